This is an optimization exercise on Yosys and OpenROAD, whose aim is small area, a short achievable clock period and few clock cycles per item, not a production implementation.
RTL that was checked went through simulation tests only; none was proved equivalent to the original.
The runs stand in the order in which they began. Some may have run side by side, so a run need not build on the results above it, and the first need not be the original design.
Some runs may be left out. An edit can pass the tests and still lose a function that they never use.
The RTL of runs 1 to 4, 7, 8, 11 to 14 and 17 to 19 was laid out without a check of its function.
Power and IR drop assume default switching activity.

==> design.v <==
`timescale 1ns / 1ps
module NN
    # (parameter DATAWIDTH = 32)
    (
    input wire signed[31:0] input_1,
    input wire signed[31:0] input_2,
    input wire clk,
    input wire resetn,
    input wire enable,
    output reg signed[31:0] final_output,
    output reg total_ovf,
    output reg total_zero,
    output reg[2:0] ovf_fsm_state,
    output reg[2:0] zero_fsm_state,
    output wire ready,
    output reg done
);
function gt_const31(input [30:0] x, input [30:0] c);
    integer k;
    reg g;
    begin
        g = 1'b0;
        for (k = 0; k < 31; k = k + 1)
            g = c[k] ? (x[k] & g) : (x[k] | g);
        gt_const31 = g;
    end
endfunction
wire [30:0] i1o = {~input_1[31], input_1[30:2]};
wire [30:0] i2o = {~input_2[31], input_2[30:1]};
wire r3 = !gt_const31(i1o, ((357913941) + 31'sd536870912)) &&  gt_const31(i1o, ((-357913941) + 31'sd536870912)) &&
          !gt_const31(i2o, ((429496729) + 32'sd1073741824)) &&  gt_const31(i2o, ((-429496730) + 32'sd1073741824));
wire r4 = !gt_const31(i1o, ((44739243) + 31'sd536870912)) &&  gt_const31(i1o, ((-44739242) + 31'sd536870912)) &&
          !gt_const31(i2o, ((42949673) + 32'sd1073741824)) &&  gt_const31(i2o, ((-42949673) + 32'sd1073741824));
wire z3 = (input_1[31:2] == 30'd0) || (input_2[31:1] == 31'd0);
wire z4 = (input_1[31:2] == 30'd89478486) || (input_1[31:2] == (30'h3FFFFFFF & -30'sd178956970)) ||
          (input_2[31:1] == (31'h7FFFFFFF & -31'sd429496729));
wire [31:0] i1x = {{2{input_1[31]}}, input_1[31:2]};
wire [31:0] i2x = {input_2[31], input_2[31:1]};
wire [31:0] u = (i1x << 4) + (i1x << 3) + (i2x << 4) + (i2x << 3) + i2x - 32'd34;
reg [31:0] u_q;
reg r3_q, r4_q, z3_q, z4_q;
always @(posedge clk) begin
    u_q  <= u;
    r3_q <= r3;
    r4_q <= r4;
    z3_q <= z3;
    z4_q <= z4 && r3;
end
always @(posedge clk, negedge resetn) begin
    if (!resetn)
        done <= 1'b0;
    else
        done <= enable;
end
assign ready = 1'b1;
wire u31 = (u_q[31] == u_q[30]);
wire u29 = (u_q[31:28] == 4'b0000) || (u_q[31:28] == 4'b1111);
wire ovf = !(r4_q && u29);
always @(*) begin
    final_output = ovf ? 32'hFFFFFFFF : {u_q[28:0], 3'b100};
    total_ovf = ovf;
    total_zero = 1'b0;
    ovf_fsm_state = !r3_q ? 3'd3 : (!r4_q || !u31) ? 3'd4 : !u29 ? 3'd5 : 3'd0;
    zero_fsm_state = z4_q ? 3'd4 : z3_q ? 3'd3 : 3'd0;
end
endmodule
==> run.sh <==
#!/bin/bash
# synth_recipe.tcl (not shown) runs the flow's synth.tcl, then flattens the netlist and writes it again
# the make line also repeats each setting of config.mk as NAME=value (left out here)
make -C /OpenROAD-flow-scripts/flow DESIGN_CONFIG=/design/flow/config.mk WORK_HOME=/design/flow/orfs CLKGATE_MAP_FILE= SYNTH_SCRIPT=/design/flow/synth_recipe.tcl finish
==> config.mk <==
export PLATFORM = sky130hd
export DESIGN_NAME = NN
export DESIGN_NICKNAME = NN
export VERILOG_FILES = /design/flow/design.v
export SDC_FILE = /design/flow/constraint.sdc
export NUM_CORES = 4
export LEC_CHECK = 0
export CAP_MARGIN = 20
export CORE_MARGIN = 2
export CORE_UTILIZATION = 40
export SLEW_MARGIN = 20
==> constraint.sdc <==
create_clock -name core_clock -period 16.0 [get_ports {clk}]
set_input_delay 3.2000 -clock core_clock [delete_from_list [all_inputs] [get_ports {clk}]]
set_output_delay 3.2000 -clock core_clock [all_outputs]
set_load 0.01 [all_outputs]
==> impl_metrics.toml, run 1 <==
[outcome]
status = "finished clean"

[floorplanning]
start_util_pct = 40.73
io_pins = 109
die_h_um = 133.5
coreArea_um2 = 16470
dieWidth_um = 133.5
rows = 47
die_area_um2 = 17820

[timing]
hold_viol = 0
setup_tns_ps = 0
finalSetupViolCount = 0
fin_crit_sh_pct = 46.37
rsz0062_at_grt = "false"
maxSlewViolCount = 0
clock.fmax_ghz = 0.1348
period_needed_ps = 7419
slew_headroom_pct = 45.91
tightestPinTransition_ps = 790.9

[clocking]
cts_buffers = 5
root_buffer = "clkbuf_16"
cts_max_path_buffers = 2
cts_tree = "yes"
clkSinkCount = 37
cts_resized = 0
clk_pin_slew_ps = 60
cts_hold_buf = 0
cts_htree_levels = 2
cts_setup_buffers = 0

[grt]
grt_pass1_wl_um = 27400
grt_pass1_vias = 5319
grtUsageTotal_pct = 19.67
grt_max_degree = 32
globalRouteOverflowTotal = 0
antenna_found_initial = 0

[worst_setup_path]
cp.arrival_ps = 7600
worst_setup_path_end_kind = "flip-flop"
cp_max_fo = 7
required_ps = 16180
crit_path_start_kind = "primary input"
crit_type = "primary input to flip-flop"

[place]
portBuffers = 102
dp_hpwl_um = 14390
place.gp.congestion = 0.9000
placedCellCount = 1062

[synthesis]
synth_cell_type_count = 63
synth_area_leader_cell = "fa_1"
syn-cell-area_um2 = 6706
yosys_register_bits = 37
yosysWarnings = 1
synth.top_cell.area_share_pct = 24.48
avgSynthCellArea_um2 = 8.871
async_reset_ff_share_pct = 2.703
synth-edff-count = 0
ys.flop_type = "dfxtp_1"
synthCells = 756
synth.area.top_cells = "fa_1, ha_1, dfxtp_1"
synthTopCellsByCount = "inv_1, ha_1, fa_1"
post-synth-top-count-cell = "inv_1"
yosysSeqAreaShare_pct = 11.12

[worst_hold_path]
hp-class = "primary input to async pin"

[route]
drcViolationCount = 0
first_pass_iters = 4
wl_per_cell_um = 15.79
wirelength_um = 16880
via_per_inst = 5.025
drt_iter0_drc = 251
via_count = 5372
ant_nets = 0

[power]
power.density_nw_per_um2 = 112.5
p_leak_nw = 3.828
peakVddDrop_uv = 72.84

[layout]
final_core_util_pct = 48.88
final_layout_size_suffix_gt1_share_pct = 5.418
area_growth_pct = 20.00
final_cells = 1069
n_antenna_cell = 0
nets = 1118

[run]
cap_violations = 0
-- cell families after synthesis --
group | synth area share, %
fa+ha+maj | 46.87
other cells | 0.1120
xor+xnor | 3.787
buf+inv | 11.12
flops | 11.12
simple gates | 12.16
compound gates | 14.83
-- layer usage --
metal	track usage (%)	share of wire (%)	vias to the layer above
li1	-	-	2663
met1	27.13	47	2540
met2	32.50	46	152
met3	2.740	5.1	17
met4	5.260	1.8	0
met5	0	0	-
-- power by group --
group | switching, mW | internal, mW
logic | 0.373 | 0.289
clock network | 0.0387 | 0.0566
registers | 0.00841 | 0.140
-- sequential cells by signal, summed over array words and instances, names as in the netlist --
name  flops
u_q      32
done      1
r3_q      1
r4_q      1
z3_q      1
z4_q      1
-- per-stage QoR --
stage | hold slack (ps) | total power, mW | cell area (um^2) | setup WS, ps
detailed placement | 3351 | 0.8123 | 7914 | 8276
global placement | 3351 | 0.8086 | 7914 | 8305
floorplan | 2904 | 0.6625 | 6710 | 9281
global route | 3042 | 1.009 | 8048 | 8418
CTS | 3034 | 0.9156 | 8048 | 8578
finish | 3043 | 0.9058 | 8048 | 8581
-- final cells by class --
class	instances	area, um^2
fill	1635	8418
multi-input combinational	529	5219
timing repair buffer	102	1021
sequential	37	745.7
inverter	174	653.1
tap	220	275.3
clock buffer	6	128.9
clock inverter	1	5.005
-- placed cells by master, fill, tap and decap left out, types with 2 or more instances in the layout --
cell type / instances
a2111oi_0: 6
a211oi_1: 5
a21o_1: 6
a21oi_1: 40
a311oi_1: 3
a31o_2: 3
a31oi_1: 3
a32oi_1: 5
and3_1: 5
and4_1: 3
clkbuf_16: 5
clkdlybuf4s50_1: 102
conb_1: 3
dfxtp_1: 36
fa_1: 82
ha_1: 120
inv_1: 174
nand2_1: 22
nand2b_1: 3
nand3_1: 11
nand4_1: 19
nand4b_1: 2
nor2_1: 24
nor2b_1: 2
nor3_1: 7
nor4_1: 13
o211ai_1: 7
o21a_1: 9
o21ai_0: 31
o21bai_1: 6
o22ai_1: 2
o22ai_2: 2
o311ai_0: 2
or2_2: 29
xnor2_1: 21
xor2_1: 8
-- critical path: stages --
cell	delay (ps)
clkdlybuf4s50_1	700
fa_1	650
inv_1	50
fa_1	490
fa_1	490
inv_1	40
ha_1	400
and4_1	360
nand3_1	140
o32ai_1	620
o22ai_2	180
a31o_2	280
-- worst max path at each step --
| stage | endpoint | start |
|---|---|---|
| 5_1_grt | u_q[20]$_DFF_P_ | input_2[5] |
| 6_report | u_q[30]$_DFF_P_ | input_2[20] |
| 2_1_floorplan | u_q[20]$_DFF_P_ | input_2[5] |
| 4_1_cts | u_q[20]$_DFF_P_ | input_2[5] |
| 3_5_place_dp | u_q[20]$_DFF_P_ | input_2[5] |
| 3_3_place_gp | u_q[20]$_DFF_P_ | input_2[5] |
==> inputs of run 2 (changes only) <==
==> flow/run.sh (new file) <==
#!/bin/bash
# Own layout flow: the standard ORFS flow (standard.sh, standard synthesis unchanged),
# with the port buffers chosen explicitly instead of the resizer's default pick.
set -euo pipefail
bash standard.sh "BUFFER_PORTS_ARGS=-buffer_cell sky130_fd_sc_hd__buf_2" finish > flow_standard.log 2>&1
==> standard.sh (new file) <==
#!/bin/bash
# synth_recipe.tcl (not shown) runs the flow's synth.tcl, then flattens the netlist and writes it again
# the make line also repeats each setting of config.mk as NAME=value (left out here)
make -C /OpenROAD-flow-scripts/flow DESIGN_CONFIG=/design/flow/config.mk WORK_HOME=/design/flow/orfs CLKGATE_MAP_FILE= SYNTH_SCRIPT=/design/flow/synth_recipe.tcl "${@:-finish}"
removed: run.sh
==> run 2 against run 1 <==
  * Still clean
  * Count of clock-buffer cells in the layout unchanged
  * Clock power increased by 0.4%
  * Power decreased by 0.91%
  * Non-clock buffer count unchanged
  * Final cell count unchanged
  * Die area unchanged
  * Maximum frequency up 7.7%
  * Largest cell class unchanged
==> impl_metrics.toml, run 2 <==
[worst_setup_path]
crit_slowest_cell = "fa_1"
path_common_cell = "fa_1"
cp.arrival_ps = 7110
crit_type = "primary input to flip-flop"
startpoint = "input_2[5]"
required_ps = 16220
path_cells = "buf_2 > inv_1 > fa_1 > fa_1 > inv_1 > ha_1 > ha_1 > fa_1 > a211oi_2 > o21ai_2 > a21oi_4 > o22ai_2 > nor2_4 > or4b_1 > o211ai_1"
crit_path_start_kind = "primary input"
crit_family = "adder cells"
slowest_delay_ps = 540
worst_setup_path_end_kind = "flip-flop"
path_depth = 15
cp_max_fo = 6
critPathBufInv = 3
setup.worst_path.end = "u_q[20]$_DFF_P_"

[floorplanning]
die_h_um = 133.5
dieWidth_um = 133.5
io_pins = 109
start_util_pct = 40.73
rows = 47
coreArea_um2 = 16470
die_area_um2 = 17820

[power]
switching_share_pct = 46.85
seqPwrFrac_pct = 16.5
p_sw_mw = 0.4205
power.total_mw = 0.8976
peakVddDrop_uv = 62.46
p_int_mw = 0.4770
power.density_nw_per_um2 = 119.1
p_leak_nw = 3.765
power_frac_clock_pct = 10.7
p_comb_share_pct = 72.8

[synthesis]
ys.flop_type = "dfxtp_1"
synth_area_leader_cell = "fa_1"
synthCells = 756
post-synth-top-count-cell = "inv_1"
synth_cell_type_count = 63
yosysWarnings = 1
synthTopCellsByCount = "inv_1, ha_1, fa_1"
avgSynthCellArea_um2 = 8.871
synth.area.top_cells = "fa_1, ha_1, dfxtp_1"
async_reset_ff_share_pct = 2.703
yosysSeqAreaShare_pct = 11.12
yosys_register_bits = 37
synth-edff-count = 0
syn-cell-area_um2 = 6706
synth.top_cell.area_share_pct = 24.48

[clocking]
cts_buffers = 5
cts_resized = 0
cts_htree_levels = 2
clk_pin_slew_ps = 60
root_buffer = "clkbuf_16"
cts_hold_buf = 0
cts_tree = "yes"
clkSinkCount = 37
cts_setup_buffers = 0
cts_max_path_buffers = 2

[timing]
slew_headroom_pct = 47.47
rsz0062_at_grt = "false"
maxSlewViolCount = 0
hold_viol = 0
period_needed_ps = 6888
fin_crit_sh_pct = 43.05
tightestPinTransition_ps = 786.0
clock.fmax_ghz = 0.1452
finalSetupViolCount = 0
setup_tns_ps = 0

[layout]
area_growth_pct = 12.39
largest_register = "u_q"
nets = 1118
final_layout_size_suffix_gt1_share_pct = 17.43
num-fill-cells = 1662
n_antenna_cell = 0
largest_reg_flops = 32
most-common-layout-cells = "inv_1, ha_1, buf_2"
mostFrequentLayoutCell = "inv_1"

[place]
place.gp.congestion = 0.9571
portBuffers = 102
dp_hpwl_um = 14390

[outcome]
status = "finished clean"

[route]
wirelength_um = 16690
ant_nets = 0
via_per_inst = 5.058
via_count = 5407
drt_iter0_drc = 284
drcViolationCount = 0
first_pass_iters = 4
wl_per_cell_um = 15.61

[grt]
grt_pass1_wl_um = 26910
globalRouteOverflowTotal = 0
grtUsageTotal_pct = 19.26
grt_max_degree = 32
grt_pass1_vias = 5322
antenna_found_initial = 0

[worst_hold_path]
hp-class = "primary input to async pin"

[run]
cap_violations = 0
## run 2: cell counts after synthesis
Identical to the previous run, type by type.
## run 2: cell families after synthesis
kind of cell,share of synthesized area (%)
xor+xnor,3.787
other cells,0.1120
compound gates,14.83
buf+inv,11.12
simple gates,12.16
flops,11.12
fa+ha+maj,46.87
## run 2: power groups by stage
stage,combinational (mW),clock [mW],sequential (mW)
2_1_floorplan,0.514,0,0.148
4_1_cts,0.657,0.100,0.149
6_report,0.654,0.0957,0.148
3_3_place_gp,0.649,0,0.150
5_1_grt,0.745,0.103,0.152
3_5_place_dp,0.653,0,0.151
## run 2: worst min path at each step
stage           start              to  slack (ps)
2_1_floorplan  resetn  done$_DFF_PN0_        2900
3_3_place_gp   resetn  done$_DFF_PN0_        2980
3_5_place_dp   resetn  done$_DFF_PN0_        2980
4_1_cts        resetn  done$_DFF_PN0_        2660
5_1_grt        resetn  done$_DFF_PN0_        2660
6_report       resetn  done$_DFF_PN0_        2670
## run 2: metal layers
layer	track usage [%]	vias to the layer above	share of wire, %
met1	27.18	2581	47
met2	31.90	145	46
li1	-	2665	-
met5	0	-	0
met4	4.314	0	1.5
met3	2.131	16	4.7
## run 2: layout make-up
class	count	area [um^2]	share of cell area, %
clock inverters	1	5.005	0.06640
multi-input cells	529	5219	69.24
clock buffers	6	128.9	1.710
flip-flops and latches	37	745.7	9.894
well taps	220	275.3	3.652
inverters	174	653.1	8.665
repair buffers	102	510.5	6.773
## run 2: per-stage QoR
step	worst slack, ps	instance area, um^2	hold WS, ps	std cells	util (%)
after global placement	8808	7403	2976	1062	44.96
after CTS	9081	7537	2661	1069	45.78
after global routing	8888	7537	2664	1069	45.78
after floorplan	9281	6710	2904	757	-
final	9112	7537	2668	1069	45.78
after detailed placement	8779	7403	2976	1062	44.96
==> inputs of run 3 (changes only) <==
==> flow/run.sh (replaced) <==
#!/bin/bash
# Own layout flow: the standard ORFS flow (standard.sh, standard synthesis unchanged),
# with the port buffers chosen explicitly instead of the resizer's default pick.
set -euo pipefail
bash standard.sh "BUFFER_PORTS_ARGS=-buffer_cell sky130_fd_sc_hd__buf_2" SETUP_SLACK_MARGIN=10 finish > flow_standard.log 2>&1
==> run 3 against run 2 <==
  * Non-clock buffer count increased by 30
  * Die area unchanged
  * Count of clock-buffer cells in the layout increased by 1
  * Utilization increased by 5.9 points
  * Still clean
  * Routed wire length increased by 7.1%
  * Power increased by 37%
  * Largest cell class unchanged
==> impl_metrics.toml, run 3 <==
[layout]
seq_area_um2 = 745.7
final_layout_size_suffix_gt1_share_pct = 29.43
most-common-layout-cells = "inv_1, ha_1, buf_2"
num-fill-cells = 1584
largest_register = "u_q"
final_cells = 1100
largest_reg_flops = 32
nets = 1148
area_growth_pct = 26.94
mostFrequentLayoutCell = "inv_1"
multi_input_area_um2 = 5798
n_antenna_cell = 0
final_core_util_pct = 51.70

[power]
power.density_nw_per_um2 = 144.7
peakVddDrop_uv = 77.46
p_leak_nw = 3.988

[synthesis]
post-synth-top-count-cell = "inv_1"
synth_cell_type_count = 63
synth-edff-count = 0
yosysSeqAreaShare_pct = 11.12
synth.area.top_cells = "fa_1, ha_1, dfxtp_1"
ys.flop_type = "dfxtp_1"
synthTopCellsByCount = "inv_1, ha_1, fa_1"
synthCells = 756
synth_area_leader_cell = "fa_1"
async_reset_ff_share_pct = 2.703
synth.top_cell.area_share_pct = 24.48
yosys_register_bits = 37
yosysWarnings = 1
avgSynthCellArea_um2 = 8.871
syn-cell-area_um2 = 6706

[route]
via_count = 5571
first_pass_iters = 4
ant_nets = 0
wirelength_um = 17870
via_per_inst = 5.065
wl_per_cell_um = 16.24
drt_iter0_drc = 255
drcViolationCount = 0

[floorplanning]
io_pins = 109
coreArea_um2 = 16470
rows = 47
start_util_pct = 40.73
die_area_um2 = 17820
die_h_um = 133.5
dieWidth_um = 133.5

[timing]
finalSetupViolCount = 0
rsz0062_at_grt = "true"
clock.fmax_ghz = 0.1562
period_needed_ps = 6403
fin_hold_ws_ps = 2670
hold_viol = 0
fin_crit_sh_pct = 40.02
setup_tns_ps = 0
maxSlewViolCount = 0
slew_headroom_pct = 46.38
tightestPinTransition_ps = 802.4

[worst_setup_path]
crit_slowest_cell = "fa_1"
required_ps = 16210
worst_setup_path_end_kind = "flip-flop"
path_common_cell = "fa_1"
slowest_delay_ps = 540
setup.worst_path.end = "u_q[20]$_DFF_P_"
startpoint = "input_1[3]"
cp_max_fo = 3
crit_path_start_kind = "primary input"
cp.arrival_ps = 6610
path_cells = "buf_8 > fa_1 > inv_2 > fa_1 > inv_1 > fa_1 > fa_2 > a211oi_4 > o21ai_2 > a21oi_4 > o22ai_4 > nor2_4 > or4b_1 > o211ai_1"
crit_type = "primary input to flip-flop"

[run]
cap_violations = 0

[clocking]
cts_htree_levels = 2
cts_hold_buf = 0
root_buffer = "clkbuf_16"
cts_tree = "yes"
cts_buffers = 5
clk_pin_slew_ps = 60
cts_max_path_buffers = 2
clkSinkCount = 37

[grt]
globalRouteOverflowTotal = 0
grtUsageMet1_pct = 28.57
grt_pass1_vias = 5549
grt_pass1_wl_um = 28680
grt_use_met3_pct = 3.311
antenna_found_initial = 0
grtUsageTotal_pct = 20.68
grt_busiest_layer = "met2"
grt_max_degree = 32
use_met2_pct = 33.88

[place]
place.gp.congestion = 0.9321
dp_hpwl_um = 14350
portBuffers = 102
placedCellCount = 1062

[outcome]
status = "finished clean"

[worst_hold_path]
hp-class = "primary input to async pin"
[run 3: routing by layer]
layer  vias up  part of all wire (%)
met2       148                    47
met4         0                   1.6
met5         -                     0
met1      2679                    46
met3        16                   5.7
li1       2728                     -
[run 3: cells by family after synthesis]
| logic type | Yosys count | synth area share (%) |
|---|---|---|
| adder cells (fa/ha/maj) | 202 | 46.87 |
| buffers and inverters | 191 | 11.12 |
| AND/OR/NAND/NOR | 148 | 12.16 |
| AO/OA/AOI/OAI | 147 | 14.83 |
| flip-flops | 37 | 11.12 |
| XOR/XNOR | 29 | 3.787 |
| other | 2 | 0.1120 |
[run 3: stage by stage]
step	setup WS (ps)	cell area, um^2	total power, mW
after global routing	9487	8513	1.350
after floorplan	9491	6820	0.7011
final	9597	8513	1.232
after CTS	9524	8185	1.108
after detailed placement	8964	7502	0.8385
after global placement	8981	7502	0.8343
[run 3: worst max-delay path, delay by kind of cell]
family          cells  cell delay [ps]
simple gates        2              530
fa+ha+maj           4             1880
compound gates      5              790
buf+inv             3              190
[run 3: worst min path at each step]
stage | cells past startpoint | slack, ps | endpoint
floorplan | 0 | 2900 | done$_DFF_PN0_
detailed placement | 1 | 2980 | done$_DFF_PN0_
CTS | 1 | 2660 | done$_DFF_PN0_
global route | 1 | 2650 | done$_DFF_PN0_
global placement | 1 | 2980 | done$_DFF_PN0_
finish | 1 | 2670 | done$_DFF_PN0_
[run 3: repair_timing]
| action | 4_1_cts | 5_1_grt |
|---|---|---|
| pin swaps | 24 | 46 |
| resized for setup | 79 | 60 |
| endpoints found under the setup margin | 21 | 21 |
| buffers inserted | 16 | 14 |
[run 3: area by class of cell]
| cell class | count | area share, % |
|---|---|---|
| inverters | 174 | 7.745 |
| well taps | 220 | 3.233 |
| multi-input cells | 529 | 68.11 |
| repair buffers | 132 | 10.13 |
| flip-flops and latches | 37 | 8.760 |
| clock buffers | 7 | 1.675 |
| clock inverters | 1 | 0.3527 |
[run 3: power breakdown]
part	switching [mW]	internal [mW]	leakage, nW
Sequential	0.00832	0.140	0.314
Clock	0.0403	0.0779	0.0841
Combinational	0.491	0.475	3.59
==> inputs of run 4 (changes only) <==
==> flow/run.sh (replaced) <==
#!/bin/bash
# Own layout flow: the standard ORFS flow (standard.sh, standard synthesis unchanged),
# with the port buffers chosen explicitly instead of the resizer's default pick.
set -euo pipefail
bash standard.sh "BUFFER_PORTS_ARGS=-buffer_cell sky130_fd_sc_hd__buf_2" SETUP_SLACK_MARGIN=11 finish > flow_standard.log 2>&1
==> run 4 against run 3 <==
  * Worst setup slack worse by 45 ps
  * Maximum frequency is 0.69% lower
  * Count of clock-buffer cells in the layout is 1 lower
  * Non-clock buffer count stayed put
  * Sequential power is 4% higher
  * First-iteration DRC count is 12% lower
  * Die area stayed put
  * Sequential share of layout area is 0.20 points lower
  * Final area is 2.3% higher
  * Critical path type unchanged
  * Critical endpoint is now u_q[28]$_DFF_P_
  * Largest cell class unchanged
==> impl_metrics.toml, run 4 <==
[worst_hold_path]
hp-class = "primary input to async pin"

[synthesis]
yosys_register_bits = 37
avgSynthCellArea_um2 = 8.871
synthTopCellsByCount = "inv_1, ha_1, fa_1"
synth.top_cell.area_share_pct = 24.48
async_reset_ff_share_pct = 2.703
yosysWarnings = 1
yosysSeqAreaShare_pct = 11.12
synth_area_leader_cell = "fa_1"
synth_cell_type_count = 63
synth.area.top_cells = "fa_1, ha_1, dfxtp_1"
post-synth-top-count-cell = "inv_1"
ys.flop_type = "dfxtp_1"
synth-edff-count = 0
synthCells = 756
syn-cell-area_um2 = 6706

[worst_setup_path]
cp_max_fo = 5
crit_type = "primary input to flip-flop"
crit_family = "adder cells"
crit_slowest_cell = "fa_1"
critPathBufInv = 6
required_ps = 16180
worst_setup_path_end_kind = "flip-flop"
cp.arrival_ps = 6630
crit_path_start_kind = "primary input"
path_cells = "buf_12 > clkinvlp_4 > buf_6 > fa_1 > fa_1 > fa_1 > inv_2 > ha_4 > o21ai_4 > o21ai_2 > a21oi_4 > buf_4 > o32ai_4 > o22ai_2 > buf_4 > xnor2_2"
slowest_delay_ps = 520
path_common_cell = "fa_1"

[layout]
area_growth_pct = 29.85
most-common-layout-cells = "inv_1, ha_1, buf_2"
num-fill-cells = 1535
mostFrequentLayoutCell = "inv_1"
nets = 1151
largest_register = "u_q"
seq_area_um2 = 745.7
multi_input_area_um2 = 6033
final_cells = 1102
final_layout_size_suffix_gt1_share_pct = 30.95
n_antenna_cell = 0
largest_reg_flops = 32

[clocking]
root_buffer = "clkbuf_16"
cts_max_path_buffers = 2
cts_hold_buf = 0
cts_tree = "yes"
cts_buffers = 5
clk_pin_slew_ps = 60
cts_htree_levels = 2
clkSinkCount = 37

[grt]
grtUsageTotal_pct = 20.17
grt_max_degree = 17
globalRouteOverflowTotal = 0
grt_pass1_vias = 5450
grt_pass1_wl_um = 28100
antenna_found_initial = 0

[place]
dp_slack_ps = 8989
dp_hpwl_um = 14300
place.gp.congestion = 0.9600
placedCellCount = 1062
portBuffers = 102

[floorplanning]
rows = 47
die_h_um = 133.5
dieWidth_um = 133.5
coreArea_um2 = 16470
start_util_pct = 40.73
io_pins = 109
die_area_um2 = 17820

[route]
via_per_inst = 5.107
drt_iter0_drc = 225
wirelength_um = 18350
drcViolationCount = 0
wl_per_cell_um = 16.65
first_pass_iters = 5
via_count = 5628
ant_nets = 0

[timing]
hold_viol = 0
setup_tns_ps = 0
fin_hold_ws_ps = 2664
rsz0062_at_grt = "true"
tightestPinTransition_ps = 883.1
maxSlewViolCount = 0
clock.fmax_ghz = 0.1551
finalSetupViolCount = 0
slew_headroom_pct = 41.05
fin_ws_ps = 9553
period_needed_ps = 6447
fin_crit_sh_pct = 40.30

[power]
p_leak_nw = 4.047
peakVddDrop_uv = 77.52
power.density_nw_per_um2 = 140.4

[run]
cap_violations = 0

[outcome]
status = "finished clean"
## run 4: stage by stage
step / utilization [%] / total power, mW / cell area (um^2)
after global routing: 52.89 / 1.336 / 8708
after detailed placement: 45.61 / 0.8421 / 7510
after floorplan: - / 0.7040 / 6828
final: 52.89 / 1.223 / 8708
after CTS: 48.34 / 1.006 / 7960
after global placement: 45.61 / 0.8388 / 7510
## run 4: power breakdown
| group | internal, mW | total [mW] | switching (mW) |
|---|---|---|---|
| logic | 0.473 | 0.973 | 0.500 |
| registers | 0.141 | 0.154 | 0.0131 |
| clock network | 0.0566 | 0.0959 | 0.0393 |
| total | 0.671 | 1.22 | 0.552 |
## run 4: layout make-up
class                      count  share of cell area [%]
inverter                     174                   7.572
clock buffer                   6                   1.480
multi-input combinational    532                   69.28
clock inverter                 1                 0.05747
tap                          220                   3.161
timing repair buffer         132                   9.885
sequential                    37                   8.563
## run 4: logic make-up after synthesis
group,share of synthesized area [%]
DFF,11.12
xor gates and xnor gates,3.787
AOI/OAI and AO/OA,14.83
and+or+nand+nor,12.16
other,0.1120
adders and majority gates,46.87
buffers and inverters,11.12
## run 4: final timing paths
path | slack [ps] | cells after the start | endpoint | startpoint
setup / recovery | 9550 | 16 | u_q[28]$_DFF_P_ | input_2[5]
min in group core_clock | 3010 | 1 | done$_DFF_PN0_ | enable
hold / removal | 2660 | 1 | done$_DFF_PN0_ | resetn
max in group asynchronous | 13250 | 1 | done$_DFF_PN0_ | resetn
## run 4: repair_timing
action | 4_1_cts | 5_1_grt
resized for setup | 48 | 149
setup buffers | 13 | 17
pin swaps | 29 | 71
endpoints found under the setup margin | 61 | 59
cloned | 1 | 2
## run 4: layer usage
metal / up-vias / share of wire, % / GRT usage [%]
met2: 140 / 46 / 31.59
met3: 21 / 4.1 / 2.131
met1: 2728 / 48 / 29.46
li1: 2739 / - / -
met5: - / 0 / 0
met4: 0 / 2.1 / 5.969
==> inputs of run 5 (changes only) <==
--- a/design.v
+++ b/design.v
@@ -37,5 +37,19 @@
 wire [31:0] i1x = {{2{input_1[31]}}, input_1[31:2]};
 wire [31:0] i2x = {input_2[31], input_2[31:1]};
-wire [31:0] u = (i1x << 4) + (i1x << 3) + (i2x << 4) + (i2x << 3) + i2x - 32'd34;
+wire [31:0] p1 = i1x << 3;
+wire [31:0] p2 = i1x << 4;
+wire [31:0] p3 = i2x << 3;
+wire [31:0] p4 = i2x << 4;
+wire [31:0] p5 = i2x;
+wire [31:0] pk = 32'hFFFFFFDE;
+wire [31:0] s1 = p1 ^ p2 ^ p3;
+wire [31:0] c1 = ((p1 & p2) | (p1 & p3) | (p2 & p3)) << 1;
+wire [31:0] s2 = p4 ^ p5 ^ pk;
+wire [31:0] c2 = ((p4 & p5) | (p4 & pk) | (p5 & pk)) << 1;
+wire [31:0] s3 = s1 ^ c1 ^ s2;
+wire [31:0] c3 = ((s1 & c1) | (s1 & s2) | (c1 & s2)) << 1;
+wire [31:0] s4 = s3 ^ c3 ^ c2;
+wire [31:0] c4 = ((s3 & c3) | (s3 & c2) | (c3 & c2)) << 1;
+wire [31:0] u = s4 + c4;
 reg [31:0] u_q;
 reg r3_q, r4_q, z3_q, z4_q;
==> flow/run.sh (replaced) <==
#!/bin/bash
# Own layout flow: the standard ORFS flow (standard.sh, standard synthesis unchanged),
# with the port buffers chosen explicitly instead of the resizer's default pick.
set -euo pipefail
bash standard.sh "BUFFER_PORTS_ARGS=-buffer_cell sky130_fd_sc_hd__buf_2" finish > flow_standard.log 2>&1
==> run 5 against run 4 <==
  * Still clean
  * Global-route usage is 0.19 points lower
  * Via count down 8.8%
  * Maximum frequency decreased by 7.0%
  * Critical path depth decreased by 1
  * Utilization fell by 6.4 points
  * Area after synthesis down 7.6%
  * Sequential share of layout area is 2.0 points higher
  * Synthesized cell count shrank 9.3%
  * Sequential cell count stayed put
  * Combinational power is 33% lower
  * Routed wire length decreased by 13%
  * Largest power group unchanged
  * Highest routed layer is now met5
==> impl_metrics.toml, run 5 <==
[outcome]
status = "finished clean"

[power]
seqPwrFrac_pct = 16.4
p_leak_nw = 3.326
power.total_mw = 0.9161
switching_share_pct = 45.16
power_frac_clock_pct = 12.8
peakVddDrop_uv = 94.95
p_comb_share_pct = 70.9
p_sw_mw = 0.4137
power.density_nw_per_um2 = 130.0
p_int_mw = 0.5024

[synthesis]
syn-cell-area_um2 = 6197
synth.top_cell.area_share_pct = 26.49
yosysSeqAreaShare_pct = 12.03
async_reset_ff_share_pct = 2.703
synth-edff-count = 0
yosysWarnings = 1
yosys_register_bits = 37
synth_area_leader_cell = "fa_1"
synthCells = 686
ys.flop_type = "dfxtp_1"
synth_cell_type_count = 60
post-synth-top-count-cell = "inv_1"
synth.area.top_cells = "fa_1, ha_1, dfxtp_1"
avgSynthCellArea_um2 = 9.034
synthTopCellsByCount = "inv_1, ha_1, fa_1"

[grt]
grt_max_degree = 32
use_met2_pct = 33.17
globalRouteOverflowTotal = 0
antenna_found_initial = 2
grtUsageMet1_pct = 26.02
grt_busiest_layer = "met2"
grt_pass1_wl_um = 25590
grtUsageTotal_pct = 19.98
grt_use_met3_pct = 4.532
grt_pass1_vias = 5246

[run]
cap_violations = 0

[route]
drt_iter0_drc = 244
wl_per_cell_um = 16.33
via_count = 5134
first_pass_iters = 5
via_per_inst = 5.276
wirelength_um = 15890
ant_nets = 0
drcViolationCount = 0

[clocking]
cts_hold_buf = 0
cts_buffers = 5
clk_pin_slew_ps = 60
cts_max_path_buffers = 2
cts_setup_buffers = 0
clkSinkCount = 37
root_buffer = "clkbuf_16"
cts_resized = 0
cts_tree = "yes"
cts_htree_levels = 2

[timing]
rsz0062_at_grt = "false"
tightestPinTransition_ps = 526.4
fin_crit_sh_pct = 43.33
maxSlewViolCount = 0
clock.fmax_ghz = 0.1442
setup_tns_ps = 0
finalSetupViolCount = 0
period_needed_ps = 6933
slew_headroom_pct = 64.58
hold_viol = 0

[worst_setup_path]
required_ps = 16200
startpoint = "input_2[4]"
cp.arrival_ps = 7140
cp_max_fo = 6
worst_setup_path_end_kind = "flip-flop"
crit_path_start_kind = "primary input"
crit_type = "primary input to flip-flop"
setup.worst_path.end = "u_q[30]$_DFF_P_"

[place]
dp_hpwl_um = 13850
place.gp.congestion = 0.8825
portBuffers = 102

[layout]
num-fill-cells = 1504
mostFrequentLayoutCell = "inv_1"
most-common-layout-cells = "inv_1, buf_2, ha_1"
largest_register = "u_q"
multi_input_area_um2 = 4866
area_growth_pct = 13.69
nets = 1025
largest_reg_flops = 32
seq_area_um2 = 745.7
final_core_util_pct = 46.52
final_layout_size_suffix_gt1_share_pct = 18.37

[floorplanning]
io_pins = 109
start_util_pct = 40.92
rows = 45
dieWidth_um = 128.5
die_area_um2 = 16500
die_h_um = 128.5
coreArea_um2 = 15150

[worst_hold_path]
hp-class = "primary input to async pin"
run 5: worst min-delay path by stage:
stage                           endpoint  depth (start not counted)
after floorplan           done$_DFF_PN0_                          0
after global placement    done$_DFF_PN0_                          1
after detailed placement  done$_DFF_PN0_                          1
after CTS                 done$_DFF_PN0_                          1
final                     done$_DFF_PN0_                          1
after global routing      done$_DFF_PN0_                          1
run 5: power groups by stage:
stage          Clock [mW]  Combinational [mW]  Sequential [mW]
3_5_place_dp            0               0.648            0.153
4_1_cts             0.123               0.654            0.151
3_3_place_gp            0               0.636            0.151
2_1_floorplan           0               0.514            0.149
6_report            0.117               0.649            0.150
5_1_grt             0.125               0.737            0.155
run 5: layout make-up:
type	instances	share of cell area [%]
clock inverter	2	0.5505
multi-input combinational	502	69.06
inverter	134	7.139
sequential	37	10.58
antenna	1	0.03552
timing repair buffer	103	7.459
tap	188	3.339
clock buffer	6	1.829
run 5: critical path, cell delays in order:
cell      delay [ps]
buf_2            130
inv_1            250
fa_1             490
fa_1             460
fa_1             490
inv_1             40
ha_1             320
o21ai_0          130
o21a_1           230
nor4_2           320
o21ai_1          140
nor2_1           210
o21ai_1          200
a2111o_1         410
o211ai_1         110
run 5: stage by stage:
step | hold WS [ps] | setup slack [ps] | cell area [um^2] | instances
5_1_grt | 2651 | 8913 | 7043 | 972
4_1_cts | 2652 | 9097 | 7028 | 971
3_3_place_gp | 2975 | 8822 | 6860 | 963
6_report | 2666 | 9067 | 7046 | 973
2_1_floorplan | 2904 | 9492 | 6201 | 687
3_5_place_dp | 2975 | 8791 | 6860 | 963
run 5: cells by family after synthesis:
group	Yosys count	synth area share, %
adders and majority gates	175	45.27
DFF	37	12.03
other	2	0.1212
AOI/OAI and AO/OA	152	16.15
buffers and inverters	148	9.509
xor gates and xnor gates	30	4.240
and+or+nand+nor	142	12.68
run 5: layer usage:
metal	vias up	wire length (um)	share of wire, %
li1	2489	-	-
met1	2477	6967	44
met2	144	7593	48
met3	22	982	6.2
met4	2	333	2.1
met5	-	13	0.082
Testbench counts for the RTL of run 5, summed over its fixed seeds: cycles 2,400, items 2,400.
==> inputs of run 6 (changes only) <==
--- a/config.mk
+++ b/config.mk
@@ -8,4 +8,4 @@
 export CAP_MARGIN = 20
 export CORE_MARGIN = 2
-export CORE_UTILIZATION = 40
+export CORE_UTILIZATION = 65
 export SLEW_MARGIN = 20
==> run 6 against run 5 <==
  * Still clean on timing, DRC and antenna
  * Maximum frequency up 0.26%
  * Utilization up 28 points
  * Worst setup slack better by 18 ps
  * Clock power shrank 35%
  * Global-route usage grew 11 points
  * Routed wire length decreased by 5.8%
  * Non-clock buffer count fell by 1
  * Critical endpoint unchanged
==> impl_metrics.toml, run 6 <==
[layout]
n_antenna_cell = 0
area_growth_pct = 11.14
final_cell_area_um2 = 6888
largest_register = "u_q"
final_core_util_pct = 74.54
final_layout_size_suffix_gt1_share_pct = 18.39
largest_reg_flops = 32
most-common-layout-cells = "inv_1, buf_2, ha_1"
nets = 1024
mostFrequentLayoutCell = "inv_1"

[floorplanning]
die_area_um2 = 10330
io_pins = 109
start_util_pct = 67.07
coreArea_um2 = 9240
die_h_um = 101.6
rows = 35
dieWidth_um = 101.6

[timing]
clock.fmax_ghz = 0.1446
hold_viol = 0
setup_tns_ps = 0
period_needed_ps = 6915
finalSetupViolCount = 0
maxSlewViolCount = 0
slew_headroom_pct = 38.67
fin_crit_sh_pct = 43.22
rsz0062_at_grt = "false"
tightestPinTransition_ps = 917.7

[place]
dp_hpwl_um = 12960
postPlaceCellArea_um2 = 6787
portBuffers = 102
place.gp.congestion = 0.9338

[clocking]
cts_tree = "yes"
cts_buffers = 5
clkSinkCount = 37
cts_htree_levels = 2
clk_pin_slew_ps = 80
cts_hold_buf = 0
root_buffer = "clkbuf_8"
cts_setup_buffers = 0
cts_resized = 0
cts_max_path_buffers = 2

[grt]
grt_max_degree = 32
globalRouteOverflowTotal = 0
grtUsageTotal_pct = 30.84
grt_pass1_vias = 5362
antenna_found_initial = 0
grt_pass1_wl_um = 24870

[worst_setup_path]
crit_type = "primary input to flip-flop"
cp.arrival_ps = 7130
cp_max_fo = 6
required_ps = 16220
worst_setup_path_end_kind = "flip-flop"
crit_path_start_kind = "primary input"

[synthesis]
muxShareOfSynthArea_pct = 0
ys.flop_type = "dfxtp_1"
synth_area_leader_cell = "fa_1"
synth-edff-count = 0
synth_cell_type_count = 60
avgSynthCellArea_um2 = 9.034
yosysSeqAreaShare_pct = 12.03
syn-cell-area_um2 = 6197
synthCells = 686
synthTopCellsByCount = "inv_1, ha_1, fa_1"
synth_top_family_by_area = "adder cells"
post-synth-top-count-cell = "inv_1"
synthXorXnorAreaFrac_pct = 4.240
yosysWarnings = 1
synthAdderAreaFrac_pct = 45.27
synth.top_cell.area_share_pct = 26.49
yosys_register_bits = 37
async_reset_ff_share_pct = 2.703
synth-simple-area-share_pct = 12.68
synth_compound_area_share_pct = 16.15
synth.area.top_cells = "fa_1, ha_1, dfxtp_1"

[route]
ant_nets = 0
via_per_inst = 5.724
drt_iter0_drc = 218
drcViolationCount = 0
wirelength_um = 14970
first_pass_iters = 5
wl_per_cell_um = 16.42
via_count = 5220

[power]
power.density_nw_per_um2 = 127.6
peakVddDrop_uv = 115.0
p_leak_nw = 3.292

[outcome]
status = "finished clean"

[run]
cap_violations = 0

[worst_hold_path]
hp-class = "primary input to async pin"
## run 6: critical path: stages
cell      delay, ps
buf_2           130
inv_1           240
fa_1            490
fa_1            460
fa_1            490
inv_1            40
ha_1            330
o21ai_0         140
o21a_1          250
nor4_2          290
o21ai_1         180
nor2_1          210
o21ai_1         190
a2111o_1        410
o211ai_1         90
## run 6: kinds of logic after synthesis
logic type,after synthesis
AO/OA/AOI/OAI,152
XOR/XNOR,30
adder cells (fa/ha/maj),175
buffers and inverters,148
flip-flops,37
other,2
AND/OR/NAND/NOR,142
## run 6: worst max-delay path by stage
stage                from         endpoint  slack (ps)  cells past startpoint
2_1_floorplan  input_2[4]  u_q[31]$_DFF_P_        9490                     14
3_3_place_gp   input_2[4]  u_q[30]$_DFF_P_        8840                     15
3_5_place_dp   input_2[4]  u_q[31]$_DFF_P_        8820                     15
4_1_cts        input_2[4]  u_q[30]$_DFF_P_        9130                     15
5_1_grt        input_2[4]  u_q[30]$_DFF_P_        8870                     15
6_report       input_2[4]  u_q[30]$_DFF_P_        9090                     15
## run 6: layer usage
metal  GRT usage, %  routed length [um]
met1          37.49                6003
met3          3.934                 787
met4          11.02                 483
met2          55.87                7697
met5              0                   0
## run 6: cell type report
type / count / area (um^2)
inverters: 134 / 503.0
repair buffers: 102 / 510.5
clock buffers: 7 / 96.34
flip-flops and latches: 37 / 745.7
well taps: 129 / 161.4
multi-input cells: 502 / 4866
clock inverters: 1 / 5.005
fillers: 712 / 2352
## run 6: power by group
part | internal [mW] | switching [mW] | leakage, nW
sequential | 0.141 | 0.00932 | 0.314
combinational | 0.287 | 0.366 | 2.92
clock | 0.0390 | 0.0366 | 0.0542
total | 0.467 | 0.412 | 3.29
## run 6: per-stage QoR
stage / setup WS [ps] / instances / total power, mW / hold WS [ps]
2_1_floorplan: 9492 / 687 / 0.6623 / 2904
3_3_place_gp: 8837 / 904 / 0.7729 / 2974
3_5_place_dp: 8818 / 904 / 0.7988 / 2976
4_1_cts: 9134 / 912 / 0.8813 / 2657
5_1_grt: 8870 / 912 / 0.9735 / 2650
6_report: 9085 / 912 / 0.8788 / 2664
==> inputs of run 7 (changes only) <==
--- a/design.v
+++ b/design.v
@@ -26,5 +26,5 @@
     end
 endfunction
-wire [30:0] i1o = {~input_1[31], input_1[30:2]};
+wire [30:0] i1o = {1'b0, ~input_1[31], input_1[30:2]};
 wire [30:0] i2o = {~input_2[31], input_2[30:1]};
 wire r3 = !gt_const31(i1o, ((357913941) + 31'sd536870912)) &&  gt_const31(i1o, ((-357913941) + 31'sd536870912)) &&
@@ -35,25 +35,45 @@
 wire z4 = (input_1[31:2] == 30'd89478486) || (input_1[31:2] == (30'h3FFFFFFF & -30'sd178956970)) ||
           (input_2[31:1] == (31'h7FFFFFFF & -31'sd429496729));
-wire [31:0] i1x = {{2{input_1[31]}}, input_1[31:2]};
-wire [31:0] i2x = {input_2[31], input_2[31:1]};
-wire [31:0] p1 = i1x << 3;
-wire [31:0] p2 = i1x << 4;
-wire [31:0] p3 = i2x << 3;
-wire [31:0] p4 = i2x << 4;
-wire [31:0] p5 = i2x;
-wire [31:0] pk = 32'hFFFFFFDE;
-wire [31:0] s1 = p1 ^ p2 ^ p3;
-wire [31:0] c1 = ((p1 & p2) | (p1 & p3) | (p2 & p3)) << 1;
-wire [31:0] s2 = p4 ^ p5 ^ pk;
-wire [31:0] c2 = ((p4 & p5) | (p4 & pk) | (p5 & pk)) << 1;
-wire [31:0] s3 = s1 ^ c1 ^ s2;
-wire [31:0] c3 = ((s1 & c1) | (s1 & s2) | (c1 & s2)) << 1;
-wire [31:0] s4 = s3 ^ c3 ^ c2;
-wire [31:0] c4 = ((s3 & c3) | (s3 & c2) | (c3 & c2)) << 1;
-wire [31:0] u = s4 + c4;
-reg [31:0] u_q;
+wire [31:0] na = ~input_1;
+wire [31:0] nb = ~input_2;
+wire [31:0] q1 = {na[30:2], 3'b000};
+wire [31:0] q2 = {na[29:2], 4'b0000};
+wire [31:0] q3 = {nb[29:1], 3'b000};
+wire [31:0] q4 = {nb[28:1], 4'b0000};
+wire [31:0] q5 = {nb[31], nb[31:1]};
+wire [31:0] qk = 32'd82;
+wire [31:0] s1 = q1 ^ q3 ^ q5;
+wire [31:0] c1 = ((q1 & q3) | (q1 & q5) | (q3 & q5)) << 1;
+wire [31:0] s2 = s1 ^ c1 ^ q2;
+wire [31:0] c2 = ((s1 & c1) | (s1 & q2) | (c1 & q2)) << 1;
+wire [31:0] s3 = s2 ^ c2 ^ q4;
+wire [31:0] c3 = ((s2 & c2) | (s2 & q4) | (c2 & q4)) << 1;
+wire [31:0] s4 = s3 ^ c3 ^ qk;
+wire [31:0] c4 = ((s3 & c3) | (s3 & qk) | (c3 & qk)) << 1;
+wire [31:0] pg_p = s4 ^ c4;
+wire [31:0] pg_g = s4 & c4;
+wire [31:0] gl [0:5];
+wire [31:0] pl [0:5];
+assign gl[0] = pg_g;
+assign pl[0] = pg_p;
+genvar lv, bi;
+generate
+    for (lv = 0; lv < 5; lv = lv + 1) begin : PREFIX
+        for (bi = 0; bi < 32; bi = bi + 1) begin : BIT
+            if (bi & (1 << lv)) begin : COMB
+                assign gl[lv+1][bi] = gl[lv][bi] | (pl[lv][bi] & gl[lv][((bi >> lv) << lv) - 1]);
+                assign pl[lv+1][bi] = pl[lv][bi] & pl[lv][((bi >> lv) << lv) - 1];
+            end else begin : PASS
+                assign gl[lv+1][bi] = gl[lv][bi];
+                assign pl[lv+1][bi] = pl[lv][bi];
+            end
+        end
+    end
+endgenerate
+wire [31:0] w = pg_p ^ {gl[5][30:0], 1'b0};
+reg [31:0] w_q;
 reg r3_q, r4_q, z3_q, z4_q;
 always @(posedge clk) begin
-    u_q  <= u;
+    w_q  <= w;
     r3_q <= r3;
     r4_q <= r4;
@@ -68,9 +88,9 @@
 end
 assign ready = 1'b1;
-wire u31 = (u_q[31] == u_q[30]);
-wire u29 = (u_q[31:28] == 4'b0000) || (u_q[31:28] == 4'b1111);
+wire u31 = (w_q[31] == w_q[30]);
+wire u29 = (w_q[31:28] == 4'b0000) || (w_q[31:28] == 4'b1111);
 wire ovf = !(r4_q && u29);
 always @(*) begin
-    final_output = ovf ? 32'hFFFFFFFF : {u_q[28:0], 3'b100};
+    final_output = {~w_q[28:0] | {29{ovf}}, 1'b1, ovf, ovf};
     total_ovf = ovf;
     total_zero = 1'b0;
==> run 7 against run 6 <==
  * Final area shrank 14%
  * Still clean
  * Routed wire length shrank 21%
  * Largest cell class unchanged
  * Non-clock buffer count is the same
  * Maximum frequency shrank 7.3%
  * Sequential share of layout area grew 1.8 points
  * Clock power grew 34%
==> impl_metrics.toml, run 7 <==
[outcome]
status = "finished clean"

[synthesis]
synthCells = 543
synth_cell_type_count = 55
async_reset_ff_share_pct = 2.703
synthTopCellsByCount = "fa_1, inv_1, ha_1"
synth-edff-count = 0
syn-cell-area_um2 = 5187
synth.top_cell.area_share_pct = 32.03
avgSynthCellArea_um2 = 9.553
synth.area.top_cells = "fa_1, ha_1, dfxtp_1"
yosysSeqAreaShare_pct = 14.38
yosys_register_bits = 37
ys.flop_type = "dfxtp_1"
synth_area_leader_cell = "fa_1"
post-synth-top-count-cell = "fa_1"
yosysWarnings = 1

[clocking]
clk_pin_slew_ps = 90
cts_hold_buf = 0
cts_buffers = 5
clkSinkCount = 37
cts_tree = "yes"
cts_setup_buffers = 0
cts_htree_levels = 2
cts_max_path_buffers = 2
root_buffer = "clkbuf_8"
cts_resized = 0

[worst_setup_path]
worst_setup_path_end_kind = "flip-flop"
cp_max_fo = 6
path_cells = "buf_2 > fa_1 > fa_1 > fa_1 > inv_1 > ha_1 > ha_1 > a21o_1 > a21oi_1 > a21oi_1 > nor3_1 > o211ai_1 > a21o_1 > fa_1 > xor2_1"
crit_family = "adder cells"
slowest_delay_ps = 560
crit_type = "primary input to flip-flop"
crit_slowest_cell = "fa_1"
path_common_cell = "fa_1"
critPathBufInv = 2
required_ps = 16180
cp.arrival_ps = 7650
crit_path_start_kind = "primary input"

[route]
first_pass_iters = 4
ant_nets = 0
wirelength_um = 11900
drt_iter0_drc = 312
via_per_inst = 5.775
wl_per_cell_um = 15.95
drcViolationCount = 0
via_count = 4308

[floorplanning]
coreArea_um2 = 7727
dieWidth_um = 93.34
die_h_um = 93.34
start_util_pct = 67.13
die_area_um2 = 8711
rows = 32
io_pins = 109

[grt]
grt_pass1_wl_um = 19830
grt_max_degree = 31
grtUsageTotal_pct = 29.09
antenna_found_initial = 0
globalRouteOverflowTotal = 0
grt_pass1_vias = 4259

[power]
p_sw_mw = 0.3830
power.density_nw_per_um2 = 144.7
peakVddDrop_uv = 152.8
power_frac_clock_pct = 11.8
seqPwrFrac_pct = 17.9
p_leak_nw = 2.730
p_comb_share_pct = 70.3
switching_share_pct = 44.85
p_int_mw = 0.4710

[timing]
tightestPinTransition_ps = 640.8
setup_tns_ps = 0
maxSlewViolCount = 0
hold_viol = 0
clock.fmax_ghz = 0.1340
fin_crit_sh_pct = 46.64
period_needed_ps = 7462
finalSetupViolCount = 0
slew_headroom_pct = 57.28
rsz0062_at_grt = "false"
fin_hold_ws_ps = 2656

[worst_hold_path]
hp-class = "primary input to async pin"

[layout]
final_layout_size_suffix_gt1_share_pct = 18.48
num-fill-cells = 594
largest_register = "w_q"
area_growth_pct = 13.75
largest_reg_flops = 32
mostFrequentLayoutCell = "buf_2"
final_cells = 746
multi_input_area_um2 = 4120
nets = 852
n_antenna_cell = 0
seq_area_um2 = 745.7
most-common-layout-cells = "buf_2, fa_1, inv_1"

[place]
dp_hpwl_um = 10150
portBuffers = 102
place.gp.congestion = 0.8918
placedCellCount = 738

[run]
cap_violations = 0
-- run 7: area by class of cell --
cell class / count / area share [%]
Clock inverter: 3 / 1.103
Inverter: 70 / 4.453
Clock buffer: 5 / 1.166
Timing Repair Buffer: 102 / 8.651
Tap cell: 102 / 2.163
Sequential cell: 37 / 12.64
Multi-Input combinational cell: 427 / 69.83
-- run 7: final timing paths --
check,startpoint,endpoint,slack [ps],cells past startpoint
max in group asynchronous,resetn,done$_DFF_PN0_,13260,1
worst min-delay path,resetn,done$_DFF_PN0_,2660,1
worst max-delay path,input_1[6],w_q[17]$_DFF_P_,8540,15
min in group core_clock,enable,done$_DFF_PN0_,3000,1
-- run 7: metrics by stage --
stage / utilization, % / power [mW] / setup WS, ps / cell area (um^2)
2_1_floorplan: - / 0.6120 / 8911 / 5191
3_3_place_gp: 74.61 / 0.7204 / 8352 / 5766
3_5_place_dp: 74.61 / 0.7513 / 8214 / 5766
4_1_cts: 76.34 / 0.8572 / 8531 / 5899
5_1_grt: 76.36 / 0.9458 / 8424 / 5901
6_report: 76.36 / 0.8541 / 8538 / 5901
-- run 7: logic make-up (layout without fill, tap and decap cells) --
kind of cell               count (synthesis)  in the layout  share of synthesized area [%]
and+or+nand+nor                          156            156                          14.93
adders and majority gates                142            142                          46.26
AOI/OAI and AO/OA                         99             99                          13.44
buffers and inverters                     80            180                          6.295
DFF                                       37             37                          14.38
xor gates and xnor gates                  27             27                          4.559
other                                      2              3                         0.1448
-- run 7: layer usage --
layer | GRT usage (%) | vias to the layer above | part of all wire [%]
met5 | 0 | - | 0
met4 | 5.637 | 0 | 1.2
met3 | 3.384 | 14 | 4.8
met2 | 52.22 | 129 | 52
met1 | 38.19 | 2101 | 42
li1 | - | 2064 | -
-- run 7: power by group through the flow --
stage	clock (mW)	combinational (mW)	sequential, mW
6_report	0.101	0.600	0.153
5_1_grt	0.105	0.685	0.156
4_1_cts	0.102	0.602	0.153
3_5_place_dp	0	0.596	0.155
3_3_place_gp	0	0.567	0.153
2_1_floorplan	0	0.460	0.152
==> inputs of run 8 (changes only) <==
--- a/design.v
+++ b/design.v
@@ -35,22 +35,20 @@
 wire z4 = (input_1[31:2] == 30'd89478486) || (input_1[31:2] == (30'h3FFFFFFF & -30'sd178956970)) ||
           (input_2[31:1] == (31'h7FFFFFFF & -31'sd429496729));
-wire [31:0] na = ~input_1;
-wire [31:0] nb = ~input_2;
-wire [31:0] q1 = {na[30:2], 3'b000};
-wire [31:0] q2 = {na[29:2], 4'b0000};
-wire [31:0] q3 = {nb[29:1], 3'b000};
-wire [31:0] q4 = {nb[28:1], 4'b0000};
-wire [31:0] q5 = {nb[31], nb[31:1]};
-wire [31:0] qk = 32'd82;
-wire [31:0] s1 = q1 ^ q3 ^ q5;
-wire [31:0] c1 = ((q1 & q3) | (q1 & q5) | (q3 & q5)) << 1;
-wire [31:0] s2 = s1 ^ c1 ^ q2;
-wire [31:0] c2 = ((s1 & c1) | (s1 & q2) | (c1 & q2)) << 1;
-wire [31:0] s3 = s2 ^ c2 ^ q4;
-wire [31:0] c3 = ((s2 & c2) | (s2 & q4) | (c2 & q4)) << 1;
-wire [31:0] s4 = s3 ^ c3 ^ qk;
-wire [31:0] c4 = ((s3 & c3) | (s3 & qk) | (c3 & qk)) << 1;
-wire [31:0] pg_p = s4 ^ c4;
-wire [31:0] pg_g = s4 & c4;
+wire [31:0] t1 = {input_1[30:2], 3'b111};
+wire [31:0] t2 = {input_1[29:2], 4'b1111};
+wire [31:0] t3 = {input_2[29:1], 3'b111};
+wire [31:0] t4 = {input_2[28:1], 4'b1111};
+wire [31:0] t5 = {input_2[31], input_2[31:1]};
+wire [31:0] tk = ~32'd82;
+wire [31:0] sa = t1 ^ t3 ^ t5;
+wire [31:0] ca = {((t1 & t3) | (t1 & t5) | (t3 & t5)), 1'b1};
+wire [31:0] sb = t2 ^ t4 ^ tk;
+wire [31:0] cb = {((t2 & t4) | (t2 & tk) | (t4 & tk)), 1'b1};
+wire [31:0] s2 = sa ^ ca ^ sb;
+wire [31:0] c2 = {((sa & ca) | (sa & sb) | (ca & sb)), 1'b1};
+wire [31:0] s3 = s2 ^ c2 ^ cb;
+wire [31:0] c3 = {((s2 & c2) | (s2 & cb) | (c2 & cb)), 1'b1};
+wire [31:0] pg_p = s3 ^ c3;
+wire [31:0] pg_g = ~(s3 | c3);
 wire [31:0] gl [0:5];
 wire [31:0] pl [0:5];
==> run 8 against run 7 <==
  * Clock power fell by 14%
  * Sequential power barely moved
  * Worst setup slack improved by 550 ps
  * Sequential share of layout area fell by 0.77 points
  * Critical path type unchanged
  * Critical endpoint unchanged
  * Largest power group unchanged
==> impl_metrics.toml, run 8 <==
[power]
p_leak_nw = 3.221
power.density_nw_per_um2 = 120.0
peakVddDrop_uv = 127.7

[grt]
globalRouteOverflowTotal = 0
grtUsageTotal_pct = 30.24
grt_pass1_vias = 5171
grt_pass1_wl_um = 23210
antenna_found_initial = 0
grt_max_degree = 18

[timing]
period_needed_ps = 6917
finalSetupViolCount = 0
rsz0062_at_grt = "false"
tightestPinTransition_ps = 630.1
fin_crit_sh_pct = 43.23
setup_tns_ps = 0
hold_viol = 0
clock.fmax_ghz = 0.1446
slew_headroom_pct = 57.99
maxSlewViolCount = 0

[synthesis]
synthCells = 646
synth_cell_type_count = 55
async_reset_ff_share_pct = 2.703
syn-cell-area_um2 = 5580
post-synth-top-count-cell = "inv_1"
synth.area.top_cells = "fa_1, ha_1, dfxtp_1"
ys.flop_type = "dfxtp_1"
avgSynthCellArea_um2 = 8.638
yosysWarnings = 1
synth_area_leader_cell = "fa_1"
synth.top_cell.area_share_pct = 27.62
synth-edff-count = 0
synthTopCellsByCount = "inv_1, fa_1, ha_1"
yosys_register_bits = 37
yosysSeqAreaShare_pct = 13.36

[layout]
most-common-layout-cells = "inv_1, buf_2, fa_1"
num-fill-cells = 632
n_antenna_cell = 0
area_growth_pct = 12.62
mostFrequentLayoutCell = "inv_1"
seq_area_um2 = 745.7
final_layout_size_suffix_gt1_share_pct = 15.51
nets = 961
largest_register = "w_q"
multi_input_area_um2 = 4140
largest_reg_flops = 32
final_cell_area_um2 = 6285

[worst_setup_path]
cp.arrival_ps = 7110
slowest_delay_ps = 500
crit_path_start_kind = "primary input"
path_cells = "buf_2 > fa_1 > fa_1 > fa_1 > inv_1 > ha_1 > and4b_1 > o31a_1 > a311o_2 > a21boi_0 > inv_1 > fa_1 > xor2_1"
critPathBufInv = 3
worst_setup_path_end_kind = "flip-flop"
required_ps = 16200
crit_slowest_cell = "a311o_2"
crit_family = "adder cells"
cp_max_fo = 7
crit_type = "primary input to flip-flop"
path_common_cell = "fa_1"

[outcome]
status = "finished clean"

[clocking]
cts_resized = 0
cts_htree_levels = 2
cts_buffers = 5
cts_max_path_buffers = 2
cts_hold_buf = 0
clkSinkCount = 37
clk_pin_slew_ps = 80
cts_tree = "yes"
cts_setup_buffers = 0
root_buffer = "clkbuf_8"

[place]
dp_hpwl_um = 11520
portBuffers = 102
postPlaceCellArea_um2 = 6170
place.gp.congestion = 0.9395

[route]
via_per_inst = 5.698
wl_per_cell_um = 15.77
first_pass_iters = 5
wirelength_um = 13450
drcViolationCount = 0
drt_iter0_drc = 282
via_count = 4860
ant_nets = 0

[floorplanning]
dieWidth_um = 96.66
die_area_um2 = 9342
die_h_um = 96.66
rows = 33
start_util_pct = 67.58
io_pins = 109
coreArea_um2 = 8258

[run]
cap_violations = 0

[worst_hold_path]
hp-class = "primary input to async pin"
## run 8: cell types whose count changed after synthesis, sizes merged, moves of 3 or more
cell,change
inv,+99
nor3,-13
ha,+11
a21o,-9
xor2,+9
nor4,+8
nand3,-7
nor2b,-7
fa,-6
nor2,+6
a211oi,+5
a21oi,+4
o31ai,+4
or2,-3
## run 8: cell type report
cell class,instances,share of cell area (%)
clock buffer,5,1.095
clock inverter,3,0.7366
inverter,169,10.09
multi-input combinational,431,65.88
sequential,37,11.87
tap,105,2.090
timing repair buffer,103,8.242
## run 8: kinds of logic (layout without fill, tap and decap cells)
| kind of cell | Yosys count | in the layout | share of synthesized area (%) |
|---|---|---|---|
| xor gates and xnor gates | 36 | 36 | 5.650 |
| DFF | 37 | 37 | 13.36 |
| adders and majority gates | 147 | 147 | 43.32 |
| AOI/OAI and AO/OA | 101 | 101 | 12.49 |
| and+or+nand+nor | 144 | 144 | 12.53 |
| buffers and inverters | 179 | 280 | 12.51 |
| other | 2 | 3 | 0.1346 |
## run 8: metal layers
metal,vias to the layer above,track usage (%),routed length [um]
met5,-,0,0
met4,0,9.317,293
met3,33,4.624,765
met2,183,54.59,6883
met1,2358,37.20,5506
li1,2286,-,-
## run 8: through the flow
step | hold WS [ps] | setup slack [ps] | util [%] | power (mW) | instances
4_1_cts | 2649 | 9072 | 76.11 | 0.7581 | 853
2_1_floorplan | 2904 | 9177 | - | 0.5429 | 647
3_5_place_dp | 2977 | 8733 | 74.71 | 0.6673 | 845
5_1_grt | 2644 | 8889 | 76.11 | 0.8377 | 853
6_report | 2651 | 9083 | 76.11 | 0.7541 | 853
3_3_place_gp | 2974 | 8781 | 74.71 | 0.6416 | 845
## run 8: worst paths after layout
path                            start              end  slack, ps  depth (start not counted)
worst min-delay path           resetn   done$_DFF_PN0_       2650                          1
min in group core_clock        enable   done$_DFF_PN0_       3000                          1
worst max-delay path       input_2[7]  w_q[17]$_DFF_P_       9080                         13
max in group asynchronous      resetn   done$_DFF_PN0_      13270                          1
## run 8: power by group
part           total (mW)  internal, mW  switching (mW)
clock network      0.0870        0.0467          0.0403
logic               0.517         0.226           0.291
registers           0.150         0.139          0.0108
total               0.754         0.412           0.342
==> inputs of run 9 (changes only) <==
--- a/design.v
+++ b/design.v
@@ -35,20 +35,22 @@
 wire z4 = (input_1[31:2] == 30'd89478486) || (input_1[31:2] == (30'h3FFFFFFF & -30'sd178956970)) ||
           (input_2[31:1] == (31'h7FFFFFFF & -31'sd429496729));
-wire [31:0] t1 = {input_1[30:2], 3'b111};
-wire [31:0] t2 = {input_1[29:2], 4'b1111};
-wire [31:0] t3 = {input_2[29:1], 3'b111};
-wire [31:0] t4 = {input_2[28:1], 4'b1111};
-wire [31:0] t5 = {input_2[31], input_2[31:1]};
-wire [31:0] tk = ~32'd82;
-wire [31:0] sa = t1 ^ t3 ^ t5;
-wire [31:0] ca = {((t1 & t3) | (t1 & t5) | (t3 & t5)), 1'b1};
-wire [31:0] sb = t2 ^ t4 ^ tk;
-wire [31:0] cb = {((t2 & t4) | (t2 & tk) | (t4 & tk)), 1'b1};
+wire [31:0] na = ~input_1;
+wire [31:0] nb = ~input_2;
+wire [31:0] q1 = {na[30:2], 3'b000};
+wire [31:0] q2 = {na[29:2], 4'b0000};
+wire [31:0] q3 = {nb[29:1], 3'b000};
+wire [31:0] q4 = {nb[28:1], 4'b0000};
+wire [31:0] q5 = {nb[31], nb[31:1]};
+wire [31:0] qk = 32'd82;
+wire [31:0] sa = q1 ^ q3 ^ q5;
+wire [31:0] ca = ((q1 & q3) | (q1 & q5) | (q3 & q5)) << 1;
+wire [31:0] sb = q2 ^ q4 ^ qk;
+wire [31:0] cb = ((q2 & q4) | (q2 & qk) | (q4 & qk)) << 1;
 wire [31:0] s2 = sa ^ ca ^ sb;
-wire [31:0] c2 = {((sa & ca) | (sa & sb) | (ca & sb)), 1'b1};
+wire [31:0] c2 = ((sa & ca) | (sa & sb) | (ca & sb)) << 1;
 wire [31:0] s3 = s2 ^ c2 ^ cb;
-wire [31:0] c3 = {((s2 & c2) | (s2 & cb) | (c2 & cb)), 1'b1};
+wire [31:0] c3 = ((s2 & c2) | (s2 & cb) | (c2 & cb)) << 1;
 wire [31:0] pg_p = s3 ^ c3;
-wire [31:0] pg_g = ~(s3 | c3);
+wire [31:0] pg_g = s3 & c3;
 wire [31:0] gl [0:5];
 wire [31:0] pl [0:5];
==> flow/run.sh (replaced) <==
#!/bin/bash
# Own layout flow: the standard ORFS flow (standard.sh, standard synthesis unchanged),
# with the port buffers chosen explicitly instead of the resizer's default pick.
set -euo pipefail
bash standard.sh "BUFFER_PORTS_ARGS=-buffer_cell sky130_fd_sc_hd__buf_2" SETUP_SLACK_MARGIN=10 finish > flow_standard.log 2>&1
==> run 9 against run 8 <==
  * Still clean on timing, DRC and antenna
  * Sequential power about the same
  * Sequential share of layout area down 1.1 points
  * Maximum frequency up 7.1%
  * Power up 37%
  * Combinational power up 57%
  * Clock power down 23%
  * Worst setup slack better by 460 ps
  * Area after synthesis up 1.4%
  * Final cell count up 3.5%
  * Routed wire length up 14%
  * Synthesized cell count up 0.46%
  * Critical path type unchanged
  * Highest routed layer unchanged
==> impl_metrics.toml, run 9 <==
[place]
portBuffers = 102
place.gp.congestion = 0.9457
dp_hpwl_um = 11990
dp_slack_ps = 9022
placedCellCount = 851

[timing]
clock.fmax_ghz = 0.1548
rsz0062_at_grt = "true"
maxSlewViolCount = 0
fin_ws_ps = 9542
setup_tns_ps = 0
fin_crit_sh_pct = 40.37
tightestPinTransition_ps = 556.4
hold_viol = 0
slew_headroom_pct = 62.51
period_needed_ps = 6458
finalSetupViolCount = 0

[synthesis]
avgSynthCellArea_um2 = 8.720
synthTopCellsByCount = "inv_1, fa_1, ha_1"
ys.flop_type = "dfxtp_1"
synth-edff-count = 0
async_reset_ff_share_pct = 2.703
syn-cell-area_um2 = 5659
yosysSeqAreaShare_pct = 13.18
synth.top_cell.area_share_pct = 29.36
post-synth-top-count-cell = "inv_1"
yosysWarnings = 1
yosys_register_bits = 37
synth_area_leader_cell = "fa_1"
synth.area.top_cells = "fa_1, ha_1, dfxtp_1"
synthCells = 649
synth_cell_type_count = 60

[clocking]
clkSinkCount = 37
root_buffer = "clkbuf_8"
cts_htree_levels = 2
clk_pin_slew_ps = 80
cts_max_path_buffers = 2
cts_buffers = 5
cts_tree = "yes"
cts_hold_buf = 0

[worst_setup_path]
path_common_cell = "fa_1"
crit_type = "primary input to flip-flop"
slowest_delay_ps = 550
startpoint = "input_1[5]"
cp.arrival_ps = 6700
crit_path_start_kind = "primary input"
path_cells = "buf_8 > fa_1 > inv_1 > fa_1 > fa_1 > ha_4 > and4b_1 > o31a_1 > a22o_4 > a211oi_4 > fa_1 > inv_1"
critPathBufInv = 3
crit_family = "adder cells"
required_ps = 16250
worst_setup_path_end_kind = "flip-flop"
cp_max_fo = 3
crit_slowest_cell = "fa_1"

[layout]
area_growth_pct = 22.77
largest_register = "w_q"
final_cells = 883
n_antenna_cell = 0
mostFrequentLayoutCell = "inv_1"
nets = 984
final_layout_size_suffix_gt1_share_pct = 24.39
largest_reg_flops = 32
most-common-layout-cells = "inv_1, buf_2, fa_1"

[grt]
grt_pass1_vias = 5278
antenna_found_initial = 0
grt_max_degree = 22
globalRouteOverflowTotal = 0
grt_pass1_wl_um = 24560
grtUsageTotal_pct = 32.08

[run]
cap_violations = 0

[power]
peakVddDrop_uv = 98.91
power.density_nw_per_um2 = 148.4
power.total_mw = 1.031
p_leak_nw = 3.341

[route]
wl_per_cell_um = 17.35
via_per_inst = 5.863
via_count = 5177
first_pass_iters = 5
wirelength_um = 15320
ant_nets = 0
drcViolationCount = 0
drt_iter0_drc = 296

[floorplanning]
die_area_um2 = 9469
dieWidth_um = 97.31
start_util_pct = 65.86
rows = 34
coreArea_um2 = 8593
io_pins = 109
die_h_um = 97.31

[worst_hold_path]
hp-class = "primary input to async pin"

[outcome]
status = "finished clean"
-- run 9: area by class of cell --
type	instances	area, um^2
sequential	37	745.7
inverter	155	581.8
clock inverter	2	10.01
timing repair buffer	127	779.5
multi-input combinational	448	4623
tap	108	135.1
fill	577	1645
clock buffer	6	72.57
-- run 9: cells by family after synthesis --
logic type,Yosys count,synth area share (%)
and+or+nand+nor,167,15.14
other,2,0.1327
xor gates and xnor gates,25,3.869
adders and majority gates,143,42.63
buffers and inverters,165,11.41
DFF,37,13.18
AOI/OAI and AO/OA,110,13.64
-- run 9: report_power, final --
| part | switching [mW] | total (mW) | internal [mW] |
|---|---|---|---|
| combinational | 0.440 | 0.813 | 0.373 |
| clock | 0.0366 | 0.0668 | 0.0303 |
| sequential | 0.0118 | 0.151 | 0.139 |
| total | 0.488 | 1.03 | 0.543 |
-- run 9: per-stage QoR --
step                instance area (um^2)  hold WS, ps  util [%]
finish                              6948         2656     80.85
global placement                    6359         2974     74.00
global route                        6948         2653     80.85
CTS                                 6683         2657     77.77
floorplan                           5769         2904         -
detailed placement                  6359         2976     74.00
-- run 9: worst paths after layout --
path	to	slack, ps	depth (start not counted)
min	done$_DFF_PN0_	2660	1
max in group asynchronous	done$_DFF_PN0_	13260	1
max	w_q[16]$_DFF_P_	9540	12
min in group core_clock	done$_DFF_PN0_	3010	1
-- run 9: metal layers --
layer	share of wire [%]	vias up	GRT usage [%]	wire length [um]
met4	1.7	0	9.402	266
met3	6.2	26	4.245	957
met1	41	2529	42.04	6252
li1	-	2391	-	-
met5	0	-	0	0
met2	51	231	55.98	7847
-- run 9: timing repair --
action                                  in CTS  in global routing
pin swaps                                   18                 24
gates cloned                                 0                  0
resized for setup                           42                 40
hold endpoints to repair                     0                  0
endpoints found under the setup margin      22                 24
setup buffers                                9                 15
Testbench counts for the RTL of run 9, summed over its fixed seeds: cycles 2,400, items 2,400.
==> inputs of run 10 (changes only) <==
==> flow/run.sh (replaced) <==
#!/bin/bash
# Own layout flow: the standard ORFS flow (standard.sh, standard synthesis unchanged),
# with the port buffers chosen explicitly instead of the resizer's default pick.
set -euo pipefail
bash standard.sh "BUFFER_PORTS_ARGS=-buffer_cell sky130_fd_sc_hd__buf_2" finish > flow_standard.log 2>&1
==> run 10 against run 9 <==
  * Still clean
  * Combinational power is 27% lower
  * First-iteration DRC count is 25% lower
  * Clock power hardly changed
  * Final cell count is 2.7% lower
  * Area after synthesis stayed put
  * Final area is 8.8% lower
  * Critical endpoint unchanged
  * Largest cell class unchanged
==> impl_metrics.toml, run 10 <==
[timing]
period_needed_ps = 6656
finalSetupViolCount = 0
tightestPinTransition_ps = 523.6
fin_ws_ps = 9344
fin_hold_ws_ps = 2660
clock.fmax_ghz = 0.1502
setup_tns_ps = 0
hold_viol = 0
maxSlewViolCount = 0
rsz0062_at_grt = "false"
fin_crit_sh_pct = 41.60
slew_headroom_pct = 64.86

[synthesis]
synth-edff-count = 0
ys.flop_type = "dfxtp_1"
synth_cell_type_count = 60
yosys_register_bits = 37
yosysSeqAreaShare_pct = 13.18
synthCells = 649
yosysWarnings = 1
async_reset_ff_share_pct = 2.703
synth.top_cell.area_share_pct = 29.36
synthTopCellsByCount = "inv_1, fa_1, ha_1"
synth_area_leader_cell = "fa_1"
syn-cell-area_um2 = 5659
synth.area.top_cells = "fa_1, ha_1, dfxtp_1"
post-synth-top-count-cell = "inv_1"
avgSynthCellArea_um2 = 8.720

[grt]
grt_pass1_vias = 5169
antenna_found_initial = 0
grt_pass1_wl_um = 23870
grtUsageTotal_pct = 31.14
grt_max_degree = 22
globalRouteOverflowTotal = 0

[worst_setup_path]
crit_slowest_cell = "fa_1"
startpoint = "input_1[5]"
slowest_delay_ps = 530
setup.worst_path.end = "w_q[16]$_DFF_P_"
worst_setup_path_end_kind = "flip-flop"
path_common_cell = "fa_1"
crit_path_start_kind = "primary input"
crit_type = "primary input to flip-flop"
required_ps = 16240
cp.arrival_ps = 6900
cp_max_fo = 5
path_cells = "buf_2 > fa_1 > inv_1 > fa_1 > fa_1 > ha_1 > and4b_1 > o31a_1 > a22o_4 > a211oi_2 > fa_1 > inv_1"

[clocking]
clk_pin_slew_ps = 80
cts_htree_levels = 2
root_buffer = "clkbuf_8"
cts_resized = 0
clkSinkCount = 37
cts_max_path_buffers = 2
cts_hold_buf = 0
cts_setup_buffers = 0
cts_tree = "yes"
cts_buffers = 5

[layout]
n_antenna_cell = 0
largest_reg_flops = 32
final_cells = 859
final_core_util_pct = 73.72
largest_register = "w_q"
num-fill-cells = 685
final_layout_size_suffix_gt1_share_pct = 15.98
final_cell_area_um2 = 6335
mostFrequentLayoutCell = "inv_1"
most-common-layout-cells = "inv_1, buf_2, fa_1"
nets = 960
seq_area_um2 = 745.7
area_growth_pct = 11.94
multi_input_area_um2 = 4272

[route]
wl_per_cell_um = 16.19
drt_iter0_drc = 223
wirelength_um = 13910
via_per_inst = 5.769
ant_nets = 0
first_pass_iters = 4
via_count = 4956
drcViolationCount = 0

[power]
seqPwrFrac_pct = 18.5
p_leak_nw = 3.102
p_sw_mw = 0.3911
power.total_mw = 0.8141
p_int_mw = 0.4230
switching_share_pct = 48.04
p_comb_share_pct = 73.3
power_frac_clock_pct = 8.2
peakVddDrop_uv = 101.2
power.density_nw_per_um2 = 128.5

[floorplanning]
die_h_um = 97.31
die_area_um2 = 9469
rows = 34
start_util_pct = 65.86
coreArea_um2 = 8593
dieWidth_um = 97.31
io_pins = 109

[place]
postPlaceCellArea_um2 = 6252
portBuffers = 102
dp_hpwl_um = 12040
dp_slack_ps = 9096
placedCellCount = 851
place.gp.congestion = 0.9517

[worst_hold_path]
hp-class = "primary input to async pin"

[outcome]
status = "finished clean"

[run]
cap_violations = 0
run 10: cell types whose count changed in the layout (fill, tap and decap cells not counted), moves of 5 or more:
cell and change:
nor2_1 +6, ha_1 +8, buf_2 +11, clkbuf_4 -5, buf_6 -9, o21ai_0 +6
a21oi_1 +8, buf_4 -19, a21oi_2 -7, o21ai_2 -6, ha_4 -8
run 10: how the worst min path moves through the flow:
stage          startpoint              to  cells past startpoint
5_1_grt            resetn  done$_DFF_PN0_                      1
3_5_place_dp       resetn  done$_DFF_PN0_                      1
4_1_cts            resetn  done$_DFF_PN0_                      1
3_3_place_gp       resetn  done$_DFF_PN0_                      1
2_1_floorplan      resetn  done$_DFF_PN0_                      0
6_report           resetn  done$_DFF_PN0_                      1
run 10: cell families after synthesis:
group	share of synthesized area (%)
adders and majority gates	42.63
DFF	13.18
other	0.1327
xor gates and xnor gates	3.869
buffers and inverters	11.41
and+or+nand+nor	15.14
AOI/OAI and AO/OA	13.64
run 10: critical path, delay by kind of cell:
kind	cells	cell delay [ps]
simple gates	1	220
buf+inv	3	250
fa+ha+maj	5	2220
compound gates	3	1010
run 10: cell type report:
class	instances	share of cell area (%)
Tap cell	108	2.133
Timing Repair Buffer	103	8.177
Inverter	155	9.184
Clock inverter	2	0.1580
Multi-Input combinational cell	448	67.43
Sequential cell	37	11.77
Clock buffer	6	1.146
run 10: power by group through the flow:
stage | registers [mW] | logic, mW | clock network [mW]
2_1_floorplan | 0.150 | 0.452 | 0
3_3_place_gp | 0.151 | 0.558 | 0
3_5_place_dp | 0.153 | 0.589 | 0
4_1_cts | 0.151 | 0.594 | 0.0683
5_1_grt | 0.154 | 0.681 | 0.0713
6_report | 0.150 | 0.597 | 0.0669
run 10: metal layers:
layer  global-route usage, %  vias to the layer above  share of wire, %  wire length (um)
met3                   5.180                       28               5.7               795
met2                   54.11                      175                49              6826
li1                        -                     2343                 -                 -
met1                   40.12                     2410                43              5948
met4                   9.615                        0               2.4               340
met5                       0                        -                 0                 0
==> inputs of run 11 (changes only) <==
--- a/design.v
+++ b/design.v
@@ -51,6 +51,17 @@
 wire [31:0] s3 = s2 ^ c2 ^ cb;
 wire [31:0] c3 = ((s2 & c2) | (s2 & cb) | (c2 & cb)) << 1;
-wire [31:0] pg_p = s3 ^ c3;
-wire [31:0] pg_g = s3 & c3;
+reg [31:0] s3_q, c3_q;
+reg r3_q, r4_q, z3_q, z4_q;
+reg en_q;
+always @(posedge clk) begin
+    s3_q <= s3;
+    c3_q <= c3;
+    r3_q <= r3;
+    r4_q <= r4;
+    z3_q <= z3;
+    z4_q <= z4 && r3;
+end
+wire [31:0] pg_p = s3_q ^ c3_q;
+wire [31:0] pg_g = s3_q & c3_q;
 wire [31:0] gl [0:5];
 wire [31:0] pl [0:5];
@@ -72,29 +83,33 @@
 endgenerate
 wire [31:0] w = pg_p ^ {gl[5][30:0], 1'b0};
-reg [31:0] w_q;
-reg r3_q, r4_q, z3_q, z4_q;
+wire u31 = (w[31] == w[30]);
+wire u29 = (w[31:28] == 4'b0000) || (w[31:28] == 4'b1111);
+wire ovf = !(r4_q && u29);
+reg [28:0] res_q;
+reg ovf_q;
+reg [2:0] ovf_st_q;
+reg [2:0] zero_st_q;
 always @(posedge clk) begin
-    w_q  <= w;
-    r3_q <= r3;
-    r4_q <= r4;
-    z3_q <= z3;
-    z4_q <= z4 && r3;
+    res_q <= ~w[28:0] | {29{ovf}};
+    ovf_q <= ovf;
+    ovf_st_q <= !r3_q ? 3'd3 : (!r4_q || !u31) ? 3'd4 : !u29 ? 3'd5 : 3'd0;
+    zero_st_q <= z4_q ? 3'd4 : z3_q ? 3'd3 : 3'd0;
 end
 always @(posedge clk, negedge resetn) begin
-    if (!resetn)
+    if (!resetn) begin
+        en_q <= 1'b0;
         done <= 1'b0;
-    else
-        done <= enable;
+    end else begin
+        en_q <= enable;
+        done <= en_q;
+    end
 end
 assign ready = 1'b1;
-wire u31 = (w_q[31] == w_q[30]);
-wire u29 = (w_q[31:28] == 4'b0000) || (w_q[31:28] == 4'b1111);
-wire ovf = !(r4_q && u29);
 always @(*) begin
-    final_output = {~w_q[28:0] | {29{ovf}}, 1'b1, ovf, ovf};
-    total_ovf = ovf;
+    final_output = {res_q, 1'b1, ovf_q, ovf_q};
+    total_ovf = ovf_q;
     total_zero = 1'b0;
-    ovf_fsm_state = !r3_q ? 3'd3 : (!r4_q || !u31) ? 3'd4 : !u29 ? 3'd5 : 3'd0;
-    zero_fsm_state = z4_q ? 3'd4 : z3_q ? 3'd3 : 3'd0;
+    ovf_fsm_state = ovf_st_q;
+    zero_fsm_state = zero_st_q;
 end
 endmodule
==> run 11 against run 10 <==
  * Via count is 3.6% higher
  * Sequential cell count is 63 higher
  * Largest cell class unchanged
  * Sequential power rose by 120%
  * Non-clock buffer count did not move
  * Critical path type unchanged
==> impl_metrics.toml, run 11 <==
[synthesis]
synth-simple-area-share_pct = 11.57
synthAdderAreaFrac_pct = 35.87
synth_area_leader_cell = "dfxtp_1"
yosysWarnings = 1
synthCells = 673
yosys_register_bits = 100
synthXorXnorAreaFrac_pct = 3.249
synth_cell_type_count = 60
synth.top_cell.area_share_pct = 29.11
synthTopCellsByCount = "inv_1, dfxtp_1, fa_1"
syn-cell-area_um2 = 6739
synth_compound_area_share_pct = 10.21
ys.flop_type = "dfxtp_1"
synth-edff-count = 0
post-synth-top-count-cell = "inv_1"
avgSynthCellArea_um2 = 10.01
synth.area.top_cells = "dfxtp_1, fa_1, ha_1"
muxShareOfSynthArea_pct = 0
yosysSeqAreaShare_pct = 29.86
synth_top_family_by_area = "adder cells"
async_reset_ff_share_pct = 2.000

[route]
first_pass_iters = 5
wirelength_um = 14810
drt_iter0_drc = 351
ant_nets = 0
drcViolationCount = 0
via_per_inst = 5.579
via_count = 5133
wl_per_cell_um = 16.10

[floorplanning]
rows = 37
die_h_um = 105.8
io_pins = 109
die_area_um2 = 11200
dieWidth_um = 105.8
coreArea_um2 = 10180
start_util_pct = 66.17

[grt]
grt_max_degree = 20
grt_pass1_wl_um = 24340
globalRouteOverflowTotal = 0
grt_pass1_vias = 5191
grtUsageTotal_pct = 28.12
antenna_found_initial = 0

[worst_hold_path]
hp-class = "flip-flop to flip-flop"
min_path_cells = 0
worstHoldStart = "en_q$_DFF_PN0_"
worst_hold_path.endpoint = "done$_DFF_PN0_"

[layout]
largest_register = "s3_q"
n_antenna_cell = 0
final_cell_area_um2 = 7575
largest_reg_flops = 32
reg_top3 = "s3_q: 32 flops, res_q: 29 flops, c3_q: 27 flops"
final_cells = 920
num-fill-cells = 786
nets = 990
mostFrequentLayoutCell = "inv_1"
area_growth_pct = 12.40
most-common-layout-cells = "inv_1, buf_2, dfxtp_1"
final_layout_size_suffix_gt1_share_pct = 16.45

[worst_setup_path]
regToRegEndpoint = "res_q[16]$_DFF_P_"
crit_type = "primary input to flip-flop"
r2r_cells = 17
crit_slowest_cell = "a2111oi_0"
slowest_delay_ps = 530
crit_path_start_kind = "primary input"
cp_max_fo = 5
worst_setup_path_end_kind = "flip-flop"
cp.arrival_ps = 5440
reg2reg_slack_ps = 11190
regToRegStartpoint = "s3_q[10]$_DFF_P_"
required_ps = 16250
path_cells = "buf_2 > inv_1 > ha_1 > nor2b_1 > o21ai_0 > a2111oi_0 > o21ai_0 > a2111oi_0 > o211ai_1 > o211ai_1 > a22oi_1"

[clocking]
root_buffer = "clkbuf_8"
cts_setup_buffers = 0
clkSinkCount = 100
cts_htree_levels = 3
cts_hold_buf = 0
cts_max_path_buffers = 2
insertion_delay_ps = 370
cts_buffers = 9
cts_resized = 0
clk_pin_slew_ps = 100
cts_tree = "yes"

[timing]
finalSetupViolCount = 0
fin_crit_sh_pct = 32.46
rsz0062_at_grt = "false"
setup_tns_ps = 0
period_needed_ps = 5194
slew_headroom_pct = 39.77
hold_viol = 0
fin_hold_ws_ps = 369.0
maxSlewViolCount = 0
clock.fmax_ghz = 0.1925
tightestPinTransition_ps = 894.0
fin_skew_ps = 11.37

[run]
cap_violations = 0

[power]
power.density_nw_per_um2 = 132.7
peakVddDrop_uv = 103.0
p_leak_nw = 3.652

[place]
placedCellCount = 904
portBuffers = 102
dp_hpwl_um = 12290
postPlaceCellArea_um2 = 7352
place.gp.congestion = 0.9169

[outcome]
status = "finished clean"
==> run 11: cell count changes after synthesis, moves of 9 or more <==
| cell | before | now |
|---|---|---|
| nand2_1 | 54 | 36 |
| dfxtp_1 | 36 | 98 |
| nor3_1 | 5 | 17 |
| nor2_1 | 24 | 15 |
| nand4_1 | 19 | 10 |
| inv_1 | 155 | 143 |
==> run 11: how the worst max path moves through the flow <==
stage	endpoint	slack, ps	depth (start not counted)	start
floorplan	r4_q$_DFF_P_	11100	10	input_2[2]
CTS	r4_q$_DFF_P_	10900	11	input_2[2]
global route	r4_q$_DFF_P_	10530	11	input_2[2]
finish	r4_q$_DFF_P_	10810	11	input_2[2]
detailed placement	r4_q$_DFF_P_	10540	11	input_2[2]
global placement	r4_q$_DFF_P_	10490	11	input_2[2]
==> run 11: metal layers <==
layer | up-vias | wire length (um) | share of wire, % | GRT usage, %
li1 | 2403 | - | - | -
met1 | 2503 | 6435 | 43 | 36.82
met2 | 199 | 7125 | 48 | 46.77
met3 | 28 | 826 | 5.6 | 4.700
met4 | 0 | 425 | 2.9 | 11.37
met5 | - | 0 | 0 | 0
==> run 11: power by group <==
part,internal [mW],total (mW),switching (mW)
clock,0.0898,0.179,0.0893
sequential,0.308,0.330,0.0222
combinational,0.211,0.496,0.284
total,0.609,1.01,0.396
==> run 11: final cells by class <==
| cell class | instances | area, um^2 | share of cell area [%] |
|---|---|---|---|
| clock buffers | 10 | 127.6 | 1.685 |
| well taps | 136 | 170.2 | 2.246 |
| multi-input cells | 422 | 4115 | 54.33 |
| inverters | 143 | 536.8 | 7.086 |
| repair buffers | 103 | 518.0 | 6.838 |
| clock inverters | 6 | 95.09 | 1.255 |
| flip-flops and latches | 100 | 2012 | 26.56 |
==> run 11: logic make-up (layout without fill, tap and decap cells) <==
| logic type | after synthesis | count (layout) |
|---|---|---|
| AND/OR/NAND/NOR | 146 | 146 |
| other | 2 | 3 |
| XOR/XNOR | 25 | 25 |
| flip-flops | 100 | 100 |
| AO/OA/AOI/OAI | 104 | 104 |
| buffers and inverters | 152 | 262 |
| adder cells (fa/ha/maj) | 144 | 144 |
==> run 11: stage by stage <==
stage | total power [mW] | setup WS [ps] | util [%]
finish | 1.005 | 10810 | 74.37
global route | 1.091 | 10530 | 74.37
CTS | 1.009 | 10900 | 74.37
detailed placement | 0.8244 | 10540 | 72.19
global placement | 0.7962 | 10490 | 72.19
floorplan | 0.6967 | 11100 | -
==> run 11: worst max-delay path: cells and delay by family <==
kind,cells,cell delay [ps]
AND/OR/NAND/NOR,1,140
adder cells (fa/ha/maj),1,240
buffers and inverters,2,230
AO/OA/AOI/OAI,7,1630
==> inputs of run 12 (changes only) <==
--- a/design.v
+++ b/design.v
@@ -17,11 +17,15 @@
 );
 function gt_const31(input [30:0] x, input [30:0] c);
-    integer k;
-    reg g;
+    integer lv, k;
+    reg [31:0] g, e;
     begin
-        g = 1'b0;
-        for (k = 0; k < 31; k = k + 1)
-            g = c[k] ? (x[k] & g) : (x[k] | g);
-        gt_const31 = g;
+        g = {1'b0, x & ~c};
+        e = {1'b1, ~(x ^ c)};
+        for (lv = 1; lv < 32; lv = lv * 2)
+            for (k = 0; k + lv < 32; k = k + 2 * lv) begin
+                g[k] = g[k+lv] | (e[k+lv] & g[k]);
+                e[k] = e[k+lv] & e[k];
+            end
+        gt_const31 = g[0];
     end
 endfunction
==> run 12 against run 11 <==
  * Still clean
  * Maximum frequency is 6.7% higher
  * Clock power hardly changed
  * Worst hold slack better by 3.7 ps
  * Critical path depth is 3 lower
  * Sequential power is 1% higher
  * Clock skew is 8.7 ps higher
  * Register-to-register slack better by 100 ps
  * Via count is 0.72% higher
  * Die area is 1.5% higher
  * Worst setup slack better by 330 ps
  * Synthesized cell count is 0.89% higher
  * Critical path type unchanged
  * Largest power group unchanged
  * Highest routed layer unchanged
==> impl_metrics.toml, run 12 <==
[place]
place.gp.congestion = 0.9371
portBuffers = 102
dp_hpwl_um = 11930

[power]
p_int_mw = 0.6349
p_comb_share_pct = 50.9
power.density_nw_per_um2 = 136.7
seqPwrFrac_pct = 31.8
p_leak_nw = 3.575
peakVddDrop_uv = 147.4
power_frac_clock_pct = 17.3
switching_share_pct = 39.46
p_sw_mw = 0.4139

[layout]
final_layout_size_suffix_gt1_share_pct = 16.22
n_antenna_cell = 0
nets = 994
largest_reg_flops = 32
most-common-layout-cells = "inv_1, buf_2, dfxtp_1"
mostFrequentLayoutCell = "inv_1"
seq_area_um2 = 2012
reg_top3 = "s3_q: 32 flops, res_q: 29 flops, c3_q: 27 flops"
multi_input_area_um2 = 4250
area_growth_pct = 12.18
num-fill-cells = 804
largest_register = "s3_q"

[synthesis]
yosysWarnings = 1
synthCells = 679
post-synth-top-count-cell = "inv_1"
synth_cell_type_count = 63
muxShareOfSynthArea_pct = 0.3658
yosys_register_bits = 100
async_reset_ff_share_pct = 2.000
syn-cell-area_um2 = 6840
yosysSeqAreaShare_pct = 29.41
synth-edff-count = 0
synth.area.top_cells = "dfxtp_1, fa_1, ha_1"
ys.flop_type = "dfxtp_1"
synthXorXnorAreaFrac_pct = 3.073
synth.top_cell.area_share_pct = 28.68
synth_area_leader_cell = "dfxtp_1"
synth_compound_area_share_pct = 11.76
synth-simple-area-share_pct = 11.51
avgSynthCellArea_um2 = 10.07
synthTopCellsByCount = "inv_1, dfxtp_1, fa_1"
synthAdderAreaFrac_pct = 35.27
synth_top_family_by_area = "adder cells"

[worst_setup_path]
worst_setup_path_end_kind = "flip-flop"
crit_type = "primary input to flip-flop"
path_cells = "buf_2 > or4_1 > nor2_1 > a21boi_0 > o21ai_0 > a21oi_1 > a221oi_1 > nor4bb_1"
required_ps = 16240
crit_slowest_cell = "or4_1"
cp.arrival_ps = 5110
slowest_delay_ps = 550
cp_max_fo = 6
crit_path_start_kind = "primary input"

[grt]
grt_pass1_wl_um = 24660
grt_pass1_vias = 5228
grtUsageTotal_pct = 27.99
grt_max_degree = 20
antenna_found_initial = 0
globalRouteOverflowTotal = 0

[floorplanning]
start_util_pct = 66.56
coreArea_um2 = 10280
die_area_um2 = 11360
rows = 37
dieWidth_um = 106.6
die_h_um = 106.6
io_pins = 109

[route]
wl_per_cell_um = 15.92
drt_iter0_drc = 356
first_pass_iters = 5
via_per_inst = 5.589
ant_nets = 0
wirelength_um = 14730
drcViolationCount = 0
via_count = 5170

[clocking]
insertion_delay_ps = 380
cts_resized = 0
cts_tree = "yes"
clkSinkCount = 100
clk_pin_slew_ps = 100
cts_max_path_buffers = 2
cts_htree_levels = 3
root_buffer = "clkbuf_8"
cts_setup_buffers = 0
cts_buffers = 9
cts_hold_buf = 0

[run]
cap_violations = 0

[timing]
fin_hold_ws_ps = 372.7
slew_headroom_pct = 43.29
fin_crit_sh_pct = 30.43
tightestPinTransition_ps = 841.7
fin_skew_ps = 20.06
hold_viol = 0
setup_tns_ps = 0
finalSetupViolCount = 0
rsz0062_at_grt = "false"
maxSlewViolCount = 0
period_needed_ps = 4869
clock.fmax_ghz = 0.2054

[outcome]
status = "finished clean"

[worst_hold_path]
hp-class = "flip-flop to flip-flop"
## run 12: worst paths after layout
path / start / to / slack, ps / cells after the start
max: input_1[15] / r4_q$_DFF_P_ / 11130 / 8
min: s3_q[1]$_DFF_P_ / res_q[1]$_DFF_P_ / 370 / 1
max in group asynchronous: resetn / done$_DFF_PN0_ / 13320 / 1
max reg2reg: s3_q[19]$_DFF_P_ / res_q[27]$_DFF_P_ / 11290 / 16
min reg2reg: s3_q[1]$_DFF_P_ / res_q[1]$_DFF_P_ / 370 / 1
min in group asynchronous: resetn / en_q$_DFF_PN0_ / 2590 / 1
## run 12: cell type report
class,count,area share [%]
Multi-Input combinational cell,437,55.39
Sequential cell,100,26.22
Inverter,133,6.506
Clock buffer,11,1.842
Tap cell,136,2.218
Clock inverter,5,1.076
Timing Repair Buffer,103,6.750
## run 12: cells by family (layout without fill, tap and decap cells)
group | after synthesis | after routing
simple gates | 149 | 149
other cells | 2 | 3
xor+xnor | 24 | 24
mux | 2 | 2
buf+inv | 143 | 252
compound gates | 116 | 116
fa+ha+maj | 143 | 143
flops | 100 | 100
## run 12: metal layers
metal	track usage, %	part of all wire, %
met2	47.77	49
met3	4.498	5.9
met5	0	0
met1	36.12	43
met4	10.30	2.2
## run 12: power by group through the flow
stage / Clock [mW] / Combinational [mW] / Sequential [mW]
3_5_place_dp: 0 / 0.526 / 0.340
3_3_place_gp: 0 / 0.502 / 0.338
5_1_grt: 0.194 / 0.609 / 0.340
4_1_cts: 0.186 / 0.532 / 0.334
6_report: 0.182 / 0.533 / 0.334
2_1_floorplan: 0 / 0.404 / 0.337
## run 12: stage by stage
step                instances  setup slack (ps)  power, mW  util (%)  cell area (um^2)
CTS                       925             11220      1.052     74.67              7674
global placement          909             10830     0.8401     72.49              7450
floorplan                 680             11140     0.7409         -              6844
global route              925             10850      1.142     74.67              7674
finish                    925             11130      1.049     74.67              7674
detailed placement        909             10850     0.8658     72.49              7450
## run 12: critical path: cells and delay by family
kind / cells / cell delay, ps
AO/OA/AOI/OAI: 4 / 590
buffers and inverters: 1 / 150
AND/OR/NAND/NOR: 3 / 1160
==> inputs of run 13 (changes only) <==
==> flow/run.sh (replaced) <==
#!/bin/bash
# Own layout flow: the standard ORFS flow (standard.sh, standard synthesis unchanged),
# with the port buffers chosen explicitly instead of the resizer's default pick.
set -euo pipefail
bash standard.sh "BUFFER_PORTS_ARGS=-buffer_cell sky130_fd_sc_hd__buf_2" SETUP_SLACK_MARGIN=11 finish > flow_standard.log 2>&1
==> run 13 against run 12 <==
  * Critical path depth did not move
  * Utilization rose by 0.13 points
  * Worst hold slack barely moved
  * Area after synthesis did not move
  * Non-clock buffer count did not move
  * Critical endpoint unchanged
==> impl_metrics.toml, run 13 <==
[clocking]
clkSinkCount = 100
cts_tree = "yes"
cts_resized = 0
root_buffer = "clkbuf_8"
cts_setup_buffers = 0
cts_buffers = 9
cts_htree_levels = 3
insertion_delay_ps = 380
cts_max_path_buffers = 2
clk_pin_slew_ps = 100
cts_hold_buf = 0

[floorplanning]
start_util_pct = 66.56
coreArea_um2 = 10280
io_pins = 109
dieWidth_um = 106.6
die_h_um = 106.6
rows = 37
die_area_um2 = 11360

[timing]
fin_crit_sh_pct = 30.46
setup_tns_ps = 0
rsz0062_at_grt = "false"
tightestPinTransition_ps = 830.6
maxSlewViolCount = 0
period_needed_ps = 4873
fin_skew_ps = 20.95
finalSetupViolCount = 0
clock.fmax_ghz = 0.2052
hold_viol = 0
slew_headroom_pct = 44.04

[layout]
mostFrequentLayoutCell = "inv_1"
largest_register = "s3_q"
most-common-layout-cells = "inv_1, buf_2, dfxtp_1"
nets = 994
seq_area_um2 = 2012
largest_reg_flops = 32
num-fill-cells = 806
reg_top3 = "s3_q: 32 flops, res_q: 29 flops, c3_q: 27 flops"
final_cell_area_um2 = 7687
n_antenna_cell = 0
final_core_util_pct = 74.80
multi_input_area_um2 = 4264
final_layout_size_suffix_gt1_share_pct = 16.60
area_growth_pct = 12.38

[worst_setup_path]
reg2reg_slack_ps = 11490
cp_max_fo = 6
regToRegStartpoint = "s3_q[19]$_DFF_P_"
required_ps = 16240
startpoint = "input_1[15]"
r2r_cells = 16
crit_path_start_kind = "primary input"
worst_setup_path_end_kind = "flip-flop"
cp.arrival_ps = 5120
crit_type = "primary input to flip-flop"

[route]
drcViolationCount = 0
wl_per_cell_um = 15.90
via_count = 5158
via_per_inst = 5.576
wirelength_um = 14700
ant_nets = 0
drt_iter0_drc = 366
first_pass_iters = 5

[power]
p_leak_nw = 3.578
peakVddDrop_uv = 148.0
power.density_nw_per_um2 = 136.5

[synthesis]
synth.area.top_cells = "dfxtp_1, fa_1, ha_1"
synthAdderAreaFrac_pct = 35.27
synth_cell_type_count = 63
async_reset_ff_share_pct = 2.000
avgSynthCellArea_um2 = 10.07
syn-cell-area_um2 = 6840
post-synth-top-count-cell = "inv_1"
synth_top_family_by_area = "adder cells"
ys.flop_type = "dfxtp_1"
synth_area_leader_cell = "dfxtp_1"
synthXorXnorAreaFrac_pct = 3.073
synth-simple-area-share_pct = 11.51
synthCells = 679
yosysSeqAreaShare_pct = 29.41
synth.top_cell.area_share_pct = 28.68
yosysWarnings = 1
synth_compound_area_share_pct = 11.76
synth-edff-count = 0
muxShareOfSynthArea_pct = 0.3658
yosys_register_bits = 100
synthTopCellsByCount = "inv_1, dfxtp_1, fa_1"

[grt]
antenna_found_initial = 0
grt_pass1_vias = 5228
grt_max_degree = 20
grt_pass1_wl_um = 24660
globalRouteOverflowTotal = 0
grtUsageTotal_pct = 27.99

[worst_hold_path]
worstHoldStart = "s3_q[1]$_DFF_P_"
hp-class = "flip-flop to flip-flop"
min_path_cells = 1

[place]
portBuffers = 102
place.gp.congestion = 0.9371
dp_hpwl_um = 11930
postPlaceCellArea_um2 = 7450

[run]
cap_violations = 0

[outcome]
status = "finished clean"
-- run 13: final timing paths --
check / endpoint
max: r4_q$_DFF_P_
min: res_q[1]$_DFF_P_
max reg2reg: res_q[27]$_DFF_P_
min reg2reg: res_q[1]$_DFF_P_
max in group asynchronous: done$_DFF_PN0_
min in group asynchronous: en_q$_DFF_PN0_
-- run 13: worst max-delay path, cell delays in order --
cell,delay [ps]
buf_2,150
or4_1,550
nor2_1,180
a21boi_0,180
o21ai_0,90
a21oi_1,200
a221oi_1,110
nor4bb_1,440
-- run 13: metrics by stage --
stage / instances / total power, mW / worst slack (ps) / hold WS (ps)
6_report: 925 / 1.049 / 11130 / 372.7
5_1_grt: 925 / 1.142 / 11060 / 380.8
4_1_cts: 925 / 1.052 / 11220 / 374.8
3_5_place_dp: 909 / 0.8658 / 10850 / 352.1
3_3_place_gp: 909 / 0.8401 / 10830 / 342.8
2_1_floorplan: 680 / 0.7409 / 11140 / 331.2
-- run 13: logic make-up (layout without fill, tap and decap cells) --
family,after synthesis,in the layout
other,2,3
multiplexers,2,2
buffers and inverters,143,252
AO/OA/AOI/OAI,116,116
flip-flops,100,100
AND/OR/NAND/NOR,149,149
XOR/XNOR,24,24
adder cells (fa/ha/maj),143,143
-- run 13: power by group --
| group | leakage [nW] | switching (mW) | internal, mW |
|---|---|---|---|
| logic | 2.63 | 0.303 | 0.230 |
| clock network | 0.114 | 0.0887 | 0.0930 |
| registers | 0.837 | 0.0223 | 0.312 |
-- run 13: area by class of cell --
cell class | instances | area share (%)
multi-input combinational | 437 | 55.47
clock inverter | 5 | 1.074
inverter | 133 | 6.494
timing repair buffer | 103 | 6.738
tap | 136 | 2.214
sequential | 100 | 26.17
clock buffer | 11 | 1.839
-- run 13: routing by layer --
| layer | global-route usage (%) | part of all wire [%] |
|---|---|---|
| met5 | 0 | 0 |
| met4 | 10.30 | 2.0 |
| met1 | 36.12 | 43 |
| met3 | 4.498 | 5.0 |
| met2 | 47.77 | 50 |
==> inputs of run 14 (changes only) <==
==> flow/run.sh (replaced) <==
#!/bin/bash
# Own layout flow: the standard ORFS flow (standard.sh, standard synthesis unchanged),
# with the port buffers chosen explicitly instead of the resizer's default pick.
set -euo pipefail
bash standard.sh "BUFFER_PORTS_ARGS=-buffer_cell sky130_fd_sc_hd__buf_2" SETUP_SLACK_MARGIN=12 finish > flow_standard.log 2>&1
==> run 14 against run 13 <==
  * Still clean on timing, DRC and antenna
  * Global-route usage grew 4.3 points
  * Sequential cell count is the same
  * Maximum frequency increased by 2.3%
  * Die area unchanged
  * Power grew 6.9%
  * Critical path type unchanged
  * Highest routed layer unchanged
==> impl_metrics.toml, run 14 <==
[synthesis]
synthCells = 679
muxShareOfSynthArea_pct = 0.3658
yosysWarnings = 1
synthAdderAreaFrac_pct = 35.27
synth_compound_area_share_pct = 11.76
avgSynthCellArea_um2 = 10.07
synth.area.top_cells = "dfxtp_1, fa_1, ha_1"
async_reset_ff_share_pct = 2.000
yosysSeqAreaShare_pct = 29.41
synth_top_family_by_area = "adder cells"
synth_area_leader_cell = "dfxtp_1"
synth_cell_type_count = 63
synthTopCellsByCount = "inv_1, dfxtp_1, fa_1"
synthXorXnorAreaFrac_pct = 3.073
synth-simple-area-share_pct = 11.51
syn-cell-area_um2 = 6840
synth-edff-count = 0
yosys_register_bits = 100
synth.top_cell.area_share_pct = 28.68
ys.flop_type = "dfxtp_1"
post-synth-top-count-cell = "inv_1"

[clocking]
clk_pin_slew_ps = 120
cts_tree = "yes"
insertion_delay_ps = 400
cts_max_path_buffers = 2
cts_htree_levels = 3
clkSinkCount = 100
root_buffer = "clkbuf_8"
cts_hold_buf = 0
cts_buffers = 9

[layout]
final_layout_size_suffix_gt1_share_pct = 32.73
n_antenna_cell = 0
most-common-layout-cells = "inv_1, dfxtp_1, ha_1"
area_growth_pct = 31.52
largest_reg_flops = 32
reg_top3 = "s3_q: 32 flops, res_q: 29 flops, c3_q: 27 flops"
mostFrequentLayoutCell = "inv_1"
largest_register = "s3_q"
nets = 1039

[place]
dp_hpwl_um = 11880
portBuffers = 102
place.gp.congestion = 0.9100

[power]
power_frac_clock_pct = 14.5
p_leak_nw = 4.022
p_sw_mw = 0.4649
switching_share_pct = 41.42
power.total_mw = 1.122
peakVddDrop_uv = 146.0
p_int_mw = 0.6574
seqPwrFrac_pct = 30.1
p_comb_share_pct = 55.4
power.density_nw_per_um2 = 124.8

[route]
drcViolationCount = 0
ant_nets = 0
via_count = 5984
drt_iter0_drc = 736
via_per_inst = 6.169
first_pass_iters = 7
wl_per_cell_um = 20.44
wirelength_um = 19830

[timing]
rsz0062_at_grt = "true"
clock.fmax_ghz = 0.2100
period_needed_ps = 4763
hold_viol = 0
fin_crit_sh_pct = 29.77
tightestPinTransition_ps = 540.5
maxSlewViolCount = 0
fin_skew_ps = 24.98
slew_headroom_pct = 63.58
fin_hold_ws_ps = 368.2
setup_tns_ps = 0
finalSetupViolCount = 0

[outcome]
status = "finished clean"

[worst_setup_path]
worst_setup_path_end_kind = "flip-flop"
startpoint = "input_2[3]"
crit_slowest_cell = "a2111oi_1"
regToRegStartpoint = "c3_q[15]$_DFF_P_"
cp.arrival_ps = 5050
path_common_cell = "o21ai_0"
cp_max_fo = 8
path_cells = "buf_6 > o21a_1 > o21ai_0 > a2111oi_1 > o21ai_1 > a2111oi_2 > o21ai_0 > nor4bb_1"
required_ps = 16280
slowest_delay_ps = 520
crit_type = "primary input to flip-flop"
crit_path_start_kind = "primary input"

[grt]
grt_pass1_wl_um = 28150
globalRouteOverflowTotal = 0
grtUsageTotal_pct = 32.26
antenna_found_initial = 0
grt_max_degree = 20
grt_pass1_vias = 5877

[floorplanning]
dieWidth_um = 106.6
start_util_pct = 66.56
coreArea_um2 = 10280
die_h_um = 106.6
rows = 37
die_area_um2 = 11360
io_pins = 109

[worst_hold_path]
hp-class = "flip-flop to flip-flop"
worstHoldStart = "z4_q$_DFF_P_"

[run]
cap_violations = 0
==> run 14: cell counts after synthesis <==
Identical to the previous run, type by type.
==> run 14: per-stage QoR <==
step / area, um^2 / cells / util [%] / setup slack (ps)
3_3_place_gp: 7468 / 909 / 72.67 / 10900
4_1_cts: 8602 / 953 / 83.70 / 11400
2_1_floorplan: 6863 / 680 / - / 11230
3_5_place_dp: 7468 / 909 / 72.67 / 10880
5_1_grt: 8996 / 970 / 87.53 / 11270
6_report: 8996 / 970 / 87.53 / 11240
==> run 14: per-layer routing <==
| metal | up-vias | routed length, um | global-route usage, % |
|---|---|---|---|
| li1 | 2571 | - | - |
| met1 | 2789 | 7131 | 39.39 |
| met2 | 473 | 9644 | 55.37 |
| met3 | 151 | 1828 | 4.863 |
| met4 | 0 | 1223 | 16.88 |
| met5 | - | 0 | 0 |
==> run 14: cells by family (layout without fill, tap and decap cells) <==
logic type,after synthesis,in the layout
buffers and inverters,143,297
muxes,2,2
xor gates and xnor gates,24,24
other,2,3
AOI/OAI and AO/OA,116,116
and+or+nand+nor,149,149
DFF,100,100
adders and majority gates,143,143
==> run 14: layout make-up <==
class                           instances  area [um^2]
Clock buffer                           11        151.4
Multi-Input combinational cell        437         4564
Clock inverter                          5        43.79
Timing Repair Buffer                  148         1533
Inverter                              133        499.2
Sequential cell                       100         2034
Fill cell                             497         1281
Tap cell                              136        170.2
==> run 14: what timing repair did <==
item	in CTS	in global routing
resized for setup	213	81
pin swaps	33	21
setup buffers	28	17
setup endpoints to repair	126	127
==> run 14: path summary, 6_finish.rpt <==
path | to | slack [ps] | depth (start not counted)
hold reg to reg | zero_st_q[2]$_SDFF_PP1_ | 370 | 0
min in group asynchronous | en_q$_DFF_PN0_ | 2570 | 1
setup / recovery | r4_q$_DFF_P_ | 11240 | 8
max in group asynchronous | done$_DFF_PN0_ | 13340 | 1
setup reg to reg | res_q[0]$_DFF_P_ | 12150 | 16
hold / removal | zero_st_q[2]$_SDFF_PP1_ | 370 | 0
==> run 14: power by group through the flow <==
| stage | registers, mW | logic [mW] | clock network (mW) |
|---|---|---|---|
| 5_1_grt | 0.343 | 0.692 | 0.174 |
| 3_3_place_gp | 0.338 | 0.500 | 0 |
| 6_report | 0.337 | 0.622 | 0.163 |
| 2_1_floorplan | 0.337 | 0.402 | 0 |
| 4_1_cts | 0.334 | 0.560 | 0.162 |
| 3_5_place_dp | 0.339 | 0.523 | 0 |
==> run 14: worst max-delay path, delay by kind of cell <==
kind | cells | cell delay, ps
AND/OR/NAND/NOR | 1 | 190
buffers and inverters | 1 | 110
AO/OA/AOI/OAI | 6 | 1540
==> inputs of run 15 (changes only) <==
--- a/design.v
+++ b/design.v
@@ -64,5 +64,5 @@
     r4_q <= r4;
     z3_q <= z3;
-    z4_q <= z4 && r3;
+    z4_q <= z4;
 end
 wire [31:0] pg_p = s3_q ^ c3_q;
@@ -90,13 +90,13 @@
 wire u29 = (w[31:28] == 4'b0000) || (w[31:28] == 4'b1111);
 wire ovf = !(r4_q && u29);
-reg [28:0] res_q;
+reg [28:0] w_q;
 reg ovf_q;
 reg [2:0] ovf_st_q;
 reg [2:0] zero_st_q;
 always @(posedge clk) begin
-    res_q <= ~w[28:0] | {29{ovf}};
+    w_q <= w[28:0];
     ovf_q <= ovf;
     ovf_st_q <= !r3_q ? 3'd3 : (!r4_q || !u31) ? 3'd4 : !u29 ? 3'd5 : 3'd0;
-    zero_st_q <= z4_q ? 3'd4 : z3_q ? 3'd3 : 3'd0;
+    zero_st_q <= (z4_q && r3_q) ? 3'd4 : z3_q ? 3'd3 : 3'd0;
 end
 always @(posedge clk, negedge resetn) begin
@@ -111,5 +111,5 @@
 assign ready = 1'b1;
 always @(*) begin
-    final_output = {res_q, 1'b1, ovf_q, ovf_q};
+    final_output = {~w_q | {29{ovf_q}}, 1'b1, ovf_q, ovf_q};
     total_ovf = ovf_q;
     total_zero = 1'b0;
==> flow/run.sh (replaced) <==
#!/bin/bash
# Own layout flow: the standard ORFS flow (standard.sh, standard synthesis unchanged),
# with the port buffers chosen explicitly instead of the resizer's default pick.
set -euo pipefail
bash standard.sh "BUFFER_PORTS_ARGS=-buffer_cell sky130_fd_sc_hd__buf_2" finish > flow_standard.log 2>&1
==> run 15 against run 14 <==
  * Critical endpoint is now final_output[13]
  * Highest routed layer unchanged
  * Still clean on timing, DRC and antenna
  * Worst hold slack worse by 32 ps
  * Combinational power is 18% lower
  * Register-to-register slack better by 130 ps
  * Area after synthesis is 1.4% lower
  * Largest cell class unchanged
  * Die area is 1.3% lower
  * Final cell count is 5.7% lower
  * Sequential cell count stayed put
==> impl_metrics.toml, run 15 <==
[layout]
multi_input_area_um2 = 4198
most-common-layout-cells = "inv_1, buf_2, dfxtp_1"
final_cell_area_um2 = 7565
seq_area_um2 = 2012
n_antenna_cell = 0
largest_register = "s3_q"
num-fill-cells = 772
mostFrequentLayoutCell = "inv_1"
final_layout_size_suffix_gt1_share_pct = 16.30
area_growth_pct = 12.13
largest_reg_flops = 32
reg_top3 = "s3_q: 32 flops, w_q: 29 flops, c3_q: 27 flops"
nets = 984

[synthesis]
synth.top_cell.area_share_pct = 29.08
synthXorXnorAreaFrac_pct = 3.375
synthCells = 670
post-synth-top-count-cell = "inv_1"
syn-cell-area_um2 = 6746
synth_area_leader_cell = "dfxtp_1"
yosysSeqAreaShare_pct = 29.82
async_reset_ff_share_pct = 2.000
synth.area.top_cells = "dfxtp_1, fa_1, ha_1"
synth_compound_area_share_pct = 9.625
yosysWarnings = 1
synth-simple-area-share_pct = 13.30
avgSynthCellArea_um2 = 10.07
synthTopCellsByCount = "inv_1, dfxtp_1, fa_1"
synth_top_family_by_area = "adder cells"
synth_cell_type_count = 59
muxShareOfSynthArea_pct = 0
synthAdderAreaFrac_pct = 35.76
yosys_register_bits = 100
synth-edff-count = 0
ys.flop_type = "dfxtp_1"

[clocking]
cts_tree = "yes"
clkSinkCount = 100
root_buffer = "clkbuf_8"
cts_hold_buf = 0
cts_buffers = 9
insertion_delay_ps = 380
cts_setup_buffers = 0
cts_resized = 0
cts_htree_levels = 3
clk_pin_slew_ps = 100
cts_max_path_buffers = 2

[worst_setup_path]
critPathBufInv = 1
crit_type = "flip-flop to output pin"
crit_path_start_kind = "flip-flop"
required_ps = 12800
crit_family = "flip-flops"
crit_slowest_cell = "dfxtp_1"
worst_setup_path_end_kind = "output pin"
regToRegStartpoint = "s3_q[11]$_DFF_P_"
path_cells = "nand2b_1 > buf_2"
cp.arrival_ps = 1620
reg2reg_slack_ps = 12280
slowest_delay_ps = 880
startpoint = "ovf_q$_DFF_P_"
path_depth = 2
r2r_cells = 14
regToRegEndpoint = "ovf_st_q[2]$_SDFF_PN0_"
setup.worst_path.end = "final_output[13]"
cp_max_fo = 32

[grt]
grt_max_degree = 33
globalRouteOverflowTotal = 0
antenna_found_initial = 0
grt_pass1_vias = 5200
grt_use_met3_pct = 4.391
grt_pass1_wl_um = 24120
grt_busiest_layer = "met2"
grtUsageMet1_pct = 37.55
use_met2_pct = 46.18
grtUsageTotal_pct = 28.09

[floorplanning]
die_area_um2 = 11210
dieWidth_um = 105.9
start_util_pct = 66.24
coreArea_um2 = 10180
die_h_um = 105.9
rows = 37
io_pins = 109

[timing]
hold_viol = 0
period_needed_ps = 4817
fin_hold_ws_ps = 335.9
fin_ws_ps = 11180
rsz0062_at_grt = "false"
clock.fmax_ghz = 0.2076
tightestPinTransition_ps = 853.2
finalSetupViolCount = 0
fin_skew_ps = 9.767
slew_headroom_pct = 42.40
setup_tns_ps = 0
maxSlewViolCount = 0
fin_crit_sh_pct = 30.11

[power]
power.total_mw = 1.045
p_leak_nw = 3.564
power.density_nw_per_um2 = 138.1
peakVddDrop_uv = 131.1

[route]
first_pass_iters = 5
via_per_inst = 5.602
via_count = 5126
ant_nets = 0
drcViolationCount = 0
wl_per_cell_um = 16.28
drt_iter0_drc = 315
wirelength_um = 14900

[worst_hold_path]
hp-class = "flip-flop to flip-flop"
worstHoldStart = "s3_q[2]$_DFF_P_"

[outcome]
status = "finished clean"

[place]
dp_hpwl_um = 12310
portBuffers = 102
dp_slack_ps = 10890
postPlaceCellArea_um2 = 7371
place.gp.congestion = 0.9145

[run]
cap_violations = 0
==> run 15: power breakdown <==
part	leakage (nW)	total, mW	switching [mW]	internal (mW)
clock network	0.0965	0.157	0.0908	0.0667
logic	2.62	0.508	0.287	0.221
registers	0.847	0.380	0.0310	0.349
total	3.56	1.04	0.409	0.636
==> run 15: stage by stage <==
stage                     util (%)  cells
after CTS                    74.28    915
after detailed placement     72.37    899
after global routing         74.28    915
after global placement       72.37    899
final                        74.28    915
after floorplan                  -    671
==> run 15: worst reg2reg max path: cells and delay by family, from the launching register on <==
family                     cells  cell delay [ps]
DFF                            1              330
xor gates and xnor gates       1              140
AOI/OAI and AO/OA              5             1680
and+or+nand+nor                6              900
adders and majority gates      2              580
==> run 15: worst min path at each step <==
stage / slack [ps] / endpoint / cells past startpoint
floorplan: 310 / w_q[0]$_DFF_P_ / 0
global placement: 310 / w_q[1]$_DFF_P_ / 0
detailed placement: 310 / w_q[0]$_DFF_P_ / 0
CTS: 340 / w_q[2]$_DFF_P_ / 0
global route: 350 / w_q[1]$_DFF_P_ / 0
finish: 340 / w_q[2]$_DFF_P_ / 0
==> run 15: kinds of logic after synthesis <==
logic type | count (synthesis)
compound gates | 98
other cells | 2
simple gates | 163
flops | 100
buf+inv | 138
xor+xnor | 26
fa+ha+maj | 143
==> run 15: layer usage <==
| metal | routed length, um | vias up | part of all wire, % |
|---|---|---|---|
| met4 | 337 | 0 | 2.3 |
| met2 | 7298 | 186 | 49 |
| li1 | - | 2414 | - |
| met1 | 6434 | 2497 | 43 |
| met5 | 0 | - | 0 |
| met3 | 828 | 29 | 5.6 |
==> run 15: layout make-up <==
cell class | instances | area share, %
sequential | 100 | 26.60
clock buffer | 11 | 2.001
inverter | 128 | 6.351
clock inverter | 5 | 0.5624
multi-input combinational | 433 | 55.49
tap | 136 | 2.249
timing repair buffer | 102 | 6.748
Testbench counts for the RTL of run 15, summed over its fixed seeds: cycles 2,408, items 2,400.
==> inputs of run 16 (changes only) <==
--- a/config.mk
+++ b/config.mk
@@ -6,6 +6,6 @@
 export NUM_CORES = 4
 export LEC_CHECK = 0
-export CAP_MARGIN = 20
+export CAP_MARGIN = 80
 export CORE_MARGIN = 2
 export CORE_UTILIZATION = 65
-export SLEW_MARGIN = 20
+export SLEW_MARGIN = 80
==> run 16 against run 15 <==
  * Critical path type is now primary input to flip-flop
  * Register-to-register slack improved by 490 ps
  * Area after synthesis did not move
  * Final cell count rose by 0.55%
  * Still clean on timing, DRC and antenna
  * Clock skew rose by 2.9 ps
  * Clock power barely moved
  * Power rose by 3.1%
  * Count of clock-buffer cells in the layout did not move
  * Utilization rose by 2.6 points
==> impl_metrics.toml, run 16 <==
[synthesis]
yosysWarnings = 1
synth_cell_type_count = 59
synth.area.top_cells = "dfxtp_1, fa_1, ha_1"
post-synth-top-count-cell = "inv_1"
yosysSeqAreaShare_pct = 29.82
yosys_register_bits = 100
synthCells = 670
ys.flop_type = "dfxtp_1"
async_reset_ff_share_pct = 2.000
avgSynthCellArea_um2 = 10.07
synth-edff-count = 0
synth_area_leader_cell = "dfxtp_1"
synthTopCellsByCount = "inv_1, dfxtp_1, fa_1"
synth.top_cell.area_share_pct = 29.08
syn-cell-area_um2 = 6746

[layout]
num-fill-cells = 742
nets = 989
mostFrequentLayoutCell = "inv_1"
seq_area_um2 = 2016
largest_reg_flops = 32
most-common-layout-cells = "inv_1, buf_2, dfxtp_1"
final_layout_size_suffix_gt1_share_pct = 20.54
area_growth_pct = 16.01
largest_register = "s3_q"
n_antenna_cell = 0
final_cell_area_um2 = 7826
reg_top3 = "s3_q: 32 flops, w_q: 29 flops, c3_q: 27 flops"
multi_input_area_um2 = 4417

[route]
first_pass_iters = 5
via_count = 5163
wirelength_um = 15150
wl_per_cell_um = 16.46
drcViolationCount = 0
via_per_inst = 5.612
ant_nets = 0
drt_iter0_drc = 391

[outcome]
status = "finished clean"

[worst_setup_path]
slowest_delay_ps = 580
cp_max_fo = 4
path_common_cell = "o221ai_1"
startpoint = "input_1[10]"
cp.arrival_ps = 5360
required_ps = 16290
path_cells = "buf_2 > nor3_2 > o221ai_1 > a221oi_1 > clkdlybuf4s50_1 > o221ai_1 > o21ai_1 > o21ai_0 > nor3_1"
regToRegStartpoint = "s3_q[6]$_DFF_P_"
crit_path_start_kind = "primary input"
r2r_cells = 15
crit_slowest_cell = "clkdlybuf4s50_1"
path_depth = 9
crit_family = "compound AO/OA/AOI/OAI gates"
critPathBufInv = 2
crit_type = "primary input to flip-flop"
worst_setup_path_end_kind = "flip-flop"

[timing]
period_needed_ps = 5073
clock.fmax_ghz = 0.1971
maxSlewViolCount = 0
fin_skew_ps = 12.64
hold_viol = 0
rsz0062_at_grt = "false"
fin_hold_ws_ps = 335.5
fin_crit_sh_pct = 31.71
setup_tns_ps = 0
finalSetupViolCount = 0
fin_ws_ps = 10930

[worst_hold_path]
min_path_cells = 0
hp-class = "flip-flop to flip-flop"
worstHoldStart = "s3_q[2]$_DFF_P_"

[clocking]
cts_max_path_buffers = 2
cts_hold_buf = 0
root_buffer = "clkbuf_8"
insertion_delay_ps = 380
cts_buffers = 9
cts_tree = "yes"
cts_resized = 0
cts_htree_levels = 3
clkSinkCount = 100
cts_setup_buffers = 0
clk_pin_slew_ps = 100

[power]
p_leak_nw = 3.624
peakVddDrop_uv = 133.5
power.density_nw_per_um2 = 137.7
power.total_mw = 1.078

[grt]
grt_pass1_wl_um = 24630
grt_pass1_vias = 5354
antenna_found_initial = 0
grtUsageTotal_pct = 28.46
grt_max_degree = 33
globalRouteOverflowTotal = 0

[place]
postPlaceCellArea_um2 = 7516
portBuffers = 102
dp_hpwl_um = 12440
place.gp.congestion = 0.9145
dp_slack_ps = 10510

[floorplanning]
coreArea_um2 = 10180
start_util_pct = 66.24
die_h_um = 105.9
rows = 37
dieWidth_um = 105.9
io_pins = 109
die_area_um2 = 11210

[run]
cap_violations = 0
## run 16: cell counts after synthesis
No cell type changed its count.
## run 16: kinds of logic (layout without fill, tap and decap cells)
kind of cell             count (synthesis)  after routing  share of synthesized area [%]
AO/OA/AOI/OAI                           98             98                          9.625
buffers and inverters                  138            251                          8.012
other                                    2              3                         0.1113
adder cells (fa/ha/maj)                143            143                          35.76
AND/OR/NAND/NOR                        163            163                          13.30
flip-flops                             100            100                          29.82
XOR/XNOR                                26             26                          3.375
## run 16: metal layers
layer	track usage, %	vias up	routed length (um)
met5	0	-	0
li1	-	2422	-
met4	11.37	0	269
met3	4.082	26	747
met1	37.56	2527	6618
met2	47.56	188	7512
## run 16: layout make-up
cell class,instances,area share (%)
clock inverter,5,0.5276
sequential,100,25.76
clock buffer,11,1.934
tap,136,2.174
timing repair buffer,107,7.034
inverter,128,6.139
multi-input combinational,433,56.43
## run 16: stage by stage
step / utilization [%] / cells
6_report: 76.84 / 920
5_1_grt: 76.84 / 920
4_1_cts: 75.69 / 918
3_5_place_dp: 73.80 / 902
3_3_place_gp: 72.37 / 899
2_1_floorplan: - / 671
## run 16: final timing paths
kind / endpoint / slack [ps]
min reg2reg: w_q[2]$_DFF_P_ / 340
min: w_q[2]$_DFF_P_ / 340
max: r4_q$_DFF_P_ / 10930
max reg2reg: ovf_st_q[2]$_SDFF_PN0_ / 12770
min in group asynchronous: en_q$_DFF_PN0_ / 2590
max in group asynchronous: done$_DFF_PN0_ / 13320
## run 16: power by group
group | total, mW | internal [mW] | switching (mW)
registers | 0.379 | 0.348 | 0.0309
clock network | 0.156 | 0.0668 | 0.0896
logic | 0.542 | 0.234 | 0.307
==> inputs of run 17 (changes only) <==
--- a/design.v
+++ b/design.v
@@ -32,11 +32,11 @@
 wire [30:0] i1o = {1'b0, ~input_1[31], input_1[30:2]};
 wire [30:0] i2o = {~input_2[31], input_2[30:1]};
-wire r3 = !gt_const31(i1o, ((357913941) + 31'sd536870912)) &&  gt_const31(i1o, ((-357913941) + 31'sd536870912)) &&
-          !gt_const31(i2o, ((429496729) + 32'sd1073741824)) &&  gt_const31(i2o, ((-429496730) + 32'sd1073741824));
-wire r4 = !gt_const31(i1o, ((44739243) + 31'sd536870912)) &&  gt_const31(i1o, ((-44739242) + 31'sd536870912)) &&
-          !gt_const31(i2o, ((42949673) + 32'sd1073741824)) &&  gt_const31(i2o, ((-42949673) + 32'sd1073741824));
-wire z3 = (input_1[31:2] == 30'd0) || (input_2[31:1] == 31'd0);
-wire z4 = (input_1[31:2] == 30'd89478486) || (input_1[31:2] == (30'h3FFFFFFF & -30'sd178956970)) ||
-          (input_2[31:1] == (31'h7FFFFFFF & -31'sd429496729));
+wire [3:0] r3 = {!gt_const31(i1o, ((357913941) + 31'sd536870912)), gt_const31(i1o, ((-357913941) + 31'sd536870912)),
+                 !gt_const31(i2o, ((429496729) + 32'sd1073741824)), gt_const31(i2o, ((-429496730) + 32'sd1073741824))};
+wire [3:0] r4 = {!gt_const31(i1o, ((44739243) + 31'sd536870912)), gt_const31(i1o, ((-44739242) + 31'sd536870912)),
+                 !gt_const31(i2o, ((42949673) + 32'sd1073741824)), gt_const31(i2o, ((-42949673) + 32'sd1073741824))};
+wire [1:0] z3 = {input_1[31:2] == 30'd0, input_2[31:1] == 31'd0};
+wire [2:0] z4 = {input_1[31:2] == 30'd89478486, input_1[31:2] == (30'h3FFFFFFF & -30'sd178956970),
+                 input_2[31:1] == (31'h7FFFFFFF & -31'sd429496729)};
 wire [31:0] na = ~input_1;
 wire [31:0] nb = ~input_2;
@@ -56,5 +56,7 @@
 wire [31:0] c3 = ((s2 & c2) | (s2 & cb) | (c2 & cb)) << 1;
 reg [31:0] s3_q, c3_q;
-reg r3_q, r4_q, z3_q, z4_q;
+reg [3:0] r3_q, r4_q;
+reg [1:0] z3_q;
+reg [2:0] z4_q;
 reg en_q;
 always @(posedge clk) begin
@@ -89,5 +91,7 @@
 wire u31 = (w[31] == w[30]);
 wire u29 = (w[31:28] == 4'b0000) || (w[31:28] == 4'b1111);
-wire ovf = !(r4_q && u29);
+wire r3_ok = &r3_q;
+wire r4_ok = &r4_q;
+wire ovf = !(r4_ok && u29);
 reg [28:0] w_q;
 reg ovf_q;
@@ -97,6 +101,6 @@
     w_q <= w[28:0];
     ovf_q <= ovf;
-    ovf_st_q <= !r3_q ? 3'd3 : (!r4_q || !u31) ? 3'd4 : !u29 ? 3'd5 : 3'd0;
-    zero_st_q <= (z4_q && r3_q) ? 3'd4 : z3_q ? 3'd3 : 3'd0;
+    ovf_st_q <= !r3_ok ? 3'd3 : (!r4_ok || !u31) ? 3'd4 : !u29 ? 3'd5 : 3'd0;
+    zero_st_q <= ((|z4_q) && r3_ok) ? 3'd4 : (|z3_q) ? 3'd3 : 3'd0;
 end
 always @(posedge clk, negedge resetn) begin
--- a/config.mk
+++ b/config.mk
@@ -6,6 +6,6 @@
 export NUM_CORES = 4
 export LEC_CHECK = 0
-export CAP_MARGIN = 80
+export CAP_MARGIN = 20
 export CORE_MARGIN = 2
 export CORE_UTILIZATION = 65
-export SLEW_MARGIN = 80
+export SLEW_MARGIN = 20
==> run 17 against run 16 <==
  * Highest routed layer unchanged
  * Combinational power down 2%
  * Utilization fell by 1.7 points
  * Clock skew barely moved
  * Maximum frequency is 4.2% higher
  * Critical path depth shrank 7
  * Global-route usage fell by 0.55 points
  * Still clean
  * Via count is 0.15% lower
  * Register-to-register slack got worse by 470 ps
  * Final cell count grew 0.76%
  * Sequential cell count increased by 9
==> impl_metrics.toml, run 17 <==
[outcome]
status = "finished clean"

[power]
p_leak_nw = 3.695
power.density_nw_per_um2 = 143.5
power.total_mw = 1.119
peakVddDrop_uv = 133.1

[timing]
fin_hold_ws_ps = 337.2
tightestPinTransition_ps = 935.6
setup_tns_ps = 0
period_needed_ps = 4868
hold_viol = 0
rsz0062_at_grt = "false"
fin_crit_sh_pct = 30.42
slew_headroom_pct = 37.54
clock.fmax_ghz = 0.2054
finalSetupViolCount = 0
maxSlewViolCount = 0
fin_skew_ps = 12.70

[clocking]
cts_resized = 0
clkSinkCount = 109
cts_hold_buf = 0
cts_buffers = 9
cts_max_path_buffers = 2
cts_htree_levels = 3
clk_pin_slew_ps = 110
cts_tree = "yes"
root_buffer = "clkbuf_8"
insertion_delay_ps = 390
cts_setup_buffers = 0

[layout]
final_layout_size_suffix_gt1_share_pct = 16.56
final_cells = 927
most-common-layout-cells = "inv_1, dfxtp_1, buf_2"
num-fill-cells = 765
reg_top3 = "s3_q: 32 flops, w_q: 29 flops, c3_q: 27 flops"
largest_reg_flops = 32
area_growth_pct = 12.09
nets = 996
mostFrequentLayoutCell = "inv_1"
n_antenna_cell = 0
largest_register = "s3_q"

[place]
place.gp.congestion = 0.9745
placedCellCount = 911
dp_hpwl_um = 12270
portBuffers = 102

[worst_setup_path]
cp.arrival_ps = 1670
required_ps = 12800
crit_path_start_kind = "flip-flop"
crit_slowest_cell = "dfxtp_1"
worst_setup_path_end_kind = "output pin"
reg2reg_slack_ps = 12300
crit_type = "flip-flop to output pin"
path_cells = "nand2b_1 > buf_2"
cp_max_fo = 32
slowest_delay_ps = 950
r2r_cells = 14

[synthesis]
synth-simple-area-share_pct = 13.28
synthAdderAreaFrac_pct = 34.69
yosysWarnings = 1
synth-edff-count = 0
ys.flop_type = "dfxtp_1"
yosys_register_bits = 109
synth_compound_area_share_pct = 9.428
synthCells = 682
synth.area.top_cells = "dfxtp_1, fa_1, ha_1"
synthXorXnorAreaFrac_pct = 3.149
synth.top_cell.area_share_pct = 30.80
syn-cell-area_um2 = 6954
synth_cell_type_count = 62
avgSynthCellArea_um2 = 10.20
post-synth-top-count-cell = "inv_1"
synth_area_leader_cell = "dfxtp_1"
synth_top_family_by_area = "adder cells"
yosysSeqAreaShare_pct = 31.52
synthTopCellsByCount = "inv_1, dfxtp_1, fa_1"
async_reset_ff_share_pct = 1.835
muxShareOfSynthArea_pct = 0

[grt]
antenna_found_initial = 0
grt_pass1_wl_um = 24630
grtUsageTotal_pct = 27.92
grt_pass1_vias = 5095
grt_max_degree = 33
globalRouteOverflowTotal = 0

[floorplanning]
io_pins = 109
die_h_um = 107.4
start_util_pct = 67.06
die_area_um2 = 11540
rows = 37
coreArea_um2 = 10370
dieWidth_um = 107.4

[route]
ant_nets = 0
via_per_inst = 5.561
first_pass_iters = 5
via_count = 5155
drt_iter0_drc = 324
drcViolationCount = 0
wirelength_um = 14870
wl_per_cell_um = 16.04

[worst_hold_path]
hp-class = "flip-flop to flip-flop"
min_path_cells = 0

[run]
cap_violations = 0
[run 17: worst max-delay path: cells and delay by family, from the launching register on]
family        cells  cell delay, ps
buf+inv           1             130
simple gates      1             200
flops             1             950
[run 17: cell families (layout without fill, tap and decap cells)]
logic type | after synthesis | after routing
XOR/XNOR | 25 | 25
adder cells (fa/ha/maj) | 143 | 143
AO/OA/AOI/OAI | 96 | 96
buffers and inverters | 139 | 247
flip-flops | 109 | 109
AND/OR/NAND/NOR | 168 | 168
other | 2 | 3
[run 17: routing by layer]
layer  vias to the layer above  global-route usage (%)  share of wire, %
met5                         -                       0                 0
li1                       2447                       -                 -
met2                       191                   47.06                50
met4                         0                   10.81               2.3
met3                        32                   3.935               6.4
met1                      2485                   36.68                42
[run 17: layout make-up]
type / count / area, um^2 / share of cell area (%)
Clock buffer: 10 / 127.6 / 1.637
Clock inverter: 6 / 88.84 / 1.140
Tap cell: 136 / 170.2 / 2.183
Sequential cell: 109 / 2192 / 28.12
Multi-Input combinational cell: 435 / 4222 / 54.16
Timing Repair Buffer: 102 / 510.5 / 6.549
Inverter: 129 / 484.2 / 6.212
[run 17: metrics by stage]
stage	area [um^2]	util [%]	worst slack, ps
after floorplan	6958	-	11140
after global placement	7579	73.08	10870
after detailed placement	7579	73.08	10850
after CTS	7795	75.17	11090
after global routing	7795	75.17	10980
final	7795	75.17	11130
[run 17: worst paths after layout]
kind	start	end
min in group asynchronous	resetn	en_q$_DFF_PN0_
max	ovf_q$_DFF_P_	final_output[27]
min reg2reg	s3_q[1]$_DFF_P_	w_q[1]$_DFF_P_
min	s3_q[1]$_DFF_P_	w_q[1]$_DFF_P_
max reg2reg	c3_q[21]$_DFF_P_	ovf_st_q[0]$_SDFF_PN1_
max in group asynchronous	resetn	done$_DFF_PN0_
[run 17: where the power goes]
| group | internal, mW | switching (mW) |
|---|---|---|
| Sequential | 0.373 | 0.0335 |
| Clock | 0.0882 | 0.0933 |
| Combinational | 0.233 | 0.299 |
| Total | 0.693 | 0.426 |
==> inputs of run 18 (changes only) <==
--- a/config.mk
+++ b/config.mk
@@ -6,6 +6,6 @@
 export NUM_CORES = 4
 export LEC_CHECK = 0
-export CAP_MARGIN = 20
+export CAP_MARGIN = 50
 export CORE_MARGIN = 2
 export CORE_UTILIZATION = 65
-export SLEW_MARGIN = 20
+export SLEW_MARGIN = 50
==> run 18 against run 17 <==
  * Still clean on timing, DRC and antenna
  * Synthesized cell count did not move
  * Maximum frequency rose by 2.2%
  * Utilization is essentially flat
  * Die area unchanged
  * Clock skew barely moved
  * Via count barely moved
  * Final area is essentially flat
  * Global-route usage is the same
  * Sequential cell count unchanged
==> impl_metrics.toml, run 18 <==
[clocking]
root_buffer = "clkbuf_8"
cts_buffers = 9
clkSinkCount = 109
clk_pin_slew_ps = 110
cts_resized = 0
insertion_delay_ps = 390
cts_tree = "yes"
cts_setup_buffers = 0
cts_htree_levels = 3
cts_hold_buf = 0
cts_max_path_buffers = 2

[synthesis]
synthTopCellsByCount = "inv_1, dfxtp_1, fa_1"
synth.top_cell.area_share_pct = 30.80
avgSynthCellArea_um2 = 10.20
synthCells = 682
yosysWarnings = 1
synth.area.top_cells = "dfxtp_1, fa_1, ha_1"
async_reset_ff_share_pct = 1.835
post-synth-top-count-cell = "inv_1"
yosysSeqAreaShare_pct = 31.52
syn-cell-area_um2 = 6954
synth_cell_type_count = 62
ys.flop_type = "dfxtp_1"
synth_area_leader_cell = "dfxtp_1"
yosys_register_bits = 109
synth-edff-count = 0

[timing]
finalSetupViolCount = 0
fin_skew_ps = 12.70
fin_ws_ps = 11240
setup_tns_ps = 0
clock.fmax_ghz = 0.2100
period_needed_ps = 4762
fin_crit_sh_pct = 29.76
slew_headroom_pct = 66.33
hold_viol = 0
tightestPinTransition_ps = 505.1
rsz0062_at_grt = "false"
maxSlewViolCount = 0

[power]
power.density_nw_per_um2 = 143.6
p_leak_nw = 3.694
power.total_mw = 1.119
peakVddDrop_uv = 133.1

[layout]
multi_input_area_um2 = 4222
nets = 996
most-common-layout-cells = "inv_1, dfxtp_1, buf_2"
num-fill-cells = 765
area_growth_pct = 12.11
largest_register = "s3_q"
seq_area_um2 = 2193
final_cell_area_um2 = 7796
final_core_util_pct = 75.18
final_layout_size_suffix_gt1_share_pct = 16.69
n_antenna_cell = 0
mostFrequentLayoutCell = "inv_1"
reg_top3 = "s3_q: 32 flops, w_q: 29 flops, c3_q: 27 flops"
largest_reg_flops = 32

[route]
drcViolationCount = 0
ant_nets = 0
wirelength_um = 14880
wl_per_cell_um = 16.05
via_count = 5160
first_pass_iters = 5
drt_iter0_drc = 324
via_per_inst = 5.566

[outcome]
status = "finished clean"

[floorplanning]
coreArea_um2 = 10370
rows = 37
io_pins = 109
die_area_um2 = 11540
start_util_pct = 67.06
die_h_um = 107.4
dieWidth_um = 107.4

[grt]
grt_pass1_wl_um = 24630
grt_pass1_vias = 5095
globalRouteOverflowTotal = 0
antenna_found_initial = 0
grt_max_degree = 33
grtUsageTotal_pct = 27.92

[place]
portBuffers = 102
postPlaceCellArea_um2 = 7580
place.gp.congestion = 0.9745
dp_slack_ps = 10850
dp_hpwl_um = 12270

[worst_setup_path]
required_ps = 16250
cp_max_fo = 6
crit_path_start_kind = "primary input"
cp.arrival_ps = 5010
crit_type = "primary input to flip-flop"
worst_setup_path_end_kind = "flip-flop"

[worst_hold_path]
hp-class = "flip-flop to flip-flop"

[run]
cap_violations = 0
run 18: layer usage:
metal	vias up	GRT usage (%)	routed length, um	part of all wire, %
met5	-	0	0	0
met4	0	10.81	350	2.4
met3	32	3.935	956	6.4
met2	196	47.06	7362	49
met1	2485	36.68	6206	42
li1	2447	-	-	-
run 18: cell type report:
class	count	share of cell area, %
clock inverter	6	1.139
clock buffer	10	1.637
inverter	129	6.211
tap	136	2.183
multi-input combinational	435	54.15
timing repair buffer	102	6.548
sequential	109	28.13
run 18: report_power, final:
part / internal (mW) / leakage, nW / total (mW) / switching (mW)
registers: 0.373 / 0.921 / 0.406 / 0.0335
clock network: 0.0882 / 0.102 / 0.182 / 0.0934
logic: 0.233 / 2.67 / 0.532 / 0.299
total: 0.693 / 3.69 / 1.12 / 0.426
run 18: worst paths after layout:
check	slack, ps	start	cells past startpoint	to
worst max register to register	12300	c3_q[21]$_DFF_P_	14	ovf_st_q[0]$_SDFF_PN1_
worst min-delay path	340	s3_q[1]$_DFF_P_	0	w_q[1]$_DFF_P_
min in group asynchronous	2570	resetn	1	en_q$_DFF_PN0_
worst min register to register	340	s3_q[1]$_DFF_P_	0	w_q[1]$_DFF_P_
max in group asynchronous	13340	resetn	1	done$_DFF_PN0_
worst max-delay path	11240	input_2[4]	8	r3_q[1]$_DFF_P_
run 18: metrics by stage:
step / hold WS, ps / cells
after floorplan: 309.6 / 683
after global placement: 310.9 / 911
after detailed placement: 313.8 / 911
after CTS: 339.2 / 927
after global routing: 344.5 / 927
final: 337.2 / 927
run 18: cell families (layout without fill, tap and decap cells):
family	after synthesis	in the layout	share of synthesized area [%]
simple gates	168	168	13.28
fa+ha+maj	143	143	34.69
buf+inv	139	247	7.826
flops	109	109	31.52
compound gates	96	96	9.428
xor+xnor	25	25	3.149
other cells	2	3	0.1080
run 18: worst max-delay path, stage by stage:
cell	delay, ps
buf_2	160
inv_1	110
o311ai_0	360
a311oi_1	160
o31ai_1	330
a311oi_1	180
o311ai_0	340
a31oi_1	170
==> inputs of run 19 (changes only) <==
--- a/design.v
+++ b/design.v
@@ -94,10 +94,10 @@
 wire r4_ok = &r4_q;
 wire ovf = !(r4_ok && u29);
-reg [28:0] w_q;
+reg [28:0] res_q;
 reg ovf_q;
 reg [2:0] ovf_st_q;
 reg [2:0] zero_st_q;
 always @(posedge clk) begin
-    w_q <= w[28:0];
+    res_q <= ~w[28:0] | {29{ovf}};
     ovf_q <= ovf;
     ovf_st_q <= !r3_ok ? 3'd3 : (!r4_ok || !u31) ? 3'd4 : !u29 ? 3'd5 : 3'd0;
@@ -115,5 +115,5 @@
 assign ready = 1'b1;
 always @(*) begin
-    final_output = {~w_q | {29{ovf_q}}, 1'b1, ovf_q, ovf_q};
+    final_output = {res_q, 1'b1, ovf_q, ovf_q};
     total_ovf = ovf_q;
     total_zero = 1'b0;
--- a/config.mk
+++ b/config.mk
@@ -6,6 +6,6 @@
 export NUM_CORES = 4
 export LEC_CHECK = 0
-export CAP_MARGIN = 50
+export CAP_MARGIN = 20
 export CORE_MARGIN = 2
 export CORE_UTILIZATION = 65
-export SLEW_MARGIN = 50
+export SLEW_MARGIN = 20
==> run 19 against run 18 <==
  * Largest cell class unchanged
  * Worst hold slack better by 30 ps
  * First-iteration DRC count up 15%
  * Power is 7.5% higher
  * Utilization down 1.1 points
  * Clock power rose by 7%
  * Highest routed layer unchanged
  * Routed wire length is 14% higher
  * Via count is 9.2% higher
==> impl_metrics.toml, run 19 <==
[outcome]
status = "finished clean"

[floorplanning]
start_util_pct = 66.57
dieWidth_um = 109.4
io_pins = 109
rows = 38
die_area_um2 = 11960
coreArea_um2 = 10840
die_h_um = 109.4

[layout]
reg_top3 = "s3_q: 32 flops, res_q: 29 flops, c3_q: 27 flops"
nets = 1013
most-common-layout-cells = "inv_1, dfxtp_1, buf_2"
largest_reg_flops = 32
largest_register = "s3_q"
n_antenna_cell = 0
final_layout_size_suffix_gt1_share_pct = 15.97
area_growth_pct = 11.23
mostFrequentLayoutCell = "inv_1"
final_core_util_pct = 74.05
num-fill-cells = 780

[grt]
antenna_found_initial = 0
grt_busiest_layer = "met2"
grt_pass1_vias = 5665
grt_use_met3_pct = 5.928
use_met2_pct = 47.31
grt_max_degree = 33
grtUsageMet1_pct = 42.38
globalRouteOverflowTotal = 0
grtUsageTotal_pct = 30.06
grt_pass1_wl_um = 27450

[route]
via_count = 5635
via_per_inst = 5.944
drt_iter0_drc = 374
wirelength_um = 16950
drcViolationCount = 0
ant_nets = 0
first_pass_iters = 4
wl_per_cell_um = 17.87

[power]
power_frac_clock_pct = 16.2
p_leak_nw = 3.712
p_int_mw = 0.6892
power.total_mw = 1.204
power.density_nw_per_um2 = 149.9
p_sw_mw = 0.5144
p_comb_share_pct = 53.4
seqPwrFrac_pct = 30.4
switching_share_pct = 42.74
peakVddDrop_uv = 149.7

[timing]
fin_skew_ps = 16.30
hold_viol = 0
clock.fmax_ghz = 0.2035
period_needed_ps = 4914
fin_ws_ps = 11090
tightestPinTransition_ps = 1073
maxSlewViolCount = 0
fin_crit_sh_pct = 30.71
setup_tns_ps = 0
rsz0062_at_grt = "false"
slew_headroom_pct = 28.26
finalSetupViolCount = 0

[worst_setup_path]
crit_type = "primary input to flip-flop"
required_ps = 16350
cp.arrival_ps = 5260
worst_setup_path_end_kind = "flip-flop"
crit_path_start_kind = "primary input"
cp_max_fo = 6

[synthesis]
synthTopCellsByCount = "inv_1, dfxtp_1, fa_1"
yosysWarnings = 1
synth.top_cell.area_share_pct = 29.68
yosys_register_bits = 109
syn-cell-area_um2 = 7217
async_reset_ff_share_pct = 1.835
post-synth-top-count-cell = "inv_1"
avgSynthCellArea_um2 = 10.21
synthCells = 707
synth-edff-count = 0
synth_cell_type_count = 64
yosysSeqAreaShare_pct = 30.37
synth_area_leader_cell = "dfxtp_1"
synth.area.top_cells = "dfxtp_1, fa_1, ha_1"
ys.flop_type = "dfxtp_1"

[clocking]
clkSinkCount = 109
cts_resized = 0
insertion_delay_ps = 400
cts_setup_buffers = 0
cts_htree_levels = 3
cts_max_path_buffers = 2
cts_tree = "yes"
clk_pin_slew_ps = 110
cts_hold_buf = 0
root_buffer = "clkbuf_8"
cts_buffers = 9

[place]
dp_hpwl_um = 13790
portBuffers = 102
dp_slack_ps = 10710
place.gp.congestion = 0.9117

[run]
cap_violations = 0

[worst_hold_path]
hp-class = "flip-flop to flip-flop"
run 19: changes by cell type in the layout (fill, tap and decap cells not counted), sizes merged, moves of 6 or more:
cell	change
nor2	-12
nor4	+10
nand4	+19
a21oi	-9
a21o	+6
nand2b	-30
run 19: worst paths after layout:
| path | start | end | slack, ps | depth (start not counted) |
|---|---|---|---|---|
| max in group asynchronous | resetn | en_q$_DFF_PN0_ | 13330 | 1 |
| min in group asynchronous | resetn | done$_DFF_PN0_ | 2580 | 1 |
| worst min register to register | en_q$_DFF_PN0_ | done$_DFF_PN0_ | 370 | 0 |
| worst max register to register | s3_q[13]$_DFF_P_ | ovf_st_q[2]$_SDFF_PN0_ | 11930 | 12 |
| worst max-delay path | input_2[2] | r3_q[1]$_DFF_P_ | 11090 | 8 |
| worst min-delay path | en_q$_DFF_PN0_ | done$_DFF_PN0_ | 370 | 0 |
run 19: power groups by stage:
stage	Sequential (mW)	Combinational [mW]	Clock (mW)
3_3_place_gp	0.370	0.601	0
4_1_cts	0.366	0.633	0.196
6_report	0.366	0.643	0.194
2_1_floorplan	0.369	0.487	0
3_5_place_dp	0.372	0.627	0
5_1_grt	0.373	0.718	0.204
run 19: kinds of logic (layout without fill, tap and decap cells):
group                    count (synthesis)  in the layout  synth area share, %
AND/OR/NAND/NOR                        172            172                13.42
buffers and inverters                  143            243                8.044
flip-flops                             109            109                30.37
other                                    2              3               0.1041
adder cells (fa/ha/maj)                143            143                33.43
AO/OA/AOI/OAI                          118            118                12.21
XOR/XNOR                                20             20                2.427
run 19: through the flow:
stage	hold WS (ps)	instances	instance area, um^2
global placement	344.3	932	7795
global route	378.6	948	8028
CTS	374.2	948	8026
detailed placement	352.4	932	7795
finish	367.3	948	8028
floorplan	331.2	708	7221
run 19: cell type report:
cell class | count | area, um^2 | share of cell area, %
Inverter | 125 | 469.2 | 5.845
Clock buffer | 10 | 137.6 | 1.714
Clock inverter | 6 | 93.84 | 1.169
Sequential cell | 109 | 2192 | 27.31
Tap cell | 140 | 175.2 | 2.182
Timing Repair Buffer | 102 | 510.5 | 6.359
Multi-Input combinational cell | 456 | 4449 | 55.42
run 19: critical path: stages:
cell and delay, ps:
buf_2 150, o21a_1 220, a211o_1 300, a311o_1 360, a311oi_1 380, o311ai_1 140
a311oi_1 330, o32a_1 190
run 19: layer usage:
layer	share of wire (%)	wire [um]
met5	0	0
met4	1.8	311
met3	6.4	1086
met2	45	7683
met1	46	7864
==> inputs of run 20 (changes only) <==
==> design.v: back to that of run 15 <==
--- a/config.mk
+++ b/config.mk
@@ -6,6 +6,6 @@
 export NUM_CORES = 4
 export LEC_CHECK = 0
-export CAP_MARGIN = 20
+export CAP_MARGIN = 50
 export CORE_MARGIN = 2
 export CORE_UTILIZATION = 65
-export SLEW_MARGIN = 20
+export SLEW_MARGIN = 50
==> run 20 against run 19 <==
  * Area after synthesis shrank 6.5%
  * Utilization grew 0.23 points
  * Register-to-register slack improved by 670 ps
  * Synthesized cell count down 5.2%
  * Critical endpoint is now r4_q$_DFF_P_
  * Still clean on timing, DRC and antenna
  * Sequential cell count down 9
==> impl_metrics.toml, run 20 <==
[outcome]
status = "finished clean"

[synthesis]
yosysWarnings = 1
post-synth-top-count-cell = "inv_1"
synthTopCellsByCount = "inv_1, dfxtp_1, fa_1"
synth.top_cell.area_share_pct = 29.08
syn-cell-area_um2 = 6746
avgSynthCellArea_um2 = 10.07
synthCells = 670
synth-edff-count = 0
async_reset_ff_share_pct = 2.000
synth_area_leader_cell = "dfxtp_1"
synth.area.top_cells = "dfxtp_1, fa_1, ha_1"
ys.flop_type = "dfxtp_1"
yosysSeqAreaShare_pct = 29.82
yosys_register_bits = 100
synth_cell_type_count = 59

[layout]
area_growth_pct = 12.15
nets = 984
final_cell_area_um2 = 7566
n_antenna_cell = 0
final_cells = 915
largest_register = "s3_q"
final_layout_size_suffix_gt1_share_pct = 16.43
largest_reg_flops = 32
most-common-layout-cells = "inv_1, buf_2, dfxtp_1"
reg_top3 = "s3_q: 32 flops, w_q: 29 flops, c3_q: 27 flops"
mostFrequentLayoutCell = "inv_1"
final_core_util_pct = 74.29

[route]
first_pass_iters = 4
drcViolationCount = 0
wirelength_um = 14830
via_per_inst = 5.555
ant_nets = 0
wl_per_cell_um = 16.21
drt_iter0_drc = 360
via_count = 5083

[floorplanning]
io_pins = 109
dieWidth_um = 105.9
die_h_um = 105.9
coreArea_um2 = 10180
die_area_um2 = 11210
rows = 37
start_util_pct = 66.24

[timing]
fin_skew_ps = 14.00
period_needed_ps = 4733
maxSlewViolCount = 0
rsz0062_at_grt = "false"
tightestPinTransition_ps = 750.1
setup_tns_ps = 0
clock.fmax_ghz = 0.2113
finalSetupViolCount = 0
hold_viol = 0
fin_crit_sh_pct = 29.58
slew_headroom_pct = 49.46

[clocking]
cts_buffers = 9
cts_resized = 0
cts_htree_levels = 3
cts_setup_buffers = 0
cts_hold_buf = 0
insertion_delay_ps = 380
clk_pin_slew_ps = 100
clkSinkCount = 100
cts_max_path_buffers = 2
cts_tree = "yes"
root_buffer = "clkbuf_8"

[grt]
grt_max_degree = 33
grtUsageMet1_pct = 37.47
grt_pass1_vias = 5231
antenna_found_initial = 0
globalRouteOverflowTotal = 0
grt_busiest_layer = "met2"
use_met2_pct = 45.62
grt_use_met3_pct = 3.711
grt_pass1_wl_um = 24110
grtUsageTotal_pct = 28.15

[place]
postPlaceCellArea_um2 = 7372
portBuffers = 102
placedCellCount = 899
dp_hpwl_um = 12300
place.gp.congestion = 0.9145

[power]
power.density_nw_per_um2 = 138.3
power.total_mw = 1.046
peakVddDrop_uv = 138.4
p_leak_nw = 3.568

[worst_hold_path]
hp-class = "flip-flop to flip-flop"

[worst_setup_path]
worst_setup_path_end_kind = "flip-flop"
cp.arrival_ps = 5020
crit_path_start_kind = "primary input"
required_ps = 16290
crit_type = "primary input to flip-flop"
cp_max_fo = 4

[run]
cap_violations = 0
-- run 20: changes by cell type after synthesis, sizes merged, moves of 6 or more --
| cell | change |
|---|---|
| a21o | -6 |
| nor4 | -10 |
| nand2b | +30 |
| nand4 | -21 |
| buf | -6 |
| and3 | -7 |
| dfxtp | -9 |
-- run 20: metal layers --
layer  vias up  wire [um]
met5         -          0
met4         0        440
met3        36        763
met2       172       7103
met1      2462       6526
li1       2413          -
-- run 20: final cells by class --
cell class	count	area (um^2)
Fill cell	786	2619
Tap cell	136	170.2
Inverter	128	480.5
Multi-Input combinational cell	433	4198
Clock buffer	11	151.4
Sequential cell	100	2013
Timing Repair Buffer	102	510.5
Clock inverter	5	42.54
-- run 20: worst max-delay path, cell delays in order --
cell and delay [ps]:
buf_2 130, inv_1 110, nand4_1 130, or4_1 530, nor3_1 390, nand2_1 90
nand2_1 80, o21ai_0 70, nor3_1 270
-- run 20: logic make-up after synthesis --
family,synth area share (%)
simple gates,13.30
fa+ha+maj,35.76
buf+inv,8.012
flops,29.82
compound gates,9.625
xor+xnor,3.375
other cells,0.1113
-- run 20: path summary, 6_finish.rpt --
check | endpoint | startpoint | slack (ps) | cells past startpoint
setup / recovery | r4_q$_DFF_P_ | input_1[23] | 11270 | 9
hold / removal | w_q[0]$_DFF_P_ | s3_q[0]$_DFF_P_ | 330 | 0
setup reg to reg | ovf_st_q[2]$_SDFF_PN0_ | s3_q[11]$_DFF_P_ | 12600 | 14
hold reg to reg | w_q[0]$_DFF_P_ | s3_q[0]$_DFF_P_ | 330 | 0
max in group asynchronous | en_q$_DFF_PN0_ | resetn | 13320 | 1
min in group asynchronous | done$_DFF_PN0_ | resetn | 2590 | 1
-- run 20: through the flow --
stage	setup WS, ps	hold WS (ps)
6_report	11270	329.6
3_5_place_dp	10890	314.4
3_3_place_gp	10900	310.8
5_1_grt	11130	338.1
4_1_cts	11280	334.6
2_1_floorplan	11140	309.6
-- run 20: power breakdown --
part,switching (mW),total [mW],internal [mW]
combinational,0.288,0.508,0.220
sequential,0.0309,0.379,0.348
clock,0.0916,0.158,0.0667
Testbench counts for the RTL of run 20, summed over its fixed seeds: cycles 2,408, items 2,400.
==> inputs of run 21 (changes only) <==
--- a/design.v
+++ b/design.v
@@ -39,20 +39,18 @@
 wire z4 = (input_1[31:2] == 30'd89478486) || (input_1[31:2] == (30'h3FFFFFFF & -30'sd178956970)) ||
           (input_2[31:1] == (31'h7FFFFFFF & -31'sd429496729));
-wire [31:0] na = ~input_1;
-wire [31:0] nb = ~input_2;
-wire [31:0] q1 = {na[30:2], 3'b000};
-wire [31:0] q2 = {na[29:2], 4'b0000};
-wire [31:0] q3 = {nb[29:1], 3'b000};
-wire [31:0] q4 = {nb[28:1], 4'b0000};
-wire [31:0] q5 = {nb[31], nb[31:1]};
+wire [31:0] q1 = {~input_1[30:2], 3'b000};
+wire [31:0] q2 = {~input_1[29:2], 4'b0000};
+wire [31:0] q3 = {~input_2[29:1], 3'b000};
+wire [31:0] q4 = {~input_2[28:1], 4'b0000};
+wire [31:0] q5 = {~input_2[31], ~input_2[31:1]};
 wire [31:0] qk = 32'd82;
-wire [31:0] sa = q1 ^ q3 ^ q5;
-wire [31:0] ca = ((q1 & q3) | (q1 & q5) | (q3 & q5)) << 1;
-wire [31:0] sb = q2 ^ q4 ^ qk;
-wire [31:0] cb = ((q2 & q4) | (q2 & qk) | (q4 & qk)) << 1;
-wire [31:0] s2 = sa ^ ca ^ sb;
-wire [31:0] c2 = ((sa & ca) | (sa & sb) | (ca & sb)) << 1;
-wire [31:0] s3 = s2 ^ c2 ^ cb;
-wire [31:0] c3 = ((s2 & c2) | (s2 & cb) | (c2 & cb)) << 1;
+wire [31:0] sa = q1 ^ q3 ^ q4;
+wire [31:0] ca = ((q1 & q3) | (q1 & q4) | (q3 & q4)) << 1;
+wire [31:0] sb = q2 ^ q5 ^ qk;
+wire [31:0] cb = ((q2 & q5) | (q2 & qk) | (q5 & qk)) << 1;
+wire [31:0] s2 = sa ^ ca ^ cb;
+wire [31:0] c2 = ((sa & ca) | (sa & cb) | (ca & cb)) << 1;
+wire [31:0] s3 = s2 ^ c2 ^ sb;
+wire [31:0] c3 = ((s2 & c2) | (s2 & sb) | (c2 & sb)) << 1;
 reg [31:0] s3_q, c3_q;
 reg r3_q, r4_q, z3_q, z4_q;
==> run 21 against run 20 <==
  * Worst hold slack improved by 3.5 ps
  * Combinational power decreased by 5.9%
  * Final area decreased by 0.50%
  * Sequential share of layout area increased by 0.66 points
  * Worst setup slack got worse by 7.3 ps
  * First-iteration DRC count decreased by 27%
  * Critical endpoint is now s3_q[27]$_DFF_P_
  * Highest routed layer unchanged
==> impl_metrics.toml, run 21 <==
[outcome]
status = "finished clean"

[layout]
area_growth_pct = 12.40
most-common-layout-cells = "inv_1, buf_2, dfxtp_1"
largest_reg_flops = 32
final_core_util_pct = 73.92
nets = 974
final_layout_size_suffix_gt1_share_pct = 15.63
final_cells = 904
reg_top3 = "s3_q: 32 flops, c3_q: 29 flops, w_q: 29 flops"
largest_register = "s3_q"
n_antenna_cell = 0
mostFrequentLayoutCell = "inv_1"

[timing]
setup_tns_ps = 0
fin_skew_ps = 7.788
rsz0062_at_grt = "false"
period_needed_ps = 4741
maxSlewViolCount = 0
slew_headroom_pct = 63.16
finalSetupViolCount = 0
fin_ws_ps = 11260
tightestPinTransition_ps = 545.5
fin_crit_sh_pct = 29.63
clock.fmax_ghz = 0.2109
hold_viol = 0

[synthesis]
syn-cell-area_um2 = 6698
post-synth-top-count-cell = "inv_1"
yosys_register_bits = 102
yosysSeqAreaShare_pct = 30.64
synth.top_cell.area_share_pct = 29.89
avgSynthCellArea_um2 = 10.18
ys.flop_type = "dfxtp_1"
yosysWarnings = 1
synth-edff-count = 0
synth.area.top_cells = "dfxtp_1, fa_1, ha_1"
synth_cell_type_count = 52
async_reset_ff_share_pct = 1.961
synthTopCellsByCount = "inv_1, dfxtp_1, fa_1"
synth_area_leader_cell = "dfxtp_1"
synthCells = 658

[grt]
grt_max_degree = 33
grt_pass1_wl_um = 24110
globalRouteOverflowTotal = 0
antenna_found_initial = 0
grt_pass1_vias = 5073
grtUsageTotal_pct = 28.36

[power]
peakVddDrop_uv = 144.5
power.density_nw_per_um2 = 135.8
p_leak_nw = 3.596

[place]
dp_hpwl_um = 12040
placedCellCount = 888
place.gp.congestion = 0.8796
portBuffers = 102
dp_slack_ps = 10880

[floorplanning]
start_util_pct = 65.76
die_h_um = 105.5
rows = 37
io_pins = 109
dieWidth_um = 105.5
coreArea_um2 = 10180
die_area_um2 = 11130

[worst_setup_path]
crit_type = "primary input to flip-flop"
cp.arrival_ps = 4980
worst_setup_path_end_kind = "flip-flop"
crit_path_start_kind = "primary input"
cp_max_fo = 6
required_ps = 16240

[route]
drt_iter0_drc = 264
drcViolationCount = 0
first_pass_iters = 5
ant_nets = 0
via_count = 4975
via_per_inst = 5.503
wl_per_cell_um = 15.86
wirelength_um = 14340

[worst_hold_path]
hp-class = "flip-flop to flip-flop"

[clocking]
clkSinkCount = 102
cts_htree_levels = 3
insertion_delay_ps = 370
root_buffer = "clkbuf_8"
cts_max_path_buffers = 2
cts_hold_buf = 0
clk_pin_slew_ps = 90
cts_buffers = 9
cts_tree = "yes"
cts_resized = 0
cts_setup_buffers = 0

[run]
cap_violations = 0
## run 21: final timing paths
kind,cells after the start,from,end,slack (ps)
max,5,input_1[26],s3_q[27]$_DFF_P_,11260
min,0,s3_q[2]$_DFF_P_,w_q[2]$_DFF_P_,330
max reg2reg,14,s3_q[4]$_DFF_P_,ovf_st_q[2]$_SDFF_PN0_,12260
min reg2reg,0,s3_q[2]$_DFF_P_,w_q[2]$_DFF_P_,330
max in group asynchronous,1,resetn,done$_DFF_PN0_,13310
min in group asynchronous,1,resetn,en_q$_DFF_PN0_,2590
## run 21: routing by layer
| metal | routed length (um) | vias to the layer above | GRT usage [%] |
|---|---|---|---|
| li1 | - | 2367 | - |
| met1 | 5805 | 2385 | 34.90 |
| met2 | 7341 | 196 | 50.00 |
| met3 | 850 | 27 | 5.442 |
| met4 | 337 | 0 | 9.774 |
| met5 | 0 | - | 0 |
## run 21: critical path, stage by stage
cell and delay [ps]:
buf_2 150, fa_1 540, inv_1 60, fa_1 500, fa_1 530
## run 21: metrics by stage
stage	hold WS, ps	power, mW	cell area, um^2
2_1_floorplan	309.6	0.7417	6701
4_1_cts	335.7	1.031	7528
6_report	333.1	1.022	7528
5_1_grt	347.0	1.119	7528
3_3_place_gp	311.3	0.8392	7326
3_5_place_dp	313.8	0.8631	7327
## run 21: power by group
group          internal (mW)  switching, mW
combinational          0.214          0.264
sequential             0.353         0.0288
clock                 0.0807         0.0816
## run 21: layout make-up
class,count,area [um^2]
Clock inverter,3,42.54
Multi-Input combinational cell,428,4143
Tap cell,136,170.2
Sequential cell,102,2053
Fill cell,780,2656
Timing Repair Buffer,102,510.5
Inverter,120,450.4
Clock buffer,13,158.9
## run 21: cell families after synthesis
logic type / synth area share [%]
DFF: 30.64
buffers and inverters: 7.566
adders and majority gates: 36.09
xor gates and xnor gates: 3.661
other: 0.1121
and+or+nand+nor: 12.18
AOI/OAI and AO/OA: 9.752
Testbench counts for the RTL of run 21, summed over its fixed seeds: cycles 2,408, items 2,400.
==> inputs of run 22 (changes only) <==
==> flow/run.sh (replaced) <==
#!/bin/bash
# Own layout flow: the standard ORFS flow (standard.sh, standard synthesis unchanged),
# with the port buffers chosen explicitly instead of the resizer's default pick.
set -euo pipefail
bash standard.sh "BUFFER_PORTS_ARGS=-buffer_cell sky130_fd_sc_hd__buf_2" SETUP_SLACK_MARGIN=11.6 finish > flow_standard.log 2>&1
==> run 22 against run 21 <==
  * Maximum frequency grew 1.2%
  * Critical path depth is the same
  * Utilization grew 13 points
  * Count of clock-buffer cells in the layout shrank 3
  * Sequential share of layout area shrank 4.1 points
  * Sequential power grew 5%
  * Sequential cell count is the same
  * Final cell count grew 3.7%
  * Critical endpoint unchanged
  * Final area grew 18%
==> impl_metrics.toml, run 22 <==
[floorplanning]
die_h_um = 105.5
coreArea_um2 = 10180
die_area_um2 = 11130
io_pins = 109
dieWidth_um = 105.5
start_util_pct = 65.76
rows = 37

[power]
switching_share_pct = 38.66
power.total_mw = 1.129
seqPwrFrac_pct = 35.5
power_frac_clock_pct = 16.4
power.density_nw_per_um2 = 127.3
p_sw_mw = 0.4364
p_leak_nw = 4.295
p_comb_share_pct = 48.1
p_int_mw = 0.6925
peakVddDrop_uv = 138.5

[worst_setup_path]
worst_setup_path_end_kind = "flip-flop"
reg2reg_slack_ps = 12330
regToRegEndpoint = "ovf_st_q[2]$_SDFF_PN0_"
regToRegStartpoint = "s3_q[4]$_DFF_P_"
r2r_cells = 14
crit_type = "primary input to flip-flop"
cp_max_fo = 3
required_ps = 16260
cp.arrival_ps = 4950
crit_path_start_kind = "primary input"

[clocking]
root_buffer = "clkbuf_8"
cts_hold_buf = 0
cts_htree_levels = 3
cts_tree = "yes"
clkSinkCount = 102
cts_max_path_buffers = 2
cts_buffers = 9
insertion_delay_ps = 390
clk_pin_slew_ps = 100

[layout]
final_cell_area_um2 = 8865
most-common-layout-cells = "inv_1, dfxtp_1, ha_1"
nets = 1007
num-fill-cells = 469
reg_top3 = "s3_q: 32 flops, c3_q: 29 flops, w_q: 29 flops"
largest_reg_flops = 32
area_growth_pct = 32.36
n_antenna_cell = 0
final_layout_size_suffix_gt1_share_pct = 28.96
mostFrequentLayoutCell = "inv_1"
largest_register = "s3_q"
final_core_util_pct = 87.04
final_cells = 937

[synthesis]
ys.flop_type = "dfxtp_1"
avgSynthCellArea_um2 = 10.18
post-synth-top-count-cell = "inv_1"
synth-simple-area-share_pct = 12.18
synth.area.top_cells = "dfxtp_1, fa_1, ha_1"
synth_cell_type_count = 52
yosysSeqAreaShare_pct = 30.64
synthTopCellsByCount = "inv_1, dfxtp_1, fa_1"
synth_area_leader_cell = "dfxtp_1"
syn-cell-area_um2 = 6698
synthAdderAreaFrac_pct = 36.09
synth.top_cell.area_share_pct = 29.89
async_reset_ff_share_pct = 1.961
synth_top_family_by_area = "adder cells"
yosys_register_bits = 102
synthXorXnorAreaFrac_pct = 3.661
synthCells = 658
synth-edff-count = 0
muxShareOfSynthArea_pct = 0
synth_compound_area_share_pct = 9.752
yosysWarnings = 1

[place]
dp_slack_ps = 10960
dp_hpwl_um = 12010
postPlaceCellArea_um2 = 7342
portBuffers = 102
placedCellCount = 888
place.gp.congestion = 0.9276

[worst_hold_path]
min_path_cells = 0
worst_hold_path.endpoint = "w_q[0]$_DFF_P_"
hp-class = "flip-flop to flip-flop"
worstHoldStart = "s3_q[0]$_DFF_P_"

[grt]
grt_pass1_wl_um = 26390
antenna_found_initial = 0
grt_pass1_vias = 5495
grtUsageTotal_pct = 30.92
grt_max_degree = 18
globalRouteOverflowTotal = 0

[route]
wirelength_um = 19110
wl_per_cell_um = 20.39
via_per_inst = 5.855
ant_nets = 0
drt_iter0_drc = 412
drcViolationCount = 0
via_count = 5486
first_pass_iters = 6

[timing]
rsz0062_at_grt = "true"
fin_skew_ps = 14.02
maxSlewViolCount = 0
setup_tns_ps = 0
fin_ws_ps = 11310
hold_viol = 0
finalSetupViolCount = 0
clock.fmax_ghz = 0.2134
period_needed_ps = 4686
tightestPinTransition_ps = 648.4
fin_hold_ws_ps = 341.4
slew_headroom_pct = 56.31
fin_crit_sh_pct = 29.29

[outcome]
status = "finished clean"

[run]
cap_violations = 0
[run 22: cell counts after synthesis]
Identical to the previous run, type by type.
[run 22: worst max path at each step]
stage | startpoint | endpoint | slack, ps | cells after the start
floorplan | input_1[6] | s3_q[7]$_DFF_P_ | 11230 | 4
global placement | input_2[4] | s3_q[6]$_DFF_P_ | 10960 | 5
detailed placement | input_2[4] | s3_q[6]$_DFF_P_ | 10960 | 5
CTS | input_2[7] | s3_q[10]$_DFF_P_ | 11390 | 5
global route | input_1[26] | s3_q[27]$_DFF_P_ | 11320 | 5
finish | input_1[26] | s3_q[27]$_DFF_P_ | 11310 | 5
[run 22: routing by layer]
metal	vias up	track usage (%)	share of wire (%)
li1	2430	-	-
met1	2650	36.63	35
met2	325	56.27	52
met3	81	4.267	7.5
met4	0	12.78	5.9
met5	-	0	0
[run 22: cell families after synthesis]
group                      count (synthesis)
buffers and inverters                    129
xor gates and xnor gates                  28
adders and majority gates                144
and+or+nand+nor                          153
DFF                                      102
AOI/OAI and AO/OA                        100
other                                      2
[run 22: area by class of cell]
class	count	area, um^2	area share [%]
Sequential cell	102	2056	23.19
Inverter	120	475.5	5.363
Clock buffer	10	137.6	1.553
Multi-Input combinational cell	428	4492	50.67
Tap cell	136	170.2	1.920
Clock inverter	6	93.84	1.059
Timing Repair Buffer	135	1440	16.25
[run 22: timing repair]
item / CTS / global route
gates cloned: 0 / 2
setup endpoints to repair: 87 / 80
pin swaps: 27 / 26
buffers inserted: 17 / 14
resized for setup: 156 / 93
[run 22: power groups by stage]
stage	Clock [mW]	Sequential [mW]	Combinational (mW)
6_report	0.185	0.401	0.543
3_3_place_gp	0	0.386	0.449
4_1_cts	0.187	0.383	0.502
2_1_floorplan	0	0.381	0.356
3_5_place_dp	0	0.389	0.474
5_1_grt	0.197	0.410	0.600
[run 22: worst max-delay path, cell delays in order]
cell and delay (ps):
buf_8 100, fa_1 570, inv_1 80, fa_1 530
fa_2 460
==> inputs of run 23 (changes only) <==
==> flow/run.sh (replaced) <==
#!/bin/bash
# Own layout flow: the standard ORFS flow (standard.sh, standard synthesis unchanged),
# with the port buffers chosen explicitly instead of the resizer's default pick.
set -euo pipefail
bash standard.sh "BUFFER_PORTS_ARGS=-buffer_cell sky130_fd_sc_hd__buf_2" SETUP_SLACK_MARGIN=11.6 SETUP_MOVE_SEQUENCE=sizeup,swap finish > flow_standard.log 2>&1
==> run 23 against run 22 <==
  * Critical path type unchanged
  * Worst hold slack got worse by 3.1 ps
  * Final area shrank 6.6%
  * Sequential share of layout area grew 1.6 points
  * Critical path depth unchanged
  * Largest power group unchanged
  * Global-route usage shrank 1.2 points
  * First-iteration DRC count down 32%
  * Sequential cell count unchanged
  * Worst setup slack better by 21 ps
  * Sequential power down 4%
  * Clock skew fell by 3.9 ps
==> impl_metrics.toml, run 23 <==
[outcome]
status = "finished clean"

[synthesis]
yosysWarnings = 1
post-synth-top-count-cell = "inv_1"
avgSynthCellArea_um2 = 10.18
yosysSeqAreaShare_pct = 30.64
synthCells = 658
ys.flop_type = "dfxtp_1"
syn-cell-area_um2 = 6698
yosys_register_bits = 102
synth_cell_type_count = 52
synth.area.top_cells = "dfxtp_1, fa_1, ha_1"
async_reset_ff_share_pct = 1.961
synth_area_leader_cell = "dfxtp_1"
synth.top_cell.area_share_pct = 29.89
synth-edff-count = 0
synthTopCellsByCount = "inv_1, dfxtp_1, fa_1"

[floorplanning]
dieWidth_um = 105.5
io_pins = 109
coreArea_um2 = 10180
start_util_pct = 65.76
die_area_um2 = 11130
rows = 37
die_h_um = 105.5

[layout]
mostFrequentLayoutCell = "inv_1"
area_growth_pct = 23.63
largest_reg_flops = 32
nets = 974
multi_input_area_um2 = 4322
reg_top3 = "s3_q: 32 flops, c3_q: 29 flops, w_q: 29 flops"
n_antenna_cell = 0
largest_register = "s3_q"
final_cells = 904
most-common-layout-cells = "inv_1, dfxtp_1, ha_1"
final_layout_size_suffix_gt1_share_pct = 23.44
num-fill-cells = 617
seq_area_um2 = 2056

[timing]
finalSetupViolCount = 0
fin_hold_ws_ps = 338.3
slew_headroom_pct = 57.16
rsz0062_at_grt = "true"
hold_viol = 0
setup_tns_ps = 0
maxSlewViolCount = 0
period_needed_ps = 4665
clock.fmax_ghz = 0.2144
fin_skew_ps = 10.10
tightestPinTransition_ps = 635.9
fin_crit_sh_pct = 29.15

[run]
cap_violations = 0

[power]
peakVddDrop_uv = 142.4
p_leak_nw = 3.795
power.total_mw = 1.086
power.density_nw_per_um2 = 131.2

[place]
place.gp.congestion = 0.9276
portBuffers = 102
placedCellCount = 888
dp_hpwl_um = 12010

[route]
wirelength_um = 16500
drt_iter0_drc = 280
via_count = 5125
ant_nets = 0
wl_per_cell_um = 18.25
drcViolationCount = 0
via_per_inst = 5.669
first_pass_iters = 5

[clocking]
clk_pin_slew_ps = 100
clkSinkCount = 102
root_buffer = "clkbuf_8"
insertion_delay_ps = 380
cts_max_path_buffers = 2
cts_htree_levels = 3
cts_setup_buffers = 0
cts_tree = "yes"
cts_hold_buf = 0
cts_buffers = 9

[worst_setup_path]
cp_max_fo = 6
worst_setup_path_end_kind = "flip-flop"
required_ps = 16260
crit_type = "primary input to flip-flop"
crit_path_start_kind = "primary input"
cp.arrival_ps = 4920

[grt]
antenna_found_initial = 0
grt_max_degree = 33
globalRouteOverflowTotal = 0
grt_pass1_vias = 5306
grt_pass1_wl_um = 25220
grtUsageTotal_pct = 29.71

[worst_hold_path]
hp-class = "flip-flop to flip-flop"
-- run 23: cell counts after synthesis --
No cell type changed its count.
-- run 23: kinds of logic (layout without fill, tap and decap cells) --
logic type	count (synthesis)	after routing	share of synthesized area (%)
AOI/OAI and AO/OA	100	100	9.752
DFF	102	102	30.64
other	2	3	0.1121
buffers and inverters	129	238	7.566
and+or+nand+nor	153	153	12.18
xor gates and xnor gates	28	28	3.661
adders and majority gates	144	144	36.09
-- run 23: path summary, 6_finish.rpt --
check                                 from                      to  slack [ps]  cells after the start
max                            input_1[16]        s3_q[17]$_DFF_P_       11340                      5
min                        s3_q[2]$_DFF_P_          w_q[2]$_DFF_P_         340                      0
max reg2reg                s3_q[4]$_DFF_P_  ovf_st_q[2]$_SDFF_PN0_       12390                     14
min reg2reg                s3_q[2]$_DFF_P_          w_q[2]$_DFF_P_         340                      0
max in group asynchronous           resetn          done$_DFF_PN0_       13330                      1
min in group asynchronous           resetn          en_q$_DFF_PN0_        2580                      1
-- run 23: power breakdown --
| group | switching (mW) | internal, mW |
|---|---|---|
| sequential | 0.0321 | 0.353 |
| clock | 0.0904 | 0.0934 |
| combinational | 0.281 | 0.236 |
-- run 23: worst max-delay path, cell delays in order --
cell    delay (ps)
buf_12         110
fa_1           560
inv_2           60
fa_2           550
fa_2           440
-- run 23: cell type report --
cell class	instances	area share, %
repair buffers	102	12.35
clock buffers	10	1.662
flip-flops and latches	102	24.83
clock inverters	6	1.133
inverters	120	5.787
well taps	136	2.055
multi-input cells	428	52.19
-- run 23: stage by stage --
step           util (%)  worst slack [ps]  instance area (um^2)
6_report          81.30             11340                  8280
3_5_place_dp      72.09             10960                  7342
3_3_place_gp      72.08             10960                  7341
5_1_grt           81.30             11340                  8280
4_1_cts           78.73             11380                  8019
2_1_floorplan         -             11230                  6716
-- run 23: timing repair --
action | in CTS | in global routing
pin swaps | 13 | 24
resized for setup | 149 | 69
setup endpoints to repair | 87 | 84
-- run 23: routing by layer --
layer | vias up | track usage [%] | part of all wire (%)
li1 | 2362 | - | -
met3 | 39 | 4.947 | 5.8
met5 | - | 0 | 0
met4 | 0 | 12.41 | 3.5
met1 | 2507 | 34.70 | 36
met2 | 217 | 53.92 | 54

-- static timing again, ports no longer ideal --
The flow's constraints put no driver on any port. The routed layouts listed below were extracted and timed again, unchanged, in two steps. Step 1 sets driving cells, clkbuf_16 on the clock port and buf_2 on the other inputs (assumed; they add their load-dependent delay and slew). Step 2 times the ports against the registers' clock, not the clock port: input delays grow and output delays shrink by t, the midpoint of the rising clock arrivals with the driver on. a / b / c = ideal / step 1 / step 2; a / b = the first two.
run | t, ns | slack for setup (ns) | pins driven straight from the clock port
run 1 | 0.329 | 8.581 / 8.587 / 8.258 | 1
run 2 | 0.330 | 9.112 / 9.121 / 8.791 | 1
run 3 | 0.333 | 9.597 / 9.600 / 9.267 | 1
run 4 | 0.332 | 9.553 / 9.519 / 9.187 | 1
run 5 | 0.337 | 9.067 / 9.086 / 8.750 | 1
run 6 | 0.325 | 9.085 / 9.098 / 8.774 | 1
run 7 | 0.332 | 8.538 / 8.551 / 8.219 | 1
run 8 | 0.340 | 9.083 / 9.090 / 8.750 | 1
run 9 | 0.331 | 9.542 / 9.534 / 9.204 | 1
run 10 | 0.324 | 9.344 / 9.356 / 9.032 | 1
run 11 | 0.399 | 10.806 / 10.818 / 10.419 | 1
run 12 | 0.404 | 11.131 / 11.145 / 10.741 | 1
run 13 | 0.403 | 11.127 / 11.141 / 10.738 | 1
run 14 | 0.425 | 11.237 / 11.230 / 10.805 | 1
run 15 | 0.415 | 11.183 / 11.145 / 10.823 | 1
run 16 | 0.407 | 10.927 / 10.942 / 10.534 | 1
run 17 | 0.417 | 11.132 / 11.095 / 10.812 | 1
run 18 | 0.417 | 11.238 / 11.230 / 10.813 | 1
run 19 | 0.422 | 11.087 / 11.099 / 10.677 | 1
run 20 | 0.412 | 11.267 / 11.282 / 10.870 | 1
run 21 | 0.406 | 11.259 / 11.276 / 10.870 | 1
run 22 | 0.416 | 11.314 / 11.307 / 10.891 | 1
run 23 | 0.414 | 11.336 / 11.324 / 10.910 | 1
After both steps every run listed still meets setup and hold. The setup slack of run 14, which loses most, moves by -0.007 ns with the drivers and by -0.432 ns with both steps.
